Background: an optimization exercise with open tools, aiming at small area. Do not read the settings as production practice.
RTL that was checked went through simulation tests only; none was proved equivalent to the original.
The runs stand in the order in which they began. Some may have run side by side, so a run need not build on the results above it, and the first need not be the original design.
Some runs may be left out. An edit can pass the tests and still lose a function that they never use.
The RTL of runs 2 to 5 was laid out without a check of its function.

--- flow/config.mk ---
export PLATFORM = sky130hd
export DESIGN_NAME = video_uut
export DESIGN_NICKNAME = video_uut
export VERILOG_FILES = /design/flow/design.v
export SDC_FILE = /design/flow/constraint.sdc
export NUM_CORES = 4
export LEC_CHECK = 0
export CAP_MARGIN = 20
export CORE_MARGIN = 2
export CORE_UTILIZATION = 45
export SLEW_MARGIN = 20
--- flow/constraint.sdc ---
create_clock -name core_clock -period 6.7 [get_ports {clk_i}]
set_input_delay 1.3400 -clock core_clock [delete_from_list [all_inputs] [get_ports {clk_i}]]
set_output_delay 1.3400 -clock core_clock [all_outputs]
set_load 0.01 [all_outputs]
--- flow/design.v ---
module video_uut (
    input  wire         clk_i           , 
    input  wire         rst_i           , 
    input  wire         cen_i           , 
    input  wire		   vid_sel_i       , 
	input  wire [29:0]  probes_i,
	input  wire [7:0]   square_length_1_i ,
	input  wire [7:0]   square_length_2_i ,
	input  wire [1:0] speed_mult_1_i,
	input  wire [1:0] speed_mult_2_i,
    input  wire [19:0]  vdat_bars_i     , 
    input  wire [19:0]  vdat_colour_i   , 
    input  wire [3:0]   fvht_i          , 
    output wire [3:0]   fvht_o          , 
    output wire [19:0]  video_o           
); 
parameter line_count = 1124;
parameter column_count = 1919;
parameter default_sq_len = 50;
parameter default_speed_mult = 1;
parameter color_yellow = 10'h3FC << 20 + 10'h0B0 << 10 + 10'h21F;
parameter luma_sq_2_p = 10'h216;
parameter chroma_b_2_p = 10'h0fd;
parameter chroma_r_2_p = 10'h0cf;
reg [7:0] square_length_1;
reg [7:0] square_length_2;
reg [1:0] speed_mult_1;
reg [1:0] speed_mult_2;
reg [1:0] speed_mult_3;
reg [19:0]  vid_d1;
reg [19:0]  vdat_bars_d1;
reg [19:0]  vdat_bars_d2;
reg [3:0]   fvht_d1;
reg [3:0]   fvht_d2;
reg [3:0]   fvht_d3;
reg [11:0] column_counter;
reg [11:0] line_counter; 
reg [9:0] luma_1;
reg [9:0] chroma_b_1;
reg [9:0] chroma_r_1;
reg [9:0] luma_2;
reg [9:0] chroma_b_2;
reg [9:0] chroma_r_2;
reg [11:0] pos_x_1;
reg [11:0] pos_y_1;
reg [11:0] pos_x_2;
reg [11:0] pos_y_2;
reg [3:0] direction;  
wire h_in, h_d, h_neg;
wire v_in, v_d, new_frame;
wire [29:0] color_sq_1;
wire [29:0] color_sq_2;
wire h_pos;
wire ballmode;
wire bounce; 
wire[3:0] difference;
assign color_sq_1 = color_yellow;
assign h_in = fvht_i[1];
assign h_d = fvht_d1[1];
assign v_in = fvht_i[2];
assign v_d = fvht_d1[2];
assign h_neg = ~h_in & h_d;
assign h_pos = h_in & ~h_d;
assign new_frame = v_in & ~v_d;
always @(posedge clk_i) begin : probes_and_delay
	 if(rst_i) begin
		square_length_1 <= 0;
		square_length_2 <= 0;
		speed_mult_1 <= 0;
		speed_mult_2 <= 0;
		speed_mult_3 <= 0;
		fvht_d1 <= 0;
		vdat_bars_d1 <= 0;
		vdat_bars_d2 <= 0;
		luma_1 <= 0;
		chroma_b_1 <= 0;
		chroma_r_1 <= 0;
		luma_2 <= 0;
		chroma_b_2 <= 0;
		chroma_r_2 <= 0;
		fvht_d2 <= 0;
		fvht_d3 <= 0;
	 end else if(cen_i) begin
		square_length_1 <= (~|square_length_1_i) ? default_sq_len : square_length_1_i;
		square_length_2 <= (~|square_length_2_i) ? default_sq_len : square_length_2_i;
		speed_mult_1 <= (~|speed_mult_1_i) ? default_speed_mult : speed_mult_1_i;
		speed_mult_2 <= (~|speed_mult_2_i) ? default_speed_mult : speed_mult_2_i;
		speed_mult_3 <= speed_mult_2;		
		fvht_d1 <= fvht_i;  
		vdat_bars_d1 <= vdat_bars_i;  
		vdat_bars_d2 <= vdat_bars_d1;
		luma_1 <= probes_i[29:20]; 
		chroma_b_1 <= probes_i[19:10];
		chroma_r_1 <= probes_i[9:0];
	    luma_2 <= luma_sq_2_p;
	    chroma_b_2 <= chroma_b_2_p;
	    chroma_r_2 <= chroma_r_2_p;
		fvht_d2 <= fvht_d1;  
		fvht_d3 <= fvht_d2;
	 end
 end
always @(posedge clk_i) begin : counter_logic
    if(rst_i) begin
		line_counter <= 0;
		column_counter <= 0;
    end else if(cen_i) begin
		 if(h_pos) begin  
			if(new_frame) begin  
				line_counter <= 0;  
			end else begin
				line_counter <= line_counter + 1;  
			end
		 end
		 if(h_neg) begin  
			column_counter <= 0;  
		 end else begin
			column_counter <= column_counter + 1;  
		 end
	end
end
always @(posedge clk_i) begin : move_squares
	if(rst_i) begin
		pos_x_1 <= 0;
		pos_y_1 <= 0;
		pos_x_2 <= 0;
		pos_y_2 <= 0;
		direction <= 0;
	end else if(cen_i) begin
		 if(new_frame) begin	
			if (pos_x_1 > column_count+100 || pos_x_1 < 6) begin
				pos_x_1 <= 6;
				direction[0] <= 0;
			end else if ((pos_x_1 + square_length_1) > column_count) begin
				pos_x_1	<= column_count - square_length_1 - 1;  
				direction[0] <= 1;
			end else begin
				if(direction[0]) begin
					pos_x_1 <= (pos_x_1 - 2*speed_mult_1*speed_mult_3);
				end else begin
					pos_x_1 <= (pos_x_1 + 2*speed_mult_1*speed_mult_3);
				end 
			end
			if ((pos_y_1 +square_length_1) >= line_count) begin
				pos_y_1 <= line_count - square_length_1 - 5;  
				direction[1] <= 1;
			end else if (pos_y_1 <= 45) begin
				pos_y_1 <= 50;
				direction[1] <= 0;
			end else begin 
				if(direction[1]) begin
					pos_y_1 <= (pos_y_1 - 2*speed_mult_1*speed_mult_3);
				end else begin
					pos_y_1 <= (pos_y_1 + 2*speed_mult_1*speed_mult_3);
				end
			end
			if (pos_x_2 > column_count+100 || pos_x_2 < 6) begin
				pos_x_2 <= 6;
				direction[2] <= 0;
			end else if ((pos_x_2 + square_length_2) >= column_count) begin
				pos_x_2	<= column_count - square_length_2 - 4;  
				direction[2] <= 1;
			end else begin
				if(direction[2]) begin
					pos_x_2 <= (pos_x_2 - 2*speed_mult_2*speed_mult_3);
				end else begin
					pos_x_2 <= (pos_x_2 + 2*speed_mult_2*speed_mult_3);
				end 
			end
			if ((pos_y_2 +square_length_2) >= line_count) begin
				pos_y_2 <= line_count - square_length_2 - 1;  
				direction[3] <= 1;
			end else if (pos_y_2 <= 45) begin
				pos_y_2 <= 50;
				direction[3] <= 0;
			end else begin 
				if(direction[3]) begin
					pos_y_2 <= (pos_y_2 - 2*speed_mult_2*speed_mult_3);
				end else begin
					pos_y_2 <= (pos_y_2 + 2*speed_mult_2*speed_mult_3);
				end
			end
		end
  	end
end
reg [19:0] square_1_o;
reg [19:0] square_2_o;
reg [19:0] out_color;
always @(posedge clk_i) begin : draw_squares
	if(rst_i) begin
		square_1_o <= 0;
		square_2_o <= 0;
		out_color <= 0;
		vid_d1 <= 0;
	end else if(cen_i) begin
			 if( (pos_x_1 < column_counter && column_counter < pos_x_1+square_length_1) &&
					 (pos_y_1 < line_counter && line_counter < pos_y_1+square_length_1 )) begin  
				 if(column_counter % 2 == 0) begin
						square_1_o <= {luma_1, chroma_b_1};  
					 end else begin
						square_1_o <= {luma_1, chroma_r_1};  
				  end
			  end else begin
			  			 square_1_o <= 0;       
			  end
			 if( (pos_x_2 < column_counter && column_counter < pos_x_2+square_length_2) &&
					 (pos_y_2 < line_counter && line_counter < pos_y_2+square_length_2 )) begin  
				 if(column_counter % 2 == 0) begin
						square_2_o <= {luma_2, chroma_b_2};
					 end else begin
						square_2_o <= {luma_2, chroma_r_2};   
				  end
			 end else begin
					square_2_o <= 0;   
			 end
			 if(vid_sel_i) begin
				if(!square_1_o && !square_2_o) begin
					out_color <= vdat_bars_d1;
				end else if(!square_1_o) begin
					out_color <= { (vdat_bars_d1[19:10]+square_2_o[19:10]), (vdat_bars_d1[9:0]+square_2_o[9:0]) >>> 1};
				end else if (!square_2_o) begin
					out_color <= { (square_1_o[19:10]+vdat_bars_d1[19:10]), (square_1_o[9:0]+vdat_bars_d1[9:0]) >>> 1};
				end else begin
					out_color <= { (square_1_o[19:10]+square_2_o[19:10]), (square_1_o[9:0]+square_2_o[9:0]) >>> 1};
				end
			 end else begin
				if(!square_1_o && !square_2_o) begin
					out_color <= {10'h050,10'h200};
				end else if(!square_1_o) begin
					out_color <= square_2_o;
				end else if (!square_2_o) begin
					out_color <= square_1_o;
				end else begin
					out_color <= { (square_1_o[19:10]+square_2_o[19:10]), (square_1_o[9:0]+square_2_o[9:0]) >>> 1};
				end
			end
			 vid_d1 <= out_color;
	 end
end
assign fvht_o  = fvht_d3;
assign video_o = vid_d1;
endmodule
--- flow/run.sh ---
#!/bin/bash
# synth_recipe.tcl (not shown) runs the flow's synth.tcl, then flattens the netlist and writes it again
# the make line also repeats each setting of config.mk as NAME=value (left out here)
make -C /OpenROAD-flow-scripts/flow DESIGN_CONFIG=/design/flow/config.mk WORK_HOME=/design/flow/orfs CLKGATE_MAP_FILE= SYNTH_SCRIPT=/design/flow/synth_recipe.tcl finish
==> flow_summary_export.csv, run 1 <==
group,metric,value,unit
global_route,grt_pass1_vias,15800,
setup_path,r2r_start,"square_length_1[0]",
setup_path,crit_chain,"ha_1 > inv_1 > fa_1 > nor2b_1 > o21a_1 > o21ai_0 > a22oi_1 > nand3_1 > xor2_1 > ha_1 > a222oi_1 > nand4_1 > nor3_2 > nand2_1 > nand4b_1 > o21ai_0",
synthesis,yosysWarnings,1,
sta,finalCritPeriodShare,67.5,%
cells_and_area,mostFrequentLayoutCell,"nor2_1",
floorplanning,die_h,203,um
cells_and_area,n_antenna_cell,0,
drt,wire_per_inst,18.9,um
drt,met1_length,24.1,mm
sta,slew_viol_final,0,
hold_path,hp-start,"out_color[6]",
floorplanning,core_area,39500,um2
sta,tightest_slew,1170,ps
cts,numCtsBuffers,29,
global_route,grt_overflow,0,
synthesis,synthCells,2191,
synthesis,ys_async_sr_fraction,0,%
placed_design,dp_slack,2210,ps
floorplanning,die_w,203,um
drt,wirelength,52.8,mm
setup_path,crit_family,"simple AND/OR/NAND/NOR gates",
sta,tns,0,ps
floorplanning,dieArea,41400,um2
cts,clk_pin_slew,60,ps
setup_path,critPathLaunchType,"flip-flop",
global_route,grt_max_degree,79,
setup_path,critPathBufInv,1,
synthesis,synth_cell_type_count,92,
hold_path,hold_path_class,"flip-flop to flip-flop",
synthesis,synth-main-ff-cell,"dfxtp_1",
drt,drt_iter0_drc,1137,
sta,rsz0062_at_grt,"no",
setup_path,path_max_fanout,10,
cts,cts.repair.resized,0,
cts,holdBufCountCts,0,
placed_design,gp_congestion,0.921,
synthesis,synth_nets,2515,
placed_design,post_dp_cell_area,19400,um2
job,maxCapViolations,0,
run_status,status,"no timing/DRC/antenna violations",
drt,ant_nets,0,
setup_path,crit_required,7210,ps
synthesis,yosysSeqAreaShare,25.1,%
sta,final_hold_viol_count,0,
placed_design,port_buffers,101,
cells_and_area,fin_area,20300,um2
sta,period_needed,4520,ps
drt,dr_wl_met2,25.1,mm
drt,drc,0,
setup_path,critPathArrivalTime,5030,ps
sta,layout_setup_ws,2180,ps
synthesis,syn_area,17900,um2
floorplanning,pin_count,122,
cts,h-tree-depth,1,
setup_path,crit_path_end_kind,"flip-flop",
setup_path,cpPeakStageDelay,720,ps
sta,relSlewSlack,21.6,%
floorplanning,start_util,45.4,%
setup_path,crit_path_start,"square_length_1[0]",
drt,vias_per_cell,5.80,
synthesis,synth_edf_count,0,
floorplanning,row_count,73,
drt,first_pass_iters,5,
sta,skew,17.1,ps
placed_design,dp_hpwl,39.6,mm
cells_and_area,nets,2568,
synthesis,synth-seq-cells,224,
drt,vias,16200,
synthesis,syn_area_per_cell,8.17,um2
drt,top_layer_used,"met4",
cts,clockRootBuffer,"clkbuf_16",
cells_and_area,final_cell_mix,"256 x nor2_1, 224 x dfxtp_1, 212 x ha_1",
global_route,grtUsageTotal,25.3,%
global_route,grt_pass1_wl,85.2,mm
sta,whs,467,ps
sta,setup_violations,0,
cts,cts_buffer_depth,3,
setup_path,crit_path_top_delay_cell,"nor3_2",
cts,clk_latency,580,ps
cts,cts_setup_buffers,0,
cts,cts_tree,"done",
cells_and_area,synthToLayoutAreaGrowth,13.7,%
sta,fmax,0.221,GHz
cts,cts.sink_count,224,
cells_and_area,layout-drive-gt1-share,5.17,%
setup_path,crit_type,"flip-flop to flip-flop",
global_route,antenna_found_initial,0,
drt,wl_met3,2.19,mm
## final timing paths
check | endpoint | slack, ps | cells after the start
setup / recovery | square_1_o[15] | 2180 | 16
hold / removal | out_color[6] | 470 | 2
setup reg to reg | square_1_o[15] | 2180 | 16
hold reg to reg | out_color[6] | 470 | 2
## registers in the layout, indices dropped and copies added (netlist names)
signal and count:
vid_d1 20, square_1_o 20, speed_mult_2 2, out_color 20
chroma_r_1 10, speed_mult_3 2, square_2_o 3, square_length_2 8
chroma_r_2 1, square_length_1 8, speed_mult_1 2, pos_x_1 12
pos_y_1 12, luma_1 10, vdat_bars_d1 20, pos_y_2 12
column_counter 12, line_counter 12, fvht_d2 4, pos_x_2 12
fvht_d3 4, fvht_d1 4, chroma_b_1 10, direction 4
## worst min-delay path, delay by kind of cell (launching register included)
| kind | cells | cell delay [ps] |
|---|---|---|
| and+or+nand+nor | 1 | 50 |
| DFF | 1 | 310 |
| AOI/OAI and AO/OA | 1 | 60 |
## logic make-up after synthesis
| kind of cell | share of synthesized area (%) |
|---|---|
| AO/OA/AOI/OAI | 20.1 |
| XOR/XNOR | 6.71 |
| adder cells (fa/ha/maj) | 16.4 |
| buffers and inverters | 4.31 |
| flip-flops | 25.1 |
| multiplexers | 7.45 |
| AND/OR/NAND/NOR | 19.9 |
## metal layers
metal,global-route usage [%],vias to the layer above
met4,7.85,0
li1,-,8091
met2,43.6,364
met3,2.84,76
met1,33.2,7664
met5,0,-
## Yosys cell counts, types with 6 or more instances
| library cell | instances | area [um2] |
|---|---|---|
| a211o_1 | 7 | 61.3 |
| a211oi_1 | 23 | 173 |
| a21o_1 | 39 | 293 |
| a21oi_1 | 122 | 611 |
| a221o_1 | 11 | 110 |
| a22o_1 | 11 | 96.3 |
| a22oi_1 | 7 | 52.6 |
| a311oi_1 | 12 | 105 |
| a31oi_1 | 15 | 93.8 |
| and2_1 | 10 | 62.6 |
| and3_1 | 21 | 131 |
| buf_1 | 8 | 30.0 |
| buf_2 | 7 | 35.0 |
| clkbuf_1 | 81 | 304 |
| dfxtp_1 | 224 | 4480 |
| fa_1 | 14 | 280 |
| ha_1 | 212 | 2650 |
| inv_1 | 102 | 383 |
| mux2i_1 | 128 | 1280 |
| nand2_1 | 160 | 601 |
| nand2b_1 | 34 | 213 |
| nand3_1 | 56 | 280 |
| nand4_1 | 35 | 219 |
| nand4b_1 | 11 | 96.3 |
| nor2_1 | 259 | 972 |
| nor2b_1 | 27 | 169 |
| nor3_1 | 53 | 265 |
| nor3b_1 | 6 | 45.0 |
| nor4_1 | 23 | 144 |
| o211ai_1 | 17 | 128 |
| o21a_1 | 17 | 128 |
| o21ai_0 | 115 | 576 |
| o21bai_1 | 13 | 97.6 |
| o221ai_1 | 7 | 61.3 |
| o22ai_1 | 8 | 50.1 |
| o31ai_1 | 12 | 90.1 |
| or2_2 | 18 | 113 |
| or3_1 | 13 | 81.3 |
| or4_1 | 10 | 75.1 |
| xnor2_1 | 82 | 718 |
| xor2_1 | 52 | 455 |
## per-stage QoR
step	util, %	cells
final	51.6	2790
after floorplan	-	2191
after detailed placement	49.1	2738
after global placement	49.1	2738
after CTS	51.6	2790
after global routing	51.6	2790
## cell type report
class,instances,area [um2]
Fill cell,3809,19100
Inverter,104,390
Tap cell,525,657
Timing Repair Buffer,119,1140
Clock inverter,12,161
Clock buffer,40,817
Sequential cell,224,4480
Multi-Input combinational cell,1766,12700
Power of run 1 is not shown: the default activity estimate is doubtful for this run.
==> run 2, diff against run 1 <==
==> flow/design.v (replaced) <==
module video_uut (
    input  wire         clk_i           , 
    input  wire         rst_i           , 
    input  wire         cen_i           , 
    input  wire         vid_sel_i       , 
    input  wire [29:0]  probes_i,
    input  wire [7:0]   square_length_1_i ,
    input  wire [7:0]   square_length_2_i ,
    input  wire [1:0]   speed_mult_1_i,
    input  wire [1:0]   speed_mult_2_i,
    input  wire [19:0]  vdat_bars_i     , 
    input  wire [19:0]  vdat_colour_i   , 
    input  wire [3:0]   fvht_i          , 
    output wire [3:0]   fvht_o          ,
    output wire [19:0]  video_o
);
reg [7:0]  square_length_1;
reg [7:0]  square_length_2;
reg [1:0]  speed_mult_1;
reg [1:0]  speed_mult_2;
reg [1:0]  speed_mult_3;
reg [3:0]  fvht_d1;
reg [3:0]  fvht_d2;
reg [3:0]  fvht_d3;
reg [11:0] column_counter;
reg [11:0] line_counter;
reg [19:0] probe_px;
reg [11:0] pos_x_1;
reg [10:0] pos_y_1;
reg [11:0] pos_x_2;
reg [10:0] pos_y_2;
reg [3:0]  direction;
reg [19:0] mix_bars;
reg [19:0] mix_flat_x;
reg [19:0] out_color;
reg [19:0] vid_d1;
function automatic [12:0] add12;    
    input [11:0] a;
    input [11:0] b;
    input        ci;
    integer i;
    reg c;
    begin
        c = ci;
        for (i = 0; i < 12; i = i + 1) begin
            add12[i] = a[i] ^ b[i] ^ c;
            c = (a[i] & b[i]) | (c & (a[i] ^ b[i]));
        end
        add12[12] = c;
    end
endfunction
function automatic lt12;            
    input [11:0] a;
    input [11:0] b;
    integer i;
    reg l;
    begin
        l = 1'b0;
        for (i = 0; i < 12; i = i + 1)
            l = (~a[i] & b[i]) | (~a[i] & l) | (b[i] & l);
        lt12 = l;
    end
endfunction
localparam [19:0] FLAT = {10'h050, 10'h200};
wire h_in = fvht_i[1];
wire h_d  = fvht_d1[1];
wire h_neg = ~h_in & h_d;
wire h_pos = h_in & ~h_d;
wire new_frame = fvht_i[2] & ~fvht_d1[2];
wire [12:0] col_inc = add12(column_counter, 12'd0, 1'b1);
wire [12:0] line_inc = add12(line_counter, 12'd0, 1'b1);
wire [11:0] column_next = h_neg ? 12'd0 : col_inc[11:0];
wire [12:0] sx1 = add12(pos_x_1, {4'b0, square_length_1}, 1'b0);
wire [12:0] sy1f = add12({1'b0, pos_y_1}, {4'b0, square_length_1}, 1'b0);
wire [10:0] sy1 = sy1f[10:0];
wire [12:0] sx2 = add12(pos_x_2, {4'b0, square_length_2}, 1'b0);
wire [12:0] sy2f = add12({1'b0, pos_y_2}, {4'b0, square_length_2}, 1'b0);
wire [10:0] sy2 = sy2f[10:0];
wire hit1 = lt12(pos_x_1, column_counter) && lt12(column_counter, sx1[11:0]) &&
            lt12({1'b0, pos_y_1}, line_counter) && lt12(line_counter, {1'b0, sy1});
wire hit2 = lt12(pos_x_2, column_counter) && lt12(column_counter, sx2[11:0]) &&
            lt12({1'b0, pos_y_2}, line_counter) && lt12(line_counter, {1'b0, sy2});
wire [3:0] p1 = speed_mult_1 * speed_mult_3;
wire [3:0] p2 = speed_mult_2 * speed_mult_3;
wire [12:0] mx1_s = add12(pos_x_1, {{7{direction[0]}}, {p1, 1'b0} ^ {5{direction[0]}}}, direction[0]);
wire [12:0] mx1 = {mx1_s[11:0], 1'b0};
wire [12:0] my1_s = add12({1'b0, pos_y_1}, {{7{direction[1]}}, {p1, 1'b0} ^ {5{direction[1]}}}, direction[1]);
wire [11:0] my1 = {my1_s[10:0], 1'b0};
wire [12:0] mx2_s = add12(pos_x_2, {{7{direction[2]}}, {p2, 1'b0} ^ {5{direction[2]}}}, direction[2]);
wire [12:0] mx2 = {mx2_s[11:0], 1'b0};
wire [12:0] my2_s = add12({1'b0, pos_y_2}, {{7{direction[3]}}, {p2, 1'b0} ^ {5{direction[3]}}}, direction[3]);
wire [11:0] my2 = {my2_s[10:0], 1'b0};
wire x1_oob = (pos_x_1 > 12'd2019) || (pos_x_1 < 12'd6);
wire x1_hi  = sx1 > 13'd1919;
wire y1_hi  = sy1 >= 11'd1124;
wire y1_lo  = pos_y_1 <= 11'd45;
wire x2_oob = (pos_x_2 > 12'd2019) || (pos_x_2 < 12'd6);
wire x2_hi  = sx2 >= 13'd1919;
wire y2_hi  = sy2 >= 11'd1124;
wire y2_lo  = pos_y_2 <= 11'd45;
wire [19:0] probe_sel = {probes_i[29:20], column_next[0] ? probes_i[9:0] : probes_i[19:10]};
wire n1 = hit1 && (|probe_px);
wire n2 = hit2;
wire [19:0] sq2 = {10'h216, column_counter[0] ? 10'h0cf : 10'h0fd};
wire [19:0] op_a = n1 ? probe_px : vdat_bars_i;
wire [19:0] op_b = n2 ? sq2 : vdat_bars_i;
wire [12:0] sum_lf = add12({2'b0, op_a[19:10]}, {2'b0, op_b[19:10]}, 1'b0);
wire [9:0]  sum_l = sum_lf[9:0];
wire [12:0] sum_cf = add12({2'b0, op_a[9:0]}, {2'b0, op_b[9:0]}, 1'b0);
wire [9:0]  sum_c = sum_cf[9:0];
wire [19:0] mixed = {sum_l, 1'b0, sum_c[9:1]};
wire [19:0] v1 = (n1 || n2) ? mixed : vdat_bars_i;
wire [19:0] v0 = (n1 && n2) ? mixed : n1 ? probe_px : n2 ? sq2 : FLAT;
always @(posedge clk_i) begin
    if (rst_i) begin
        square_length_1 <= 0;
        square_length_2 <= 0;
        speed_mult_1 <= 0;
        speed_mult_2 <= 0;
        speed_mult_3 <= 0;
        fvht_d1 <= 0;
        fvht_d2 <= 0;
        fvht_d3 <= 0;
        column_counter <= 0;
        line_counter <= 0;
        probe_px <= 0;
        pos_x_1 <= 0;
        pos_y_1 <= 0;
        pos_x_2 <= 0;
        pos_y_2 <= 0;
        direction <= 0;
        mix_bars <= 0;
        mix_flat_x <= 0;
        out_color <= 0;
        vid_d1 <= 0;
    end else if (cen_i) begin
        square_length_1 <= (~|square_length_1_i) ? 8'd50 : square_length_1_i;
        square_length_2 <= (~|square_length_2_i) ? 8'd50 : square_length_2_i;
        speed_mult_1 <= (~|speed_mult_1_i) ? 2'd1 : speed_mult_1_i;
        speed_mult_2 <= (~|speed_mult_2_i) ? 2'd1 : speed_mult_2_i;
        speed_mult_3 <= speed_mult_2;
        fvht_d1 <= fvht_i;
        fvht_d2 <= fvht_d1;
        fvht_d3 <= fvht_d2;
        column_counter <= column_next;
        if (h_pos)
            line_counter <= new_frame ? 12'd0 : line_inc[11:0];
        probe_px <= probe_sel;
        if (new_frame) begin
            if (x1_oob) begin
                pos_x_1 <= 12'd6;
                direction[0] <= 1'b0;
            end else if (x1_hi) begin
                pos_x_1 <= 12'd1918 - {4'b0, square_length_1};
                direction[0] <= 1'b1;
            end else
                pos_x_1 <= mx1[12:1];
            if (y1_hi) begin
                pos_y_1 <= 11'd1119 - {3'b0, square_length_1};
                direction[1] <= 1'b1;
            end else if (y1_lo) begin
                pos_y_1 <= 11'd50;
                direction[1] <= 1'b0;
            end else
                pos_y_1 <= my1[11:1];
            if (x2_oob) begin
                pos_x_2 <= 12'd6;
                direction[2] <= 1'b0;
            end else if (x2_hi) begin
                pos_x_2 <= 12'd1915 - {4'b0, square_length_2};
                direction[2] <= 1'b1;
            end else
                pos_x_2 <= mx2[12:1];
            if (y2_hi) begin
                pos_y_2 <= 11'd1123 - {3'b0, square_length_2};
                direction[3] <= 1'b1;
            end else if (y2_lo) begin
                pos_y_2 <= 11'd50;
                direction[3] <= 1'b0;
            end else
                pos_y_2 <= my2[11:1];
        end
        mix_bars <= v1;
        mix_flat_x <= v0 ^ FLAT;
        out_color <= vid_sel_i ? mix_bars : (mix_flat_x ^ FLAT);
        vid_d1 <= out_color;
    end
end
assign fvht_o  = fvht_d3;
assign video_o = vid_d1;
endmodule
==> run 2 against run 1 <==
- now fails the layout checks on negative setup slack
- utilization is 5.1 points higher
- via count is 25% lower
- sequential share of layout area is 2.1 points higher
- synthesized cell count is 26% lower
- design area is 15% lower
- setup slack worse by 4400 ps
- synthesized area is 22% lower
- non-clock buffer count is 130 higher
- register-to-register slack worse by 4400 ps
- flip-flop and latch count is 16 lower
- clock-buffer cell count is 10 lower
- critical path depth is 23 higher
- highest routed layer is now met5
==> flow_summary_export.csv, run 2 <==
group,metric,value,unit
cts,clockRootBuffer,"clkbuf_16",
cells_and_area,final_cell_mix,"211 x nor2_1, 205 x dfxtp_1, 144 x buf_4",
cells_and_area,n_antenna_cell,0,
setup_path,crit_type,"flip-flop to flip-flop",
drt,wire_per_inst,18.0,um
drt,drc,0,
synthesis,yosysTopAreaCell,"dfxtp_1",
setup_path,critPathArrivalTime,9390,ps
sta,skew,17.0,ps
drt,wirelength,39.4,mm
sta,rsz0062_at_grt,"yes",
synthesis,synth_cell_type_count,71,
sta,layout_setup_ws,-2250,ps
cells_and_area,multi_input_area,9170,um2
sta,setup_violations,30,
setup_path,cpPeakStageDelay,520,ps
synthesis,yosysSeqAreaShare,30.0,%
run_status,so_faults,"negative setup slack",
placed_design,dp_slack,-2370,ps
cts,cts_tree,"done",
cts,numCtsBuffers,25,
floorplanning,row_count,64,
synthesis,yosysMostFrequentCell,"nor2_1",
setup_path,path_max_fanout,7,
floorplanning,die_w,180,um
synthesis,synth.top_cells.by_area,"dfxtp_1 30%, fa_1 12%, mux2i_1 8.2%, nor2_1 5.8%, ha_1 5.2%",
hold_path,hold_path_class,"flip-flop to flip-flop",
drt,ant_nets,0,
synthesis,yosysWarnings,1,
setup_path,crit_path_top_delay_cell,"or4_4",
cells_and_area,mostFrequentLayoutCell,"nor2_1",
drt,vias,12200,
cells_and_area,ff_latch_area,4170,um2
synthesis,synth_nets,1849,
synthesis,synth_common_cells,"213 x nor2_1, 208 x dfxtp_1, 125 x nand2_1",
floorplanning,start_util,45.5,%
cts,h-tree-depth,1,
synthesis,ys_async_sr_fraction,0,%
setup_path,crit_family,"adder cells",
global_route,grtUsageTotal,24.2,%
sta,fmax,0.112,GHz
global_route,antenna_found_initial,1,
setup_path,crit_path_end_kind,"flip-flop",
drt,first_pass_iters,5,
cells_and_area,fillers,2832,
sta,final_hold_viol_count,0,
floorplanning,dieArea,32200,um2
sta,period_needed,8950,ps
floorplanning,pin_count,122,
placed_design,port_buffers,101,
synthesis,syn_area,13900,um2
synthesis,synth-seq-cells,208,
placed_design,gp_congestion,0.917,
placed_design,dp_hpwl,28.8,mm
sta,relSlewSlack,35.4,%
floorplanning,core_area,30500,um2
setup_path,cp_common_cell,"fa_2",
floorplanning,die_h,180,um
setup_path,critPathLaunchType,"flip-flop",
global_route,grt_pass1_vias,12000,
setup_path,critPathBufInv,7,
cts,cts.sink_count,208,
cts,cts_buffer_depth,3,
sta,tightest_slew,969,ps
synthesis,synth-main-ff-cell,"dfxtp_1",
run_status,status,"complete, but fails checks",
synthesis,synth_edf_count,0,
cells_and_area,layout-drive-gt1-share,16.2,%
global_route,grt_pass1_wl,64.3,mm
cells_and_area,nets,2018,
global_route,grt_max_degree,119,
cts,clk_pin_slew,60,ps
drt,vias_per_cell,5.56,
drt,drt_iter0_drc,896,
sta,finalCritPeriodShare,134,%
synthesis,syn_area_per_cell,8.61,um2
cells_and_area,synthToLayoutAreaGrowth,24.6,%
cts,holdBufCountCts,0,
cts,clk_latency,530,ps
synthesis,synthCells,1611,
job,maxCapViolations,0,
global_route,grt_overflow,0,
setup_path,crit_required,7140,ps
synthesis,netlist.area_leader.share,30.0,%
sta,slew_viol_final,0,
run 2: changes by cell type in the layout (fill, tap and decap cells not counted), sizes merged, moves of 45 or more:
cell	before	now
buf	20	150
xnor2	82	28
nor2	259	214
ha	212	58
fa	14	82
a21oi	123	73
o21ai	120	49
run 2: area by class of cell:
| class | count | area share, % |
|---|---|---|
| multi-input combinational | 1184 | 53.1 |
| sequential | 208 | 24.1 |
| timing repair buffer | 249 | 12.4 |
| clock buffer | 30 | 3.96 |
| tap | 396 | 2.87 |
| inverter | 112 | 2.43 |
| clock inverter | 15 | 1.14 |
run 2: worst min-delay path: stages (launching register included):
cell	delay, ps
dfxtp_1	310
nand2_1	60
a21oi_1	50
run 2: worst paths after layout:
check / start / end / slack (ps) / cells after the start
worst min-delay path: mix_bars[12] / mix_bars[12] / 460 / 2
worst max register to register: square_length_1[0] / mix_bars[8] / -2250 / 39
worst min register to register: mix_bars[12] / mix_bars[12] / 460 / 2
worst max-delay path: square_length_1[0] / mix_bars[8] / -2250 / 39
run 2: routing by layer:
metal	wire length [um]	up-vias	track usage (%)
met4	801	2	5.56
met5	13	-	0
met3	1840	52	2.71
li1	-	5968	-
met1	19000	5889	35.4
met2	17700	291	38.5
run 2: timing repair:
item | CTS | global route
gates resized for setup | 13 | 33
pin swaps | 9 | 12
setup endpoints to repair | 32 | 34
buffers inserted | 1 | 2
run 2: cells by family (layout without fill, tap and decap cells):
kind of cell | count (synthesis) | count (layout) | share of synthesized area (%)
XOR/XNOR | 44 | 44 | 2.78
multiplexers | 119 | 119 | 8.64
buffers and inverters | 219 | 406 | 6.21
AO/OA/AOI/OAI | 336 | 336 | 16.8
AND/OR/NAND/NOR | 534 | 534 | 17.7
adder cells (fa/ha/maj) | 151 | 151 | 17.9
flip-flops | 208 | 208 | 30.0
run 2: metrics by stage:
| step | hold WS, ps | cells | cell area [um2] | utilization [%] | setup TNS [ps] |
|---|---|---|---|---|---|
| 5_1_grt | 488 | 2194 | 17300 | 56.6 | -40640 |
| 3_3_place_gp | 447 | 2147 | 16200 | 53.1 | -33600 |
| 6_report | 460 | 2194 | 17300 | 56.6 | -32330 |
| 2_1_floorplan | 425 | 1611 | 14100 | - | -28800 |
| 3_5_place_dp | 452 | 2147 | 16200 | 53.1 | -37130 |
| 4_1_cts | 463 | 2193 | 17100 | 56.2 | -33890 |
Power of run 2 is not shown: the default activity estimate is doubtful for this run.
==> run 3, diff against run 2 <==
--- a/flow/design.v
+++ b/flow/design.v
@@ -30,8 +30,11 @@
 reg [11:0] pos_x_2;
 reg [10:0] pos_y_2;
 reg [3:0]  direction;
-reg [19:0] mix_bars;
-reg [19:0] mix_flat_x;
+reg [19:0] sq1_px;
+reg        sq1_on;
+reg        sq2_on;
+reg        sq2_odd;
+reg [19:0] vdat_bars_d1;
 reg [19:0] out_color;
 reg [19:0] vid_d1;
 function automatic [12:0] add12;    
@@ -99,53 +102,43 @@
 wire y2_hi  = sy2 >= 11'd1124;
 wire y2_lo  = pos_y_2 <= 11'd45;
 wire [19:0] probe_sel = {probes_i[29:20], column_next[0] ? probes_i[9:0] : probes_i[19:10]};
-wire n1 = hit1 && (|probe_px);
-wire n2 = hit2;
-wire [19:0] sq2 = {10'h216, column_counter[0] ? 10'h0cf : 10'h0fd};
-wire [19:0] op_a = n1 ? probe_px : vdat_bars_i;
-wire [19:0] op_b = n2 ? sq2 : vdat_bars_i;
+wire [19:0] sq2 = {10'h216, sq2_odd ? 10'h0cf : 10'h0fd};
+wire [19:0] op_a = sq1_on ? sq1_px : vdat_bars_d1;
+wire [19:0] op_b = sq2_on ? sq2 : vdat_bars_d1;
 wire [12:0] sum_lf = add12({2'b0, op_a[19:10]}, {2'b0, op_b[19:10]}, 1'b0);
-wire [9:0]  sum_l = sum_lf[9:0];
 wire [12:0] sum_cf = add12({2'b0, op_a[9:0]}, {2'b0, op_b[9:0]}, 1'b0);
-wire [9:0]  sum_c = sum_cf[9:0];
-wire [19:0] mixed = {sum_l, 1'b0, sum_c[9:1]};
-wire [19:0] v1 = (n1 || n2) ? mixed : vdat_bars_i;
-wire [19:0] v0 = (n1 && n2) ? mixed : n1 ? probe_px : n2 ? sq2 : FLAT;
+wire [19:0] mixed = {sum_lf[9:0], 1'b0, sum_cf[9:1]};
+wire both = sq1_on & sq2_on;
+wire any  = sq1_on | sq2_on;
+wire [19:0] out_next = (vid_sel_i ? any : both) ? mixed :
+                       sq1_on ? sq1_px : sq2_on ? sq2 :
+                       vid_sel_i ? vdat_bars_d1 : FLAT;
 always @(posedge clk_i) begin
     if (rst_i) begin
-        square_length_1 <= 0;
-        square_length_2 <= 0;
-        speed_mult_1 <= 0;
         speed_mult_2 <= 0;
-        speed_mult_3 <= 0;
         fvht_d1 <= 0;
         fvht_d2 <= 0;
         fvht_d3 <= 0;
         column_counter <= 0;
         line_counter <= 0;
-        probe_px <= 0;
         pos_x_1 <= 0;
         pos_y_1 <= 0;
         pos_x_2 <= 0;
         pos_y_2 <= 0;
         direction <= 0;
-        mix_bars <= 0;
-        mix_flat_x <= 0;
+        sq1_on <= 0;
+        sq2_on <= 0;
+        vdat_bars_d1 <= 0;
         out_color <= 0;
         vid_d1 <= 0;
     end else if (cen_i) begin
-        square_length_1 <= (~|square_length_1_i) ? 8'd50 : square_length_1_i;
-        square_length_2 <= (~|square_length_2_i) ? 8'd50 : square_length_2_i;
-        speed_mult_1 <= (~|speed_mult_1_i) ? 2'd1 : speed_mult_1_i;
         speed_mult_2 <= (~|speed_mult_2_i) ? 2'd1 : speed_mult_2_i;
-        speed_mult_3 <= speed_mult_2;
         fvht_d1 <= fvht_i;
         fvht_d2 <= fvht_d1;
         fvht_d3 <= fvht_d2;
         column_counter <= column_next;
         if (h_pos)
             line_counter <= new_frame ? 12'd0 : line_inc[11:0];
-        probe_px <= probe_sel;
         if (new_frame) begin
             if (x1_oob) begin
                 pos_x_1 <= 12'd6;
@@ -180,10 +173,22 @@
             end else
                 pos_y_2 <= my2[11:1];
         end
-        mix_bars <= v1;
-        mix_flat_x <= v0 ^ FLAT;
-        out_color <= vid_sel_i ? mix_bars : (mix_flat_x ^ FLAT);
+        sq1_on <= hit1 && (|probe_px);
+        sq2_on <= hit2;
+        vdat_bars_d1 <= vdat_bars_i;
+        out_color <= out_next;
         vid_d1 <= out_color;
+    end
+end
+always @(posedge clk_i) begin
+    if (cen_i) begin
+        square_length_1 <= (~|square_length_1_i) ? 8'd50 : square_length_1_i;
+        square_length_2 <= (~|square_length_2_i) ? 8'd50 : square_length_2_i;
+        speed_mult_1 <= (~|speed_mult_1_i) ? 2'd1 : speed_mult_1_i;
+        speed_mult_3 <= speed_mult_2;
+        probe_px <= probe_sel;
+        sq1_px <= probe_px;
+        sq2_odd <= column_counter[0];
     end
 end
 assign fvht_o  = fvht_d3;
==> run 3 against run 2 <==
- non-clock buffer count decreased by 138
- global-route usage decreased by 1.1 points
- clock-buffer cell count decreased by 2
- via count decreased by 12%
- sequential share of layout area increased by 6.7 points
- the run now finishes clean
- synthesized area decreased by 2.0%
- design area decreased by 9.3%
- flip-flop and latch count increased by 3
- final cell count decreased by 14%
==> flow_summary_export.csv, run 3 <==
group,metric,value,unit
run_status,status,"no timing/DRC/antenna violations",
setup_path,r2r_start,"square_length_2[0]",
drt,first_pass_iters,5,
cts,cts.sink_count,211,
floorplanning,start_util,45.7,%
cells_and_area,synthToLayoutAreaGrowth,15.4,%
cts,clockRootBuffer,"clkbuf_16",
global_route,grt_pass1_vias,10300,
sta,relSlewSlack,28.9,%
drt,vias_per_cell,5.68,
setup_path,r2r_end,"pos_x_2[1]",
sta,finalCritPeriodShare,85.9,%
sta,rsz0062_at_grt,"no",
sta,tns,0,ps
synthesis,syn_area_per_cell,9.56,um2
cts,holdBufCountCts,0,
synthesis,syn_area,13600,um2
drt,wirelength,35.9,mm
placed_design,gp_congestion,0.946,
cells_and_area,n_antenna_cell,0,
synthesis,synth_cell_type_count,82,
global_route,grt_overflow,0,
setup_path,crit_type,"flip-flop to flip-flop",
synthesis,synth-seq-cells,211,
sta,period_needed,5760,ps
synthesis,yosysSeqAreaShare,35.6,%
cts,clk_latency,530,ps
global_route,grt_max_degree,87,
cts,cts_tree,"done",
cts,cts_buffer_depth,3,
placed_design,port_buffers,101,
synthesis,synthCells,1421,
sta,tightest_slew,1070,ps
synthesis,synth-main-ff-cell,"dfxtp_1",
setup_path,crit_path_end_kind,"flip-flop",
cts,numCtsBuffers,25,
drt,wire_per_inst,19.0,um
setup_path,critPathArrivalTime,6190,ps
global_route,antenna_found_initial,0,
synthesis,synth_nets,1659,
synthesis,synth.top_cells.by_area,"dfxtp_1 22%, edfxtp_1 13%, fa_1 12%, mux2i_1 6.3%, ha_1 5.3%",
hold_path,hp-start,"probe_px[8]",
sta,skew,13.9,ps
synthesis,netlist.area_leader.share,22.1,%
hold_path,hold_path_class,"flip-flop to flip-flop",
setup_path,path_max_fanout,13,
global_route,grt_pass1_wl,57.3,mm
cts,h-tree-depth,1,
cells_and_area,mostFrequentLayoutCell,"nor2_1",
cts,clk_pin_slew,60,ps
synthesis,yosysMostFrequentCell,"nor2_1",
floorplanning,pin_count,122,
placed_design,dp_hpwl,26.7,mm
synthesis,synth_edf_count,61,
setup_path,crit_required,7130,ps
floorplanning,die_h,178,um
job,maxCapViolations,0,
synthesis,synth_common_cells,"153 x nor2_1, 150 x dfxtp_1, 112 x inv_1",
cells_and_area,final_cell_mix,"153 x nor2_1, 149 x dfxtp_1, 112 x inv_1",
setup_path,worst_r2r_path_depth,20,
setup_path,critPathLaunchType,"flip-flop",
floorplanning,dieArea,31600,um2
cells_and_area,nets,1714,
floorplanning,die_w,178,um
synthesis,yosysWarnings,1,
drt,ant_nets,0,
drt,drt_iter0_drc,876,
drt,vias,10700,
hold_path,hold_depth,0,
global_route,grtUsageTotal,23.1,%
cts,cts.repair.resized,0,
sta,setup_violations,0,
synthesis,ys_async_sr_fraction,0,%
drt,drc,0,
cts,cts_setup_buffers,0,
setup_path,rrSetupSlack,940,ps
floorplanning,core_area,29700,um2
hold_path,hold_end,"sq1_px[8]",
sta,slew_viol_final,0,
floorplanning,row_count,63,
cells_and_area,layout-drive-gt1-share,6.49,%
sta,final_hold_viol_count,0,
sta,fmax,0.174,GHz
synthesis,yosysTopAreaCell,"dfxtp_1",
-- run 3: cell types whose count changed after synthesis, moves of 28 or more --
cell / previous run / this run
dfxtp_1: 208 / 150
nor2_1: 213 / 153
nand2_1: 125 / 90
mux2i_1: 113 / 85
edfxtp_1: 0 / 61
a211oi_1: 62 / 19
-- run 3: final cells by class --
cell class	count	area (um2)
fill	2689	14000
inverter	117	439
multi-input combinational	1010	7980
sequential	211	4840
timing repair buffer	111	1090
tap	390	488
clock inverter	18	201
clock buffer	28	637
-- run 3: metrics by stage --
step | area [um2] | hold slack [ps] | setup WS (ps) | utilization [%] | cells
2_1_floorplan | 13600 | 427 | 1390 | - | 1421
3_3_place_gp | 14800 | 436 | 1050 | 49.9 | 1839
3_5_place_dp | 14800 | 439 | 956 | 49.9 | 1839
4_1_cts | 15700 | 452 | 944 | 52.7 | 1885
5_1_grt | 15700 | 461 | 625 | 52.7 | 1885
6_report | 15700 | 450 | 943 | 52.7 | 1885
-- run 3: how the worst max path moves through the flow --
stage | to | start
after floorplan | out_color[8] | sq1_on
after global routing | pos_x_2[1] | square_length_2[0]
final | pos_x_2[1] | square_length_2[0]
after detailed placement | pos_x_2[1] | square_length_2[0]
after global placement | pos_x_2[4] | square_length_2[0]
after CTS | pos_x_2[1] | square_length_2[0]
-- run 3: cells by family (layout without fill, tap and decap cells) --
group | Yosys count | in the layout | share of synthesized area, %
fa+ha+maj | 150 | 150 | 18.2
compound gates | 312 | 312 | 15.7
buf+inv | 200 | 274 | 5.68
mux | 105 | 105 | 7.95
xor+xnor | 47 | 47 | 3.03
flops | 211 | 211 | 35.6
simple gates | 396 | 396 | 13.9
-- run 3: worst max-delay path, stage by stage (launching register included) --
cell and delay (ps):
edfxtp_1 490, ha_1 190, inv_1 50, fa_1 390, fa_1 400, fa_1 400
fa_1 390, fa_1 390, fa_1 370, inv_1 80, fa_1 180, ha_1 160
ha_1 140, ha_1 170, inv_1 70, ha_1 330, nor3_1 140, o2111ai_1 150
o21ai_2 540, mux2_1 380, a221oi_1 260
-- run 3: metal layers --
| layer | part of all wire (%) | vias up | global-route usage [%] | routed length, um |
|---|---|---|---|---|
| met5 | 0 | - | 0 | 0 |
| met4 | 2.4 | 0 | 5.91 | 865 |
| met3 | 6.2 | 45 | 2.36 | 2220 |
| met2 | 46 | 326 | 37.5 | 16500 |
| met1 | 45 | 5215 | 33.1 | 16300 |
| li1 | - | 5130 | - | - |
Power of run 3 is not shown: the default activity estimate is doubtful for this run.
==> run 4, diff against run 3 <==
--- a/flow/config.mk
+++ b/flow/config.mk
@@ -8,4 +8,5 @@
 export CAP_MARGIN = 20
 export CORE_MARGIN = 2
 export CORE_UTILIZATION = 45
+export CTS_BUF_LIST = sky130_fd_sc_hd__clkbuf_4
 export SLEW_MARGIN = 20
==> run 4 against run 3 <==
- still clean on timing, DRC and antenna
- non-clock buffer count stayed put
- synthesized area is the same
- global-route usage increased by 0.20 points
- register-to-register slack worse by 30 ps
- utilization down 0.23 points
- setup slack got worse by 30 ps
- die area unchanged
- sequential share of layout area increased by 0.13 points
==> flow_summary_export.csv, run 4 <==
group,metric,value,unit
cts,cts.sink_count,211,
drt,vias_per_cell,5.61,
setup_path,critPathArrivalTime,6370,ps
floorplanning,dieArea,31600,um2
cells_and_area,mostFrequentLayoutCell,"nor2_1",
cts,holdBufCountCts,0,
global_route,use_met1,32.5,%
setup_path,critPathLaunchType,"flip-flop",
synthesis,ys_async_sr_fraction,0,%
synthesis,synthXorXnorAreaFrac,3.03,%
synthesis,synth_common_cells,"153 x nor2_1, 150 x dfxtp_1, 112 x inv_1",
sta,skew,59.5,ps
synthesis,yosys.area_share.simple,13.9,%
synthesis,synth_nets,1659,
cts,cts_setup_buffers,0,
floorplanning,die_w,178,um
floorplanning,pin_count,122,
synthesis,syn_area,13600,um2
synthesis,synth-seq-cells,211,
drt,first_pass_iters,5,
synthesis,synth_top_family_by_area,"adder cells",
cells_and_area,final_cell_mix,"153 x nor2_1, 149 x dfxtp_1, 112 x inv_1",
sta,setup_violations,0,
sta,relSlewSlack,30.5,%
sta,finalCritPeriodShare,86.4,%
synthesis,synth_cell_type_count,82,
job,maxCapViolations,0,
cts,clk_pin_slew,70,ps
synthesis,netlist.area_leader.share,22.1,%
cells_and_area,nets,1746,
synthesis,yosysWarnings,1,
sta,slew_viol_final,0,
sta,rsz0062_at_grt,"no",
global_route,grt_pass1_vias,10600,
synthesis,synthMuxAreaShare,7.95,%
global_route,use_met2,37.0,%
cts,cts_tree,"done",
placed_design,dp_hpwl,26.7,mm
setup_path,crit_required,7280,ps
cts,h-tree-depth,2,
drt,drt_iter0_drc,903,
cells_and_area,synthToLayoutAreaGrowth,14.9,%
cells_and_area,fillers,2751,
floorplanning,row_count,63,
global_route,grt_use_met3,3.83,%
cts,cts.repair.resized,0,
floorplanning,start_util,45.7,%
synthesis,yosysSeqAreaShare,35.6,%
setup_path,path_max_fanout,13,
synthesis,yosysTopAreaCell,"dfxtp_1",
global_route,grt_overflow,0,
floorplanning,core_area,29700,um2
setup_path,crit_type,"flip-flop to flip-flop",
synthesis,synth_compound_area_share,15.7,%
global_route,grt_max_degree,87,
synthesis,synth.top_cells.by_area,"dfxtp_1 22%, edfxtp_1 13%, fa_1 12%, mux2i_1 6.3%, ha_1 5.3%",
cells_and_area,layout-drive-gt1-share,9.66,%
drt,vias,10900,
drt,wire_per_inst,18.5,um
global_route,grt_pass1_wl,57.7,mm
global_route,antenna_found_initial,1,
synthesis,synthAdderAreaFrac,18.2,%
drt,wirelength,36.0,mm
synthesis,synth-main-ff-cell,"dfxtp_1",
floorplanning,die_h,178,um
drt,drc,0,
sta,final_hold_viol_count,0,
synthesis,synth_edf_count,61,
synthesis,syn_area_per_cell,9.56,um2
cts,clockRootBuffer,"clkbuf_4",
synthesis,synthCells,1421,
run_status,status,"no timing/DRC/antenna violations",
placed_design,gp_congestion,0.946,
sta,tightest_slew,1040,ps
cts,numCtsBuffers,57,
sta,tns,0,ps
sta,fmax,0.173,GHz
cts,clk_latency,740,ps
drt,ant_nets,0,
synthesis,yosysMostFrequentCell,"nor2_1",
sta,period_needed,5790,ps
global_route,grtUsageTotal,23.3,%
setup_path,crit_path_end_kind,"flip-flop",
hold_path,hold_path_class,"flip-flop to flip-flop",
global_route,grt_busiest_layer,"met2",
placed_design,port_buffers,101,
cts,cts_buffer_depth,3,
[run 4: worst max-delay path, stage by stage, from the launching register on]
cell	delay (ps)
edfxtp_1	500
ha_1	190
inv_1	50
fa_1	390
fa_1	400
fa_1	400
fa_1	390
fa_1	390
fa_1	370
inv_1	80
fa_1	180
ha_1	160
ha_1	140
ha_1	170
inv_1	70
ha_1	330
nor3_1	150
o2111ai_1	160
o21ai_2	540
mux2_1	380
a221oi_1	260
[run 4: final cells by class]
class                           instances  area (um2)  area share (%)
Multi-Input combinational cell       1010        7980            51.2
Antenna cell                            2        5.00          0.0321
Inverter                              117         439            2.81
Timing Repair Buffer                  111        1090            6.97
Sequential cell                       211        4840            31.0
Clock inverter                         18         120           0.770
Tap cell                              390         488            3.13
Clock buffer                           86         646            4.14
[run 4: final timing paths]
path	from	to	slack, ps	cells after the start
worst min-delay path	probe_px[2]	sq1_px[2]	450	0
worst max-delay path	square_length_2[0]	pos_x_2[1]	910	20
worst max register to register	square_length_2[0]	pos_x_2[1]	910	20
worst min register to register	probe_px[2]	sq1_px[2]	450	0
[run 4: per-stage QoR]
step                setup WS (ps)  utilization (%)  hold slack, ps  instances  instance area, um2
finish                        913             52.5             447       1945               15600
global route                  616             52.5             458       1945               15600
CTS                           922             52.5             431       1943               15600
detailed placement            956             49.9             439       1839               14800
global placement             1050             49.9             436       1839               14800
floorplan                    1390                -             427       1421               13600
[run 4: logic make-up after synthesis]
| logic type | after synthesis |
|---|---|
| simple gates | 396 |
| compound gates | 312 |
| flops | 211 |
| buf+inv | 200 |
| fa+ha+maj | 150 |
| mux | 105 |
| xor+xnor | 47 |
[run 4: routing by layer]
metal,vias to the layer above,wire length [um]
li1,5240,-
met2,320,16300
met1,5298,16700
met3,58,2060
met4,0,926
met5,-,0
Power of run 4 is not shown: the default activity estimate is doubtful for this run.
==> run 5, diff against run 4 <==
--- a/flow/config.mk
+++ b/flow/config.mk
@@ -8,5 +8,7 @@
 export CAP_MARGIN = 20
 export CORE_MARGIN = 2
 export CORE_UTILIZATION = 45
-export CTS_BUF_LIST = sky130_fd_sc_hd__clkbuf_4
+export CTS_BUF_LIST = sky130_fd_sc_hd__clkbuf_8
+export CTS_CLUSTER_DIAMETER = 80
+export CTS_CLUSTER_SIZE = 14
 export SLEW_MARGIN = 20
==> run 5 against run 4 <==
- routed wire length shrank 1.5%
- flip-flop and latch count unchanged
- clock-buffer cell count is 66 lower
- register-to-register slack is essentially flat
- via count decreased by 2.7%
- setup slack better by 8.6 ps
- worst hold slack better by 13 ps
- fmax grew 0.15%
- die area is the same
- critical endpoint unchanged
- highest routed layer unchanged
==> flow_summary_export.csv, run 5 <==
group,metric,value,unit
run_status,status,"no timing/DRC/antenna violations",
floorplanning,pin_count,122,
setup_path,crit_path_end_kind,"flip-flop",
sta,relSlewSlack,30.4,%
floorplanning,row_count,63,
drt,vias,10600,
sta,slew_viol_final,0,
setup_path,path_depth,20,
setup_path,crit_family,"adder cells",
sta,period_needed,5780,ps
synthesis,synth_top_family_by_area,"adder cells",
drt,vias_per_cell,5.69,
setup_path,cpPeakStageDelay,550,ps
setup_path,crit_chain,"ha_1 > inv_1 > fa_1 > fa_1 > fa_1 > fa_1 > fa_1 > fa_1 > inv_1 > fa_1 > ha_1 > ha_1 > ha_1 > inv_1 > ha_1 > nor3_1 > o2111ai_1 > o21ai_2 > mux2_1 > a221oi_1",
cts,numCtsBuffers,19,
floorplanning,die_w,178,um
drt,drt_iter0_drc,841,
synthesis,syn_area,13600,um2
drt,ant_nets,0,
synthesis,ys_async_sr_fraction,0,%
cts,clk_pin_slew,90,ps
floorplanning,start_util,45.7,%
global_route,grtUsageTotal,22.9,%
job,maxCapViolations,0,
floorplanning,core_area,29700,um2
cells_and_area,n_antenna_cell,0,
global_route,grt_pass1_vias,10200,
cells_and_area,layout-drive-gt1-share,5.34,%
sta,skew,44.9,ps
global_route,grt_max_degree,87,
cells_and_area,fin_area,15200,um2
synthesis,synthCells,1421,
cells_and_area,synthToLayoutAreaGrowth,11.5,%
synthesis,synth-seq-cells,211,
cells_and_area,final_core_util,51.0,%
synthesis,synth_cell_type_count,82,
setup_path,worst_r2r_path_depth,20,
setup_path,critPathArrivalTime,6230,ps
drt,first_pass_iters,7,
drt,drc,0,
sta,tightest_slew,1040,ps
sta,tns,0,ps
setup_path,critPathBufInv,3,
synthesis,syn_area_per_cell,9.56,um2
placed_design,post_dp_cell_area,14800,um2
global_route,antenna_found_initial,0,
synthesis,yosysWarnings,1,
synthesis,synthXorXnorAreaFrac,3.03,%
synthesis,synth_compound_area_share,15.7,%
setup_path,crit_required,7150,ps
synthesis,yosysMostFrequentCell,"nor2_1",
cts,cts_tree,"done",
hold_path,hold_depth,0,
cells_and_area,nets,1708,
setup_path,path_max_fanout,13,
cts,cts_buffer_depth,3,
cts,holdBufCountCts,0,
setup_path,rrSetupSlack,920,ps
cells_and_area,final_cell_mix,"153 x nor2_1, 149 x dfxtp_1, 120 x inv_1",
synthesis,yosysSeqAreaShare,35.6,%
cts,cts_setup_buffers,0,
sta,whs,460,ps
cells_and_area,ff_latch_area,4840,um2
floorplanning,dieArea,31600,um2
synthesis,synth-main-ff-cell,"dfxtp_1",
cts,cts.sink_count,211,
synthesis,synthAdderAreaFrac,18.2,%
cts,clk_latency,560,ps
setup_path,critPathLaunchType,"flip-flop",
cells_and_area,multi_input_area,7980,um2
placed_design,gp_congestion,0.946,
synthesis,synth.top_cells.by_area,"dfxtp_1 22%, edfxtp_1 13%, fa_1 12%, mux2i_1 6.3%, ha_1 5.3%",
global_route,grt_pass1_wl,56.8,mm
sta,setup_violations,0,
hold_path,hold_path_class,"flip-flop to flip-flop",
synthesis,yosysTopAreaCell,"dfxtp_1",
synthesis,yosys.area_share.simple,13.9,%
synthesis,synth_edf_count,61,
setup_path,crit_type,"flip-flop to flip-flop",
placed_design,port_buffers,101,
cts,clockRootBuffer,"clkbuf_8",
sta,rsz0062_at_grt,"no",
drt,wire_per_inst,19.0,um
cts,h-tree-depth,1,
floorplanning,die_h,178,um
placed_design,dp_hpwl,26.7,mm
synthesis,synthMuxAreaShare,7.95,%
cells_and_area,mostFrequentLayoutCell,"nor2_1",
sta,fmax,0.173,GHz
synthesis,synth_common_cells,"153 x nor2_1, 150 x dfxtp_1, 112 x inv_1",
drt,wirelength,35.5,mm
setup_path,cp_common_cell,"fa_1",
synthesis,netlist.area_leader.share,22.1,%
setup_path,crit_path_top_delay_cell,"o21ai_2",
cells_and_area,fillers,2756,
synthesis,synth_nets,1659,
global_route,grt_overflow,0,
cts,cts.repair.resized,0,
sta,finalCritPeriodShare,86.3,%
sta,final_hold_viol_count,0,
-- run 5: cell counts after synthesis --
No cell type changed its count.
-- run 5: area by class of cell --
type | count | share of cell area [%]
clock buffers | 20 | 1.82
clock inverters | 10 | 0.289
inverters | 117 | 2.90
multi-input cells | 1010 | 52.7
flip-flops and latches | 211 | 31.9
well taps | 390 | 3.22
repair buffers | 111 | 7.18
-- run 5: final timing paths --
check | startpoint | to
worst max-delay path | square_length_2[0] | pos_x_2[1]
worst min-delay path | probe_px[8] | sq1_px[8]
worst max register to register | square_length_2[0] | pos_x_2[1]
worst min register to register | probe_px[8] | sq1_px[8]
-- run 5: worst register-to-register path: stages (launching register included) --
cell and delay (ps):
edfxtp_1 510, ha_1 200, inv_1 50, fa_1 390, fa_1 400, fa_1 400, fa_1 390, fa_1 390
fa_1 370, inv_1 80, fa_1 180, ha_1 160, ha_1 140, ha_1 170, inv_1 70, ha_1 330
nor3_1 140, o2111ai_1 150, o21ai_2 550, mux2_1 390, a221oi_1 260
-- run 5: logic make-up after synthesis --
family,after synthesis
and+or+nand+nor,396
DFF,211
AOI/OAI and AO/OA,312
xor gates and xnor gates,47
muxes,105
buffers and inverters,200
adders and majority gates,150
-- run 5: per-stage QoR --
stage / setup WS, ps / instances
after floorplan: 1390 / 1421
after global placement: 1050 / 1839
after detailed placement: 956 / 1839
after CTS: 931 / 1869
after global routing: 598 / 1869
final: 921 / 1869
-- run 5: layer usage --
metal	GRT usage, %	share of wire (%)	up-vias
met5	0	0	-
met4	6.05	2.5	0
met3	2.63	5.3	50
met2	36.6	45	295
met1	32.9	47	5178
li1	-	-	5103
Power of run 5 is not shown: the default activity estimate is doubtful for this run.
==> run 6, diff against run 5 <==
==> flow/design.v (replaced) <==
module video_uut (
    input  wire         clk_i           , 
    input  wire         rst_i           , 
    input  wire         cen_i           , 
    input  wire         vid_sel_i       , 
    input  wire [29:0]  probes_i,
    input  wire [7:0]   square_length_1_i ,
    input  wire [7:0]   square_length_2_i ,
    input  wire [1:0]   speed_mult_1_i,
    input  wire [1:0]   speed_mult_2_i,
    input  wire [19:0]  vdat_bars_i     , 
    input  wire [19:0]  vdat_colour_i   , 
    input  wire [3:0]   fvht_i          , 
    output wire [3:0]   fvht_o          ,
    output wire [19:0]  video_o
);
reg [7:0]  square_length_1;
reg [7:0]  square_length_2;
reg [1:0]  speed_mult_1;
reg [1:0]  speed_mult_2;
reg [1:0]  speed_mult_3;
reg [3:0]  fvht_d1;
reg [3:0]  fvht_d2;
reg [3:0]  fvht_d3;
reg [11:0] column_counter;
reg [11:0] line_counter;
reg [19:0] probe_px;
reg [11:0] pos_x_1;
reg [10:0] pos_y_1;
reg [11:0] pos_x_2;
reg [10:0] pos_y_2;
reg [3:0]  direction;  
reg [19:0] sq1_px;
reg        sq1_on;
reg        sq2_on;
reg        sq2_odd;
reg [19:0] vdat_bars_d1;
reg [19:0] out_color;
reg [19:0] vid_d1;
function automatic [12:0] add12;    
    input [11:0] a;
    input [11:0] b;
    input        ci;
    integer i;
    reg c;
    begin
        c = ci;
        for (i = 0; i < 12; i = i + 1) begin
            add12[i] = a[i] ^ b[i] ^ c;
            c = (a[i] & b[i]) | (c & (a[i] ^ b[i]));
        end
        add12[12] = c;
    end
endfunction
function automatic lt12;            
    input [11:0] a;
    input [11:0] b;
    integer i;
    reg l;
    begin
        l = 1'b0;
        for (i = 0; i < 12; i = i + 1)
            l = (~a[i] & b[i]) | (~a[i] & l) | (b[i] & l);
        lt12 = l;
    end
endfunction
localparam [19:0] FLAT = {10'h050, 10'h200};
wire h_in = fvht_i[1];
wire h_d  = fvht_d1[1];
wire h_neg = ~h_in & h_d;
wire h_pos = h_in & ~h_d;
wire new_frame = fvht_i[2] & ~fvht_d1[2];
wire col_clr  = rst_i | (cen_i & h_neg);
wire line_clr = rst_i | (cen_i & h_pos & new_frame);
wire line_en  = cen_i & h_pos;
wire nf       = cen_i & new_frame;
wire [12:0] col_inc  = add12(column_counter, 12'd0, cen_i);
wire [12:0] line_inc = add12(line_counter, 12'd0, line_en);
wire [11:0] column_next = col_clr ? 12'd0 : col_inc[11:0];
wire [11:0] line_next   = line_clr ? 12'd0 : line_inc[11:0];
wire [12:0] sx1  = add12(pos_x_1, {4'b0, square_length_1}, 1'b0);
wire [12:0] sy1f = add12({1'b0, pos_y_1}, {4'b0, square_length_1}, 1'b0);
wire [12:0] sx2  = add12(pos_x_2, {4'b0, square_length_2}, 1'b0);
wire [12:0] sy2f = add12({1'b0, pos_y_2}, {4'b0, square_length_2}, 1'b0);
wire [10:0] sy1 = sy1f[10:0];
wire [10:0] sy2 = sy2f[10:0];
wire hit1 = lt12(pos_x_1, column_counter) && lt12(column_counter, sx1[11:0]) &&
            lt12({1'b0, pos_y_1}, line_counter) && lt12(line_counter, {1'b0, sy1});
wire hit2 = lt12(pos_x_2, column_counter) && lt12(column_counter, sx2[11:0]) &&
            lt12({1'b0, pos_y_2}, line_counter) && lt12(line_counter, {1'b0, sy2});
wire [3:0] p1 = (speed_mult_1 * speed_mult_3) & {4{nf}};
wire [3:0] p2 = (speed_mult_2 * speed_mult_3) & {4{nf}};
wire [12:0] mx1 = add12(pos_x_1, {{7{direction[0]}}, {p1, 1'b0} ^ {5{direction[0]}}}, direction[0]);
wire [12:0] my1 = add12({1'b0, pos_y_1}, {{7{direction[1]}}, {p1, 1'b0} ^ {5{direction[1]}}}, direction[1]);
wire [12:0] mx2 = add12(pos_x_2, {{7{direction[2]}}, {p2, 1'b0} ^ {5{direction[2]}}}, direction[2]);
wire [12:0] my2 = add12({1'b0, pos_y_2}, {{7{direction[3]}}, {p2, 1'b0} ^ {5{direction[3]}}}, direction[3]);
wire x1_oob = pos_x_1[11] | (pos_x_1[10:3] == 8'd0 && pos_x_1[2:0] < 3'd6);
wire x1_hi  = sx1 > 13'd1919;
wire y1_hi  = sy1 >= 11'd1124;
wire y1_lo  = pos_y_1 <= 11'd45;
wire x2_oob = pos_x_2[11] | (pos_x_2[10:3] == 8'd0 && pos_x_2[2:0] < 3'd6);
wire x2_hi  = sx2 >= 13'd1919;
wire y2_hi  = sy2 >= 11'd1124;
wire y2_lo  = pos_y_2 <= 11'd45;
wire [11:0] pos_x_1_next = (nf & x1_oob) ? 12'd6 :
                           (nf & x1_hi)  ? 12'd1918 - {4'b0, square_length_1} : mx1[11:0];
wire [10:0] pos_y_1_next = (nf & y1_hi)  ? 11'd1119 - {3'b0, square_length_1} :
                           (nf & y1_lo)  ? 11'd50 : my1[10:0];
wire [11:0] pos_x_2_next = (nf & x2_oob) ? 12'd6 :
                           (nf & x2_hi)  ? 12'd1915 - {4'b0, square_length_2} : mx2[11:0];
wire [10:0] pos_y_2_next = (nf & y2_hi)  ? 11'd1123 - {3'b0, square_length_2} :
                           (nf & y2_lo)  ? 11'd50 : my2[10:0];
wire [3:0] direction_next = {
    (nf & y2_hi) ? 1'b1 : (nf & y2_lo) ? 1'b0 : direction[3],
    (nf & x2_oob) ? 1'b0 : (nf & x2_hi) ? 1'b1 : direction[2],
    (nf & y1_hi) ? 1'b1 : (nf & y1_lo) ? 1'b0 : direction[1],
    (nf & x1_oob) ? 1'b0 : (nf & x1_hi) ? 1'b1 : direction[0]};
wire [19:0] probe_sel = {probes_i[29:20], column_next[0] ? probes_i[9:0] : probes_i[19:10]};
wire [19:0] sq2 = {10'h216, sq2_odd ? 10'h0cf : 10'h0fd};
wire both  = sq1_on & sq2_on;
wire any   = sq1_on | sq2_on;
wire mixed = vid_sel_i ? any : both;
wire [19:0] opx = sq1_on ? sq1_px : sq2_on ? sq2 : vid_sel_i ? vdat_bars_d1 : FLAT;
wire [19:0] opy = mixed ? (both ? sq2 : vdat_bars_d1) : 20'd0;
wire [12:0] sum_lf = add12({2'b0, opx[19:10]}, {2'b0, opy[19:10]}, 1'b0);
wire [12:0] sum_cf = add12({2'b0, opx[9:0]}, {2'b0, opy[9:0]}, 1'b0);
wire [19:0] out_next = {sum_lf[9:0], mixed ? {1'b0, sum_cf[9:1]} : sum_cf[9:0]};
always @(posedge clk_i) begin
    column_counter <= column_next;
    line_counter   <= line_next;
    if (rst_i) begin
        pos_x_1 <= 0;
        pos_y_1 <= 0;
        pos_x_2 <= 0;
        pos_y_2 <= 0;
        direction <= 0;
    end else begin
        pos_x_1 <= pos_x_1_next;
        pos_y_1 <= pos_y_1_next;
        pos_x_2 <= pos_x_2_next;
        pos_y_2 <= pos_y_2_next;
        direction <= direction_next;
    end
end
always @(posedge clk_i) begin
    if (rst_i) begin
        speed_mult_2 <= 0;
        fvht_d1 <= 0;
        fvht_d2 <= 0;
        fvht_d3 <= 0;
        sq1_on <= 0;
        sq2_on <= 0;
        vdat_bars_d1 <= 0;
        out_color <= 0;
        vid_d1 <= 0;
    end else if (cen_i) begin
        speed_mult_2 <= (~|speed_mult_2_i) ? 2'd1 : speed_mult_2_i;
        fvht_d1 <= fvht_i;
        fvht_d2 <= fvht_d1;
        fvht_d3 <= fvht_d2;
        sq1_on <= hit1 && (|probe_px);
        sq2_on <= hit2;
        vdat_bars_d1 <= vdat_bars_i;
        out_color <= out_next;
        vid_d1 <= out_color;
    end
end
always @(posedge clk_i) begin
    if (cen_i) begin
        square_length_1 <= (~|square_length_1_i) ? 8'd50 : square_length_1_i;
        square_length_2 <= (~|square_length_2_i) ? 8'd50 : square_length_2_i;
        speed_mult_1 <= (~|speed_mult_1_i) ? 2'd1 : speed_mult_1_i;
        speed_mult_3 <= speed_mult_2;
        probe_px <= probe_sel;
        sq1_px <= probe_px;
        sq2_odd <= column_counter[0];
    end
end
assign fvht_o  = fvht_d3;
assign video_o = vid_d1;
endmodule
==> flow/flow/run.sh (new file) <==
#!/bin/bash
# Standard ORFS flow (unchanged synthesis), with the port buffers made from
# the smallest buffer cell instead of the default pick.
set -euo pipefail
bash standard.sh "BUFFER_PORTS_ARGS=-buffer_cell sky130_fd_sc_hd__buf_1" finish > standard.log 2>&1
==> flow/standard.sh (new file) <==
#!/bin/bash
# synth_recipe.tcl (not shown) runs the flow's synth.tcl, then flattens the netlist and writes it again
# the make line also repeats each setting of config.mk as NAME=value (left out here)
make -C /OpenROAD-flow-scripts/flow DESIGN_CONFIG=/design/flow/config.mk WORK_HOME=/design/flow/orfs CLKGATE_MAP_FILE= SYNTH_SCRIPT=/design/flow/synth_recipe.tcl "${@:-finish}"
--- a/flow/config.mk
+++ b/flow/config.mk
@@ -8,7 +8,4 @@
 export CAP_MARGIN = 20
 export CORE_MARGIN = 2
 export CORE_UTILIZATION = 45
-export CTS_BUF_LIST = sky130_fd_sc_hd__clkbuf_8
-export CTS_CLUSTER_DIAMETER = 80
-export CTS_CLUSTER_SIZE = 14
 export SLEW_MARGIN = 20
removed: flow/run.sh
==> run 6 against run 5 <==
- via count down 13%
- non-clock buffer count unchanged
- largest cell class unchanged
- flip-flop and latch count unchanged
- worst hold slack worse by 10 ps
- first-iteration DRC count down 15%
- clock-buffer cell count up 13
- clock skew down 31 ps
- design area down 6.6%
==> flow_summary_export.csv, run 6 <==
group,metric,value,unit
drt,vias,9219,
cts,cts_buffer_depth,3,
cells_and_area,synthToLayoutAreaGrowth,12.0,%
global_route,grt_pass1_wl,47.4,mm
placed_design,dp_slack,608,ps
sta,period_needed,5700,ps
cells_and_area,fin_cells,1739,
drt,wire_per_inst,17.2,um
global_route,grt_max_degree,137,
floorplanning,die_h,172,um
synthesis,synth-main-ff-cell,"dfxtp_1",
cts,holdBufCountCts,0,
cts,cts.sink_count,211,
cts,clockRootBuffer,"clkbuf_16",
synthesis,netlist.area_leader.share,23.8,%
synthesis,yosysMostFrequentCell,"nor2_1",
cells_and_area,layout-drive-gt1-share,5.88,%
sta,skew,13.7,ps
synthesis,ys_async_sr_fraction,0,%
setup_path,critPathArrivalTime,6090,ps
setup_path,rrSetupSlack,1000,ps
synthesis,synth_common_cells,"158 x nor2_1, 150 x dfxtp_1, 102 x inv_1",
drt,drc,0,
floorplanning,row_count,61,
synthesis,yosysTopAreaCell,"dfxtp_1",
cells_and_area,nets,1583,
cells_and_area,final_core_util,51.1,%
hold_path,hold_end,"sq1_px[4]",
setup_path,crit_path_end_kind,"flip-flop",
synthesis,synth_edf_count,61,
cells_and_area,n_antenna_cell,0,
sta,layout_setup_ws,1000,ps
sta,fmax,0.176,GHz
cts,clk_pin_slew,60,ps
drt,wirelength,30.0,mm
drt,drt_iter0_drc,717,
sta,tns,0,ps
synthesis,yosysWarnings,1,
sta,setup_violations,0,
cells_and_area,mostFrequentLayoutCell,"nor2_1",
sta,final_hold_viol_count,0,
setup_path,critPathLaunchType,"flip-flop",
cts,numCtsBuffers,24,
setup_path,path_max_fanout,4,
drt,vias_per_cell,5.30,
setup_path,r2r_end,"sq1_on",
placed_design,port_buffers,101,
placed_design,gp_congestion,0.887,
sta,relSlewSlack,39.9,%
global_route,antenna_found_initial,0,
cts,clk_latency,520,ps
global_route,grt_pass1_vias,8673,
setup_path,crit_type,"flip-flop to flip-flop",
floorplanning,start_util,45.6,%
synthesis,synth_nets,1514,
setup_path,r2r_start,"pos_x_1[0]",
run_status,status,"no timing/DRC/antenna violations",
hold_path,hp-start,"probe_px[4]",
drt,first_pass_iters,6,
cells_and_area,final_cell_mix,"158 x nor2_1, 150 x dfxtp_1, 102 x inv_1",
synthesis,yosysSeqAreaShare,38.2,%
synthesis,syn_area_per_cell,9.92,um2
sta,finalCritPeriodShare,85.0,%
synthesis,syn_area,12600,um2
sta,slew_viol_final,0,
synthesis,synth-seq-cells,211,
floorplanning,die_w,172,um
global_route,grt_overflow,0,
job,maxCapViolations,0,
sta,rsz0062_at_grt,"no",
drt,ant_nets,0,
hold_path,hold_path_class,"flip-flop to flip-flop",
placed_design,dp.cells,1695,
cts,cts_setup_buffers,0,
sta,tightest_slew,902,ps
cts,cts_tree,"done",
cts,h-tree-depth,1,
setup_path,crit_path_start,"pos_x_1[0]",
setup_path,worst_r2r_path_depth,21,
cts,cts.repair.resized,0,
synthesis,synth.top_cells.by_area,"dfxtp_1 24%, edfxtp_1 14%, fa_1 13%, ha_1 5.9%, mux2i_1 5.9%",
setup_path,crit_required,7100,ps
global_route,grtUsageTotal,20.6,%
synthesis,synthCells,1274,
placed_design,dp_hpwl,22.3,mm
hold_path,hold_depth,0,
floorplanning,pin_count,122,
synthesis,synth_cell_type_count,73,
floorplanning,core_area,27700,um2
floorplanning,dieArea,29500,um2
==> run 6: metrics by stage <==
stage          area [um2]  hold WS [ps]
2_1_floorplan       12600           427
3_5_place_dp        13300           436
3_3_place_gp        13300           438
6_report            14200           450
4_1_cts             14200           449
5_1_grt             14200           461
==> run 6: final cells by class <==
cell class	count	area, um2
clock buffer	33	676
clock inverter	11	184
fill	2542	13500
inverter	104	390
multi-input combinational	891	7120
sequential	211	4830
tap	378	473
timing repair buffer	111	474
==> run 6: metal layers <==
layer  up-vias  GRT usage, %  share of wire (%)
met5         -             0                  0
met1      4416          32.0                 51
met4         0          4.53                1.9
met3        37          2.88                5.0
met2       232          30.4                 42
li1       4534             -                  -
==> run 6: worst max path at each step <==
stage	end	slack, ps	depth (start not counted)
2_1_floorplan	pos_x_1[11]	920	19
3_3_place_gp	pos_x_2[11]	660	20
3_5_place_dp	pos_x_2[11]	610	20
4_1_cts	sq1_on	980	21
5_1_grt	sq1_on	710	21
6_report	sq1_on	1000	21
==> run 6: critical path, cell delays in order, from the launching register on <==
cell	delay [ps]
dfxtp_1	420
ha_1	180
inv_1	50
fa_1	370
fa_1	390
fa_1	380
fa_1	410
fa_1	400
fa_1	360
inv_1	70
fa_1	160
ha_1	140
ha_1	140
ha_1	160
inv_1	50
ha_1	320
nand2_1	60
o21ai_0	190
nand4b_1	250
a311oi_1	570
a31oi_1	180
a2111oi_2	320
==> run 6: logic make-up after synthesis <==
kind of cell               Yosys count  share of synthesized area (%)
xor gates and xnor gates            51                           3.53
adders and majority gates          161                           20.5
and+or+nand+nor                    370                           13.9
DFF                                211                           38.2
muxes                               87                           7.02
AOI/OAI and AO/OA                  222                           11.4
buffers and inverters              172                           5.41
Power of run 6 is not shown: the default activity estimate is doubtful for this run.
==> run 7, diff against run 6 <==
==> flow/flow/run.sh (replaced) <==
#!/bin/bash
# Standard ORFS flow (unchanged synthesis). Port buffers use the smallest
# buffer cell; gates off the critical paths are downsized after routing.
set -euo pipefail
bash standard.sh "BUFFER_PORTS_ARGS=-buffer_cell sky130_fd_sc_hd__buf_1" RECOVER_POWER=100 finish > standard.log 2>&1
--- a/flow/config.mk
+++ b/flow/config.mk
@@ -8,4 +8,7 @@
 export CAP_MARGIN = 20
 export CORE_MARGIN = 2
 export CORE_UTILIZATION = 45
+export CTS_BUF_LIST = sky130_fd_sc_hd__clkbuf_8
+export CTS_CLUSTER_DIAMETER = 80
+export CTS_CLUSTER_SIZE = 14
 export SLEW_MARGIN = 20
==> run 7 against run 6 <==
- the layout now fails its checks (max-capacitance violations, max-slew violations)
- die area is the same
- final cell count fell by 0.81%
- synthesized cell count is the same
- sequential share of layout area grew 1.4 points
- register-to-register slack worse by 170 ps
- synthesized area did not move
- utilization fell by 2.1 points
- via count shrank 0.43%
- first-iteration DRC count is 4.0% higher
- highest routed layer unchanged
==> flow_summary_export.csv, run 7 <==
group,metric,value,unit
floorplanning,core_area,27700,um2
sta,layout_setup_ws,777,ps
placed_design,port_buffers,101,
synthesis,yosysTopAreaCell,"dfxtp_1",
placed_design,dp_hpwl,22.3,mm
cells_and_area,synthToLayoutAreaGrowth,7.43,%
drt,first_pass_iters,5,
global_route,antenna_found_initial,1,
cts,cts_setup_buffers,0,
setup_path,crit_type,"input pin to flip-flop",
drt,vias_per_cell,5.32,
cts,holdBufCountCts,0,
cells_and_area,n_antenna_cell,0,
cells_and_area,multi_input_area,7120,um2
global_route,grtUsageTotal,20.5,%
cells_and_area,final_cell_mix,"158 x nor2_1, 150 x dfxtp_1, 110 x inv_1",
sta,rsz0062_at_grt,"no",
synthesis,synthCells,1274,
setup_path,crit_required,7180,ps
drt,wirelength,29.8,mm
sta,setup_violations,0,
synthesis,synth-seq-cells,211,
sta,period_needed,5920,ps
hold_path,hold_path_class,"flip-flop to flip-flop",
cells_and_area,ff_latch_area,4830,um2
cells_and_area,nets,1578,
sta,tns,0,ps
synthesis,yosysWarnings,1,
cts,clk_pin_slew,100,ps
floorplanning,dieArea,29500,um2
floorplanning,row_count,61,
sta,slew_viol_final,111,
global_route,grt_pass1_vias,8566,
sta,final_hold_viol_count,0,
synthesis,syn_area,12600,um2
synthesis,synth-main-ff-cell,"dfxtp_1",
cts,cts.repair.resized,0,
global_route,grt_overflow,0,
global_route,grt_use_met3,2.99,%
drt,drt_iter0_drc,746,
placed_design,dp_slack,608,ps
global_route,grt_max_degree,137,
cts,clockRootBuffer,"clkbuf_8",
setup_path,crit_path_start,"cen_i",
global_route,use_met1,31.6,%
drt,ant_nets,0,
synthesis,synth_edf_count,61,
synthesis,yosysSeqAreaShare,38.2,%
sta,finalCritPeriodShare,88.4,%
cells_and_area,layout-drive-gt1-share,4.23,%
hold_path,hp-start,"square_length_2[1]",
drt,vias,9179,
synthesis,netlist.area_leader.share,23.8,%
drt,drc,0,
placed_design,dp.cells,1695,
drt,wire_per_inst,17.3,um
sta,whs,443,ps
sta,relSlewSlack,-96.5,%
global_route,use_met2,30.3,%
placed_design,gp_congestion,0.887,
cells_and_area,mostFrequentLayoutCell,"nor2_1",
run_status,so_faults,"max-capacitance violations, max-slew violations",
cts,cts_tree,"done",
setup_path,crit_path_end_kind,"flip-flop",
cells_and_area,fin_cells,1725,
synthesis,synth.top_cells.by_area,"dfxtp_1 24%, edfxtp_1 14%, fa_1 13%, ha_1 5.9%, mux2i_1 5.9%",
floorplanning,pin_count,122,
sta,fmax,0.169,GHz
synthesis,ys_async_sr_fraction,0,%
cells_and_area,fillers,2609,
synthesis,synth_common_cells,"158 x nor2_1, 150 x dfxtp_1, 102 x inv_1",
synthesis,yosysMostFrequentCell,"nor2_1",
cts,cts_buffer_depth,3,
synthesis,syn_area_per_cell,9.92,um2
sta,skew,26.9,ps
cts,h-tree-depth,1,
setup_path,r2r_start,"pos_x_1[0]",
floorplanning,die_w,172,um
setup_path,critPathArrivalTime,6400,ps
cts,clk_latency,540,ps
job,maxCapViolations,2,
floorplanning,start_util,45.6,%
sta,tightest_slew,2950,ps
synthesis,synth_nets,1514,
run_status,status,"complete, but fails checks",
global_route,grt_pass1_wl,47.1,mm
global_route,grt_busiest_layer,"met1",
setup_path,path_max_fanout,11,
setup_path,critPathLaunchType,"input pin",
synthesis,synth_cell_type_count,73,
cts,numCtsBuffers,19,
cts,cts.sink_count,211,
floorplanning,die_h,172,um
-- run 7: critical path, cell delays in order --
cell      delay [ps]
clkbuf_1         550
and2_0           220
buf_4            210
nand3_1          160
xnor2_1          230
fa_1             230
fa_1             180
fa_1             180
fa_1             160
inv_1             50
fa_1             380
fa_1             390
fa_1             390
fa_1             420
fa_1             400
fa_1             390
xnor2_1          200
xnor2_1          140
nand2_1           70
nor2_1           100
-- run 7: cell families after synthesis --
| family | after synthesis | share of synthesized area, % |
|---|---|---|
| simple gates | 370 | 13.9 |
| compound gates | 222 | 11.4 |
| flops | 211 | 38.2 |
| buf+inv | 172 | 5.41 |
| fa+ha+maj | 161 | 20.5 |
| mux | 87 | 7.02 |
| xor+xnor | 51 | 3.53 |
-- run 7: path summary, 6_finish.rpt --
kind / endpoint / slack, ps / cells past startpoint
max: pos_x_2[11] / 780 / 20
min: pos_y_2[1] / 440 / 1
max reg2reg: sq1_on / 830 / 21
min reg2reg: pos_y_2[1] / 440 / 1
-- run 7: routing by layer --
layer / share of wire, % / vias to the layer above
li1: - / 4502
met1: 50 / 4393
met2: 42 / 250
met3: 5.7 / 34
met4: 1.8 / 0
met5: 0 / -
-- run 7: final cells by class --
cell class | instances | share of cell area [%]
Timing Repair Buffer | 111 | 3.33
Clock buffer | 19 | 1.93
Tap cell | 378 | 3.48
Clock inverter | 11 | 0.396
Inverter | 104 | 2.87
Multi-Input combinational cell | 891 | 52.4
Sequential cell | 211 | 35.6
-- run 7: per-stage QoR --
| stage | util, % | cell area (um2) |
|---|---|---|
| floorplan | - | 12600 |
| global placement | 48.0 | 13300 |
| detailed placement | 48.0 | 13300 |
| CTS | 49.1 | 13600 |
| global route | 49.0 | 13600 |
| finish | 49.0 | 13600 |
Power of run 7 is not shown: the default activity estimate is doubtful for this run.
==> run 8, diff against run 7 <==
==> flow/run.sh (new file) <==
#!/bin/bash
# synth_recipe.tcl (not shown) runs the flow's synth.tcl, then flattens the netlist and writes it again
# the make line also repeats each setting of config.mk as NAME=value (left out here)
make -C /OpenROAD-flow-scripts/flow DESIGN_CONFIG=/design/flow/config.mk WORK_HOME=/design/flow/orfs CLKGATE_MAP_FILE= SYNTH_SCRIPT=/design/flow/synth_recipe.tcl finish
--- a/flow/config.mk
+++ b/flow/config.mk
@@ -8,7 +8,7 @@
 export CAP_MARGIN = 20
 export CORE_MARGIN = 2
 export CORE_UTILIZATION = 45
-export CTS_BUF_LIST = sky130_fd_sc_hd__clkbuf_8
+export CTS_BUF_LIST = sky130_fd_sc_hd__clkbuf_16
 export CTS_CLUSTER_DIAMETER = 80
-export CTS_CLUSTER_SIZE = 14
+export CTS_CLUSTER_SIZE = 24
 export SLEW_MARGIN = 20
removed: flow/flow/run.sh
removed: flow/standard.sh
==> run 8 against run 7 <==
- now clean on timing, DRC and antenna
- non-clock buffer count is 3 higher
- utilization rose by 3.0 points
- flip-flop and latch count unchanged
- first-iteration DRC count fell by 17%
- fmax fell by 2.2%
- critical endpoint is now pos_x_1[11]
- largest cell class unchanged
- highest routed layer unchanged
==> flow_summary_export.csv, run 8 <==
group,metric,value,unit
synthesis,netlist.area_leader.share,23.8,%
global_route,grt_pass1_wl,48.0,mm
sta,period_needed,6050,ps
global_route,grt_overflow,0,
sta,whs,459,ps
global_route,antenna_found_initial,0,
drt,wirelength,30.2,mm
synthesis,yosysTopAreaCell,"dfxtp_1",
cts,numCtsBuffers,15,
cells_and_area,final_cell_mix,"158 x nor2_1, 150 x dfxtp_1, 102 x inv_1",
sta,slew_viol_final,0,
floorplanning,die_h,172,um
global_route,grt_pass1_vias,8888,
hold_path,hold_path_class,"flip-flop to flip-flop",
job,maxCapViolations,0,
drt,vias_per_cell,5.32,
setup_path,critPathArrivalTime,6470,ps
cts,cts.sink_count,211,
setup_path,path_max_fanout,5,
synthesis,syn_area,12600,um2
drt,vias,9173,
synthesis,synth_cell_type_count,73,
synthesis,synth-seq-cells,211,
synthesis,synth_nets,1514,
sta,finalCritPeriodShare,90.4,%
floorplanning,dieArea,29500,um2
cells_and_area,multi_input_area,7120,um2
floorplanning,die_w,172,um
cells_and_area,nets,1577,
setup_path,worst_r2r_path_depth,21,
synthesis,syn_area_per_cell,9.92,um2
setup_path,crit_required,7110,ps
run_status,status,"no timing/DRC/antenna violations",
cts,cts_setup_buffers,0,
setup_path,r2r_end,"sq1_on",
global_route,grt_max_degree,146,
synthesis,synth_common_cells,"158 x nor2_1, 150 x dfxtp_1, 102 x inv_1",
synthesis,yosysMostFrequentCell,"nor2_1",
synthesis,synth-main-ff-cell,"dfxtp_1",
cts,clk_pin_slew,90,ps
cts,clockRootBuffer,"clkbuf_16",
synthesis,synth_edf_count,61,
cts,h-tree-depth,1,
drt,first_pass_iters,6,
cts,cts.repair.resized,0,
drt,drc,0,
drt,drt_iter0_drc,620,
cells_and_area,mostFrequentLayoutCell,"nor2_1",
hold_path,hold_depth,0,
cells_and_area,ff_latch_area,4830,um2
setup_path,r2r_start,"pos_x_1[0]",
placed_design,gp_congestion,0.867,
placed_design,port_buffers,101,
cts,clk_latency,500,ps
floorplanning,row_count,61,
global_route,grtUsageTotal,20.9,%
sta,tightest_slew,926,ps
synthesis,yosysSeqAreaShare,38.2,%
floorplanning,core_area,27700,um2
drt,wire_per_inst,17.5,um
cts,cts_buffer_depth,3,
synthesis,synthCells,1274,
sta,skew,25.7,ps
synthesis,ys_async_sr_fraction,0,%
synthesis,yosysWarnings,1,
cts,holdBufCountCts,0,
sta,setup_violations,0,
cells_and_area,n_antenna_cell,0,
placed_design,dp_hpwl,22.6,mm
cells_and_area,layout-drive-gt1-share,5.27,%
floorplanning,pin_count,122,
sta,final_hold_viol_count,0,
setup_path,critPathLaunchType,"input pin",
sta,rsz0062_at_grt,"no",
sta,fmax,0.165,GHz
hold_path,hp-start,"probe_px[0]",
sta,relSlewSlack,38.3,%
synthesis,synth.top_cells.by_area,"dfxtp_1 24%, edfxtp_1 14%, fa_1 13%, ha_1 5.9%, mux2i_1 5.9%",
cells_and_area,synthToLayoutAreaGrowth,14.1,%
cts,cts_tree,"done",
setup_path,crit_type,"input pin to flip-flop",
sta,tns,0,ps
setup_path,crit_path_end_kind,"flip-flop",
setup_path,rrSetupSlack,1000,ps
hold_path,hold_end,"sq1_px[0]",
cells_and_area,fillers,2537,
floorplanning,start_util,45.6,%
drt,ant_nets,0,
==> run 8: cell count changes in the layout (fill, tap and decap cells not counted), moves of 3 or more <==
cell             previous run  this run
clkdlybuf4s50_1             0        99
clkbuf_1                    7         0
clkinv_8                    0         3
inv_1                     110       102
and2_0                      9         0
buf_1                      98         0
clkbuf_8                   19         0
and2_1                     24        33
clkbuf_16                   0        15
buf_4                       5        13
inv_6                       0         6
==> run 8: cell type report <==
type	count	share of cell area, %
multi-input combinational	891	49.4
sequential	211	33.5
timing repair buffer	114	7.76
tap	378	3.28
inverter	104	2.71
clock buffer	15	2.60
clock inverter	11	0.763
==> run 8: cell families after synthesis <==
family	Yosys count	share of synthesized area, %
AOI/OAI and AO/OA	222	11.4
buffers and inverters	172	5.41
muxes	87	7.02
and+or+nand+nor	370	13.9
adders and majority gates	161	20.5
xor gates and xnor gates	51	3.53
DFF	211	38.2
==> run 8: per-layer routing <==
layer / wire (um) / global-route usage, %
met1: 15000 / 32.2
met2: 13100 / 31.0
met3: 1300 / 2.30
met4: 739 / 5.42
met5: 0 / 0
==> run 8: worst max-delay path, cell delays in order <==
cell	delay, ps
clkdlybuf4s50_1	480
and2b_2	190
and2_1	290
buf_4	210
nand3_1	140
xnor2_1	230
fa_1	220
fa_1	180
fa_1	180
fa_1	170
inv_1	50
fa_1	380
fa_1	410
fa_1	390
fa_1	390
fa_1	390
fa_1	380
xnor2_1	200
xnor2_1	90
nor3b_1	160
==> run 8: worst max path at each step <==
stage / start / end / slack (ps) / cells past startpoint
final: fvht_i[2] / pos_x_1[11] / 650 / 20
after global routing: fvht_i[2] / pos_x_1[11] / 390 / 20
after CTS: fvht_i[2] / pos_x_1[11] / 680 / 20
after detailed placement: fvht_i[2] / pos_x_1[11] / 170 / 20
after global placement: fvht_i[2] / pos_x_1[11] / 210 / 20
after floorplan: cen_i / pos_x_1[11] / 920 / 19
==> run 8: per-stage QoR <==
stage | util (%) | instance area [um2] | std cells | setup slack [ps]
floorplan | - | 12600 | 1274 | 924
global placement | 50.3 | 13900 | 1698 | 214
detailed placement | 50.3 | 13900 | 1698 | 166
CTS | 52.1 | 14400 | 1724 | 682
global route | 52.1 | 14400 | 1724 | 390
finish | 52.1 | 14400 | 1724 | 646
Power of run 8 is not shown: the default activity estimate is doubtful for this run.
==> run 9, diff against run 8 <==
--- a/flow/config.mk
+++ b/flow/config.mk
@@ -8,7 +8,7 @@
 export CAP_MARGIN = 20
 export CORE_MARGIN = 2
 export CORE_UTILIZATION = 45
-export CTS_BUF_LIST = sky130_fd_sc_hd__clkbuf_16
-export CTS_CLUSTER_DIAMETER = 80
-export CTS_CLUSTER_SIZE = 24
+export CTS_BUF_LIST = sky130_fd_sc_hd__clkbuf_8
+export CTS_CLUSTER_DIAMETER = 60
+export CTS_CLUSTER_SIZE = 18
 export SLEW_MARGIN = 20
==> run 9 against run 8 <==
- worst hold slack about the same
- setup slack better by 99 ps
- clock-buffer cell count grew 9
- synthesized cell count unchanged
- die area unchanged
- utilization up 0.14 points
- critical path type unchanged
- critical endpoint unchanged
==> flow_summary_export.csv, run 9 <==
group,metric,value,unit
synthesis,synth_compound_area_share,11.4,%
synthesis,synthMuxAreaShare,7.02,%
drt,drc,0,
cells_and_area,mostFrequentLayoutCell,"nor2_1",
synthesis,yosysSeqAreaShare,38.2,%
floorplanning,pin_count,122,
setup_path,critPathLaunchType,"input pin",
setup_path,crit_type,"input pin to flip-flop",
cells_and_area,synthToLayoutAreaGrowth,14.4,%
synthesis,syn_area_per_cell,9.92,um2
drt,first_pass_iters,5,
cts,clockRootBuffer,"clkbuf_8",
cells_and_area,nets,1585,
synthesis,synth_common_cells,"158 x nor2_1, 150 x dfxtp_1, 102 x inv_1",
synthesis,yosys.area_share.simple,13.9,%
placed_design,gp_congestion,0.867,
global_route,grt_max_degree,146,
sta,setup_violations,0,
placed_design,port_buffers,101,
hold_path,hold_path_class,"flip-flop to flip-flop",
cts,clk_pin_slew,100,ps
cts,numCtsBuffers,23,
cells_and_area,n_antenna_cell,0,
global_route,antenna_found_initial,0,
cells_and_area,layout-drive-gt1-share,6.46,%
setup_path,critPathArrivalTime,6440,ps
synthesis,ys_async_sr_fraction,0,%
synthesis,synth-main-ff-cell,"dfxtp_1",
cts,cts_tree,"done",
run_status,status,"no timing/DRC/antenna violations",
cts,h-tree-depth,1,
cts,cts_setup_buffers,0,
sta,tightest_slew,913,ps
setup_path,path_max_fanout,5,
sta,slew_viol_final,0,
drt,ant_nets,0,
global_route,grt_overflow,0,
synthesis,syn_area,12600,um2
sta,skew,30.8,ps
sta,rsz0062_at_grt,"no",
synthesis,yosysWarnings,1,
synthesis,netlist.area_leader.share,23.8,%
drt,wire_per_inst,17.3,um
global_route,use_met2,31.2,%
global_route,grt_pass1_vias,8934,
drt,vias_per_cell,5.31,
floorplanning,start_util,45.6,%
sta,finalCritPeriodShare,88.9,%
setup_path,crit_required,7190,ps
floorplanning,die_w,172,um
synthesis,synthCells,1274,
global_route,use_met1,31.8,%
cts,cts_buffer_depth,3,
floorplanning,row_count,61,
synthesis,yosysMostFrequentCell,"nor2_1",
placed_design,dp_hpwl,22.6,mm
floorplanning,dieArea,29500,um2
synthesis,yosysTopAreaCell,"dfxtp_1",
global_route,grt_busiest_layer,"met1",
sta,period_needed,5950,ps
floorplanning,core_area,27700,um2
global_route,grt_pass1_wl,48.0,mm
drt,wirelength,30.2,mm
cts,holdBufCountCts,0,
synthesis,synth_edf_count,61,
sta,final_hold_viol_count,0,
cts,cts.repair.resized,0,
synthesis,synth-seq-cells,211,
synthesis,synthXorXnorAreaFrac,3.53,%
synthesis,synth_cell_type_count,73,
sta,relSlewSlack,39.1,%
global_route,grt_use_met3,2.74,%
cts,cts.sink_count,211,
sta,tns,0,ps
synthesis,synth_top_family_by_area,"adder cells",
synthesis,synth_nets,1514,
drt,drt_iter0_drc,512,
job,maxCapViolations,0,
synthesis,synth.top_cells.by_area,"dfxtp_1 24%, edfxtp_1 14%, fa_1 13%, ha_1 5.9%, mux2i_1 5.9%",
cells_and_area,final_cell_mix,"158 x nor2_1, 150 x dfxtp_1, 102 x inv_1",
setup_path,crit_path_end_kind,"flip-flop",
global_route,grtUsageTotal,20.9,%
synthesis,synthAdderAreaFrac,20.5,%
sta,fmax,0.168,GHz
cts,clk_latency,580,ps
drt,vias,9234,
floorplanning,die_h,172,um
==> run 9: cell counts after synthesis <==
Identical to the previous run, type by type.
==> run 9: cell families (layout without fill, tap and decap cells) <==
logic type / Yosys count / after routing
AND/OR/NAND/NOR: 370 / 370
multiplexers: 87 / 87
XOR/XNOR: 51 / 51
flip-flops: 211 / 211
adder cells (fa/ha/maj): 161 / 161
AO/OA/AOI/OAI: 222 / 222
buffers and inverters: 172 / 260
==> run 9: final timing paths <==
kind	start	endpoint	slack (ps)	depth (start not counted)
max reg2reg	square_length_1[1]	sq1_on	920	20
min	probe_px[0]	sq1_px[0]	460	0
max	fvht_i[2]	pos_x_1[11]	750	20
min reg2reg	probe_px[0]	sq1_px[0]	460	0
==> run 9: stage by stage <==
stage	utilization (%)	hold slack [ps]	cells	setup slack, ps	area [um2]
2_1_floorplan	-	427	1274	924	12600
3_3_place_gp	50.3	434	1698	214	13900
3_5_place_dp	50.3	437	1698	166	13900
4_1_cts	52.2	460	1740	776	14500
5_1_grt	52.2	469	1740	465	14500
6_report	52.2	458	1740	745	14500
==> run 9: metal layers <==
layer	share of wire (%)	routed length [um]	vias up
met5	0	0	-
met4	2.3	702	0
met3	4.5	1360	41
met2	43	13000	221
met1	50	15100	4432
li1	-	-	4540
==> run 9: cell type report <==
| type | instances | area [um2] |
|---|---|---|
| clock buffer | 24 | 330 |
| clock inverter | 18 | 194 |
| fill | 2555 | 13200 |
| inverter | 104 | 390 |
| multi-input combinational | 891 | 7120 |
| sequential | 211 | 4830 |
| tap | 378 | 473 |
| timing repair buffer | 114 | 1120 |
==> run 9: critical path, cell delays in order <==
cell and delay (ps):
clkdlybuf4s50_1 470, and2b_2 180, and2_1 290, buf_4 210
nand3_1 140, xnor2_1 230, fa_1 220, fa_1 180
fa_1 180, fa_1 170, inv_1 50, fa_1 380
fa_1 410, fa_1 390, fa_1 390, fa_1 390
fa_1 380, xnor2_1 200, xnor2_1 80, nor3b_1 160
Power of run 9 is not shown: the default activity estimate is doubtful for this run.
==> run 10, diff against run 9 <==
==> flow/flow/run.sh (new file) <==
#!/bin/bash
# Standard ORFS flow (unchanged synthesis), with the port buffers made from
# the smallest buffer cell instead of the default pick.
set -euo pipefail
bash standard.sh "BUFFER_PORTS_ARGS=-buffer_cell sky130_fd_sc_hd__buf_1" finish > standard.log 2>&1
==> flow/standard.sh (new file) <==
#!/bin/bash
# synth_recipe.tcl (not shown) runs the flow's synth.tcl, then flattens the netlist and writes it again
# the make line also repeats each setting of config.mk as NAME=value (left out here)
make -C /OpenROAD-flow-scripts/flow DESIGN_CONFIG=/design/flow/config.mk WORK_HOME=/design/flow/orfs CLKGATE_MAP_FILE= SYNTH_SCRIPT=/design/flow/synth_recipe.tcl "${@:-finish}"
--- a/flow/config.mk
+++ b/flow/config.mk
@@ -9,6 +9,6 @@
 export CORE_MARGIN = 2
 export CORE_UTILIZATION = 45
 export CTS_BUF_LIST = sky130_fd_sc_hd__clkbuf_8
-export CTS_CLUSTER_DIAMETER = 60
-export CTS_CLUSTER_SIZE = 18
+export CTS_CLUSTER_DIAMETER = 80
+export CTS_CLUSTER_SIZE = 14
 export SLEW_MARGIN = 20
removed: flow/run.sh
==> run 10 against run 9 <==
- via count decreased by 0.49%
- design area is 5.9% lower
- sequential share of layout area increased by 2.1 points
- fmax increased by 4.7%
- worst hold slack worse by 17 ps
- critical endpoint is now sq1_on
- highest routed layer unchanged
==> flow_summary_export.csv, run 10 <==
group,metric,value,unit
setup_path,crit_path_end_kind,"flip-flop",
cts,cts_tree,"done",
cts,cts_setup_buffers,0,
global_route,grt_overflow,0,
drt,drc,0,
setup_path,crit_chain,"ha_1 > inv_1 > fa_1 > fa_1 > fa_1 > fa_1 > fa_1 > fa_1 > inv_1 > fa_1 > ha_1 > ha_1 > ha_1 > inv_1 > ha_1 > nand2_1 > o21ai_0 > nand4b_1 > a311oi_1 > a31oi_1 > a2111oi_2",
synthesis,synthCells,1274,
sta,setup_violations,0,
sta,fmax,0.176,GHz
cts,clk_pin_slew,100,ps
sta,skew,31.1,ps
setup_path,cpPeakStageDelay,570,ps
setup_path,crit_path_top_delay_cell,"a311oi_1",
floorplanning,core_area,27700,um2
cells_and_area,fillers,2605,
sta,period_needed,5690,ps
sta,finalCritPeriodShare,84.9,%
global_route,grtUsageTotal,20.5,%
cts,cts.repair.resized,0,
floorplanning,dieArea,29500,um2
drt,vias,9189,
setup_path,cp_common_cell,"fa_1",
sta,slew_viol_final,0,
cells_and_area,n_antenna_cell,0,
sta,final_hold_viol_count,0,
cts,cts.sink_count,211,
cts,numCtsBuffers,19,
setup_path,path_max_fanout,4,
cells_and_area,layout-drive-gt1-share,4.83,%
synthesis,synth_edf_count,61,
cts,h-tree-depth,1,
synthesis,yosysSeqAreaShare,38.2,%
hold_path,hold_path_class,"flip-flop to flip-flop",
floorplanning,pin_count,122,
floorplanning,die_h,172,um
setup_path,critPathArrivalTime,6110,ps
drt,ant_nets,0,
sta,rsz0062_at_grt,"no",
job,maxCapViolations,0,
floorplanning,die_w,172,um
cts,cts_buffer_depth,3,
placed_design,port_buffers,101,
cells_and_area,mostFrequentLayoutCell,"nor2_1",
placed_design,dp_hpwl,22.3,mm
drt,vias_per_cell,5.33,
synthesis,synth-seq-cells,211,
floorplanning,row_count,61,
cells_and_area,nets,1578,
floorplanning,start_util,45.6,%
synthesis,netlist.area_leader.share,23.8,%
synthesis,syn_area_per_cell,9.92,um2
sta,tightest_slew,859,ps
setup_path,critPathLaunchType,"flip-flop",
global_route,antenna_found_initial,1,
drt,first_pass_iters,5,
drt,drt_iter0_drc,744,
run_status,status,"no timing/DRC/antenna violations",
cts,clockRootBuffer,"clkbuf_8",
setup_path,crit_required,7120,ps
drt,wirelength,29.9,mm
synthesis,yosysTopAreaCell,"dfxtp_1",
synthesis,synth.top_cells.by_area,"dfxtp_1 24%, edfxtp_1 14%, fa_1 13%, ha_1 5.9%, mux2i_1 5.9%",
setup_path,crit_type,"flip-flop to flip-flop",
global_route,grt_pass1_wl,47.1,mm
synthesis,synth_nets,1514,
placed_design,gp_congestion,0.887,
synthesis,yosysWarnings,1,
synthesis,synth-main-ff-cell,"dfxtp_1",
drt,wire_per_inst,17.3,um
synthesis,ys_async_sr_fraction,0,%
sta,relSlewSlack,42.3,%
synthesis,syn_area,12600,um2
global_route,grt_max_degree,137,
synthesis,yosysMostFrequentCell,"nor2_1",
cts,holdBufCountCts,0,
cells_and_area,final_cell_mix,"158 x nor2_1, 150 x dfxtp_1, 110 x inv_1",
synthesis,synth_cell_type_count,73,
cells_and_area,synthToLayoutAreaGrowth,7.66,%
synthesis,synth_common_cells,"158 x nor2_1, 150 x dfxtp_1, 102 x inv_1",
sta,tns,0,ps
cts,clk_latency,540,ps
global_route,grt_pass1_vias,8566,
[run 10: cell counts after synthesis]
Identical to the previous run, type by type.
[run 10: critical path: cells and delay by family (launching register included)]
kind | cells | cell delay, ps
simple gates | 2 | 300
flops | 1 | 430
fa+ha+maj | 12 | 3400
compound gates | 4 | 1270
buf+inv | 3 | 170
[run 10: routing by layer]
layer / track usage (%) / routed length, um / vias up
met5: 0 / 0 / -
met4: 4.27 / 561 / 0
met3: 2.99 / 1670 / 34
met2: 30.3 / 12700 / 241
met1: 31.6 / 15000 / 4409
li1: - / - / 4505
[run 10: final timing paths]
check                          start    endpoint  slack [ps]  cells past startpoint
setup / recovery          pos_x_1[0]      sq1_on        1010                     21
hold / removal    square_length_2[1]  pos_y_2[1]         440                      1
setup reg to reg          pos_x_1[0]      sq1_on        1010                     21
hold reg to reg   square_length_2[1]  pos_y_2[1]         440                      1
[run 10: layout make-up]
type                    instances  area [um2]  area share [%]
clock inverters                11        53.8           0.395
repair buffers                111         474            3.48
clock buffers                  19         262            1.92
well taps                     378         473            3.47
inverters                     104         390            2.87
multi-input cells             891        7120            52.3
flip-flops and latches        211        4830            35.5
[run 10: stage by stage]
step,hold WS [ps],instances,setup WS [ps],util (%),instance area [um2]
floorplan,427,1274,924,-,12600
global placement,438,1695,664,48.0,13300
detailed placement,436,1695,608,48.0,13300
CTS,441,1725,980,49.1,13600
global route,472,1725,708,49.1,13600
finish,441,1725,1010,49.1,13600
[run 10: logic make-up after synthesis]
group | synth area share [%]
AO/OA/AOI/OAI | 11.4
XOR/XNOR | 3.53
adder cells (fa/ha/maj) | 20.5
buffers and inverters | 5.41
flip-flops | 38.2
multiplexers | 7.02
AND/OR/NAND/NOR | 13.9
Power of run 10 is not shown: the default activity estimate is doubtful for this run.
==> run 11, diff against run 10 <==
==> flow/flow/run.sh (replaced) <==
#!/bin/bash
# Standard ORFS flow (unchanged synthesis). Port buffers use the smallest
# buffer cell; the clock tree uses clkbuf_8 sink clusters of up to 14 flops
# and no dummy loads.
set -euo pipefail
bash standard.sh \
  "BUFFER_PORTS_ARGS=-buffer_cell sky130_fd_sc_hd__buf_1" \
  "CTS_ARGS=-sink_clustering_enable -repair_clock_nets -buf_list sky130_fd_sc_hd__clkbuf_8 -sink_clustering_size 14 -sink_clustering_max_diameter 80 -dont_use_dummy_load" \
  finish > standard.log 2>&1
--- a/flow/config.mk
+++ b/flow/config.mk
@@ -8,7 +8,4 @@
 export CAP_MARGIN = 20
 export CORE_MARGIN = 2
 export CORE_UTILIZATION = 45
-export CTS_BUF_LIST = sky130_fd_sc_hd__clkbuf_8
-export CTS_CLUSTER_DIAMETER = 80
-export CTS_CLUSTER_SIZE = 14
 export SLEW_MARGIN = 20
==> run 11 against run 10 <==
- non-clock buffer count did not move
- flip-flop and latch count is the same
- routed wire length decreased by 0.27%
- final cell count down 0.64%
- utilization decreased by 0.19 points
- fmax is 0.25% lower
- die area stayed put
- critical path type unchanged
- critical endpoint unchanged
==> flow_summary_export.csv, run 11 <==
group,metric,value,unit
floorplanning,core_area,27700,um2
synthesis,syn_area,12600,um2
sta,setup_violations,0,
synthesis,synth_nets,1514,
floorplanning,start_util,45.6,%
floorplanning,row_count,61,
floorplanning,die_h,172,um
sta,rsz0062_at_grt,"no",
run_status,status,"no timing/DRC/antenna violations",
cts,clk_pin_slew,100,ps
setup_path,crit_required,7100,ps
setup_path,crit_path_end_kind,"flip-flop",
synthesis,netlist.area_leader.share,23.8,%
cts,cts.sink_count,211,
synthesis,synth_compound_area_share,11.4,%
synthesis,yosysMostFrequentCell,"nor2_1",
drt,vias_per_cell,5.33,
sta,finalCritPeriodShare,85.1,%
cts,cts_buffer_depth,3,
cells_and_area,fillers,2600,
hold_path,hold_path_class,"flip-flop to flip-flop",
global_route,antenna_found_initial,1,
setup_path,crit_type,"flip-flop to flip-flop",
cts,h-tree-depth,1,
synthesis,synthXorXnorAreaFrac,3.53,%
global_route,grt_overflow,0,
sta,final_hold_viol_count,0,
cells_and_area,mostFrequentLayoutCell,"nor2_1",
job,maxCapViolations,0,
cts,clk_latency,540,ps
cells_and_area,synthToLayoutAreaGrowth,7.23,%
synthesis,synth_edf_count,61,
synthesis,yosysWarnings,1,
synthesis,synth_top_family_by_area,"adder cells",
global_route,grt_max_degree,137,
global_route,grtUsageTotal,20.5,%
cts,cts.repair.resized,0,
drt,wirelength,29.8,mm
synthesis,synthMuxAreaShare,7.02,%
cts,cts_tree,"done",
placed_design,post_dp_cell_area,13300,um2
cts,clockRootBuffer,"clkbuf_8",
sta,slew_viol_final,0,
floorplanning,die_w,172,um
synthesis,synthCells,1274,
cells_and_area,layout-drive-gt1-share,4.64,%
sta,fmax,0.175,GHz
drt,drt_iter0_drc,702,
sta,skew,52.7,ps
synthesis,syn_area_per_cell,9.92,um2
drt,wire_per_inst,17.4,um
synthesis,synth_cell_type_count,73,
sta,period_needed,5700,ps
sta,tns,0,ps
synthesis,synth_common_cells,"158 x nor2_1, 150 x dfxtp_1, 102 x inv_1",
setup_path,critPathLaunchType,"flip-flop",
sta,tightest_slew,877,ps
sta,relSlewSlack,41.1,%
synthesis,synth-seq-cells,211,
synthesis,synth.top_cells.by_area,"dfxtp_1 24%, edfxtp_1 14%, fa_1 13%, ha_1 5.9%, mux2i_1 5.9%",
synthesis,yosys.area_share.simple,13.9,%
setup_path,path_max_fanout,4,
synthesis,synthAdderAreaFrac,20.5,%
synthesis,yosysSeqAreaShare,38.2,%
placed_design,gp_congestion,0.887,
sta,layout_setup_ws,997,ps
cts,holdBufCountCts,0,
synthesis,synth-main-ff-cell,"dfxtp_1",
cells_and_area,final_cell_mix,"158 x nor2_1, 150 x dfxtp_1, 102 x inv_1",
placed_design,dp_hpwl,22.3,mm
placed_design,dp_slack,608,ps
cells_and_area,fin_area,13600,um2
synthesis,ys_async_sr_fraction,0,%
placed_design,port_buffers,101,
drt,vias,9131,
cells_and_area,nets,1578,
floorplanning,pin_count,122,
synthesis,yosysTopAreaCell,"dfxtp_1",
drt,ant_nets,0,
global_route,grt_pass1_vias,8561,
drt,drc,0,
drt,first_pass_iters,8,
global_route,grt_pass1_wl,47.1,mm
floorplanning,dieArea,29500,um2
cts,cts_setup_buffers,0,
cells_and_area,n_antenna_cell,0,
setup_path,critPathArrivalTime,6110,ps
cts,numCtsBuffers,19,
## run 11: cell families after synthesis
logic type	after synthesis
flip-flops	211
buffers and inverters	172
adder cells (fa/ha/maj)	161
XOR/XNOR	51
AND/OR/NAND/NOR	370
AO/OA/AOI/OAI	222
multiplexers	87
## run 11: per-layer routing
layer,GRT usage (%),up-vias,routed length [um],part of all wire [%]
met1,31.6,4366,15100,51
met2,30.3,234,12600,42
met5,0,-,0,0
met4,4.27,0,589,2.0
li1,-,4494,-,-
met3,2.99,37,1500,5.0
## run 11: area by class of cell
class                      count  area, um2  area share (%)
sequential                   211       4830            35.7
clock buffer                  19        262            1.93
inverter                     104        390            2.88
tap                          378        473            3.49
timing repair buffer         111        474            3.50
multi-input combinational    891       7120            52.5
## run 11: worst max-delay path: stages, from the launching register on
cell       delay (ps)
dfxtp_1           430
ha_1              180
inv_1              50
fa_1              370
fa_1              390
fa_1              380
fa_1              410
fa_1              400
fa_1              360
inv_1              70
fa_1              160
ha_1              140
ha_1              140
ha_1              160
inv_1              50
ha_1              320
nand2_1            60
o21ai_0           180
nand4b_1          250
a311oi_1          570
a31oi_1           180
a2111oi_2         340
## run 11: per-stage QoR
stage / cells / hold WS (ps) / utilization, %
2_1_floorplan: 1274 / 427 / -
6_report: 1714 / 406 / 48.9
4_1_cts: 1714 / 405 / 48.9
3_5_place_dp: 1695 / 436 / 48.0
3_3_place_gp: 1695 / 438 / 48.0
5_1_grt: 1714 / 435 / 48.9
## run 11: path summary, 6_finish.rpt
path,depth (start not counted),start,endpoint,slack (ps)
worst min register to register,1,square_length_2[1],pos_y_2[1],410
worst max-delay path,21,pos_x_1[0],sq1_on,1000
worst min-delay path,1,square_length_2[1],pos_y_2[1],410
worst max register to register,21,pos_x_1[0],sq1_on,1000
Power of run 11 is not shown: the default activity estimate is doubtful for this run.
==> run 12, diff against run 11 <==
--- a/flow/config.mk
+++ b/flow/config.mk
@@ -7,5 +7,5 @@
 export LEC_CHECK = 0
 export CAP_MARGIN = 20
 export CORE_MARGIN = 2
-export CORE_UTILIZATION = 45
+export CORE_UTILIZATION = 65
 export SLEW_MARGIN = 20
==> run 12 against run 11 <==
- still clean
- global-route usage up 7.2 points
- fmax down 2.2%
- setup slack worse by 130 ps
- synthesized cell count unchanged
- routed wire length down 6.5%
- clock skew down 28 ps
- critical path type unchanged
==> flow_summary_export.csv, run 12 <==
group,metric,value,unit
run_status,status,"no timing/DRC/antenna violations",
placed_design,dp.cells,1585,
sta,period_needed,5830,ps
synthesis,synthAdderAreaFrac,20.5,%
synthesis,yosysSeqAreaShare,38.2,%
global_route,grtUsageTotal,27.7,%
floorplanning,dieArea,20600,um2
drt,drc,0,
hold_path,hold_depth,0,
sta,finalCritPeriodShare,87.1,%
synthesis,yosysTopAreaCell,"dfxtp_1",
floorplanning,core_area,19300,um2
setup_path,r2r_end,"sq1_on",
cells_and_area,final_cell_mix,"158 x nor2_1, 150 x dfxtp_1, 102 x inv_1",
synthesis,synth_cell_type_count,73,
global_route,grt_overflow,0,
synthesis,synth_compound_area_share,11.4,%
floorplanning,row_count,51,
sta,layout_setup_ws,868,ps
hold_path,hold_end,"sq1_px[8]",
cts,clk_pin_slew,100,ps
sta,final_hold_viol_count,0,
setup_path,path_max_fanout,6,
cells_and_area,fillers,1584,
cts,cts.sink_count,211,
drt,ant_nets,0,
synthesis,synthMuxAreaShare,7.02,%
floorplanning,die_w,143,um
synthesis,synth_top_family_by_area,"adder cells",
cells_and_area,layout-drive-gt1-share,4.93,%
synthesis,yosysMostFrequentCell,"nor2_1",
sta,skew,25.0,ps
setup_path,crit_type,"flip-flop to flip-flop",
synthesis,synthXorXnorAreaFrac,3.53,%
synthesis,synth.top_cells.by_area,"dfxtp_1 24%, edfxtp_1 14%, fa_1 13%, ha_1 5.9%, mux2i_1 5.9%",
setup_path,critPathArrivalTime,6260,ps
setup_path,cpPeakStageDelay,530,ps
synthesis,yosysWarnings,1,
synthesis,syn_area_per_cell,9.92,um2
sta,slew_viol_final,0,
cts,clk_latency,530,ps
setup_path,crit_path_top_delay_cell,"edfxtp_1",
synthesis,syn_area,12600,um2
setup_path,worst_r2r_path_depth,21,
sta,tightest_slew,1080,ps
synthesis,ys_async_sr_fraction,0,%
drt,wirelength,27.9,mm
global_route,antenna_found_initial,0,
drt,drt_iter0_drc,517,
global_route,grt_max_degree,106,
hold_path,hold_path_class,"flip-flop to flip-flop",
synthesis,yosys.area_share.simple,13.9,%
cts,numCtsBuffers,19,
synthesis,synth_nets,1514,
placed_design,gp_congestion,0.902,
cts,cts_setup_buffers,0,
sta,setup_violations,0,
drt,vias,9240,
synthesis,synth-seq-cells,211,
synthesis,synth-main-ff-cell,"dfxtp_1",
cells_and_area,fin_cells,1605,
drt,wire_per_inst,17.4,um
drt,vias_per_cell,5.76,
synthesis,synth_common_cells,"158 x nor2_1, 150 x dfxtp_1, 102 x inv_1",
global_route,grt_pass1_wl,44.5,mm
setup_path,cp_common_cell,"fa_1",
sta,fmax,0.171,GHz
hold_path,hp-start,"probe_px[8]",
cts,holdBufCountCts,0,
setup_path,crit_required,7120,ps
global_route,grt_pass1_vias,8483,
cts,h-tree-depth,1,
setup_path,critPathLaunchType,"flip-flop",
synthesis,synthCells,1274,
drt,first_pass_iters,7,
cts,cts_buffer_depth,3,
cells_and_area,n_antenna_cell,0,
sta,relSlewSlack,28.0,%
cts,cts.repair.resized,0,
cells_and_area,final_core_util,69.8,%
floorplanning,die_h,143,um
job,maxCapViolations,0,
sta,tns,0,ps
placed_design,dp_slack,531,ps
synthesis,synth_edf_count,61,
setup_path,crit_chain,"ha_1 > inv_1 > fa_1 > fa_1 > fa_1 > fa_1 > fa_1 > fa_1 > inv_1 > fa_1 > ha_1 > ha_1 > ha_1 > inv_1 > ha_1 > nand2_1 > o21ai_0 > nand4b_1 > a311oi_1 > a31oi_1 > a2111oi_2",
floorplanning,pin_count,122,
setup_path,crit_path_end_kind,"flip-flop",
cells_and_area,mostFrequentLayoutCell,"nor2_1",
cells_and_area,synthToLayoutAreaGrowth,6.41,%
cts,cts_tree,"done",
cells_and_area,nets,1582,
synthesis,netlist.area_leader.share,23.8,%
setup_path,r2r_start,"square_length_1[0]",
placed_design,port_buffers,101,
cts,clockRootBuffer,"clkbuf_8",
floorplanning,start_util,65.6,%
placed_design,dp_hpwl,21.2,mm
setup_path,rrSetupSlack,870,ps
sta,rsz0062_at_grt,"no",
-- run 12: cell counts after synthesis --
Identical to the previous run, type by type.
-- run 12: per-stage QoR --
step / instance area [um2] / hold slack, ps
final: 13500 / 448
after global routing: 13500 / 466
after CTS: 13400 / 453
after floorplan: 12600 / 427
after detailed placement: 13200 / 436
after global placement: 13200 / 433
-- run 12: worst max path at each step --
stage          depth (start not counted)          end          startpoint  slack, ps
2_1_floorplan                         19  pos_x_1[11]               cen_i        920
3_3_place_gp                          20  pos_x_2[11]           fvht_i[2]        590
3_5_place_dp                          20  pos_x_2[11]           fvht_i[2]        530
4_1_cts                               21       sq1_on  square_length_1[0]        850
5_1_grt                               21       sq1_on  square_length_1[0]        680
6_report                              21       sq1_on  square_length_1[0]        870
-- run 12: worst max-delay path: cells and delay by family (launching register included) --
kind | cells | cell delay [ps]
AOI/OAI and AO/OA | 4 | 1210
adders and majority gates | 12 | 3480
buffers and inverters | 3 | 180
DFF | 1 | 530
and+or+nand+nor | 2 | 340
-- run 12: cell type report --
type / count / area, um2 / share of cell area (%)
Tap cell: 265 / 332 / 2.46
Clock buffer: 19 / 262 / 1.94
Sequential cell: 211 / 4830 / 35.9
Inverter: 104 / 390 / 2.90
Timing Repair Buffer: 115 / 512 / 3.80
Multi-Input combinational cell: 891 / 7120 / 53.0
-- run 12: cell families after synthesis --
kind of cell | Yosys count
compound gates | 222
simple gates | 370
fa+ha+maj | 161
flops | 211
buf+inv | 172
mux | 87
xor+xnor | 51
-- run 12: layer usage --
layer  vias up  track usage [%]  wire length [um]
met5         -                0                 0
met4         0             6.45               635
met3        40             3.67              1520
met2       243             41.9             12200
met1      4438             42.5             13600
li1       4519                -                 -
Power of run 12 is not shown: the default activity estimate is doubtful for this run.
==> run 13, diff against run 12 <==
--- a/flow/design.v
+++ b/flow/design.v
@@ -133,15 +133,15 @@
         pos_y_1 <= 0;
         pos_x_2 <= 0;
         pos_y_2 <= 0;
-        direction <= 0;
     end else begin
         pos_x_1 <= pos_x_1_next;
         pos_y_1 <= pos_y_1_next;
         pos_x_2 <= pos_x_2_next;
         pos_y_2 <= pos_y_2_next;
-        direction <= direction_next;
     end
 end
+always @(posedge clk_i)
+    direction <= direction_next;
 always @(posedge clk_i) begin
     if (rst_i) begin
         speed_mult_2 <= 0;
--- a/flow/config.mk
+++ b/flow/config.mk
@@ -7,5 +7,5 @@
 export LEC_CHECK = 0
 export CAP_MARGIN = 20
 export CORE_MARGIN = 2
-export CORE_UTILIZATION = 65
+export CORE_UTILIZATION = 45
 export SLEW_MARGIN = 20
==> run 13 against run 12 <==
- routed wire length grew 6.6%
- synthesized area shrank 0.87%
- final cell count grew 6.2%
- flip-flop and latch count is the same
- non-clock buffer count shrank 2
==> flow_summary_export.csv, run 13 <==
group,metric,value,unit
drt,ant_nets,0,
sta,rsz0062_at_grt,"no",
drt,first_pass_iters,7,
drt,drc,0,
drt,wire_per_inst,17.4,um
synthesis,syn_area,12500,um2
sta,relSlewSlack,37.7,%
setup_path,path_max_fanout,18,
synthesis,synthXorXnorAreaFrac,3.49,%
placed_design,gp_congestion,0.893,
sta,finalCritPeriodShare,85.0,%
sta,skew,38.5,ps
setup_path,critPathLaunchType,"input pin",
cts,clockRootBuffer,"clkbuf_8",
setup_path,rrSetupSlack,1150,ps
sta,tightest_slew,934,ps
synthesis,synth_common_cells,"158 x nor2_1, 150 x dfxtp_1, 94 x inv_1",
floorplanning,pin_count,122,
global_route,grt_max_degree,76,
setup_path,cpPeakStageDelay,410,ps
synthesis,synth-main-ff-cell,"dfxtp_1",
setup_path,crit_type,"input pin to flip-flop",
placed_design,port_buffers,101,
drt,drt_iter0_drc,811,
synthesis,netlist.area_leader.share,24.0,%
synthesis,synth.top_cells.by_area,"dfxtp_1 24%, edfxtp_1 15%, fa_1 13%, ha_1 6.0%, mux2i_1 6.0%",
cts,cts_buffer_depth,3,
setup_path,critPathBufInv,3,
cells_and_area,layout-drive-gt1-share,4.37,%
synthesis,synth_edf_count,61,
synthesis,syn_area_per_cell,9.97,um2
global_route,grt_pass1_wl,47.1,mm
cts,clk_latency,540,ps
synthesis,synth_nets,1497,
global_route,grt_pass1_vias,8797,
synthesis,synth_cell_type_count,64,
cells_and_area,nets,1569,
drt,vias,9119,
floorplanning,core_area,27600,um2
synthesis,synth-seq-cells,211,
global_route,grtUsageTotal,20.5,%
global_route,antenna_found_initial,1,
cells_and_area,multi_input_area,7090,um2
cells_and_area,fillers,2657,
drt,vias_per_cell,5.35,
sta,final_hold_viol_count,0,
setup_path,path_depth,19,
setup_path,cp_common_cell,"fa_1",
setup_path,crit_required,7160,ps
cts,cts_setup_buffers,0,
sta,slew_viol_final,0,
floorplanning,start_util,45.4,%
setup_path,crit_family,"adder cells",
setup_path,crit_chain,"buf_1 > nor2b_1 > and2_1 > buf_4 > nand2_1 > xor2_1 > fa_1 > fa_1 > fa_1 > inv_1 > fa_1 > fa_1 > fa_1 > fa_1 > fa_1 > fa_1 > xor2_1 > xnor2_1 > nor3b_1",
setup_path,crit_path_top_delay_cell,"fa_1",
cts,h-tree-depth,1,
job,maxCapViolations,0,
floorplanning,row_count,61,
setup_path,worst_r2r_path_depth,21,
synthesis,yosysTopAreaCell,"dfxtp_1",
synthesis,synth_compound_area_share,10.6,%
drt,wirelength,29.7,mm
synthesis,yosys.area_share.simple,14.0,%
synthesis,synthCells,1257,
cts,cts.sink_count,211,
floorplanning,die_w,171,um
hold_path,hold_end,"sq1_px[16]",
synthesis,yosysSeqAreaShare,38.6,%
cells_and_area,mostFrequentLayoutCell,"nor2_1",
setup_path,r2r_start,"square_length_2[0]",
setup_path,r2r_end,"sq2_on",
cts,holdBufCountCts,0,
cts,numCtsBuffers,19,
sta,setup_violations,0,
global_route,grt_overflow,0,
cells_and_area,synthToLayoutAreaGrowth,7.81,%
hold_path,hold_depth,0,
sta,fmax,0.176,GHz
sta,period_needed,5700,ps
cts,clk_pin_slew,100,ps
cells_and_area,ff_latch_area,4830,um2
synthesis,synthAdderAreaFrac,21.4,%
cts,cts_tree,"done",
hold_path,hold_path_class,"flip-flop to flip-flop",
setup_path,critPathArrivalTime,6160,ps
sta,tns,0,ps
cells_and_area,n_antenna_cell,0,
floorplanning,dieArea,29200,um2
setup_path,crit_path_end_kind,"flip-flop",
run_status,status,"no timing/DRC/antenna violations",
floorplanning,die_h,171,um
placed_design,dp_hpwl,22.7,mm
synthesis,yosysWarnings,1,
cells_and_area,final_cell_mix,"158 x nor2_1, 150 x dfxtp_1, 99 x buf_1",
cts,cts.repair.resized,0,
synthesis,synth_top_family_by_area,"adder cells",
synthesis,ys_async_sr_fraction,0,%
hold_path,hp-start,"probe_px[16]",
synthesis,synthMuxAreaShare,7.07,%
synthesis,yosysMostFrequentCell,"nor2_1",
[run 13: kinds of logic after synthesis]
logic type               after synthesis
AND/OR/NAND/NOR                      376
flip-flops                           211
AO/OA/AOI/OAI                        201
adder cells (fa/ha/maj)              171
buffers and inverters                161
multiplexers                          87
XOR/XNOR                              50
[run 13: worst max path at each step]
stage | from | to | slack (ps)
4_1_cts | fvht_i[2] | pos_x_2[11] | 1000
6_report | fvht_i[2] | pos_x_2[11] | 1000
3_3_place_gp | fvht_i[2] | pos_x_1[11] | 550
5_1_grt | fvht_i[2] | pos_x_2[11] | 690
3_5_place_dp | fvht_i[2] | pos_x_2[11] | 450
2_1_floorplan | fvht_i[2] | pos_x_1[11] | 820
[run 13: layout make-up]
class,count,area share (%)
clock buffer,19,1.94
timing repair buffer,113,3.53
sequential,211,35.8
multi-input combinational,885,52.5
tap,378,3.50
inverter,99,2.75
[run 13: per-layer routing]
layer	global-route usage [%]	wire, um	part of all wire (%)
met2	32.7	13600	46
met4	4.20	450	1.5
met1	29.5	14000	47
met5	0	0	0
met3	3.31	1730	5.8
[run 13: per-stage QoR]
step | instances | setup slack (ps) | instance area (um2) | util [%] | hold slack [ps]
after floorplan | 1257 | 820 | 12500 | - | 427
after global placement | 1686 | 549 | 13300 | 48.0 | 432
after detailed placement | 1686 | 449 | 13300 | 48.0 | 434
after CTS | 1705 | 998 | 13500 | 48.9 | 455
after global routing | 1705 | 695 | 13500 | 48.9 | 459
final | 1705 | 1000 | 13500 | 48.9 | 453
Power of run 13 is not shown: the default activity estimate is doubtful for this run.
==> run 14, diff against run 13 <==
==> flow/flow/run.sh (replaced) <==
#!/bin/bash
# Standard ORFS flow with the standard synthesis, plus:
#  - area-driven restructuring of the combinational logic after floorplan
#  - port buffers from the smallest buffer cell
#  - clock tree of clkbuf_8 sink clusters (up to 14 flops), no dummy loads
set -euo pipefail
ARGS=("BUFFER_PORTS_ARGS=-buffer_cell sky130_fd_sc_hd__buf_1"
      "CTS_ARGS=-sink_clustering_enable -repair_clock_nets -buf_list sky130_fd_sc_hd__clkbuf_8 -sink_clustering_size 14 -sink_clustering_max_diameter 80 -dont_use_dummy_load")
bash standard.sh "${ARGS[@]}" floorplan > standard_floorplan.log 2>&1
export RES_DIR=$PWD/orfs/results/$FLOW_PLATFORM/video_uut/base
export RMP_DIR=$PWD/rmp
export DONT_USE="sky130_fd_sc_hd__probe_p_8 sky130_fd_sc_hd__probec_p_8 sky130_fd_sc_hd__lpflow_*"
# the mapping library for the restructuring leaves out the don't-use cells
mkdir -p "$RMP_DIR"
export RMP_LIB=$RMP_DIR/mapping.lib
python3 flow/filter_lib.py "$FLOW_HOME/platforms/sky130hd/lib/sky130_fd_sc_hd__tt_025C_1v80.lib" "$RMP_LIB" "$DONT_USE" > filter_lib.log 2>&1
openroad -no_init -exit flow/restructure.tcl > restructure.log 2>&1
bash standard.sh "${ARGS[@]}" finish > standard_finish.log 2>&1
==> flow/flow/filter_lib.py (new file) <==
"""Copy a liberty file without the cells whose names match the given patterns."""
import fnmatch
import re
import sys

src, dst, patterns = sys.argv[1], sys.argv[2], sys.argv[3].split()
text = open(src).read()
head = re.compile(r'cell\s*\(\s*"?([A-Za-z0-9_]+)"?\s*\)\s*\{')
out = []
pos = 0
dropped = 0
for m in head.finditer(text):
    if m.start() < pos:
        continue
    if not any(fnmatch.fnmatch(m.group(1), p) for p in patterns):
        continue
    depth = 0
    j = m.end() - 1
    while True:
        c = text[j]
        if c == '{':
            depth += 1
        elif c == '}':
            depth -= 1
            if depth == 0:
                break
        j += 1
    out.append(text[pos:m.start()])
    pos = j + 1
    dropped += 1
out.append(text[pos:])
open(dst, 'w').write(''.join(out))
print("dropped %d cells" % dropped)
==> flow/flow/restructure.tcl (new file) <==
# Area-driven logic restructuring of the synthesized netlist (registers are
# left as they are), run on the floorplan before placement.
set lib $::env(FLOW_HOME)/platforms/sky130hd/lib/sky130_fd_sc_hd__tt_025C_1v80.lib
set res $::env(RES_DIR)
read_liberty $lib
read_db $res/2_floorplan.odb
read_sdc $res/2_floorplan.sdc
source $::env(FLOW_HOME)/platforms/sky130hd/setRC.tcl
set_dont_use $::env(DONT_USE)
report_design_area
file mkdir $::env(RMP_DIR)
restructure -target area -abc_logfile $::env(RMP_DIR)/abc.log -liberty_file $::env(RMP_LIB) \
  -tielo_port sky130_fd_sc_hd__conb_1/LO -tiehi_port sky130_fd_sc_hd__conb_1/HI \
  -work_dir $::env(RMP_DIR)
report_design_area
report_checks
write_db $res/2_floorplan.odb
==> run 14 against run 13 <==
- still clean on timing, DRC and antenna
- via count is 26% higher
- die area unchanged
- setup slack better by 56 ps
- sequential share of layout area rose by 1.0 points
- clock skew up 2.4 ps
- final cell count rose by 16%
- non-clock buffer count rose by 7
- clock-buffer cell count stayed put
- critical path depth increased by 4
- synthesized area stayed put
- synthesized cell count stayed put
- fmax up 0.99%
- critical path type is now flip-flop to flip-flop
- largest cell class unchanged
==> flow_summary_export.csv, run 14 <==
group,metric,value,unit
run_status,status,"no timing/DRC/antenna violations",
global_route,grt_overflow,0,
setup_path,crit_path_start,"square_length_1[0]",
sta,tightest_slew,1060,ps
cells_and_area,layout-drive-gt1-share,2.62,%
drt,ant_nets,0,
synthesis,synth_common_cells,"158 x nor2_1, 150 x dfxtp_1, 94 x inv_1",
hold_path,hold_depth,0,
synthesis,synth-main-ff-cell,"dfxtp_1",
cts,cts_setup_buffers,0,
cts,cts_buffer_depth,3,
synthesis,synthCells,1257,
setup_path,crit_type,"flip-flop to flip-flop",
cts,clockRootBuffer,"clkbuf_8",
setup_path,r2r_start,"square_length_1[0]",
setup_path,r2r_end,"pos_y_1[4]",
global_route,grt_max_degree,84,
synthesis,synth.top_cells.by_area,"dfxtp_1 24%, edfxtp_1 15%, fa_1 13%, ha_1 6.0%, mux2i_1 6.0%",
cells_and_area,n_antenna_cell,0,
global_route,grt_pass1_wl,53.2,mm
setup_path,critPathLaunchType,"flip-flop",
synthesis,syn_area,12500,um2
drt,wire_per_inst,17.0,um
cts,h-tree-depth,1,
sta,period_needed,5640,ps
synthesis,netlist.area_leader.share,24.0,%
cts,cts.repair.resized,0,
cts,clk_pin_slew,100,ps
synthesis,yosysSeqAreaShare,38.6,%
floorplanning,die_w,171,um
hold_path,hold_path_class,"flip-flop to flip-flop",
cts,numCtsBuffers,19,
synthesis,synth_edf_count,61,
placed_design,gp_congestion,0.877,
cells_and_area,final_core_util,47.6,%
synthesis,synth_cell_type_count,64,
sta,fmax,0.177,GHz
hold_path,hp-start,"probe_px[8]",
cts,clk_latency,530,ps
floorplanning,core_area,27600,um2
floorplanning,pin_count,122,
drt,vias_per_cell,5.78,
sta,finalCritPeriodShare,84.2,%
cts,cts.sink_count,211,
hold_path,hold_end,"sq1_px[8]",
drt,vias,11500,
job,maxCapViolations,0,
global_route,antenna_found_initial,0,
sta,relSlewSlack,28.6,%
synthesis,yosysTopAreaCell,"dfxtp_1",
cts,holdBufCountCts,0,
drt,wirelength,33.7,mm
synthesis,yosysWarnings,1,
synthesis,synth_nets,1497,
setup_path,critPathArrivalTime,6050,ps
sta,tns,0,ps
synthesis,syn_area_per_cell,9.97,um2
sta,skew,40.9,ps
global_route,grt_pass1_vias,10200,
sta,rsz0062_at_grt,"no",
floorplanning,start_util,45.4,%
setup_path,crit_required,7110,ps
setup_path,worst_r2r_path_depth,23,
global_route,grtUsageTotal,22.7,%
setup_path,rrSetupSlack,1060,ps
placed_design,port_buffers,101,
cells_and_area,mostFrequentLayoutCell,"clkinv_1",
setup_path,path_max_fanout,6,
sta,setup_violations,0,
cells_and_area,synthToLayoutAreaGrowth,4.82,%
synthesis,yosysMostFrequentCell,"nor2_1",
drt,drc,0,
floorplanning,die_h,171,um
drt,drt_iter0_drc,948,
drt,first_pass_iters,6,
floorplanning,dieArea,29200,um2
synthesis,ys_async_sr_fraction,0,%
cells_and_area,fillers,2788,
cts,cts_tree,"done",
floorplanning,row_count,61,
cells_and_area,nets,1706,
cells_and_area,final_cell_mix,"194 x clkinv_1, 191 x nor2_1, 165 x o21ai_0",
synthesis,synth-seq-cells,211,
sta,final_hold_viol_count,0,
placed_design,dp_hpwl,24.5,mm
setup_path,crit_path_end_kind,"flip-flop",
sta,slew_viol_final,0,
## run 14: kinds of logic after synthesis
group                    share of synthesized area [%]
adder cells (fa/ha/maj)                           21.4
AND/OR/NAND/NOR                                   14.0
XOR/XNOR                                          3.49
buffers and inverters                             4.82
flip-flops                                        38.6
AO/OA/AOI/OAI                                     10.6
multiplexers                                      7.07
## run 14: worst max-delay path by stage
stage / to / slack, ps / cells past startpoint
after global routing: pos_y_1[6] / 600 / 24
final: pos_y_1[4] / 1060 / 23
after global placement: out_color[19] / 920 / 24
after CTS: pos_y_1[4] / 1110 / 23
after detailed placement: out_color[19] / 760 / 24
after floorplan: pos_x_1[11] / 820 / 19
## run 14: worst max-delay path: stages (launching register included)
cell      delay [ps]
edfxtp_1         460
clkinv_1         250
nor2_1           290
clkinv_1         130
o21ai_0          140
o21ai_0          160
nor2_1           150
o21ai_0          150
nor2_1           160
o21ai_0          150
nor2_1           160
o21ai_0          150
nor2_1           160
o21ai_0          140
nor2_1           160
o21ai_0          150
nor2_1           170
o21ai_0          110
or2_0            310
o32ai_1          380
clkinv_1         150
nor3_1           700
clkinv_1         400
o221a_1          340
## run 14: per-layer routing
metal,GRT usage (%),up-vias,wire length (um)
met5,0,-,0
met4,5.53,0,664
met3,2.34,43,1920
met2,38.8,284,15600
met1,30.9,5267,15500
li1,-,5866,-
## run 14: area by class of cell
| class | count | area [um2] | share of cell area, % |
|---|---|---|---|
| clock buffers | 19 | 262 | 1.99 |
| inverters | 196 | 736 | 5.60 |
| multi-input cells | 1060 | 6310 | 48.0 |
| flip-flops and latches | 211 | 4830 | 36.8 |
| well taps | 378 | 473 | 3.60 |
| repair buffers | 120 | 526 | 4.00 |
## run 14: through the flow
stage                     instance area (um2)  setup WS, ps  std cells  hold slack [ps]
after floorplan                         12500           820       1257              427
final                                   13100          1060       1984              449
after detailed placement                12900           763       1965              429
after global routing                    13100           604       1984              465
after global placement                  12900           917       1965              424
after CTS                               13100          1110       1984              454
Power of run 14 is not shown: the default activity estimate is doubtful for this run.
==> run 15, diff against run 14 <==
--- a/flow/flow/run.sh
+++ b/flow/flow/run.sh
@@ -5,7 +5,7 @@
 #  - clock tree of clkbuf_8 sink clusters (up to 14 flops), no dummy loads
 set -euo pipefail
 ARGS=("BUFFER_PORTS_ARGS=-buffer_cell sky130_fd_sc_hd__buf_1"
-      "CTS_ARGS=-sink_clustering_enable -repair_clock_nets -buf_list sky130_fd_sc_hd__clkbuf_8 -sink_clustering_size 14 -sink_clustering_max_diameter 80 -dont_use_dummy_load")
+      "CTS_ARGS=-sink_clustering_enable -repair_clock_nets -buf_list sky130_fd_sc_hd__clkbuf_8 -sink_clustering_size 20 -sink_clustering_max_diameter 50 -dont_use_dummy_load")
 bash standard.sh "${ARGS[@]}" floorplan > standard_floorplan.log 2>&1
 export RES_DIR=$PWD/orfs/results/$FLOW_PLATFORM/video_uut/base
 export RMP_DIR=$PWD/rmp
==> run 15 against run 14 <==
- worst hold slack worse by 42 ps
- global-route usage about the same
- critical path depth unchanged
- critical path type unchanged
- still clean on timing, DRC and antenna
- highest routed layer unchanged
==> flow_summary_export.csv, run 15 <==
group,metric,value,unit
setup_path,critPathArrivalTime,6120,ps
floorplanning,die_h,171,um
global_route,grtUsageTotal,22.8,%
cells_and_area,synthToLayoutAreaGrowth,6.03,%
cells_and_area,nets,1717,
drt,drt_iter0_drc,1033,
setup_path,crit_path_top_delay_cell,"nor3_1",
setup_path,path_max_fanout,6,
drt,vias,11500,
cts,h-tree-depth,1,
synthesis,yosysSeqAreaShare,38.6,%
sta,setup_violations,0,
cts,cts.repair.resized,0,
synthesis,synth_cell_type_count,64,
cts,numCtsBuffers,30,
synthesis,syn_area_per_cell,9.97,um2
synthesis,syn_area,12500,um2
cts,cts_buffer_depth,3,
setup_path,crit_required,7120,ps
floorplanning,dieArea,29200,um2
synthesis,synth-main-ff-cell,"dfxtp_1",
synthesis,yosysMostFrequentCell,"nor2_1",
setup_path,crit_type,"flip-flop to flip-flop",
synthesis,synth_edf_count,61,
sta,period_needed,5700,ps
placed_design,port_buffers,101,
placed_design,dp_hpwl,24.5,mm
synthesis,yosysWarnings,1,
placed_design,gp_congestion,0.877,
synthesis,yosysTopAreaCell,"dfxtp_1",
setup_path,crit_path_end_kind,"flip-flop",
setup_path,cp_common_cell,"o21ai_0",
synthesis,synth_common_cells,"158 x nor2_1, 150 x dfxtp_1, 94 x inv_1",
cts,cts.sink_count,211,
placed_design,post_dp_cell_area,12900,um2
cells_and_area,fin_area,13300,um2
synthesis,synth.top_cells.by_area,"dfxtp_1 24%, edfxtp_1 15%, fa_1 13%, ha_1 6.0%, mux2i_1 6.0%",
sta,final_hold_viol_count,0,
setup_path,crit_family,"simple AND/OR/NAND/NOR gates",
global_route,grt_max_degree,84,
sta,tightest_slew,994,ps
global_route,grt_pass1_wl,53.4,mm
cells_and_area,final_cell_mix,"194 x clkinv_1, 191 x nor2_1, 165 x o21ai_0",
synthesis,netlist.area_leader.share,24.0,%
sta,tns,0,ps
cells_and_area,fin_cells,1995,
drt,wire_per_inst,16.9,um
cts,clockRootBuffer,"clkbuf_8",
synthesis,synthCells,1257,
global_route,grt_overflow,0,
cts,clk_pin_slew,90,ps
sta,rsz0062_at_grt,"no",
setup_path,critPathBufInv,4,
sta,relSlewSlack,33.0,%
cts,clk_latency,590,ps
floorplanning,start_util,45.4,%
job,maxCapViolations,0,
cts,cts_setup_buffers,0,
drt,wirelength,33.8,mm
run_status,status,"no timing/DRC/antenna violations",
drt,drc,0,
cts,cts_tree,"done",
sta,slew_viol_final,0,
setup_path,rrSetupSlack,1000,ps
floorplanning,die_w,171,um
hold_path,hold_path_class,"flip-flop to flip-flop",
sta,fmax,0.175,GHz
drt,vias_per_cell,5.77,
global_route,antenna_found_initial,0,
setup_path,cpPeakStageDelay,690,ps
synthesis,ys_async_sr_fraction,0,%
cells_and_area,layout-drive-gt1-share,3.28,%
floorplanning,row_count,61,
drt,first_pass_iters,7,
sta,finalCritPeriodShare,85.0,%
cells_and_area,n_antenna_cell,0,
drt,ant_nets,0,
cells_and_area,mostFrequentLayoutCell,"clkinv_1",
setup_path,critPathLaunchType,"flip-flop",
sta,skew,55.9,ps
floorplanning,pin_count,122,
setup_path,crit_chain,"clkinv_1 > nor2_1 > clkinv_1 > o21ai_0 > o21ai_0 > nor2_1 > o21ai_0 > nor2_1 > o21ai_0 > nor2_1 > o21ai_0 > nor2_1 > o21ai_0 > nor2_1 > o21ai_0 > nor2_1 > o21ai_0 > or2_0 > o32ai_1 > clkinv_1 > nor3_1 > clkinv_1 > o221a_1",
global_route,grt_pass1_vias,10300,
floorplanning,core_area,27600,um2
synthesis,synth-seq-cells,211,
cts,holdBufCountCts,0,
placed_design,dp.cells,1965,
synthesis,synth_nets,1497,
## run 15: cell counts after synthesis
Identical to the previous run, type by type.
## run 15: cell families after synthesis
logic type / count (synthesis) / share of synthesized area (%)
simple gates: 376 / 14.0
compound gates: 201 / 10.6
mux: 87 / 7.07
buf+inv: 161 / 4.82
xor+xnor: 50 / 3.49
flops: 211 / 38.6
fa+ha+maj: 171 / 21.4
## run 15: final timing paths
check | start | endpoint | depth (start not counted)
worst min-delay path | probe_px[3] | sq1_px[3] | 0
worst min register to register | probe_px[3] | sq1_px[3] | 0
worst max-delay path | square_length_1[0] | pos_y_1[1] | 23
worst max register to register | square_length_1[0] | pos_y_1[1] | 23
## run 15: stage by stage
| step | utilization [%] | hold slack, ps | setup slack (ps) |
|---|---|---|---|
| after floorplan | - | 427 | 820 |
| after global routing | 48.1 | 416 | 597 |
| final | 48.1 | 407 | 1000 |
| after global placement | 46.6 | 424 | 917 |
| after detailed placement | 46.6 | 429 | 763 |
| after CTS | 48.1 | 411 | 1100 |
## run 15: per-layer routing
metal  track usage [%]  share of wire, %
met5                 0                 0
met4              5.56               2.0
met3              2.94               6.4
met2              38.7                46
met1              30.8                45
## run 15: cell type report
type | count | area (um2)
clock buffers | 30 | 413
fillers | 2779 | 14300
inverters | 196 | 736
multi-input cells | 1060 | 6310
flip-flops and latches | 211 | 4830
well taps | 378 | 473
repair buffers | 120 | 526
Power of run 15 is not shown: the default activity estimate is doubtful for this run.
==> run 16, diff against run 15 <==
--- a/flow/flow/run.sh
+++ b/flow/flow/run.sh
@@ -5,7 +5,7 @@
 #  - clock tree of clkbuf_8 sink clusters (up to 14 flops), no dummy loads
 set -euo pipefail
 ARGS=("BUFFER_PORTS_ARGS=-buffer_cell sky130_fd_sc_hd__buf_1"
-      "CTS_ARGS=-sink_clustering_enable -repair_clock_nets -buf_list sky130_fd_sc_hd__clkbuf_8 -sink_clustering_size 20 -sink_clustering_max_diameter 50 -dont_use_dummy_load")
+      "CTS_ARGS=-sink_clustering_enable -repair_clock_nets -buf_list {sky130_fd_sc_hd__clkbuf_4 sky130_fd_sc_hd__clkbuf_8} -sink_clustering_size 14 -sink_clustering_max_diameter 80 -dont_use_dummy_load")
 bash standard.sh "${ARGS[@]}" floorplan > standard_floorplan.log 2>&1
 export RES_DIR=$PWD/orfs/results/$FLOW_PLATFORM/video_uut/base
 export RMP_DIR=$PWD/rmp
==> run 16 against run 15 <==
- synthesized area unchanged
- critical endpoint is now pos_y_1[4]
- setup slack improved by 57 ps
- via count down 0.41%
- synthesized cell count did not move
- design area shrank 1.1%
- utilization down 0.55 points
- first-iteration DRC count shrank 8.2%
- still clean on timing, DRC and antenna
- critical path depth did not move
- final cell count decreased by 0.55%
- highest routed layer unchanged
==> flow_summary_export.csv, run 16 <==
group,metric,value,unit
hold_path,hold_depth,0,
drt,ant_nets,0,
cells_and_area,final_cell_mix,"194 x clkinv_1, 191 x nor2_1, 165 x o21ai_0",
cells_and_area,synthToLayoutAreaGrowth,4.82,%
run_status,status,"no timing/DRC/antenna violations",
setup_path,crit_path_end_kind,"flip-flop",
drt,drt_iter0_drc,948,
synthesis,netlist.area_leader.share,24.0,%
floorplanning,start_util,45.4,%
hold_path,hold_path_class,"flip-flop to flip-flop",
global_route,grt_pass1_wl,53.2,mm
setup_path,r2r_end,"pos_y_1[4]",
sta,fmax,0.177,GHz
sta,slew_viol_final,0,
placed_design,dp_hpwl,24.5,mm
cells_and_area,mostFrequentLayoutCell,"clkinv_1",
cts,clk_pin_slew,100,ps
drt,first_pass_iters,6,
cts,cts.sink_count,211,
synthesis,yosysSeqAreaShare,38.6,%
hold_path,hp-start,"probe_px[8]",
cts,clk_latency,530,ps
placed_design,port_buffers,101,
cts,cts.repair.resized,0,
cts,h-tree-depth,1,
hold_path,hold_end,"sq1_px[8]",
floorplanning,dieArea,29200,um2
cells_and_area,layout-drive-gt1-share,2.62,%
job,maxCapViolations,0,
setup_path,rrSetupSlack,1060,ps
synthesis,synth_nets,1497,
cts,numCtsBuffers,19,
setup_path,r2r_start,"square_length_1[0]",
drt,drc,0,
synthesis,synth_common_cells,"158 x nor2_1, 150 x dfxtp_1, 94 x inv_1",
sta,rsz0062_at_grt,"no",
sta,finalCritPeriodShare,84.2,%
global_route,grt_pass1_vias,10200,
global_route,grt_overflow,0,
drt,wire_per_inst,17.0,um
synthesis,ys_async_sr_fraction,0,%
sta,setup_violations,0,
synthesis,synth-main-ff-cell,"dfxtp_1",
setup_path,critPathLaunchType,"flip-flop",
sta,final_hold_viol_count,0,
setup_path,path_max_fanout,6,
cts,cts_buffer_depth,3,
drt,vias,11500,
floorplanning,core_area,27600,um2
synthesis,synth_edf_count,61,
synthesis,syn_area,12500,um2
synthesis,synth_cell_type_count,64,
global_route,antenna_found_initial,0,
floorplanning,die_h,171,um
cts,clockRootBuffer,"clkbuf_8",
synthesis,synth-seq-cells,211,
setup_path,critPathArrivalTime,6050,ps
global_route,grt_max_degree,84,
cts,cts_setup_buffers,0,
global_route,grtUsageTotal,22.7,%
sta,skew,40.9,ps
cts,cts_tree,"done",
cts,holdBufCountCts,0,
setup_path,crit_required,7110,ps
placed_design,gp_congestion,0.877,
synthesis,synthCells,1257,
synthesis,syn_area_per_cell,9.97,um2
drt,wirelength,33.7,mm
synthesis,yosysTopAreaCell,"dfxtp_1",
synthesis,yosysMostFrequentCell,"nor2_1",
synthesis,synth.top_cells.by_area,"dfxtp_1 24%, edfxtp_1 15%, fa_1 13%, ha_1 6.0%, mux2i_1 6.0%",
floorplanning,row_count,61,
sta,period_needed,5640,ps
setup_path,crit_type,"flip-flop to flip-flop",
sta,tightest_slew,1060,ps
cells_and_area,nets,1706,
drt,vias_per_cell,5.78,
cells_and_area,n_antenna_cell,0,
sta,relSlewSlack,28.6,%
synthesis,yosysWarnings,1,
sta,tns,0,ps
setup_path,worst_r2r_path_depth,23,
floorplanning,pin_count,122,
floorplanning,die_w,171,um
[run 16: how the worst max path moves through the flow]
| stage | from | to | slack [ps] | cells past startpoint |
|---|---|---|---|---|
| 4_1_cts | square_length_1[0] | pos_y_1[4] | 1110 | 23 |
| 2_1_floorplan | fvht_i[2] | pos_x_1[11] | 820 | 19 |
| 3_3_place_gp | vid_sel_i | out_color[19] | 920 | 24 |
| 6_report | square_length_1[0] | pos_y_1[4] | 1060 | 23 |
| 5_1_grt | square_length_1[0] | pos_y_1[6] | 600 | 24 |
| 3_5_place_dp | vid_sel_i | out_color[19] | 760 | 24 |
[run 16: per-stage QoR]
stage	hold WS (ps)	util, %	area (um2)	std cells	setup WS [ps]
2_1_floorplan	427	-	12500	1257	820
3_3_place_gp	424	46.6	12900	1965	917
3_5_place_dp	429	46.6	12900	1965	763
4_1_cts	454	47.5	13100	1984	1110
5_1_grt	465	47.6	13100	1984	604
6_report	449	47.6	13100	1984	1060
[run 16: metal layers]
layer  part of all wire, %  global-route usage, %  routed length [um]  up-vias
li1                      -                      -                   -     5866
met1                    46                   30.9               15500     5267
met2                    46                   38.8               15600      284
met3                   5.7                   2.34                1920       43
met4                   2.0                   5.53                 664        0
met5                     0                      0                   0        -
[run 16: cells by family after synthesis]
| group | after synthesis | share of synthesized area [%] |
|---|---|---|
| AND/OR/NAND/NOR | 376 | 14.0 |
| flip-flops | 211 | 38.6 |
| AO/OA/AOI/OAI | 201 | 10.6 |
| adder cells (fa/ha/maj) | 171 | 21.4 |
| buffers and inverters | 161 | 4.82 |
| multiplexers | 87 | 7.07 |
| XOR/XNOR | 50 | 3.49 |
[run 16: final cells by class]
type | instances | area, um2
tap | 378 | 473
fill | 2788 | 14500
timing repair buffer | 120 | 526
inverter | 196 | 736
sequential | 211 | 4830
multi-input combinational | 1060 | 6310
clock buffer | 19 | 262
[run 16: critical path: stages (launching register included)]
cell      delay (ps)
edfxtp_1         460
clkinv_1         250
nor2_1           290
clkinv_1         130
o21ai_0          140
o21ai_0          160
nor2_1           150
o21ai_0          150
nor2_1           160
o21ai_0          150
nor2_1           160
o21ai_0          150
nor2_1           160
o21ai_0          140
nor2_1           160
o21ai_0          150
nor2_1           170
o21ai_0          110
or2_0            310
o32ai_1          380
clkinv_1         150
nor3_1           700
clkinv_1         400
o221a_1          340
Power of run 16 is not shown: the default activity estimate is doubtful for this run.
==> run 17, diff against run 16 <==
--- a/flow/design.v
+++ b/flow/design.v
@@ -96,11 +96,11 @@
 wire [12:0] my2 = add12({1'b0, pos_y_2}, {{7{direction[3]}}, {p2, 1'b0} ^ {5{direction[3]}}}, direction[3]);
 wire x1_oob = pos_x_1[11] | (pos_x_1[10:3] == 8'd0 && pos_x_1[2:0] < 3'd6);
 wire x1_hi  = sx1 > 13'd1919;
-wire y1_hi  = sy1 >= 11'd1124;
+wire y1_hi  = (pos_y_1[10] | pos_y_1[9]) & (sy1 >= 11'd1124);
 wire y1_lo  = pos_y_1 <= 11'd45;
 wire x2_oob = pos_x_2[11] | (pos_x_2[10:3] == 8'd0 && pos_x_2[2:0] < 3'd6);
 wire x2_hi  = sx2 >= 13'd1919;
-wire y2_hi  = sy2 >= 11'd1124;
+wire y2_hi  = (pos_y_2[10] | pos_y_2[9]) & (sy2 >= 11'd1124);
 wire y2_lo  = pos_y_2 <= 11'd45;
 wire [11:0] pos_x_1_next = (nf & x1_oob) ? 12'd6 :
                            (nf & x1_hi)  ? 12'd1918 - {4'b0, square_length_1} : mx1[11:0];
@@ -133,15 +133,15 @@
         pos_y_1 <= 0;
         pos_x_2 <= 0;
         pos_y_2 <= 0;
+        direction <= 0;
     end else begin
         pos_x_1 <= pos_x_1_next;
         pos_y_1 <= pos_y_1_next;
         pos_x_2 <= pos_x_2_next;
         pos_y_2 <= pos_y_2_next;
+        direction <= direction_next;
     end
 end
-always @(posedge clk_i)
-    direction <= direction_next;
 always @(posedge clk_i) begin
     if (rst_i) begin
         speed_mult_2 <= 0;
--- a/flow/flow/run.sh
+++ b/flow/flow/run.sh
@@ -5,7 +5,7 @@
 #  - clock tree of clkbuf_8 sink clusters (up to 14 flops), no dummy loads
 set -euo pipefail
 ARGS=("BUFFER_PORTS_ARGS=-buffer_cell sky130_fd_sc_hd__buf_1"
-      "CTS_ARGS=-sink_clustering_enable -repair_clock_nets -buf_list {sky130_fd_sc_hd__clkbuf_4 sky130_fd_sc_hd__clkbuf_8} -sink_clustering_size 14 -sink_clustering_max_diameter 80 -dont_use_dummy_load")
+      "CTS_ARGS=-sink_clustering_enable -repair_clock_nets -buf_list sky130_fd_sc_hd__clkbuf_8 -sink_clustering_size 14 -sink_clustering_max_diameter 80 -dont_use_dummy_load")
 bash standard.sh "${ARGS[@]}" floorplan > standard_floorplan.log 2>&1
 export RES_DIR=$PWD/orfs/results/$FLOW_PLATFORM/video_uut/base
 export RMP_DIR=$PWD/rmp
==> run 17 against run 16 <==
- global-route usage shrank 0.28 points
- first-iteration DRC count shrank 20%
- synthesized area grew 1.1%
- setup slack gained 340 ps
- highest routed layer unchanged
==> flow_summary_export.csv, run 17 <==
group,metric,value,unit
sta,rsz0062_at_grt,"no",
placed_design,dp_slack,933,ps
placed_design,port_buffers,101,
cells_and_area,nets,1716,
placed_design,dp.cells,1975,
synthesis,synth-seq-cells,211,
synthesis,synthCells,1277,
cts,cts_buffer_depth,3,
synthesis,netlist.area_leader.share,23.7,%
floorplanning,dieArea,29500,um2
setup_path,cpPeakStageDelay,400,ps
synthesis,yosysMostFrequentCell,"nor2_1",
synthesis,syn_area_per_cell,9.92,um2
drt,drc,0,
drt,vias,11500,
drt,wire_per_inst,16.7,um
synthesis,synth_nets,1517,
sta,finalCritPeriodShare,79.1,%
global_route,grt_pass1_wl,53.2,mm
cts,clk_latency,540,ps
job,maxCapViolations,0,
cells_and_area,n_antenna_cell,0,
sta,tightest_slew,984,ps
placed_design,gp_congestion,0.875,
cts,cts_tree,"done",
sta,layout_setup_ws,1400,ps
drt,drt_iter0_drc,756,
synthesis,synth-main-ff-cell,"dfxtp_1",
setup_path,path_max_fanout,16,
setup_path,critPathArrivalTime,5780,ps
global_route,grt_busiest_layer,"met2",
cts,cts.repair.resized,0,
setup_path,crit_path_end_kind,"flip-flop",
global_route,grt_use_met3,2.85,%
cts,h-tree-depth,1,
sta,fmax,0.189,GHz
floorplanning,die_h,172,um
cts,numCtsBuffers,19,
sta,period_needed,5300,ps
setup_path,r2r_start,"square_length_2[0]",
global_route,grtUsageTotal,22.5,%
cts,holdBufCountCts,0,
run_status,status,"no timing/DRC/antenna violations",
global_route,antenna_found_initial,0,
setup_path,crit_path_start,"vid_sel_i",
hold_path,hold_path_class,"flip-flop to flip-flop",
synthesis,synth.top_cells.by_area,"dfxtp_1 24%, edfxtp_1 14%, fa_1 13%, ha_1 5.9%, mux2i_1 5.9%",
setup_path,crit_path_top_delay_cell,"nor3_1",
global_route,grt_overflow,0,
sta,final_hold_viol_count,0,
global_route,use_met2,39.8,%
drt,wirelength,33.3,mm
floorplanning,row_count,61,
sta,setup_violations,0,
cts,clk_pin_slew,100,ps
sta,tns,0,ps
setup_path,crit_family,"simple AND/OR/NAND/NOR gates",
global_route,use_met1,28.8,%
synthesis,yosysTopAreaCell,"dfxtp_1",
floorplanning,start_util,45.6,%
drt,vias_per_cell,5.77,
cts,cts.sink_count,211,
drt,first_pass_iters,6,
floorplanning,die_w,172,um
cells_and_area,layout-drive-gt1-share,2.60,%
sta,skew,41.0,ps
cells_and_area,fin_cells,1994,
cells_and_area,ff_latch_area,4830,um2
drt,ant_nets,0,
synthesis,synth_cell_type_count,69,
floorplanning,pin_count,122,
global_route,grt_pass1_vias,10500,
sta,relSlewSlack,34.4,%
synthesis,yosysWarnings,1,
placed_design,dp_hpwl,24.1,mm
synthesis,synth_edf_count,61,
setup_path,crit_required,7180,ps
floorplanning,core_area,27800,um2
synthesis,synth_common_cells,"156 x nor2_1, 150 x dfxtp_1, 105 x inv_1",
hold_path,hp-start,"probe_px[2]",
sta,slew_viol_final,0,
cells_and_area,multi_input_area,6320,um2
setup_path,critPathBufInv,4,
synthesis,syn_area,12700,um2
setup_path,critPathLaunchType,"input pin",
cells_and_area,synthToLayoutAreaGrowth,3.68,%
cells_and_area,final_cell_mix,"194 x nor2_1, 191 x clkinv_1, 180 x o21ai_0",
setup_path,crit_type,"input pin to flip-flop",
cts,cts_setup_buffers,0,
cells_and_area,mostFrequentLayoutCell,"nor2_1",
setup_path,cp_common_cell,"nor2_1",
synthesis,ys_async_sr_fraction,0,%
synthesis,yosysSeqAreaShare,38.2,%
cts,clockRootBuffer,"clkbuf_8",
cells_and_area,fillers,2892,
global_route,grt_max_degree,91,
## run 17: cell types whose count changed after synthesis, sizes merged, moves of 7 or more
cell   previous run  this run
nand2            70        61
inv              97       106
o21ai            29        43
a21oi            72        79
nor2b            12        20
maj3             29        22
nand3            13         5
## run 17: worst paths after layout
path                                 endpoint  slack [ps]  depth (start not counted)
worst max-delay path            out_color[19]        1400                         25
worst min-delay path                sq1_px[2]         440                          0
worst max register to register     pos_y_2[5]        1520                         24
worst min register to register      sq1_px[2]         440                          0
## run 17: worst register-to-register path, cell delays in order (launching register included)
cell and delay (ps):
edfxtp_1 480, clkinv_1 110, nor2_1 60, o21ai_0 270
nor2_1 90, o21ai_0 300, nor2_1 90, o21ai_0 280
nor2_1 90, o21ai_0 300, nor2_1 90, o21ai_0 280
nor2_1 90, o21ai_0 280, nor2_1 100, o21ai_0 240
or2_0 240, nor2_1 80, a21o_1 190, o2111a_1 120
nor3_1 130, buf_4 200, or2_0 580, a211oi_1 100
a311oi_1 260
## run 17: logic make-up (layout without fill, tap and decap cells)
kind of cell / after synthesis / count (layout) / share of synthesized area, %
AOI/OAI and AO/OA: 233 / 656 / 11.9
xor gates and xnor gates: 49 / 9 / 3.39
adders and majority gates: 164 / 0 / 20.7
buffers and inverters: 174 / 332 / 5.54
DFF: 211 / 211 / 38.2
muxes: 87 / 0 / 6.99
and+or+nand+nor: 359 / 408 / 13.4
## run 17: metrics by stage
stage | instance area [um2] | utilization [%] | hold WS (ps)
3_3_place_gp | 12900 | 46.3 | 427
4_1_cts | 13100 | 47.3 | 443
2_1_floorplan | 12700 | - | 427
3_5_place_dp | 12900 | 46.3 | 431
6_report | 13100 | 47.3 | 439
5_1_grt | 13100 | 47.3 | 464
## run 17: final cells by class
class	instances	area share [%]
Sequential cell	211	36.8
Timing Repair Buffer	120	4.00
Inverter	193	5.51
Tap cell	378	3.60
Multi-Input combinational cell	1073	48.1
Clock buffer	19	1.99
## run 17: per-layer routing
metal | part of all wire, % | wire length (um)
met1 | 46 | 15300
met2 | 47 | 15600
met3 | 4.7 | 1560
met4 | 2.5 | 818
met5 | 0 | 0
Power of run 17 is not shown: the default activity estimate is doubtful for this run.
==> run 18, diff against run 17 <==
--- a/flow/config.mk
+++ b/flow/config.mk
@@ -5,6 +5,7 @@
 export SDC_FILE = /design/flow/constraint.sdc
 export NUM_CORES = 4
 export LEC_CHECK = 0
+export ABC_AREA = 1
 export CAP_MARGIN = 20
 export CORE_MARGIN = 2
 export CORE_UTILIZATION = 45
==> run 18 against run 17 <==
- design area fell by 0.53%
- critical endpoint is now pos_y_2[10]
- routed wire length rose by 1.7%
- non-clock buffer count rose by 2
- via count fell by 1.7%
- worst hold slack improved by 11 ps
- final cell count fell by 1.8%
- fmax fell by 3.6%
- flip-flop and latch count did not move
- sequential share of layout area rose by 0.20 points
- first-iteration DRC count rose by 6.2%
- clock skew rose by 25 ps
- register-to-register slack got worse by 280 ps
==> flow_summary_export.csv, run 18 <==
group,metric,value,unit
synthesis,yosysMostFrequentCell,"nand2_1",
synthesis,synth-seq-cells,211,
synthesis,synthCells,1535,
synthesis,syn_area_per_cell,8.32,um2
placed_design,gp_congestion,0.882,
synthesis,synth-main-ff-cell,"dfxtp_1",
drt,vias_per_cell,5.78,
setup_path,r2r_start,"sq1_on",
drt,wire_per_inst,17.3,um
sta,relSlewSlack,27.1,%
cts,holdBufCountCts,0,
synthesis,ys_async_sr_fraction,0,%
drt,vias,11300,
cts,clk_pin_slew,100,ps
floorplanning,pin_count,122,
setup_path,path_max_fanout,8,
setup_path,path_depth,22,
setup_path,crit_type,"input pin to flip-flop",
sta,finalCritPeriodShare,82.0,%
cells_and_area,synthToLayoutAreaGrowth,2.26,%
hold_path,hold_path_class,"flip-flop to flip-flop",
setup_path,cpPeakStageDelay,460,ps
sta,tns,0,ps
cts,cts.sink_count,211,
cells_and_area,ff_latch_area,4830,um2
setup_path,crit_path_start,"cen_i",
global_route,grtUsageTotal,22.0,%
floorplanning,die_h,173,um
cts,h-tree-depth,1,
sta,period_needed,5490,ps
setup_path,worst_r2r_path_depth,27,
synthesis,synth_common_cells,"271 x nand2_1, 258 x inv_1, 182 x nor2_1",
sta,tightest_slew,1090,ps
setup_path,crit_chain,"clkbuf_4 > nand3_1 > clkinv_1 > o2111ai_1 > clkinv_1 > o22ai_1 > nor2_1 > o21ai_0 > nor2_1 > nor2_1 > a21oi_1 > o21ai_0 > clkinv_1 > nor3_1 > o21a_1 > o21a_1 > nor4_1 > o21a_1 > a2bb2oi_1 > nor2_1 > a211oi_1 > o21a_1",
global_route,grt_pass1_wl,54.0,mm
setup_path,critPathArrivalTime,5970,ps
global_route,antenna_found_initial,1,
sta,final_hold_viol_count,0,
cts,numCtsBuffers,19,
synthesis,synth_cell_type_count,56,
cts,cts_tree,"done",
setup_path,crit_path_top_delay_cell,"o21ai_0",
cts,cts_buffer_depth,3,
cells_and_area,final_cell_mix,"198 x nor2_1, 181 x clkinv_1, 154 x o21ai_0",
cells_and_area,nets,1680,
sta,rsz0062_at_grt,"no",
cells_and_area,fillers,2813,
setup_path,worstSetupEndpoint,"pos_y_2[10]",
sta,slew_viol_final,0,
synthesis,yosysWarnings,1,
job,maxCapViolations,0,
setup_path,crit_required,7180,ps
setup_path,crit_family,"compound AO/OA/AOI/OAI gates",
floorplanning,row_count,61,
placed_design,port_buffers,101,
synthesis,synth_nets,1775,
global_route,grt_pass1_vias,10300,
run_status,status,"no timing/DRC/antenna violations",
drt,ant_nets,0,
setup_path,rrSetupSlack,1240,ps
synthesis,synth.top_cells.by_area,"dfxtp_1 24%, edfxtp_1 14%, fa_1 13%, nand2_1 8.0%, inv_1 7.6%",
cells_and_area,mostFrequentLayoutCell,"nor2_1",
sta,setup_violations,0,
synthesis,netlist.area_leader.share,23.5,%
global_route,grt_max_degree,131,
floorplanning,core_area,27900,um2
cts,cts.repair.resized,0,
synthesis,synth_edf_count,61,
cells_and_area,layout-drive-gt1-share,2.78,%
placed_design,dp_hpwl,24.4,mm
setup_path,critPathBufInv,4,
drt,drc,0,
synthesis,syn_area,12800,um2
synthesis,yosysSeqAreaShare,37.8,%
drt,drt_iter0_drc,803,
cts,cts_setup_buffers,0,
setup_path,r2r_end,"out_color[8]",
setup_path,critPathLaunchType,"input pin",
floorplanning,die_w,173,um
drt,first_pass_iters,8,
synthesis,yosysTopAreaCell,"dfxtp_1",
sta,skew,66.1,ps
global_route,grt_overflow,0,
sta,fmax,0.182,GHz
cts,clk_latency,540,ps
cts,clockRootBuffer,"clkbuf_8",
cells_and_area,multi_input_area,6240,um2
floorplanning,start_util,45.9,%
setup_path,crit_path_end_kind,"flip-flop",
drt,wirelength,33.9,mm
floorplanning,dieArea,29800,um2
## run 18: cell count changes after synthesis, sizes merged, moves of 19 or more
cell    delta
maj3      -22
inv      +163
and2      -33
xor2      +24
nand2b    -20
xnor2     -33
nor2b     -20
nand2    +216
o21ai     +74
nor2      +34
clkbuf    -19
mux2i     -75
o22ai     +32
## run 18: cell type report
class / instances / share of cell area, %
sequential: 211 / 37.0
timing repair buffer: 122 / 4.34
clock buffer: 19 / 2.00
tap: 378 / 3.62
inverter: 183 / 5.26
multi-input combinational: 1045 / 47.8
antenna: 1 / 0.0192
## run 18: worst min-delay path by stage
stage / start / to / slack, ps / cells past startpoint
after floorplan: probe_px[0] / sq1_px[0] / 430 / 0
after global placement: probe_px[19] / sq1_px[19] / 420 / 0
after detailed placement: probe_px[8] / sq1_px[8] / 430 / 0
after CTS: probe_px[12] / sq1_px[12] / 450 / 0
after global routing: probe_px[12] / sq1_px[12] / 450 / 0
final: probe_px[12] / sq1_px[12] / 450 / 0
## run 18: stage by stage
step / instances / worst slack, ps / hold slack (ps) / utilization, % / area [um2]
after floorplan: 1535 / 1010 / 427 / - / 12800
after global routing: 1958 / 414 / 454 / 46.9 / 13100
after CTS: 1958 / 1240 / 451 / 46.9 / 13100
after global placement: 1939 / 932 / 422 / 46.0 / 12800
final: 1959 / 1210 / 450 / 46.9 / 13100
after detailed placement: 1939 / 815 / 430 / 46.0 / 12800
## run 18: cell families (layout without fill, tap and decap cells)
logic type / count (synthesis) / after routing / share of synthesized area [%]
and+or+nand+nor: 537 / 398 / 17.9
AOI/OAI and AO/OA: 280 / 638 / 12.8
other: 0 / 1 / 0
adders and majority gates: 142 / 0 / 18.7
buffers and inverters: 325 / 324 / 9.89
DFF: 211 / 211 / 37.8
xor gates and xnor gates: 40 / 9 / 2.86
## run 18: routing by layer
metal	track usage, %	wire (um)	vias up
met1	29.8	15800	5195
met2	36.7	15600	300
li1	-	-	5767
met3	2.74	1530	54
met5	0	0	-
met4	6.73	926	0
Power of run 18 is not shown: the default activity estimate is doubtful for this run.
==> run 19, diff against run 18 <==
--- a/flow/design.v
+++ b/flow/design.v
@@ -64,6 +64,23 @@
         lt12 = l;
     end
 endfunction
+function automatic [11:0] move12;
+    input [11:0] pos;
+    input [4:0]  s;
+    input        d;
+    reg [12:0] lo;
+    reg k;
+    integer i;
+    begin
+        lo = add12({7'b0, pos[4:0]}, {7'b0, s ^ {5{d}}}, d);
+        move12[4:0] = lo[4:0];
+        k = lo[5] ^ d;
+        for (i = 5; i < 12; i = i + 1) begin
+            move12[i] = pos[i] ^ k;
+            k = k & (pos[i] ^ d);
+        end
+    end
+endfunction
 localparam [19:0] FLAT = {10'h050, 10'h200};
 wire h_in = fvht_i[1];
 wire h_d  = fvht_d1[1];
@@ -90,10 +107,10 @@
             lt12({1'b0, pos_y_2}, line_counter) && lt12(line_counter, {1'b0, sy2});
 wire [3:0] p1 = (speed_mult_1 * speed_mult_3) & {4{nf}};
 wire [3:0] p2 = (speed_mult_2 * speed_mult_3) & {4{nf}};
-wire [12:0] mx1 = add12(pos_x_1, {{7{direction[0]}}, {p1, 1'b0} ^ {5{direction[0]}}}, direction[0]);
-wire [12:0] my1 = add12({1'b0, pos_y_1}, {{7{direction[1]}}, {p1, 1'b0} ^ {5{direction[1]}}}, direction[1]);
-wire [12:0] mx2 = add12(pos_x_2, {{7{direction[2]}}, {p2, 1'b0} ^ {5{direction[2]}}}, direction[2]);
-wire [12:0] my2 = add12({1'b0, pos_y_2}, {{7{direction[3]}}, {p2, 1'b0} ^ {5{direction[3]}}}, direction[3]);
+wire [11:0] mx1 = move12(pos_x_1, {p1, 1'b0}, direction[0]);
+wire [11:0] my1 = move12({1'b0, pos_y_1}, {p1, 1'b0}, direction[1]);
+wire [11:0] mx2 = move12(pos_x_2, {p2, 1'b0}, direction[2]);
+wire [11:0] my2 = move12({1'b0, pos_y_2}, {p2, 1'b0}, direction[3]);
 wire x1_oob = pos_x_1[11] | (pos_x_1[10:3] == 8'd0 && pos_x_1[2:0] < 3'd6);
 wire x1_hi  = sx1 > 13'd1919;
 wire y1_hi  = (pos_y_1[10] | pos_y_1[9]) & (sy1 >= 11'd1124);
==> run 19 against run 18 <==
- synthesized cell count grew 4.6%
- global-route usage shrank 0.80 points
- sequential share of layout area up 0.91 points
- register-to-register slack improved by 140 ps
- clock-buffer cell count unchanged
- non-clock buffer count fell by 4
- final cell count down 2.0%
- die area up 0.71%
- highest routed layer unchanged
- critical path type is now flip-flop to flip-flop
- fmax is 3.3% higher
- first-iteration DRC count is 4.5% lower
==> flow_summary_export.csv, run 19 <==
group,metric,value,unit
floorplanning,pin_count,122,
setup_path,critPathLaunchType,"flip-flop",
drt,wire_per_inst,17.1,um
cts,clockRootBuffer,"clkbuf_8",
cts,cts_buffer_depth,3,
sta,setup_violations,0,
global_route,grt_pass1_vias,9853,
setup_path,critPathArrivalTime,5730,ps
cells_and_area,mostFrequentLayoutCell,"nor2_1",
cts,clk_latency,540,ps
cts,cts_tree,"done",
synthesis,syn_area,12900,um2
sta,skew,42.6,ps
setup_path,cpPeakStageDelay,530,ps
synthesis,synth_nets,1823,
sta,tightest_slew,926,ps
setup_path,crit_path_top_delay_cell,"a31oi_1",
sta,rsz0062_at_grt,"no",
floorplanning,row_count,61,
cts,numCtsBuffers,19,
sta,relSlewSlack,38.0,%
floorplanning,die_w,173,um
global_route,antenna_found_initial,0,
synthesis,yosysWarnings,1,
global_route,grtUsageTotal,21.2,%
synthesis,synthCells,1605,
sta,tns,0,ps
placed_design,port_buffers,101,
cts,cts.sink_count,211,
sta,period_needed,5320,ps
synthesis,syn_area_per_cell,8.02,um2
drt,vias,10900,
hold_path,hold_path_class,"flip-flop to flip-flop",
setup_path,crit_required,7110,ps
synthesis,synth.top_cells.by_area,"dfxtp_1 23%, edfxtp_1 14%, fa_1 9.3%, nand2_1 8.7%, inv_1 7.5%",
setup_path,cp_common_cell,"nor2_1",
floorplanning,core_area,27900,um2
drt,wirelength,32.9,mm
drt,drt_iter0_drc,767,
floorplanning,dieArea,30000,um2
floorplanning,die_h,173,um
synthesis,synth_cell_type_count,56,
synthesis,netlist.area_leader.share,23.3,%
cells_and_area,fin_area,12800,um2
drt,vias_per_cell,5.70,
synthesis,synth-seq-cells,211,
placed_design,dp_hpwl,23.9,mm
synthesis,yosysSeqAreaShare,37.6,%
setup_path,critPathBufInv,3,
cells_and_area,final_cell_mix,"206 x nor2_1, 173 x clkinv_1, 150 x dfxtp_1, 150 x o21ai_0, 119 x a21oi_1",
cts,holdBufCountCts,0,
cells_and_area,nets,1641,
cells_and_area,fillers,2855,
setup_path,path_max_fanout,11,
cts,cts_setup_buffers,0,
synthesis,yosysMostFrequentCell,"nand2_1",
synthesis,yosysTopAreaCell,"dfxtp_1",
synthesis,synth_edf_count,61,
sta,slew_viol_final,0,
drt,first_pass_iters,5,
global_route,grt_max_degree,79,
synthesis,synth-main-ff-cell,"dfxtp_1",
setup_path,crit_chain,"clkinv_1 > nor2_1 > o21ai_0 > nor2_1 > o21ai_0 > nor2_1 > o21ai_0 > nor2_1 > o21ai_0 > nor2_1 > o21ai_0 > nor2_1 > o21ai_0 > nor2_1 > o21ai_0 > nor2_1 > nand2_1 > nor2_1 > a21oi_1 > o2111ai_1 > a31oi_1 > buf_4 > clkinv_1 > o221a_1",
cells_and_area,layout-drive-gt1-share,2.60,%
sta,fmax,0.188,GHz
run_status,status,"no timing/DRC/antenna violations",
cts,cts.repair.resized,0,
drt,drc,0,
placed_design,gp_congestion,0.841,
synthesis,synth_common_cells,"300 x nand2_1, 258 x inv_1, 205 x nor2_1",
job,maxCapViolations,0,
synthesis,ys_async_sr_fraction,0,%
cts,clk_pin_slew,100,ps
sta,final_hold_viol_count,0,
drt,ant_nets,0,
sta,finalCritPeriodShare,79.4,%
global_route,grt_overflow,0,
cts,h-tree-depth,1,
cells_and_area,synthToLayoutAreaGrowth,-0.904,%
global_route,grt_pass1_wl,51.8,mm
setup_path,crit_family,"compound AO/OA/AOI/OAI gates",
setup_path,crit_type,"flip-flop to flip-flop",
floorplanning,start_util,46.1,%
setup_path,crit_path_end_kind,"flip-flop",
cells_and_area,n_antenna_cell,0,
placed_design,post_dp_cell_area,12500,um2
==> run 19: changes by cell type in the layout (fill, tap and decap cells not counted), moves of 10 or more <==
cell / previous run / this run
nand2_1: 101 / 113
o21a_1: 43 / 22
o221ai_1: 38 / 52
o22a_1: 29 / 19
o22ai_1: 57 / 47
==> run 19: cell families (layout without fill, tap and decap cells) <==
group / after synthesis / in the layout / share of synthesized area [%]
buffers and inverters: 328 / 312 / 10.0
DFF: 211 / 211 / 37.6
xor gates and xnor gates: 65 / 11 / 4.54
AOI/OAI and AO/OA: 289 / 601 / 13.4
adders and majority gates: 120 / 0 / 15.2
and+or+nand+nor: 592 / 406 / 19.4
==> run 19: through the flow <==
step                      hold slack [ps]  util, %  std cells  setup slack (ps)
after global routing                  456     45.7       1919               552
after CTS                             450     45.7       1919              1440
after detailed placement              428     44.7       1900              1030
final                                 450     45.7       1919              1380
after floorplan                       427        -       1605              1600
after global placement                421     44.7       1900              1100
==> run 19: final timing paths <==
check                      from    endpoint  slack [ps]  cells past startpoint
min reg2reg         probe_px[7]   sq1_px[7]         450                      0
min                 probe_px[7]   sq1_px[7]         450                      0
max reg2reg  square_length_2[0]  pos_x_2[5]        1380                     24
max          square_length_2[0]  pos_x_2[5]        1380                     24
==> run 19: layer usage <==
layer	GRT usage [%]	vias up	wire length (um)	part of all wire (%)
li1	-	5615	-	-
met1	28.9	5027	15400	47
met4	5.44	0	711	2.2
met3	2.31	46	1400	4.3
met5	0	-	0	0
met2	35.9	243	15300	47
==> run 19: worst register-to-register path, cell delays in order (launching register included) <==
cell	delay (ps)
edfxtp_1	490
clkinv_1	110
nor2_1	70
o21ai_0	290
nor2_1	90
o21ai_0	280
nor2_1	90
o21ai_0	270
nor2_1	90
o21ai_0	280
nor2_1	90
o21ai_0	290
nor2_1	80
o21ai_0	290
nor2_1	90
o21ai_0	220
nor2_1	100
nand2_1	120
nor2_1	80
a21oi_1	240
o2111ai_1	160
a31oi_1	530
buf_4	290
clkinv_1	230
o221a_1	320
==> run 19: final cells by class <==
cell class,count,area (um2),area share [%]
Clock buffer,19,262,2.05
Inverter,175,657,5.15
Sequential cell,211,4830,37.9
Tap cell,378,473,3.71
Timing Repair Buffer,118,512,4.01
Multi-Input combinational cell,1018,6020,47.2
Power of run 19 is not shown: the default activity estimate is doubtful for this run.
==> run 20, diff against run 19 <==
--- a/flow/config.mk
+++ b/flow/config.mk
@@ -6,7 +6,7 @@
 export NUM_CORES = 4
 export LEC_CHECK = 0
 export ABC_AREA = 1
-export CAP_MARGIN = 20
+export CAP_MARGIN = 0
 export CORE_MARGIN = 2
 export CORE_UTILIZATION = 45
-export SLEW_MARGIN = 20
+export SLEW_MARGIN = 0
==> run 20 against run 19 <==
- fmax unchanged
- utilization unchanged
- die area unchanged
- clock-buffer cell count unchanged
- still clean
- synthesized cell count unchanged
- routed wire length unchanged
- final cell count unchanged
==> flow_summary_export.csv, run 20 <==
group,metric,value,unit
sta,slew_viol_final,0,
cells_and_area,final_cell_mix,"206 x nor2_1, 173 x clkinv_1, 150 x dfxtp_1, 150 x o21ai_0, 119 x a21oi_1",
synthesis,yosysTopAreaCell,"dfxtp_1",
floorplanning,row_count,61,
sta,whs,450,ps
sta,fmax,0.188,GHz
job,maxCapViolations,0,
drt,wirelength,32.9,mm
cells_and_area,multi_input_area,6020,um2
placed_design,dp.cells,1900,
synthesis,yosysMostFrequentCell,"nand2_1",
setup_path,cpPeakStageDelay,530,ps
setup_path,crit_chain,"clkinv_1 > nor2_1 > o21ai_0 > nor2_1 > o21ai_0 > nor2_1 > o21ai_0 > nor2_1 > o21ai_0 > nor2_1 > o21ai_0 > nor2_1 > o21ai_0 > nor2_1 > o21ai_0 > nor2_1 > nand2_1 > nor2_1 > a21oi_1 > o2111ai_1 > a31oi_1 > buf_4 > clkinv_1 > o221a_1",
sta,skew,42.6,ps
synthesis,synth-seq-cells,211,
hold_path,hold_path_class,"flip-flop to flip-flop",
cells_and_area,mostFrequentLayoutCell,"nor2_1",
floorplanning,die_h,173,um
global_route,grt_use_met3,2.31,%
global_route,grt_max_degree,79,
floorplanning,start_util,46.1,%
setup_path,cp_common_cell,"nor2_1",
synthesis,yosysWarnings,1,
cts,cts.repair.resized,0,
cts,clk_latency,540,ps
hold_path,hold_end,"sq1_px[7]",
cts,holdBufCountCts,0,
setup_path,crit_path_end_kind,"flip-flop",
synthesis,synth_cell_type_count,56,
global_route,grt_pass1_vias,9853,
synthesis,synth_nets,1823,
sta,relSlewSlack,38.0,%
setup_path,crit_path_top_delay_cell,"a31oi_1",
drt,first_pass_iters,5,
setup_path,r2r_end,"pos_x_2[5]",
global_route,grt_overflow,0,
cells_and_area,layout-drive-gt1-share,2.60,%
synthesis,ys_async_sr_fraction,0,%
cells_and_area,final_core_util,45.7,%
global_route,grt_busiest_layer,"met2",
drt,drt_iter0_drc,767,
cts,clk_pin_slew,100,ps
drt,vias_per_cell,5.70,
cts,cts_setup_buffers,0,
cts,h-tree-depth,1,
synthesis,yosysSeqAreaShare,37.6,%
synthesis,synthCells,1605,
setup_path,critPathLaunchType,"flip-flop",
run_status,status,"no timing/DRC/antenna violations",
cts,clockRootBuffer,"clkbuf_8",
cells_and_area,nets,1641,
setup_path,crit_type,"flip-flop to flip-flop",
placed_design,dp_hpwl,23.9,mm
synthesis,synth_edf_count,61,
cts,cts.sink_count,211,
global_route,grt_pass1_wl,51.8,mm
synthesis,synth_common_cells,"300 x nand2_1, 258 x inv_1, 205 x nor2_1",
setup_path,rrSetupSlack,1380,ps
placed_design,port_buffers,101,
cells_and_area,synthToLayoutAreaGrowth,-0.904,%
cts,numCtsBuffers,19,
floorplanning,pin_count,122,
floorplanning,dieArea,30000,um2
cells_and_area,fillers,2855,
drt,wire_per_inst,17.1,um
setup_path,worst_r2r_path_depth,24,
setup_path,r2r_start,"square_length_2[0]",
global_route,antenna_found_initial,0,
cts,cts_buffer_depth,3,
sta,tightest_slew,926,ps
synthesis,synth-main-ff-cell,"dfxtp_1",
floorplanning,die_w,173,um
cells_and_area,ff_latch_area,4830,um2
placed_design,gp_congestion,0.841,
sta,tns,0,ps
synthesis,netlist.area_leader.share,23.3,%
global_route,use_met2,35.9,%
sta,setup_violations,0,
drt,ant_nets,0,
drt,drc,0,
synthesis,syn_area,12900,um2
synthesis,syn_area_per_cell,8.02,um2
cts,cts_tree,"done",
sta,period_needed,5320,ps
cells_and_area,fin_cells,1919,
sta,finalCritPeriodShare,79.4,%
floorplanning,core_area,27900,um2
sta,final_hold_viol_count,0,
setup_path,crit_required,7110,ps
hold_path,hold_depth,0,
drt,vias,10900,
setup_path,path_max_fanout,11,
global_route,grtUsageTotal,21.2,%
setup_path,critPathArrivalTime,5730,ps
sta,rsz0062_at_grt,"no",
hold_path,hp-start,"probe_px[7]",
cells_and_area,n_antenna_cell,0,
synthesis,synth.top_cells.by_area,"dfxtp_1 23%, edfxtp_1 14%, fa_1 9.3%, nand2_1 8.7%, inv_1 7.5%",
global_route,use_met1,28.9,%
==> run 20: metrics by stage <==
stage,area [um2],worst slack (ps)
4_1_cts,12800,1440
5_1_grt,12800,552
6_report,12800,1380
2_1_floorplan,12900,1600
3_5_place_dp,12500,1030
3_3_place_gp,12500,1100
==> run 20: critical path, delay by kind of cell, from the launching register on <==
kind,cells,cell delay (ps)
AOI/OAI and AO/OA,11,3170
buffers and inverters,3,630
DFF,1,490
and+or+nand+nor,10,900
==> run 20: kinds of logic after synthesis <==
logic type / Yosys count / synth area share (%)
AO/OA/AOI/OAI: 289 / 13.4
XOR/XNOR: 65 / 4.54
adder cells (fa/ha/maj): 120 / 15.2
buffers and inverters: 328 / 10.0
flip-flops: 211 / 37.6
AND/OR/NAND/NOR: 592 / 19.4
==> run 20: area by class of cell <==
cell class	instances	area share, %
Inverter	175	5.15
Timing Repair Buffer	118	4.01
Multi-Input combinational cell	1018	47.2
Sequential cell	211	37.9
Tap cell	378	3.71
Clock buffer	19	2.05
==> run 20: per-layer routing <==
metal  vias to the layer above  wire length, um
met5                         -                0
li1                       5615                -
met4                         0              711
met1                      5027            15400
met3                        46             1400
met2                       243            15300
==> run 20: how the worst max path moves through the flow <==
stage	from	end	slack [ps]	depth (start not counted)
floorplan	vid_sel_i	out_color[7]	1600	20
global placement	vid_sel_i	out_color[8]	1100	27
detailed placement	vid_sel_i	out_color[8]	1030	27
CTS	square_length_2[0]	pos_x_2[5]	1440	24
global route	sq1_on	out_color[18]	550	25
finish	square_length_2[0]	pos_x_2[5]	1380	24
Power of run 20 is not shown: the default activity estimate is doubtful for this run.
==> run 21, diff against run 20 <==
--- a/flow/config.mk
+++ b/flow/config.mk
@@ -6,7 +6,8 @@
 export NUM_CORES = 4
 export LEC_CHECK = 0
 export ABC_AREA = 1
-export CAP_MARGIN = 0
+export CAP_MARGIN = 20
 export CORE_MARGIN = 2
 export CORE_UTILIZATION = 45
-export SLEW_MARGIN = 0
+export GPL_TIMING_DRIVEN = 0
+export SLEW_MARGIN = 20
==> run 21 against run 20 <==
- synthesized area is the same
- still clean
- non-clock buffer count grew 1
- flip-flop and latch count is the same
- sequential share of layout area fell by 0.21 points
- utilization rose by 0.25 points
- clock-buffer cell count is the same
- design area rose by 0.55%
- critical path type unchanged
- global-route usage increased by 0.41 points
- via count hardly changed
- first-iteration DRC count is 2.1% higher
==> flow_summary_export.csv, run 21 <==
group,metric,value,unit
setup_path,critPathArrivalTime,6530,ps
drt,first_pass_iters,5,
cells_and_area,fin_cells,1920,
floorplanning,row_count,61,
synthesis,synth-main-ff-cell,"dfxtp_1",
cts,cts.sink_count,211,
synthesis,synth_common_cells,"300 x nand2_1, 258 x inv_1, 205 x nor2_1",
drt,wire_per_inst,17.2,um
setup_path,critPathLaunchType,"flip-flop",
placed_design,dp_slack,222,ps
sta,skew,51.2,ps
floorplanning,die_h,173,um
cells_and_area,final_core_util,45.9,%
placed_design,gp_congestion,0.833,
placed_design,dp.cells,1901,
setup_path,crit_required,7140,ps
floorplanning,start_util,46.1,%
cells_and_area,fillers,2855,
synthesis,synth_cell_type_count,56,
cts,cts_tree,"done",
synthesis,syn_area_per_cell,8.02,um2
run_status,status,"no timing/DRC/antenna violations",
sta,final_hold_viol_count,0,
hold_path,hold_path_class,"flip-flop to flip-flop",
cts,cts_buffer_depth,3,
sta,relSlewSlack,37.5,%
global_route,grt_overflow,0,
global_route,grt_pass1_wl,53.3,mm
synthesis,yosysTopAreaCell,"dfxtp_1",
synthesis,yosysMostFrequentCell,"nand2_1",
sta,setup_violations,0,
sta,rsz0062_at_grt,"no",
drt,vias,10900,
setup_path,crit_path_end_kind,"flip-flop",
cells_and_area,mostFrequentLayoutCell,"nor2_1",
cts,numCtsBuffers,19,
cells_and_area,n_antenna_cell,0,
drt,drt_iter0_drc,783,
synthesis,yosysSeqAreaShare,37.6,%
cts,h-tree-depth,1,
sta,tightest_slew,933,ps
global_route,grt_max_degree,82,
cells_and_area,synthToLayoutAreaGrowth,-0.360,%
cts,clk_pin_slew,90,ps
cells_and_area,multi_input_area,6050,um2
sta,fmax,0.164,GHz
cells_and_area,layout-drive-gt1-share,2.27,%
setup_path,path_max_fanout,19,
synthesis,netlist.area_leader.share,23.3,%
cts,holdBufCountCts,0,
floorplanning,die_w,173,um
synthesis,synth.top_cells.by_area,"dfxtp_1 23%, edfxtp_1 14%, fa_1 9.3%, nand2_1 8.7%, inv_1 7.5%",
floorplanning,dieArea,30000,um2
floorplanning,pin_count,122,
drt,drc,0,
placed_design,dp_hpwl,24.0,mm
sta,slew_viol_final,0,
global_route,grt_pass1_vias,10300,
global_route,antenna_found_initial,0,
synthesis,synth-seq-cells,211,
cells_and_area,final_cell_mix,"205 x nor2_1, 172 x clkinv_1, 150 x dfxtp_1",
cts,clk_latency,530,ps
setup_path,crit_type,"flip-flop to flip-flop",
synthesis,synthCells,1605,
placed_design,port_buffers,101,
global_route,grtUsageTotal,21.6,%
floorplanning,core_area,27900,um2
sta,layout_setup_ws,605,ps
drt,vias_per_cell,5.69,
synthesis,synth_edf_count,61,
drt,wirelength,33.1,mm
synthesis,yosysWarnings,1,
synthesis,ys_async_sr_fraction,0,%
cts,clockRootBuffer,"clkbuf_8",
cells_and_area,ff_latch_area,4830,um2
drt,ant_nets,0,
cells_and_area,nets,1642,
synthesis,synth_nets,1823,
sta,period_needed,6090,ps
job,maxCapViolations,0,
sta,finalCritPeriodShare,91.0,%
synthesis,syn_area,12900,um2
-- run 21: path summary, 6_finish.rpt --
path / endpoint / depth (start not counted) / startpoint / slack, ps
worst max-delay path: out_color[8] / 27 / sq1_on / 610
worst min-delay path: sq1_px[5] / 0 / probe_px[5] / 430
worst max register to register: out_color[8] / 27 / sq1_on / 610
worst min register to register: sq1_px[5] / 0 / probe_px[5] / 430
-- run 21: cell type report --
class / count / share of cell area, %
Multi-Input combinational cell: 1018 / 47.2
Sequential cell: 211 / 37.7
Inverter: 175 / 5.23
Timing Repair Buffer: 107 / 3.82
Tap cell: 378 / 3.69
Clock buffer: 19 / 2.04
Buffer: 12 / 0.351
-- run 21: routing by layer --
layer	global-route usage, %	wire [um]	share of wire (%)
met1	28.7	15300	46
met2	37.8	15600	47
met3	2.37	1350	4.1
met4	5.12	715	2.2
met5	0	0	0
-- run 21: timing repair --
action	in CTS	in global routing
buffers inserted	0	0
resized for setup	0	2
setup endpoints to repair	0	4
-- run 21: cells by family (layout without fill, tap and decap cells) --
kind of cell | after synthesis | count (layout) | synth area share, %
adder cells (fa/ha/maj) | 120 | 0 | 15.2
AND/OR/NAND/NOR | 592 | 406 | 19.4
XOR/XNOR | 65 | 11 | 4.54
buffers and inverters | 328 | 313 | 10.0
AO/OA/AOI/OAI | 289 | 601 | 13.4
flip-flops | 211 | 211 | 37.6
-- run 21: worst max-delay path: stages (launching register included) --
cell        delay (ps)
dfxtp_1            750
clkinvlp_4         500
nor2_4             500
clkinv_1           320
nor2_1             260
a211oi_1           110
nor2_1             170
nor2_1              60
a21oi_1            210
nor2_1              60
o21ai_0            330
nor2_1              60
o21ai_0            290
nor2_1              60
o21ai_0            300
nor2_1              70
o21ai_0            280
nor2_1              60
o21ai_0            260
nand2_1            110
nand2_1             70
o21ai_0            140
nor2_1             130
o21a_1             150
a2bb2oi_1          260
a311oi_1           130
a222oi_1           270
nor2_1              60
-- run 21: per-stage QoR --
step / instance area (um2) / setup TNS [ps] / hold WS (ps)
global route: 12800 / 0 / 452
finish: 12800 / 0 / 426
detailed placement: 12600 / 0 / 425
CTS: 12800 / 0 / 424
global placement: 12400 / -803960 / 423
floorplan: 12900 / 0 / 427
Power of run 21 is not shown: the default activity estimate is doubtful for this run.
==> run 22, diff against run 21 <==
--- a/flow/flow/run.sh
+++ b/flow/flow/run.sh
@@ -5,7 +5,7 @@
 #  - clock tree of clkbuf_8 sink clusters (up to 14 flops), no dummy loads
 set -euo pipefail
 ARGS=("BUFFER_PORTS_ARGS=-buffer_cell sky130_fd_sc_hd__buf_1"
-      "CTS_ARGS=-sink_clustering_enable -repair_clock_nets -buf_list sky130_fd_sc_hd__clkbuf_8 -sink_clustering_size 14 -sink_clustering_max_diameter 80 -dont_use_dummy_load")
+      "CTS_ARGS=-sink_clustering_enable -repair_clock_nets -buf_list sky130_fd_sc_hd__clkbuf_4 -sink_clustering_size 9 -sink_clustering_max_diameter 50 -dont_use_dummy_load")
 bash standard.sh "${ARGS[@]}" floorplan > standard_floorplan.log 2>&1
 export RES_DIR=$PWD/orfs/results/$FLOW_PLATFORM/video_uut/base
 export RMP_DIR=$PWD/rmp
--- a/flow/config.mk
+++ b/flow/config.mk
@@ -9,5 +9,4 @@
 export CAP_MARGIN = 20
 export CORE_MARGIN = 2
 export CORE_UTILIZATION = 45
-export GPL_TIMING_DRIVEN = 0
 export SLEW_MARGIN = 20
==> run 22 against run 21 <==
- sequential share of layout area rose by 0.20 points
- setup slack better by 770 ps
- final cell count is 0.83% higher
- still clean
- global-route usage shrank 0.22 points
- clock-buffer cell count grew 16
- design area down 0.52%
- utilization shrank 0.24 points
- clock skew increased by 40 ps
==> flow_summary_export.csv, run 22 <==
group,metric,value,unit
run_status,status,"no timing/DRC/antenna violations",
placed_design,gp_congestion,0.841,
drt,ant_nets,0,
global_route,antenna_found_initial,1,
cells_and_area,mostFrequentLayoutCell,"nor2_1",
floorplanning,core_area,27900,um2
synthesis,synth_nets,1823,
setup_path,critPathBufInv,3,
cts,cts.repair.resized,0,
cells_and_area,layout-drive-gt1-share,3.60,%
setup_path,cpPeakStageDelay,510,ps
hold_path,hp-start,"probe_px[13]",
cts,cts_setup_buffers,0,
cells_and_area,multi_input_area,6020,um2
floorplanning,dieArea,30000,um2
global_route,grt_pass1_vias,9986,
sta,final_hold_viol_count,0,
sta,fmax,0.188,GHz
cts,clk_latency,660,ps
cts,h-tree-depth,2,
hold_path,hold_end,"sq1_px[13]",
placed_design,dp.cells,1900,
synthesis,yosysWarnings,1,
synthesis,yosysTopAreaCell,"dfxtp_1",
setup_path,crit_type,"flip-flop to flip-flop",
global_route,grt_pass1_wl,52.3,mm
cells_and_area,nets,1657,
drt,wire_per_inst,17.1,um
cts,cts.sink_count,211,
cells_and_area,synthToLayoutAreaGrowth,-0.875,%
synthesis,yosysMostFrequentCell,"nand2_1",
job,maxCapViolations,0,
global_route,grtUsageTotal,21.4,%
cts,cts_tree,"done",
setup_path,crit_required,7260,ps
floorplanning,die_w,173,um
drt,wirelength,33.1,mm
cells_and_area,fin_cells,1936,
drt,drt_iter0_drc,772,
setup_path,path_max_fanout,11,
sta,tightest_slew,982,ps
synthesis,syn_area_per_cell,8.02,um2
sta,tns,0,ps
synthesis,synth-main-ff-cell,"dfxtp_1",
sta,finalCritPeriodShare,79.5,%
setup_path,crit_path_end_kind,"flip-flop",
global_route,grt_overflow,0,
drt,vias,11100,
sta,rsz0062_at_grt,"no",
floorplanning,die_h,173,um
setup_path,rrSetupSlack,1370,ps
setup_path,r2r_start,"square_length_2[0]",
cells_and_area,ff_latch_area,4830,um2
sta,period_needed,5330,ps
synthesis,synth.top_cells.by_area,"dfxtp_1 23%, edfxtp_1 14%, fa_1 9.3%, nand2_1 8.7%, inv_1 7.5%",
hold_path,hold_depth,0,
drt,first_pass_iters,7,
placed_design,dp_hpwl,23.9,mm
synthesis,yosysSeqAreaShare,37.6,%
cts,numCtsBuffers,35,
setup_path,crit_family,"compound AO/OA/AOI/OAI gates",
drt,drc,0,
synthesis,netlist.area_leader.share,23.3,%
synthesis,synth_cell_type_count,56,
sta,whs,438,ps
synthesis,synth_common_cells,"300 x nand2_1, 258 x inv_1, 205 x nor2_1",
drt,vias_per_cell,5.73,
synthesis,syn_area,12900,um2
sta,skew,91.7,ps
synthesis,ys_async_sr_fraction,0,%
setup_path,cp_common_cell,"nor2_1",
setup_path,critPathArrivalTime,5880,ps
synthesis,synth_edf_count,61,
sta,relSlewSlack,34.2,%
setup_path,crit_path_top_delay_cell,"a31oi_1",
placed_design,port_buffers,101,
synthesis,synth-seq-cells,211,
setup_path,critPathLaunchType,"flip-flop",
hold_path,hold_path_class,"flip-flop to flip-flop",
floorplanning,start_util,46.1,%
cts,cts_buffer_depth,3,
cts,holdBufCountCts,0,
setup_path,crit_chain,"clkinv_1 > nor2_1 > o21ai_0 > nor2_1 > o21ai_0 > nor2_1 > o21ai_0 > nor2_1 > o21ai_0 > nor2_1 > o21ai_0 > nor2_1 > o21ai_0 > nor2_1 > o21ai_0 > nor2_1 > nand2_1 > nor2_1 > a21oi_1 > o2111ai_1 > a31oi_1 > buf_4 > clkinv_1 > o221a_1",
floorplanning,row_count,61,
sta,slew_viol_final,0,
global_route,grt_max_degree,79,
setup_path,r2r_end,"pos_x_2[5]",
cells_and_area,final_cell_mix,"206 x nor2_1, 173 x clkinv_1, 150 x dfxtp_1, 150 x o21ai_0, 119 x a21oi_1",
synthesis,synthCells,1605,
setup_path,worst_r2r_path_depth,24,
cts,clockRootBuffer,"clkbuf_4",
cells_and_area,fillers,2857,
cts,clk_pin_slew,100,ps
floorplanning,pin_count,122,
sta,setup_violations,0,
==> run 22: kinds of logic (layout without fill, tap and decap cells) <==
kind of cell | Yosys count | after routing | share of synthesized area, %
other | 0 | 1 | 0
adder cells (fa/ha/maj) | 120 | 0 | 15.2
AND/OR/NAND/NOR | 592 | 406 | 19.4
XOR/XNOR | 65 | 11 | 4.54
buffers and inverters | 328 | 328 | 10.0
AO/OA/AOI/OAI | 289 | 601 | 13.4
flip-flops | 211 | 211 | 37.6
==> run 22: per-stage QoR <==
stage | utilization, % | area (um2) | worst slack (ps)
detailed placement | 44.7 | 12500 | 1030
floorplan | - | 12900 | 1600
global placement | 44.7 | 12500 | 1100
finish | 45.7 | 12800 | 1370
CTS | 45.7 | 12800 | 1450
global route | 45.7 | 12800 | 550
==> run 22: final cells by class <==
class	count	share of cell area [%]
Multi-Input combinational cell	1018	47.2
Inverter	175	5.15
Sequential cell	211	37.9
Antenna cell	1	0.0196
Clock buffer	35	2.06
Timing Repair Buffer	118	4.01
Tap cell	378	3.71
==> run 22: layer usage <==
| layer | share of wire [%] | vias up | track usage [%] | wire (um) |
|---|---|---|---|---|
| met1 | 46 | 5111 | 28.8 | 15400 |
| met5 | 0 | - | 0 | 0 |
| li1 | - | 5661 | - | - |
| met3 | 5.2 | 53 | 3.01 | 1710 |
| met4 | 2.2 | 0 | 6.14 | 718 |
| met2 | 46 | 266 | 35.8 | 15300 |
==> run 22: worst reg2reg max path: cells and delay by family (launching register included) <==
family                 cells  cell delay (ps)
AND/OR/NAND/NOR           10              910
flip-flops                 1              500
AO/OA/AOI/OAI             11             3170
buffers and inverters      3              640
==> run 22: worst max path at each step <==
stage / startpoint / endpoint / slack (ps) / depth (start not counted)
after floorplan: vid_sel_i / out_color[7] / 1600 / 20
after global placement: vid_sel_i / out_color[8] / 1100 / 27
after detailed placement: vid_sel_i / out_color[8] / 1030 / 27
after CTS: square_length_2[0] / pos_x_2[1] / 1450 / 25
after global routing: sq1_on / out_color[18] / 550 / 25
final: square_length_2[0] / pos_x_2[5] / 1370 / 24
Power of run 22 is not shown: the default activity estimate is doubtful for this run.

[port drivers added, routing unchanged]
The flow's constraints put no driver on any port. The routed layouts listed below were extracted and timed again, unchanged, in two steps. Step 1 assumes that a clkbuf_16 drives the clock port and a buf_2 every other input. Step 2 adds t to the input delays and takes it off the output delays; t is the mean of the earliest and latest rising clock arrival at the registers after step 1. Input paths then give back, and output paths get back, about the clock's delay inside the block. a / b / c = ideal ports / drivers / drivers and shift; a / b = the first two.
| run | t, ns | setup WS [ns] | pins driven straight from the clock port |
|---|---|---|---|
| run 1 | 0.629 | 2.175 / 2.175 / 2.175 | 1 |
| run 2 | 0.575 | -2.251 / -2.251 / -2.251 | 1 |
| run 3 | 0.577 | 0.943 / 0.943 / 0.943 | 1 |
| run 4 | 0.755 | 0.913 / 0.913 / 0.913 | 1 |
| run 5 | 0.584 | 0.921 / 0.921 / 0.921 | 1 |
| run 6 | 0.559 | 1.005 / 1.005 / 0.541 | 1 |
| run 7 | 0.575 | 0.777 / 0.793 / 0.218 | 1 |
| run 8 | 0.543 | 0.646 / 0.630 / 0.087 | 1 |
| run 9 | 0.613 | 0.745 / 0.730 / 0.118 | 1 |
| run 10 | 0.576 | 1.011 / 1.011 / 0.563 | 1 |
| run 11 | 0.565 | 0.997 / 0.997 / 0.574 | 1 |
| run 12 | 0.554 | 0.868 / 0.868 / 0.468 | 1 |
| run 13 | 0.557 | 1.003 / 1.015 / 0.458 | 1 |
| run 14 | 0.553 | 1.059 / 1.059 / 0.699 | 1 |
| run 15 | 0.609 | 1.002 / 1.002 / 0.723 | 1 |
| run 16 | 0.553 | 1.059 / 1.059 / 0.699 | 1 |
| run 17 | 0.568 | 1.402 / 1.408 / 0.840 | 1 |
| run 18 | 0.553 | 1.205 / 1.226 / 0.673 | 1 |
| run 19 | 0.571 | 1.381 / 1.381 / 0.999 | 1 |
| run 20 | 0.571 | 1.381 / 1.381 / 0.999 | 1 |
| run 21 | 0.562 | 0.605 / 0.605 / 0.169 | 1 |
| run 22 | 0.647 | 1.374 / 1.374 / 0.956 | 1 |
The setup slack of run 9, which loses most, moves by -0.015 ns with the drivers and by -0.627 ns with both steps.
